This design comes from an exercise in tuning for small area on the open sky130 flow, not from production work.
Only simulation tests tie the RTL to the original design; equivalence was not proved.
Order is by start time. A run may have started before the one above it ended, and the first run may already hold edits.
Not every run is shown, and edits may drop behaviour that the tests do not exercise.
Power figures rest on the tool's default switching activity, not on a simulated workload.

File: design.v
module ahb_decoder #(
        parameter  AHB_BASE_ADDR    =  32'h20300000,
        parameter  AHB_SPACE_WIDTH  =  16,
        parameter  AHB_ADDR_WIDTH   =  32,
        parameter  SLAVE_DEVICES    =  2
        )
(
    input   ahb_clk_in,
    input   ahb_rstn_in,
    input   [AHB_ADDR_WIDTH -1:0]  ahb_addr_in,
    input   multi_ready_in,
    output  reg  [$clog2(SLAVE_DEVICES) :0]  multi_sel_out,
    output  [SLAVE_DEVICES -1: 0]  slave_sel_out
);
localparam  SLAVE_DEVICE1_OFFSET = 16'h0;
localparam  SLAVE_DEVICE2_OFFSET = 16'h400;
localparam  SLAVE_DEVICE3_OFFSET = 16'h800;
localparam  SLAVE_DEVICE4_OFFSET = 16'hc00;
localparam  SLAVE_DEVICE1_ADDR =  AHB_BASE_ADDR + SLAVE_DEVICE1_OFFSET;
localparam  SLAVE_DEVICE2_ADDR =  AHB_BASE_ADDR + SLAVE_DEVICE2_OFFSET;
localparam  SLAVE_DEVICE3_ADDR =  AHB_BASE_ADDR + SLAVE_DEVICE3_OFFSET;
localparam  SLAVE_DEVICE4_ADDR =  AHB_BASE_ADDR + SLAVE_DEVICE4_OFFSET;
reg  [AHB_ADDR_WIDTH-1: 0]  addr_cur;
reg  [AHB_ADDR_WIDTH-1: 0]  addr_next;
reg  [SLAVE_DEVICES -1: 0]  cur_slave_selx;
reg  [SLAVE_DEVICES -1: 0]  next_slave_selx;
reg  trans_unready;
wire  addr_valid;
always @(*) begin
    next_slave_selx  =  0;
    case (addr_next[AHB_ADDR_WIDTH -1: 10])
            SLAVE_DEVICE1_ADDR[AHB_ADDR_WIDTH -1: 10]: next_slave_selx  =  2'd1;
            SLAVE_DEVICE2_ADDR[AHB_ADDR_WIDTH -1: 10]: next_slave_selx  =  2'd2;
            default: next_slave_selx        =  0;
    endcase
end
always @(*) begin
    multi_sel_out       =    0;
    cur_slave_selx      =    0;
    case (addr_cur[AHB_ADDR_WIDTH -1: 10])
            SLAVE_DEVICE1_ADDR[AHB_ADDR_WIDTH -1: 10]: begin
                multi_sel_out           =   2;
                cur_slave_selx          =   1;
            end
            SLAVE_DEVICE2_ADDR[AHB_ADDR_WIDTH -1: 10]: begin
                multi_sel_out           =   3;
                cur_slave_selx          =   2;
            end
            default: begin
                    multi_sel_out           =   addr_cur? 1: 0;
                    cur_slave_selx          =   0;
            end
    endcase
end
always @(posedge ahb_clk_in  or negedge ahb_rstn_in) begin
        if (!ahb_rstn_in) begin
            addr_cur            <=   0;
            addr_next           <=   0;
            trans_unready       <=   0;
        end
        else begin
            if (multi_ready_in) begin
                addr_cur         <=  addr_next;
                addr_next        <=  addr_valid? ahb_addr_in: 0;
                trans_unready    <=  addr_next?   1: 0;
            end
            else begin
                addr_cur         <=   trans_unready? addr_cur: addr_next;
                addr_next        <=   trans_unready? addr_next: (addr_valid ? ahb_addr_in:   0);
                trans_unready    <=   trans_unready? trans_unready: (addr_next? 1: 0);
            end
        end
end
assign  addr_valid  = (ahb_addr_in[AHB_ADDR_WIDTH -1: AHB_SPACE_WIDTH] ==  AHB_BASE_ADDR[AHB_ADDR_WIDTH -1: AHB_SPACE_WIDTH]);
assign  slave_sel_out  =  next_slave_selx | cur_slave_selx;
endmodule  
module ahb_master_if #(
                parameter  AHB_ADDR_WIDTH      =  32,
                parameter  AHB_DATA_WIDTH      =  32,
                parameter  AHB_WAIT_TIMEOUT    =  6
                )
(
    input  ahb_clk_in,
    input  ahb_rstn_in,
    output  reg  [AHB_ADDR_WIDTH-1: 0]  ahb_addr_out,
    output  reg  [2:0]  ahb_burst_out,
    input   [AHB_DATA_WIDTH-1: 0]  ahb_rdata_in,
    input   ahb_ready_in,
    input   ahb_resp_in,
    output  reg  [2:0]  ahb_size_out,
    output  reg  [1:0]  ahb_trans_out,
    output  reg  [AHB_DATA_WIDTH-1: 0] ahb_wdata_out,
    output  reg  ahb_write_out,
    input   [AHB_ADDR_WIDTH -1: 0]  other_addr_in,
    input   [2:0]  other_burst_in,
    output  other_busy_out,
    output  other_clk_out,
    input   other_delay_in,
    input   other_error_in,    
    output  reg  other_error_out,
    output  reg  [AHB_DATA_WIDTH-1: 0]  other_rdata_out,
    output  reg  other_ready_out,
    input   other_sel_in,
    input   [2:0]  other_size_in,
    input   other_valid_in,    
    input   [AHB_DATA_WIDTH-1: 0]  other_wdata_in,
    input   other_write_in
);
localparam  AHB_BURST_SINGLE   =  3'd0;
localparam  AHB_BURST_INCR     =  3'd1;
localparam  AHB_BURST_WRAP4    =  3'd2;
localparam  AHB_BURST_INCR4    =  3'd3;
localparam  AHB_BURST_WRAP8    =  3'd4;
localparam  AHB_BURST_INCR8    =  3'd5;
localparam  AHB_BURST_WRAP16   =  3'd6;
localparam  AHB_BURST_INCR16   =  3'd7;
localparam  AHB_TRANS_IDLE    = 2'd0;
localparam  AHB_TRANS_BUSY    = 2'd1;
localparam  AHB_TRANS_NONSEQ  = 2'd2;
localparam  AHB_TRANS_SEQ     = 2'd3;
localparam  STATE_RST               =  3'd0;
localparam  STATE_TRANS_IDLE        =  3'd1;
localparam  STATE_TRANS_BUSY        =  3'd2;
localparam  STATE_TRANS_NONSEQ      =  3'd3;
localparam  STATE_TRANS_SEQ         =  3'd4;
localparam  STATE_ERROR             =  3'd5;
reg  [2:0]  ahb_state;
reg  [2:0]  next_state;
reg  [AHB_DATA_WIDTH -1: 0]  ahb_wdata_next;
reg  [4:0]  burst_counter;
reg  busy_2_seq;
reg  [$clog2(AHB_WAIT_TIMEOUT) -1: 0]  wait_counter;
reg  [1:0]  trans_unready;
reg  [AHB_ADDR_WIDTH -1: 0]  burst_next_addr;
reg  [AHB_ADDR_WIDTH -1: 0]  trans_addr;
reg  [2:0]  trans_len;
wire  add_new_trans;
wire  addr_aligned;
wire  addr_changed;
wire  addr_cross_bound;
wire  [AHB_ADDR_WIDTH -1: 0]  addr_next;
wire  [AHB_ADDR_WIDTH -1: 0]  addr_other_end;
wire  [7:0]  ahb_size_byte;
wire  addr_valid;
wire  burst_changed;
wire  burst_len_fixed;
wire  prot_changed;
wire  size_changed;
wire  size_valid;
wire  [ 7:0 ]  size_byte;
wire  [ 6:0 ]  size_mask;
wire  strb_changed;
wire  trans_changed;
wire  ready_timeout;
wire  wrap4_bound;
wire  wrap8_bound;
wire  wrap16_bound;
wire  cur_burst_incr;
always @(*) begin
    trans_len  =  0;
    case(other_burst_in)
        AHB_BURST_SINGLE, AHB_BURST_INCR:  trans_len  =  0;
        AHB_BURST_INCR4,  AHB_BURST_WRAP4:   trans_len  =  2;
        AHB_BURST_INCR8,  AHB_BURST_WRAP8:   trans_len  =  3;
        AHB_BURST_INCR16, AHB_BURST_WRAP16:  trans_len  =  4;
    endcase
end
always @(*) begin
    burst_next_addr  =  0;
    if (!ahb_burst_out || !burst_counter)
        burst_next_addr  =  0;
    else if(ahb_burst_out[0])
        burst_next_addr  =  addr_next;
    else begin
        case(ahb_burst_out)
        AHB_BURST_WRAP4: burst_next_addr   =  !wrap4_bound?  addr_next: 
                                    ahb_addr_out - ( 3 << ahb_size_out );
        AHB_BURST_WRAP8: burst_next_addr   =  !wrap8_bound?  addr_next: 
                                    ahb_addr_out -  ( 7 << ahb_size_out );
        AHB_BURST_WRAP16: burst_next_addr  =  !wrap16_bound? addr_next:
                                    ahb_addr_out - ( 15 << ahb_size_out );
        default: burst_next_addr = 0;
        endcase
    end
end
always @(*) begin
    next_state =  0;
    if (!ahb_rstn_in)
        next_state      =  STATE_RST;
    else begin
        case (ahb_state)
            STATE_RST: begin
                if (!other_sel_in )
                    next_state          =    STATE_RST;
                else if (!other_valid_in)
                    next_state          =    STATE_TRANS_IDLE;
                else if ( other_error_in || !addr_valid  || !size_valid )
                    next_state          =    STATE_ERROR;
                else
                    next_state          =    STATE_TRANS_NONSEQ;
            end
            STATE_TRANS_IDLE: begin
                if (  trans_unready[1] || ( trans_unready && ( !other_sel_in || other_error_in || ready_timeout ) ) 
                       || ahb_resp_in  )
                    next_state         =     STATE_ERROR;
                else if(!other_sel_in)
                    next_state         =     STATE_RST;
                else if (  !other_valid_in )
                    next_state         =     STATE_TRANS_IDLE;
                else
                    next_state         =     STATE_TRANS_NONSEQ;
            end
            STATE_TRANS_BUSY: begin
                if ( !ahb_burst_out || (  burst_len_fixed && ( trans_changed || !other_sel_in || !other_valid_in
                        || !burst_counter ) )  || (trans_unready && ready_timeout) 
                        || other_error_in || ahb_resp_in )
                    next_state          =    STATE_ERROR;
                else  if(!other_sel_in)
                    next_state          =    STATE_RST;
                else  if (!other_valid_in)
                    next_state          =    STATE_TRANS_IDLE;
                else  if ( other_delay_in )
                    next_state          =    STATE_TRANS_BUSY;
                else  if ( burst_len_fixed || !trans_changed )
                    next_state          =    STATE_TRANS_SEQ;
                else
                    next_state          =    STATE_TRANS_NONSEQ;
            end
            STATE_TRANS_NONSEQ: begin
                if (!other_sel_in || ( !other_valid_in && burst_len_fixed) ||  other_error_in || 
                            (!ahb_burst_out && other_delay_in ) || (trans_unready && ready_timeout) )
                    next_state              =     STATE_ERROR;
                else  if (!other_valid_in)
                    next_state              =     STATE_TRANS_IDLE;
                else  if (other_delay_in)
                    next_state              =     STATE_TRANS_BUSY;
                else  if (ahb_burst_out)
                    next_state              =     STATE_TRANS_SEQ;
                else
                    next_state              =     STATE_TRANS_NONSEQ;
            end
            STATE_TRANS_SEQ: begin
                if ( !other_sel_in || !ahb_burst_out ||  other_error_in || ahb_resp_in || 
                    ( burst_counter && burst_len_fixed && ( trans_changed || !other_valid_in ) )
                    || (trans_unready && ready_timeout) || ( !burst_counter && burst_len_fixed 
                    && other_delay_in ) )
                    next_state         =     STATE_ERROR;
                else  if (!other_valid_in)
                    next_state         =     STATE_TRANS_IDLE;
                else if ( other_delay_in)
                    next_state         =     STATE_TRANS_BUSY;
                else if ( !burst_counter )
                    next_state         =     STATE_TRANS_NONSEQ;
                else
                    next_state         =    STATE_TRANS_SEQ;
            end
            STATE_ERROR: begin
                if (trans_unready[1])
                    next_state   =   STATE_ERROR;
                else
                    next_state   =   STATE_RST;
            end
            default: next_state           =   STATE_RST;
        endcase
    end
end
always @(negedge ahb_clk_in  or negedge ahb_rstn_in) begin
    if (!ahb_rstn_in)
        ahb_state       <=   STATE_RST;
    else
        ahb_state       <=   next_state;
end
always @(posedge ahb_clk_in or negedge ahb_rstn_in) begin
    if (!ahb_rstn_in) begin
        ahb_addr_out            <=   0;
        ahb_burst_out           <=   0;
        ahb_size_out            <=   0;
        ahb_trans_out           <=   0;
        ahb_write_out           <=   0;
        burst_counter           <=   0;
        busy_2_seq              <=   0;
        trans_unready           <=   0;
        wait_counter            <=   0;
        trans_addr              <=   0;
    end  else begin
        case (ahb_state)
            STATE_RST: begin
                ahb_addr_out            <=   0;
                ahb_burst_out           <=   0;
                ahb_size_out            <=   0;
                ahb_trans_out           <=   0;
                ahb_write_out           <=   0;
                burst_counter           <=   0;
                busy_2_seq              <=   0;
                trans_unready           <=   0;
                wait_counter            <=   0;
                trans_addr              <=   0;
            end
            STATE_TRANS_IDLE: begin
                ahb_trans_out       <=   AHB_TRANS_IDLE;
                busy_2_seq          <=  0;
                if ( trans_unready && ahb_ready_in )begin
                    trans_unready       <=   (trans_unready - 1);
                    wait_counter        <=   trans_unready[1] ? wait_counter: 0;
                end
                else if (trans_unready)begin
                    trans_unready       <=   trans_unready;
                    wait_counter        <=   (wait_counter + 1);
                end
                else begin
                    trans_unready       <=    0;
                    wait_counter        <=    0; 
                end
            end
            STATE_TRANS_BUSY:begin
                ahb_trans_out     <=   AHB_TRANS_BUSY;
                busy_2_seq        <=   1;
                ahb_addr_out      <=   burst_next_addr;
                burst_counter     <=   cur_burst_incr? 0 :(burst_counter - 1);
                if ( trans_unready && ahb_ready_in )begin
                    trans_unready       <=   (trans_unready - 1);
                    wait_counter        <=   trans_unready[1] ? wait_counter: 0;
                end
                else if (trans_unready)begin
                    trans_unready       <=   trans_unready;
                    wait_counter        <=   (wait_counter + 1);
                end
                else begin
                    trans_unready       <=    0;
                    wait_counter        <=    0; 
                end
            end
            STATE_TRANS_NONSEQ:begin
                ahb_addr_out        <=  add_new_trans?  other_addr_in  : ahb_addr_out;
                ahb_burst_out       <=  add_new_trans?  other_burst_in  : ahb_burst_out;
                ahb_size_out        <=  add_new_trans?  other_size_in  : ahb_size_out;
                ahb_trans_out       <=  add_new_trans? AHB_TRANS_NONSEQ : ahb_trans_out;
                ahb_write_out       <=  add_new_trans? other_write_in  : ahb_write_out ;
                burst_counter       <=   add_new_trans?  ( 1<<trans_len ):  burst_counter;
                busy_2_seq          <=   0;
                trans_addr          <=   add_new_trans?  other_addr_in  : ahb_addr_out;
                if ( add_new_trans )
                    trans_unready   <=  ahb_ready_in ? trans_unready: (trans_unready + 1);                    
                else
                    trans_unready   <=  ahb_ready_in? (trans_unready -1) : trans_unready;
                if (trans_unready[1])
                    wait_counter    <=  !ahb_ready_in ?  (wait_counter+1):  wait_counter;
                else
                    wait_counter    <=  !ahb_ready_in ? wait_counter  : 0;
            end
            STATE_TRANS_SEQ:begin
                ahb_trans_out       <=   AHB_TRANS_SEQ;
                if (busy_2_seq) begin
                    busy_2_seq <= 1'd0;                    
                    ahb_addr_out       <=  ahb_addr_out;
                    burst_counter      <=  burst_counter;
                end
                else if (burst_counter  || cur_burst_incr )begin
                    ahb_addr_out    <=  trans_unready[1] && !ahb_ready_in? ahb_addr_out : burst_next_addr;
                    burst_counter   <=  cur_burst_incr || (trans_unready[1] && !ahb_ready_in) ?
                                        burst_counter :  (burst_counter -1);
                end
                else  begin
                    ahb_addr_out    <=  ahb_addr_out;                    
                    burst_counter   <=  burst_counter;
                end
                trans_unready    <=  ahb_ready_in ? trans_unready:  (trans_unready + 1);
                if (ahb_ready_in)
                    wait_counter       <=  trans_unready[1]?  wait_counter: 0;
                else
                    wait_counter       <=  trans_unready? (wait_counter + 1) :  0;
            end
            STATE_ERROR: begin
                if (trans_unready && ahb_ready_in)
                    trans_unready   <=  (trans_unready - 1);
            end
            default: ;
        endcase
    end
end
always @(posedge ahb_clk_in or negedge ahb_rstn_in) begin
    if (!ahb_rstn_in) begin
        ahb_wdata_next    <=   0;
        ahb_wdata_out     <=   0;
        other_ready_out   <=   0;
        other_error_out   <=   0;
        other_rdata_out   <=   0;
    end
    else begin
        case  (ahb_state)
            STATE_RST: begin
                ahb_wdata_next    <=   0;
                ahb_wdata_out     <=   0;
                other_ready_out   <=   0;
                other_error_out   <=   0;
                other_rdata_out   <=   0;
            end
            STATE_TRANS_IDLE: begin
                ahb_wdata_next     <=   ahb_ready_in && ahb_write_out ? other_wdata_in: ahb_wdata_next;
                ahb_wdata_out      <=   ahb_ready_in && ahb_write_out ? ahb_wdata_next:  ahb_wdata_out;
                other_ready_out    <=   trans_unready?  ahb_ready_in:  0;
                other_error_out    <=   trans_unready?  ahb_resp_in:  0;
                other_rdata_out    <=   !trans_unready || ahb_resp_in || !ahb_ready_in ? 0: ahb_rdata_in;
            end
            STATE_TRANS_BUSY, STATE_TRANS_NONSEQ,
            STATE_TRANS_SEQ :begin
                ahb_wdata_next     <=   !trans_unready[1] || ahb_ready_in ? other_wdata_in: ahb_wdata_next;
                ahb_wdata_out      <=   !trans_unready[1] || ahb_ready_in ? ahb_wdata_next: ahb_wdata_out;
                other_ready_out    <=   ahb_ready_in;
                other_error_out    <=   ahb_resp_in;
                other_rdata_out    <=   !ahb_resp_in && ahb_ready_in? ahb_rdata_in: 0;
            end
            STATE_ERROR:begin
                ahb_wdata_next      <=   0;
                ahb_wdata_out       <=   0;
                other_ready_out     <=   1;
                other_error_out     <=   1;
                other_rdata_out     <=   0;
            end
            default:  ;
        endcase
    end
end
assign  add_new_trans  =  (other_ready_out || !trans_unready[1] ) && other_valid_in ;
assign  addr_aligned  =  ( other_addr_in & size_mask  )?  0: 1;
assign  addr_changed  = ( trans_addr != other_addr_in);
assign  addr_cross_bound  =  (addr_other_end[11:10]  != other_addr_in[11:10] );
assign  addr_other_end  =  ( other_addr_in + (size_byte << trans_len) );
assign  addr_next  =  ( ahb_addr_out + ahb_size_byte );
assign  ahb_size_byte  =  ( 1 <<  ahb_size_out);
assign  addr_valid  =  ( addr_aligned && !addr_cross_bound );
assign  burst_changed  =  ( other_burst_in  !=  ahb_burst_out);
assign  burst_len_fixed  =  (ahb_burst_out  >  AHB_BURST_INCR);
    assign  prot_changed  =  0;
    assign  strb_changed  =  0;
assign  ready_timeout  =  (wait_counter == AHB_WAIT_TIMEOUT);
assign  size_byte   =  ( 1 << other_size_in );
assign  size_changed  =  ( other_size_in  !=  ahb_size_out );
assign  size_mask   =  ( size_byte  - 1 );
assign  size_valid  =  ( size_byte  << 3 ) > AHB_DATA_WIDTH ? 0: 1;
assign  trans_changed  =  addr_changed || burst_changed || prot_changed 
                        || size_changed || strb_changed;
assign  cur_burst_incr = ( ahb_burst_out == AHB_BURST_INCR )? 1'd1: 1'd0 ;
assign  other_busy_out  =  trans_unready[1] && !ahb_ready_in ;
assign  other_clk_out =  ahb_clk_in;
assign   wrap4_bound   =  ( addr_next & ( ( ahb_size_byte << 2) - 1))?  0:  1;
assign   wrap8_bound   =  ( addr_next & ( ( ahb_size_byte << 3) - 1))?  0:  1;
assign   wrap16_bound  =  ( addr_next & ( ( ahb_size_byte << 4) - 1))?  0:  1;
endmodule
module ahb_multiplexor #(
        parameter AHB_DATA_WIDTH = 32,
        parameter SLAVE_DEICES = 2
    )
(
    input   ahb_clk_in,
    output  reg  [AHB_DATA_WIDTH-1: 0] ahb_rdata_out,
    output  reg  ahb_ready_out,
    output  reg  ahb_resp_out,    
    input   ahb_rstn_in,
    input   [ $clog2(SLAVE_DEICES): 0] decoder_sel_in,
    input  [AHB_DATA_WIDTH-1: 0]  slave1_rdata_in,    
    input  slave1_readyout_in,
    input  slave1_resp_in,
    input  [AHB_DATA_WIDTH-1: 0]  slave2_rdata_in,    
    input  slave2_readyout_in,
    input  slave2_resp_in
);
localparam  SLAVE_DEFAULT =  1;
localparam  SLAVE1_DEVICE =  2;
localparam  SLAVE2_DEVICE =  3;
always @(posedge ahb_clk_in or negedge ahb_rstn_in) begin
    if (!ahb_rstn_in) begin
        ahb_rdata_out       <=  0;
        ahb_ready_out       <=  1;
        ahb_resp_out        <=  0;
    end
    else  begin
        case (decoder_sel_in)
            SLAVE_DEFAULT:begin
                ahb_ready_out   <=  1;
                ahb_resp_out    <=  1;
            end
            SLAVE1_DEVICE:begin
                ahb_rdata_out        <=  slave1_rdata_in;
                ahb_ready_out        <=  slave1_readyout_in;
                ahb_resp_out         <=  slave1_resp_in;
            end
            SLAVE2_DEVICE:begin
                ahb_rdata_out        <=  slave2_rdata_in;
                ahb_ready_out        <=  slave2_readyout_in;
                ahb_resp_out         <=  slave2_resp_in;
            end
            default: begin
                ahb_rdata_out        <=  0;
                ahb_ready_out        <=  1;
                ahb_resp_out         <=  0;
            end
        endcase
    end
end
endmodule  
module ahb_slave_if #(  parameter   AHB_DATA_WIDTH    = 32,
                        parameter   AHB_ADDR_WIDTH    = 32,
                        parameter   AHB_WAIT_TIMEOUT  =  6
                        )
(
    input   ahb_clk_in,
    input   ahb_rstn_in,
    input   [AHB_ADDR_WIDTH -1:0]  ahb_addr_in,
    input   [2:0]  ahb_burst_in,
    output  reg  [AHB_DATA_WIDTH -1:0]  ahb_rdata_out,
    output  reg  ahb_ready_out,    
    output  reg  ahb_resp_out,
    input   ahb_sel_in,
    input   [2:0]  ahb_size_in,
    input   [1:0]  ahb_trans_in,
    input   [AHB_DATA_WIDTH -1: 0]  ahb_wdata_in,
    input   ahb_write_in,
    output  reg  [AHB_ADDR_WIDTH -1:0]  other_addr_out,
        output [2:0]  other_burst_out,
    output  other_clk_out,
    input   other_error_in,
    output  reg  other_error_out,
    input   [AHB_DATA_WIDTH -1: 0]  other_rdata_in,
    input   other_ready_in,
    output  reg  other_sel_out,
    output  reg  [2:0]  other_size_out,
    output  reg  [AHB_DATA_WIDTH -1:0]  other_wdata_out,
    output  reg  other_write_out
);
localparam  AHB_TRANS_IDLE = 2'd0;
localparam  AHB_TRANS_BUSY = 2'd1;
localparam  AHB_TRANS_NONSEQ = 2'd2;
localparam  AHB_TRANS_SEQ = 2'd3;
localparam  AHB_BURST_SINGLE   =  3'd0;
localparam  AHB_BURST_INCR     =  3'd1;
localparam  AHB_BURST_WRAP4    =  3'd2;
localparam  AHB_BURST_INCR4    =  3'd3;
localparam  AHB_BURST_WRAP8    =  3'd4;
localparam  AHB_BURST_INCR8    =  3'd5;
localparam  AHB_BURST_WRAP16   =  3'd6;
localparam  AHB_BURST_INCR16   =  3'd7;
localparam  STATE_RST               =   3'd0;
localparam  STATE_TRANS_IDLE        =   3'd1;
localparam  STATE_TRANS_BUSY        =   3'd2;
localparam  STATE_TRANS_NONSEQ      =   3'd3;
localparam  STATE_TRANS_SEQ         =   3'd4;
localparam  STATE_ERROR             =   3'd5;
reg  [2:0]  ahb_state;
reg  [2:0]  next_state;
reg  [3:0]  burst_counter;
reg  busy_2_seq;
reg  [AHB_ADDR_WIDTH -1: 0]  burst_next_addr;
reg  [2:0]  cur_burst;
reg  [2:0]  next_burst;
reg  [AHB_ADDR_WIDTH -1: 0]  trans_addr;
reg  [1:0]  trans_unready;
reg  [$clog2(AHB_WAIT_TIMEOUT) -1: 0]  wait_counter;
wire  add_new_trans;
wire  addr_aligned;
wire  addr_changed;
wire  addr_cross_bound;
wire  [AHB_ADDR_WIDTH -1: 0]  addr_next;
wire  [AHB_ADDR_WIDTH -1: 0]  addr_other_end;
wire  [7:0]  ahb_size_byte;
wire  addr_valid;
wire  burst_changed;
wire  cur_burst_incr;
wire  prot_changed;
wire  size_changed;
wire  size_valid;
wire  [ 7:0 ]  size_byte;
wire  [ 6:0 ]  size_mask;
wire  strb_changed;
wire  trans_changed;
wire  [2:0]  trans_len;
wire  wrap4_bound;
wire  wrap8_bound;
wire  wrap16_bound;
wire  ready_timeout;
wire  next_burst_incr;
wire  next_trans_idle;
wire  next_trans_busy;
wire  next_trans_nonseq;
wire  next_trans_seq;
wire  burst_addr_valid;
function  [2:0] get_len(input [2: 0] burst);
    case(burst)
        AHB_BURST_SINGLE, AHB_BURST_INCR:  get_len  =  0;
        AHB_BURST_INCR4,  AHB_BURST_WRAP4:   get_len  =  2;
        AHB_BURST_INCR8,  AHB_BURST_WRAP8:   get_len  =  3;
        AHB_BURST_INCR16, AHB_BURST_WRAP16:  get_len  =  4;
        default:   get_len = 0;
    endcase
endfunction
always @(*) begin
    burst_next_addr  =  0;
    if (!cur_burst || !burst_counter)
        burst_next_addr  =  0;
    else if(cur_burst[0])
        burst_next_addr  =  addr_next;
    else begin
        case(cur_burst)
            AHB_BURST_WRAP4: burst_next_addr   =  !wrap4_bound?  addr_next: 
                                        other_addr_out - ( 3 << other_size_out );
            AHB_BURST_WRAP8: burst_next_addr   =  !wrap8_bound?  addr_next: 
                                        other_addr_out -  ( 7 << other_size_out );
            AHB_BURST_WRAP16: burst_next_addr  =  !wrap16_bound? addr_next:
                                        other_addr_out - ( 15 << other_size_out );
            default: burst_next_addr = 0;
        endcase
    end
end
always @(*) begin
    if (!ahb_rstn_in)begin
        next_state       =    STATE_RST;
    end
    else begin
        case (ahb_state)
            STATE_RST:begin
                if (!ahb_sel_in)
                    next_state          =   STATE_RST;
                else  if (  !size_valid ||  !next_trans_nonseq || !addr_valid) 
                    next_state          =   STATE_ERROR;
                else
                    next_state          =   STATE_TRANS_NONSEQ;
            end
            STATE_TRANS_IDLE:begin
                if ( (!ahb_sel_in && trans_unready) || (ahb_sel_in && (next_trans_busy || next_trans_seq ))
                        ||  (  trans_unready  &&  ready_timeout ) )
                    next_state            =     STATE_ERROR;
                else if (!ahb_sel_in)
                    next_state            =     STATE_RST;
                else if (next_trans_nonseq)
                    next_state            =     STATE_TRANS_NONSEQ;
                else
                    next_state            =     STATE_TRANS_IDLE;
            end    
            STATE_TRANS_BUSY:begin
                if ( (!cur_burst_incr &&  ( !ahb_sel_in || burst_changed ||  trans_changed  || next_trans_idle 
                        || next_trans_nonseq || !burst_counter ) ) || (next_trans_busy && trans_changed) 
                        ||  (  trans_unready  &&  ready_timeout ) )
                        next_state                  =    STATE_ERROR;
                else  if (!ahb_sel_in)
                        next_state                  =    STATE_RST;
                else  if (next_trans_busy)
                        next_state                  =    STATE_TRANS_BUSY;
                else  if (next_trans_idle)
                        next_state                  =    STATE_TRANS_IDLE;
                else  if (next_trans_nonseq)
                        next_state                  =    STATE_TRANS_NONSEQ;
                else
                        next_state                  =    STATE_TRANS_SEQ;
            end
            STATE_TRANS_NONSEQ:begin
                if (!ahb_sel_in  || ( !cur_burst &&  (next_trans_busy || next_trans_seq) ) ||
                    ( !cur_burst_incr  && ( next_trans_idle ||next_trans_nonseq) ) ||  
                    (  trans_unready  &&  ready_timeout )  )
                    next_state              =   STATE_ERROR;
                else  if (next_trans_busy)
                        next_state                  =    STATE_TRANS_BUSY;
                else  if (next_trans_idle)
                        next_state                  =    STATE_TRANS_IDLE;
                else  if (next_trans_nonseq)
                        next_state                  =    STATE_TRANS_NONSEQ;
                else
                        next_state                  =    STATE_TRANS_SEQ;
            end
            STATE_TRANS_SEQ:begin
                if ( !ahb_sel_in  || !cur_burst || ( (next_trans_idle || next_trans_nonseq)  && burst_counter  ) || 
                ( !burst_counter && ( next_trans_seq || next_trans_busy ) && !cur_burst_incr ) 
                ||  (  trans_unready  &&  ready_timeout ) )
                    next_state              =   STATE_ERROR;
                else  if (next_trans_busy)
                        next_state                  =    STATE_TRANS_BUSY;
                else  if (next_trans_idle)
                        next_state                  =    STATE_TRANS_IDLE;
                else  if (next_trans_nonseq)
                        next_state                  =    STATE_TRANS_NONSEQ;
                else
                        next_state                  =    STATE_TRANS_SEQ;
            end
            STATE_ERROR: next_state  =  trans_unready[1] ?  STATE_ERROR:  STATE_RST;
            default:begin
                next_state         =    STATE_RST ;
            end
        endcase
    end
end
always @(negedge ahb_clk_in or negedge ahb_rstn_in) begin
    if (!ahb_rstn_in)
        ahb_state    <=    STATE_RST;
    else
        ahb_state    <=    next_state;
end
always @(posedge ahb_clk_in  or  negedge ahb_rstn_in) begin
    if (!ahb_rstn_in) begin
        burst_counter          <=   0;
        busy_2_seq             <=   0;
        cur_burst              <=   0;
        next_burst             <=   0;
        other_addr_out         <=   0;
        other_error_out        <=   0;
        other_sel_out          <=   0;
        other_size_out         <=   0;
        other_write_out        <=   0;
        trans_addr             <=   0;
        trans_unready          <=   0;
        wait_counter           <=   0;
    end
    else  begin
        case (ahb_state)
            STATE_RST: begin
                burst_counter          <=   0;
                busy_2_seq             <=   0;
                cur_burst              <=   0;
                next_burst             <=   0;
                other_addr_out         <=   0;
                other_error_out        <=   0;
                other_sel_out          <=   0;
                other_size_out         <=   0;
                other_write_out        <=   0;
                trans_addr             <=   0;
                trans_unready          <=   0;
                wait_counter           <=   0;
            end
            STATE_TRANS_IDLE: begin
                if (trans_unready  && other_ready_in )
                    trans_unready       <=  (trans_unready - 1);
                else
                    trans_unready       <=  trans_unready;
                if (trans_unready[1] && other_ready_in)
                    wait_counter        <=  wait_counter;
                else  if (other_ready_in)
                    wait_counter        <=  0;
                else
                    wait_counter        <=  (wait_counter + 1);
                busy_2_seq              <=  0;
                other_sel_out           <=  trans_unready? 1:  0;
            end
            STATE_TRANS_BUSY: begin
                if (trans_unready  && other_ready_in )
                    trans_unready       <=  (trans_unready - 1);
                else
                    trans_unready       <=  trans_unready;
                if (trans_unready[1] && other_ready_in)
                    wait_counter        <=  wait_counter;
                else  if (other_ready_in)
                    wait_counter        <=  0;
                else
                    wait_counter        <=  (wait_counter + 1);
                busy_2_seq              <=  1;
            end
            STATE_TRANS_NONSEQ: begin
                busy_2_seq         <=   0;
                cur_burst          <=   add_new_trans? ahb_burst_in : cur_burst;
                other_addr_out     <=   add_new_trans? ahb_addr_in: other_addr_out;
                other_sel_out      <=   1;
                other_size_out     <=   add_new_trans? ahb_size_in: other_size_out;
                other_write_out    <=   add_new_trans? ahb_write_in: other_write_out;
                burst_counter          <=    add_new_trans?  trans_len: burst_counter;
            end
            STATE_TRANS_SEQ:begin
                other_addr_out      <=   other_ready_in?  burst_next_addr: other_addr_out;
                burst_counter       <=   cur_burst_incr || !other_ready_in?  burst_counter: (burst_counter -  1);
            end
            STATE_ERROR: begin
                if (trans_unready && other_ready_in)
                    trans_unready   <=  (trans_unready - 1);
            end
            default: ;
        endcase
    end
end
always @(posedge ahb_clk_in  or  negedge ahb_rstn_in ) begin
    if (!ahb_rstn_in) begin
        other_wdata_out         <=    0;
        ahb_rdata_out           <=    0;
        ahb_ready_out           <=    0;
        ahb_resp_out            <=    0;
    end
    else begin
        case (ahb_state)
            STATE_RST: begin
                other_wdata_out         <=    0;
                ahb_rdata_out           <=    0;
                ahb_ready_out           <=    0;
                ahb_resp_out            <=    0;
            end
            STATE_TRANS_IDLE, STATE_TRANS_BUSY, STATE_TRANS_NONSEQ,
                STATE_TRANS_SEQ: begin
                other_wdata_out         <=    !other_write_out || other_error_in ? 0:  ahb_wdata_in;
                ahb_rdata_out           <=    other_write_out  || other_error_in ? 0:  other_rdata_in;
                ahb_ready_out           <=    other_ready_in;
                ahb_resp_out            <=    other_error_in;
            end
            STATE_ERROR: begin
                other_wdata_out         <=    0;
                ahb_rdata_out           <=    0;
                ahb_ready_out           <=    trans_unready[1]? 0:  1;
                ahb_resp_out            <=    1;
            end
            default: begin
                other_wdata_out         <=    0;
                ahb_rdata_out           <=    0;
                ahb_ready_out           <=    trans_unready[1]? 0:  1;
                ahb_resp_out            <=    1;
            end
        endcase
    end
end
assign  add_new_trans  =  (other_ready_in || !trans_unready[1] );
assign  addr_aligned  =  ( ( ahb_addr_in & size_mask ) & size_byte )?  0: 1;
assign  addr_changed  = ( burst_next_addr !=  ahb_addr_in );
assign  addr_cross_bound  =  (addr_other_end[11:10]  != ahb_addr_in[11:10] );
assign  addr_other_end  =  ( ahb_addr_in + (size_byte << trans_len) );
assign  addr_next  =  ( other_addr_out + ahb_size_byte );
assign  ahb_size_byte  =  ( 1 <<  other_size_out);
assign  addr_valid  =  ( addr_aligned || !addr_cross_bound );
assign  burst_changed  =  ( ahb_burst_in  !=  cur_burst );
assign  cur_burst_incr = ( cur_burst == AHB_BURST_INCR ) ;
    assign  other_burst_out  =  cur_burst;
assign next_trans_idle   =  (ahb_trans_in == AHB_TRANS_IDLE);
assign next_trans_busy   =  (ahb_trans_in == AHB_TRANS_BUSY);
assign next_trans_nonseq  = (ahb_trans_in == AHB_TRANS_NONSEQ);
assign next_trans_seq  =  (ahb_trans_in == AHB_TRANS_SEQ);
    assign  prot_changed  =  0;
    assign  strb_changed  =  0;
assign  ready_timeout  =  (wait_counter ==  AHB_WAIT_TIMEOUT);
assign  size_byte   =  ( 1 << ahb_size_in );
assign  size_changed  =  ( ahb_size_in  !=  other_size_out );
assign  size_mask   =  ( size_byte  - 1 );
assign  size_valid  =  ( size_byte  << 3 ) > AHB_DATA_WIDTH ? 0: 1;
assign  trans_changed  =  addr_changed || burst_changed || prot_changed 
                        || size_changed || strb_changed;
assign  trans_len  =  get_len(cur_burst);
assign  next_burst_incr = ( ahb_burst_in == AHB_BURST_INCR ) ;
assign  other_clk_out =  ahb_clk_in;
assign   wrap4_bound   =  ( addr_next & ( ( ahb_size_byte << 2) - 1))?  0:  1;
assign   wrap8_bound   =  ( addr_next & ( ( ahb_size_byte << 3) - 1))?  0:  1;
assign   wrap16_bound  =  ( addr_next & ( ( ahb_size_byte << 4) - 1))?  0:  1;
endmodule  
module ahb_system (
    input          clk,
    input          rstn,
    input  [31:0]  m_addr_in,
    input  [2:0]   m_burst_in,
    input  [2:0]   m_size_in,
    input          m_sel_in,
    input          m_valid_in,
    input          m_write_in,
    input          m_delay_in,
    input          m_error_in,
    input  [31:0]  m_wdata_in,
    output         m_busy_out,
    output         m_error_out,
    output [31:0]  m_rdata_out,
    output         m_ready_out,
    output [31:0]  s0_addr_out,
    output [2:0]   s0_burst_out,
    output [2:0]   s0_size_out,
    output         s0_sel_out,
    output         s0_write_out,
    output [31:0]  s0_wdata_out,
    output         s0_error_out,
    input          s0_error_in,
    input  [31:0]  s0_rdata_in,
    input          s0_ready_in,
    output [31:0]  s1_addr_out,
    output [2:0]   s1_burst_out,
    output [2:0]   s1_size_out,
    output         s1_sel_out,
    output         s1_write_out,
    output [31:0]  s1_wdata_out,
    output         s1_error_out,
    input          s1_error_in,
    input  [31:0]  s1_rdata_in,
    input          s1_ready_in
);
wire  [31:0]  bus_addr;
wire  [2:0]   bus_burst;
wire  [2:0]   bus_size;
wire  [1:0]   bus_trans;
wire  [31:0]  bus_wdata;
wire          bus_write;
wire  [31:0]  m_rdata;
wire          m_ready;
wire          m_resp;
wire  [31:0]  s_rdata0, s_rdata1;
wire          s_ready0, s_ready1;
wire          s_resp0,  s_resp1;
wire  [1:0]   multip_sel;
wire  [1:0]   selx;
ahb_multiplexor #(32, 2) multiplexor (
    .ahb_clk_in         (clk),
    .ahb_rstn_in        (rstn),
    .ahb_rdata_out      (m_rdata),
    .ahb_ready_out      (m_ready),
    .ahb_resp_out       (m_resp),
    .decoder_sel_in     (multip_sel),
    .slave1_rdata_in    (s_rdata0),
    .slave1_readyout_in (s_ready0),
    .slave1_resp_in     (s_resp0),
    .slave2_rdata_in    (s_rdata1),
    .slave2_readyout_in (s_ready1),
    .slave2_resp_in     (s_resp1)
);
ahb_decoder #(32'h20300000, 16, 32, 2) decoders (
    .ahb_clk_in     (clk),
    .ahb_rstn_in    (rstn),
    .ahb_addr_in    (bus_addr),
    .multi_ready_in (m_ready),
    .multi_sel_out  (multip_sel),
    .slave_sel_out  (selx)
);
ahb_master_if #(32, 32, 6) ahb_bus_master (
    .ahb_clk_in      (clk),
    .ahb_rstn_in     (rstn),
    .ahb_addr_out    (bus_addr),
    .ahb_burst_out   (bus_burst),
    .ahb_rdata_in    (m_rdata),
    .ahb_ready_in    (m_ready),
    .ahb_resp_in     (m_resp),
    .ahb_size_out    (bus_size),
    .ahb_trans_out   (bus_trans),
    .ahb_wdata_out   (bus_wdata),
    .ahb_write_out   (bus_write),
    .other_addr_in   (m_addr_in),
    .other_burst_in  (m_burst_in),
    .other_busy_out  (m_busy_out),
    .other_clk_out   (),
    .other_delay_in  (m_delay_in),
    .other_error_in  (m_error_in),
    .other_error_out (m_error_out),
    .other_rdata_out (m_rdata_out),
    .other_ready_out (m_ready_out),
    .other_sel_in    (m_sel_in),
    .other_size_in   (m_size_in),
    .other_valid_in  (m_valid_in),
    .other_wdata_in  (m_wdata_in),
    .other_write_in  (m_write_in)
);
ahb_slave_if #(32, 32, 6) slave0 (
    .ahb_clk_in      (clk),
    .ahb_rstn_in     (rstn),
    .ahb_addr_in     (bus_addr),
    .ahb_burst_in    (bus_burst),
    .ahb_rdata_out   (s_rdata0),
    .ahb_ready_out   (s_ready0),
    .ahb_resp_out    (s_resp0),
    .ahb_sel_in      (selx[0]),
    .ahb_size_in     (bus_size),
    .ahb_trans_in    (bus_trans),
    .ahb_wdata_in    (bus_wdata),
    .ahb_write_in    (bus_write),
    .other_addr_out  (s0_addr_out),
    .other_burst_out (s0_burst_out),
    .other_clk_out   (),
    .other_error_in  (s0_error_in),
    .other_error_out (s0_error_out),
    .other_rdata_in  (s0_rdata_in),
    .other_ready_in  (s0_ready_in),
    .other_sel_out   (s0_sel_out),
    .other_size_out  (s0_size_out),
    .other_wdata_out (s0_wdata_out),
    .other_write_out (s0_write_out)
);
ahb_slave_if #(32, 32, 6) slave1 (
    .ahb_clk_in      (clk),
    .ahb_rstn_in     (rstn),
    .ahb_addr_in     (bus_addr),
    .ahb_burst_in    (bus_burst),
    .ahb_rdata_out   (s_rdata1),
    .ahb_ready_out   (s_ready1),
    .ahb_resp_out    (s_resp1),
    .ahb_sel_in      (selx[1]),
    .ahb_size_in     (bus_size),
    .ahb_trans_in    (bus_trans),
    .ahb_wdata_in    (bus_wdata),
    .ahb_write_in    (bus_write),
    .other_addr_out  (s1_addr_out),
    .other_burst_out (s1_burst_out),
    .other_clk_out   (),
    .other_error_in  (s1_error_in),
    .other_error_out (s1_error_out),
    .other_rdata_in  (s1_rdata_in),
    .other_ready_in  (s1_ready_in),
    .other_sel_out   (s1_sel_out),
    .other_size_out  (s1_size_out),
    .other_wdata_out (s1_wdata_out),
    .other_write_out (s1_write_out)
);
endmodule
File: run.sh
#!/bin/bash
# synth_recipe.tcl (not shown) runs the flow's synth.tcl, then flattens the netlist and writes it again
# the make line also repeats each setting of config.mk as NAME=value (left out here)
make -C /OpenROAD-flow-scripts/flow DESIGN_CONFIG=/design/flow/config.mk WORK_HOME=/design/flow/orfs CLKGATE_MAP_FILE= SYNTH_SCRIPT=/design/flow/synth_recipe.tcl finish
File: config.mk
export PLATFORM = sky130hd
export DESIGN_NAME = ahb_system
export DESIGN_NICKNAME = ahb_system
export VERILOG_FILES = /design/flow/design.v
export SDC_FILE = /design/flow/constraint.sdc
export NUM_CORES = 4
export LEC_CHECK = 0
export CAP_MARGIN = 20
export CORE_MARGIN = 2
export CORE_UTILIZATION = 40
export SLEW_MARGIN = 20
File: constraint.sdc
create_clock -name core_clock -period 20.0 [get_ports {clk}]
set_input_delay 4.0000 -clock core_clock [delete_from_list [all_inputs] [get_ports {clk}]]
set_output_delay 4.0000 -clock core_clock [all_outputs]
set_load 0.01 [all_outputs]
==> results of run 1 <==
-- path summary, 6_finish.rpt --
path,endpoint,cells past startpoint,startpoint
max,slave1.ahb_state[0],21,slave1.other_size_out[1]
min,multiplexor.ahb_ready_out,2,slave0.ahb_ready_out
max reg2reg,slave1.ahb_state[0],21,slave1.other_size_out[1]
min reg2reg,multiplexor.ahb_ready_out,2,slave0.ahb_ready_out
max in group asynchronous,slave0.ahb_state[2],2,rstn
min in group asynchronous,slave1.other_addr_out[21],1,rstn
-- synth_stat cells, drive strengths merged, types with 146 or more instances --
master / instances
nand2: 627
dfrtp: 510
ha: 195
a21oi: 337
inv: 200
and2: 192
clkbuf: 353
xnor2: 187
nor3: 182
nor2: 485
xor2: 146
nand3: 168
o21ai: 443
-- cells in the final DEF, fill, tap and decap left out, types with 44 or more instances in the layout --
master           netlist  final
buf_4                  3    175
nand2_1              627    626
o21ai_0              429    426
o211ai_1              69     69
and3_1                44     44
xnor2_1              187    187
nand4_1               62     62
a22o_1                61     61
a21oi_1              334    332
ha_1                 195    195
clkdlybuf4s50_1        0    322
nor2_1               484    480
nor2b_1               51     49
nor3_1               181    176
nor4_1                93     92
o22ai_1               49     49
a21o_1                74     74
nand3_1              168    168
mux2_2                44     44
inv_1                200    200
a221oi_1              55     55
dfrtp_1              510    509
a211oi_1              63     62
a31oi_1               54     54
nand2b_1              54     54
mux2i_1               75     75
xor2_1               145    145
and2_1               189    188
clkbuf_16              0     66
-- routing by layer --
| layer | vias up | wire length [um] |
|---|---|---|
| met3 | 697 | 22300 |
| li1 | 21234 | - |
| met4 | 6 | 14100 |
| met1 | 23283 | 85500 |
| met2 | 2934 | 90100 |
| met5 | - | 35 |
-- layout make-up --
cell class | instances | share of cell area, %
flip-flops and latches | 520 | 25.1
inverters | 204 | 1.48
clock inverters | 20 | 0.710
diodes | 5 | 0.0242
multi-input cells | 4555 | 56.5
clock buffers | 93 | 3.65
repair buffers | 501 | 8.92
well taps | 1488 | 3.59
-- state kept, by name, summed over array words and instances (netlist names), 5 cells and up --
signal	count
slave1.other_addr_out	32
ahb_bus_master.ahb_wdata_out	32
ahb_bus_master.other_rdata_out	32
decoders.addr_next	32
ahb_bus_master.trans_addr	32
slave0.other_addr_out	32
decoders.addr_cur	32
ahb_bus_master.ahb_wdata_next	32
ahb_bus_master.burst_counter	5
slave1.ahb_rdata_out	32
slave0.ahb_rdata_out	32
slave1.other_wdata_out	32
multiplexor.ahb_rdata_out	32
slave0.other_wdata_out	32
ahb_bus_master.ahb_addr_out	32
-- critical path, stage by stage (launching register included) --
cell	delay, ns
dfrtp_1	0.57
inv_1	0.24
ha_1	0.37
nor2b_1	0.25
ha_1	0.32
ha_1	0.25
a221oi_1	0.29
o31ai_1	0.17
a21oi_1	0.18
buf_4	0.26
nor3_1	0.10
xnor2_1	0.87
nand4_1	0.45
or4_1	1.05
a21oi_4	0.61
mux2i_1	0.31
mux2i_1	0.14
o31ai_1	0.63
a41oi_1	0.22
or4b_2	0.67
o31ai_2	0.31
o221ai_1	0.17
-- through the flow --
| stage | hold WS, ns | cells | worst slack (ns) | instance area [sq um] | utilization (%) |
|---|---|---|---|---|---|
| finish | 0.465 | 7386 | 1.31 | 51800 | 46.9 |
| CTS | 0.466 | 7378 | 1.39 | 51700 | 46.8 |
| global route | 0.484 | 7385 | 1.03 | 51800 | 46.9 |
| global placement | 0.456 | 7265 | 1.09 | 49500 | 44.7 |
| detailed placement | 0.456 | 7265 | 1.19 | 49500 | 44.8 |
| floorplan | 0.444 | 5693 | 2.28 | 44600 | - |
-- power breakdown --
group	total [W]	switching, W	internal, W	leakage (nW)
Sequential	0.00115	0.0000432	0.00110	7.23
Combinational	0.000417	0.000287	0.000130	14.5
Clock	0.00125	0.000527	0.000724	1.09
-- logic make-up (layout without fill, tap and decap cells) --
kind of cell,after synthesis,after routing,synth area share [%]
other cells,1,7,0.00842
compound gates,1738,1738,26.6
flops,520,520,29.2
simple gates,2159,2159,23.7
mux,119,119,2.80
buf+inv,618,818,5.34
fa+ha+maj,204,204,5.77
xor+xnor,333,333,6.56
==> summary.txt, run 1 <==
Floorplan
In this run the horizontal extent of the chip is 338 um. The total area inside the core boundary comes to 111000 sq um. The die covers approximately 110000 sq um. The vertical extent of the die is around 340 um.

The floorplan has 122 rows. During I/O placement, the number of pins put on the boundary was between 300 and 400. The starting density of the core is between 40% and 50%.

Drt
The number of vias per cell after detailed routing is 6.52. Across all layers, the routed design uses just under 50000 vias. For this block, the initial DRC count from the detailed router was between 6000 and 7000. The first detailed-routing pass ran for 9 iterations. The average routed wire per standard cell is roughly 29 um. For this run, design rule violations remaining after detail routing come to 0.

Summed over all layers, the routed wires come to 212000 um. In this run the remaining antenna-violating nets after routing total 0.

Synthesis
The number of cells produced by synthesis is 5692. The area share of the largest cell type after synthesis is approximately 29%. After synthesis, the share of flip-flops with an asynchronous set or reset is 100%. Yosys attributes the largest share of cell area to dfrtp_1 (29%), ha_1 (5.5%), nand2_1 (5.3%). The count of flip-flops with a built-in enable after synthesis is 0.

For this run, the number of Yosys warnings is 4. The mean post-synth cell area is 7.83 sq um. Among all flip-flop cells after synthesis, the most frequent one is dfrtp_1. Synthesis instantiated between 100 and 150 different standard cells from the library. The sequential cell area fraction in the yosys report is 29.2%. The mapped netlist covers 44600 sq um. The synthesized design contains between 500 and 600 register bits. The synthesized design spends more area on one cell type than any other, namely dfrtp_1.

Global route
Global routing consumed, on the met3 layer, 8.76% of the routing resources. For this run, global-route usage on met2 was measured as between 50 and 60%. The via count of the first global-routing pass is 45704.

The number of antenna violations at the first check in global routing is 8. For met1 alone, demand over resource in global routing was 47.6%. The most heavily used metal layer in global routing is met2. In the global route stage, overall resource usage came out at 36.1%. The first global-routing pass estimated approximately 310000 um of wire. Entering global routing, the biggest net connects 123 pins. The global route total overflow is 0.

Finish
From synthesis to final layout, the design area changed by 16.3%. The net total in the final layout is 6192. The multi-input combinational cell area is 29300 sq um. The share of cells above drive strength 1 is 7.35%. The count of filler cells inserted in the layout is 11043. In the final layout, flip-flops and latches occupy roughly 13000 sq um.

Min path
The min-delay analysis places its worst path in the category reg2reg.

Clocking
The source-to-sink clock delay at the later pin of the worst-skew pair is 0.67 ns. TritonCTS built the clock tree. The number of setup buffers added after CTS is 0. Post-CTS repair changed the size of 0 cells. Buffers inserted to repair hold after CTS numbered 0.

The cell at the root of the clock tree is clkbuf_16. After clock tree synthesis, the clock-pin slew on the worst setup and hold paths is 0.06 ns. Counting every sink on the clock net gives 520.

The H-tree generated during clock tree synthesis spans 3 levels. The maximum clock path buffer count is 3. The number of buffers added by the clock tree synthesis step is 66.

Worst setup path
The critical path arrival is around 9.1 ns. Across all register-to-register paths, the minimum setup slack is 1.31 ns. The kind of end point of the critical path is a flop. The critical path is of the reg2reg type. The required arrival time at the worst endpoint is between 10 and 15 ns. The biggest fanout along the worst timing path is 13.

The worst setup path is launched from a flop.

Power
The power consumption is ~0.0028 W. The power density of the placed cells is 54.3 nW/um^2. IR analysis of the VDD net gives a maximum drop of 71.2 uV. The leakage power figure is between 20 and 25 nW.

Timing
Setup violations remaining at the end of the flow were counted as 0. The final hold violation count was 0. For the final routed database, the setup TNS stands at 0 ns. The worst pin sits at a relative slew slack of roughly 15%.

The final clock skew is between 0.06 and 0.07 ns. The final-report max-slew violation count is 0. Setup repair after global routing left no endpoint under its margin.

For the pin with the worst max-slew slack, the measured transition is 1.25 ns.

Placement
The HPWL after detailed placement is 157000 um. The congestion estimate from routability-driven global placement came to 1.05. The port buffer count is 323.

Outcome
The run finished with no timing, DRC or antenna violations.

Job
Max-cap violations in this run came to 0.
==> run 2, diff against run 1 <==
==> design.v (replaced) <==
module ahb_system (
    input          clk,
    input          rstn,
    input  [31:0]  m_addr_in,
    input  [2:0]   m_burst_in,
    input  [2:0]   m_size_in,
    input          m_sel_in,
    input          m_valid_in,
    input          m_write_in,
    input          m_delay_in,
    input          m_error_in,
    input  [31:0]  m_wdata_in,
    output         m_busy_out,
    output         m_error_out,
    output [31:0]  m_rdata_out,
    output         m_ready_out,
    output [31:0]  s0_addr_out,
    output [2:0]   s0_burst_out,
    output [2:0]   s0_size_out,
    output         s0_sel_out,
    output         s0_write_out,
    output [31:0]  s0_wdata_out,
    output         s0_error_out,
    input          s0_error_in,
    input  [31:0]  s0_rdata_in,
    input          s0_ready_in,
    output [31:0]  s1_addr_out,
    output [2:0]   s1_burst_out,
    output [2:0]   s1_size_out,
    output         s1_sel_out,
    output         s1_write_out,
    output [31:0]  s1_wdata_out,
    output         s1_error_out,
    input          s1_error_in,
    input  [31:0]  s1_rdata_in,
    input          s1_ready_in
);
localparam  ST_RST     =  3'd0;
localparam  ST_IDLE    =  3'd1;
localparam  ST_BUSY    =  3'd2;
localparam  ST_NONSEQ  =  3'd3;
localparam  ST_SEQ     =  3'd4;
localparam  ST_ERROR   =  3'd5;
localparam  TR_IDLE    =  2'd0;
localparam  TR_BUSY    =  2'd1;
localparam  TR_NONSEQ  =  2'd2;
localparam  TR_SEQ     =  2'd3;
function [31:0] burst_addr(input [31:0] a, input [2:0] sz, input [2:0] burst);
    integer     i;
    reg         c;
    reg         t;
    reg         kill;
    reg  [3:0]  top;
    begin
        kill = !burst[0] && !(a[6:0] & ~(7'h7f << sz));
        top  = {1'b0, sz} + {2'b00, burst[2:1]};
        c    = 1'b0;
        for (i = 0; i < 32; i = i + 1) begin
            t             = c || (i < 8 && sz == i);
            burst_addr[i] = a[i] ^ t;
            c             = a[i] && t && !(kill && top == i);
        end
    end
endfunction
reg  [31:0]  haddr;
reg  [2:0]   hburst;
reg  [2:0]   hsize;
reg  [1:0]   htrans;
reg          hwrite;
reg  [2:0]   m_state;
reg  [2:0]   m_next;
reg  [4:0]   m_bc;
reg          m_b2s;
reg  [1:0]   m_tu;
reg  [2:0]   m_wc;
reg  [31:0]  m_taddr;
reg  [31:0]  m_wnext;
reg  [31:0]  m_wout;
reg          m_ready_r;
reg          m_error_r;
reg  [31:0]  m_rdata_r;
reg  [31:0]  x_rdata;
reg          x_ready;
reg          x_resp;
reg  [1:0]   d_cur;
reg  [1:0]   d_nxt;
reg  [31:0]  c_rdata;
reg          c_ready;
reg          c_resp;
reg  [31:0]  w_data;
wire  [1:0]  h_class  =  (haddr[31:16] != 16'h2030)  ? 2'd0 :
                         (haddr[15:10] == 6'd0)      ? 2'd2 :
                         (haddr[15:10] == 6'd1)      ? 2'd3 : 2'd1;
wire         d_upd    =  x_ready || !d_cur;
wire  [1:0]  d_cur_nx =  d_upd ? d_nxt : d_cur;
wire  [1:0]  sel_x    =  { (d_nxt == 2'd3) || (d_cur == 2'd3),
                           (d_nxt == 2'd2) || (d_cur == 2'd2) };
always @(posedge clk or negedge rstn) begin
    if (!rstn) begin
        d_cur  <=  0;
        d_nxt  <=  0;
    end else if (d_upd) begin
        d_cur  <=  d_nxt;
        d_nxt  <=  h_class;
    end
end
wire  [31:0]  s_rdata_nx0, s_rdata_nx1;
wire          s_ready_nx0, s_ready_nx1;
wire          s_resp_nx0,  s_resp_nx1;
wire          s_wgate0,    s_wgate1;
ahb_sys_slave slave0 (
    .clk          (clk),
    .rstn         (rstn),
    .haddr        (haddr),
    .hburst       (hburst),
    .hsize        (hsize),
    .htrans       (htrans),
    .hwrite       (hwrite),
    .hsel         (sel_x[0]),
    .addr_out     (s0_addr_out),
    .burst_out    (s0_burst_out),
    .size_out     (s0_size_out),
    .sel_out      (s0_sel_out),
    .write_out    (s0_write_out),
    .error_in     (s0_error_in),
    .rdata_in     (s0_rdata_in),
    .ready_in     (s0_ready_in),
    .rdata_nx     (s_rdata_nx0),
    .ready_nx     (s_ready_nx0),
    .resp_nx      (s_resp_nx0),
    .wgate        (s_wgate0)
);
ahb_sys_slave slave1 (
    .clk          (clk),
    .rstn         (rstn),
    .haddr        (haddr),
    .hburst       (hburst),
    .hsize        (hsize),
    .htrans       (htrans),
    .hwrite       (hwrite),
    .hsel         (sel_x[1]),
    .addr_out     (s1_addr_out),
    .burst_out    (s1_burst_out),
    .size_out     (s1_size_out),
    .sel_out      (s1_sel_out),
    .write_out    (s1_write_out),
    .error_in     (s1_error_in),
    .rdata_in     (s1_rdata_in),
    .ready_in     (s1_ready_in),
    .rdata_nx     (s_rdata_nx1),
    .ready_nx     (s_ready_nx1),
    .resp_nx      (s_resp_nx1),
    .wgate        (s_wgate1)
);
assign  s0_wdata_out  =  s_wgate0 ? w_data : 32'd0;
assign  s1_wdata_out  =  s_wgate1 ? w_data : 32'd0;
assign  s0_error_out  =  1'b0;
assign  s1_error_out  =  1'b0;
always @(posedge clk) begin
    w_data   <=  m_wout;
    c_rdata  <=  d_cur_nx[0] ? s_rdata_nx1 : s_rdata_nx0;
    c_ready  <=  d_cur_nx[0] ? s_ready_nx1 : s_ready_nx0;
    c_resp   <=  d_cur_nx[0] ? s_resp_nx1  : s_resp_nx0;
end
always @(posedge clk or negedge rstn) begin
    if (!rstn) begin
        x_rdata  <=  0;
        x_ready  <=  1;
        x_resp   <=  0;
    end else begin
        case (d_cur)
            2'd1: begin
                x_ready  <=  1;
                x_resp   <=  1;
            end
            2'd2, 2'd3: begin
                x_rdata  <=  c_rdata;
                x_ready  <=  c_ready;
                x_resp   <=  c_resp;
            end
            default: begin
                x_rdata  <=  0;
                x_ready  <=  1;
                x_resp   <=  0;
            end
        endcase
    end
end
reg  [2:0]  m_len;
always @(*) begin
    case (m_burst_in)
        3'd2, 3'd3:  m_len  =  2;
        3'd4, 3'd5:  m_len  =  3;
        3'd6, 3'd7:  m_len  =  4;
        default:     m_len  =  0;
    endcase
end
wire  [6:0]   m_size_mask     =  ~(7'h7f << m_size_in);
wire  [3:0]   m_end_q         =  {1'b0, m_size_in} + {1'b0, m_len};
reg           m_cross;
integer       mi;
always @(*) begin
    m_cross  =  1'b1;
    for (mi = 0; mi < 10; mi = mi + 1)
        if (mi >= m_end_q && !m_addr_in[mi])
            m_cross  =  1'b0;
end
wire          m_addr_valid    =  !(m_addr_in[6:0] & m_size_mask) && !m_cross;
wire          m_size_valid    =  !m_size_in[2] && !(m_size_in[1] && m_size_in[0]);
wire          m_add_new       =  (m_ready_r || !m_tu[1]) && m_valid_in;
wire          m_trans_changed =  (m_taddr != m_addr_in) || (m_burst_in != hburst) || (m_size_in != hsize);
wire          m_len_fixed     =  hburst[2] || hburst[1];
wire          m_incr          =  (hburst == 3'd1);
wire          m_timeout       =  (m_wc == 3'd6);
wire  [31:0]  m_bnext         =  (!hburst || !m_bc) ? 32'd0 : burst_addr(haddr, hsize, hburst);
always @(*) begin
    m_next  =  ST_RST;
    case (m_state)
        ST_RST: begin
            if (!m_sel_in)
                m_next  =  ST_RST;
            else if (!m_valid_in)
                m_next  =  ST_IDLE;
            else if (m_error_in || !m_addr_valid || !m_size_valid)
                m_next  =  ST_ERROR;
            else
                m_next  =  ST_NONSEQ;
        end
        ST_IDLE: begin
            if (m_tu[1] || (m_tu && (!m_sel_in || m_error_in || m_timeout)) || x_resp)
                m_next  =  ST_ERROR;
            else if (!m_sel_in)
                m_next  =  ST_RST;
            else if (!m_valid_in)
                m_next  =  ST_IDLE;
            else
                m_next  =  ST_NONSEQ;
        end
        ST_BUSY: begin
            if (!hburst || (m_len_fixed && (m_trans_changed || !m_sel_in || !m_valid_in || !m_bc))
                    || (m_tu && m_timeout) || m_error_in || x_resp)
                m_next  =  ST_ERROR;
            else if (!m_sel_in)
                m_next  =  ST_RST;
            else if (!m_valid_in)
                m_next  =  ST_IDLE;
            else if (m_delay_in)
                m_next  =  ST_BUSY;
            else if (m_len_fixed || !m_trans_changed)
                m_next  =  ST_SEQ;
            else
                m_next  =  ST_NONSEQ;
        end
        ST_NONSEQ: begin
            if (!m_sel_in || (!m_valid_in && m_len_fixed) || m_error_in
                    || (!hburst && m_delay_in) || (m_tu && m_timeout))
                m_next  =  ST_ERROR;
            else if (!m_valid_in)
                m_next  =  ST_IDLE;
            else if (m_delay_in)
                m_next  =  ST_BUSY;
            else if (hburst)
                m_next  =  ST_SEQ;
            else
                m_next  =  ST_NONSEQ;
        end
        ST_SEQ: begin
            if (!m_sel_in || !hburst || m_error_in || x_resp
                    || (m_bc && m_len_fixed && (m_trans_changed || !m_valid_in))
                    || (m_tu && m_timeout) || (!m_bc && m_len_fixed && m_delay_in))
                m_next  =  ST_ERROR;
            else if (!m_valid_in)
                m_next  =  ST_IDLE;
            else if (m_delay_in)
                m_next  =  ST_BUSY;
            else if (!m_bc)
                m_next  =  ST_NONSEQ;
            else
                m_next  =  ST_SEQ;
        end
        ST_ERROR: begin
            m_next  =  m_tu[1] ? ST_ERROR : ST_RST;
        end
        default: m_next  =  ST_RST;
    endcase
end
always @(negedge clk or negedge rstn) begin
    if (!rstn)
        m_state  <=  ST_RST;
    else
        m_state  <=  m_next;
end
always @(posedge clk or negedge rstn) begin
    if (!rstn) begin
        haddr   <=  0;
        hburst  <=  0;
        hsize   <=  0;
        htrans  <=  0;
        hwrite  <=  0;
        m_bc    <=  0;
        m_b2s   <=  0;
        m_tu    <=  0;
        m_wc    <=  0;
    end else begin
        case (m_state)
            ST_RST: begin
                haddr   <=  0;
                hburst  <=  0;
                hsize   <=  0;
                htrans  <=  0;
                hwrite  <=  0;
                m_bc    <=  0;
                m_b2s   <=  0;
                m_tu    <=  0;
                m_wc    <=  0;
            end
            ST_IDLE: begin
                htrans  <=  TR_IDLE;
                m_b2s   <=  0;
                if (m_tu && x_ready) begin
                    m_tu  <=  m_tu - 2'd1;
                    m_wc  <=  m_tu[1] ? m_wc : 3'd0;
                end else if (m_tu) begin
                    m_wc  <=  m_wc + 3'd1;
                end else begin
                    m_wc  <=  0;
                end
            end
            ST_BUSY: begin
                htrans  <=  TR_BUSY;
                m_b2s   <=  1;
                haddr   <=  m_bnext;
                m_bc    <=  m_incr ? 5'd0 : (m_bc - 5'd1);
                if (m_tu && x_ready) begin
                    m_tu  <=  m_tu - 2'd1;
                    m_wc  <=  m_tu[1] ? m_wc : 3'd0;
                end else if (m_tu) begin
                    m_wc  <=  m_wc + 3'd1;
                end else begin
                    m_wc  <=  0;
                end
            end
            ST_NONSEQ: begin
                if (m_add_new) begin
                    haddr   <=  m_addr_in;
                    hburst  <=  m_burst_in;
                    hsize   <=  m_size_in;
                    htrans  <=  TR_NONSEQ;
                    hwrite  <=  m_write_in;
                    m_bc    <=  5'd1 << m_len;
                    m_tu    <=  x_ready ? m_tu : (m_tu + 2'd1);
                end else begin
                    m_tu    <=  x_ready ? (m_tu - 2'd1) : m_tu;
                end
                m_b2s  <=  0;
                if (m_tu[1])
                    m_wc  <=  !x_ready ? (m_wc + 3'd1) : m_wc;
                else
                    m_wc  <=  !x_ready ? m_wc : 3'd0;
            end
            ST_SEQ: begin
                htrans  <=  TR_SEQ;
                if (m_b2s) begin
                    m_b2s  <=  0;
                end else if (m_bc || m_incr) begin
                    haddr  <=  (m_tu[1] && !x_ready) ? haddr : m_bnext;
                    m_bc   <=  (m_incr || (m_tu[1] && !x_ready)) ? m_bc : (m_bc - 5'd1);
                end
                m_tu  <=  x_ready ? m_tu : (m_tu + 2'd1);
                if (x_ready)
                    m_wc  <=  m_tu[1] ? m_wc : 3'd0;
                else
                    m_wc  <=  m_tu ? (m_wc + 3'd1) : 3'd0;
            end
            ST_ERROR: begin
                if (m_tu && x_ready)
                    m_tu  <=  m_tu - 2'd1;
            end
            default: ;
        endcase
    end
end
always @(posedge clk) begin
    if (m_state == ST_NONSEQ && m_add_new)
        m_taddr  <=  m_addr_in;
    else if (m_state == ST_NONSEQ)
        m_taddr  <=  haddr;
end
always @(posedge clk) begin
    case (m_state)
        ST_IDLE: begin
            if (x_ready && hwrite) begin
                m_wnext  <=  m_wdata_in;
                m_wout   <=  m_wnext;
            end
        end
        ST_BUSY, ST_NONSEQ, ST_SEQ: begin
            if (!m_tu[1] || x_ready) begin
                m_wnext  <=  m_wdata_in;
                m_wout   <=  m_wnext;
            end
        end
        ST_RST, ST_ERROR: begin
            m_wnext  <=  0;
            m_wout   <=  0;
        end
        default: ;
    endcase
end
always @(posedge clk or negedge rstn) begin
    if (!rstn) begin
        m_ready_r  <=  0;
        m_error_r  <=  0;
        m_rdata_r  <=  0;
    end else begin
        case (m_state)
            ST_RST: begin
                m_ready_r  <=  0;
                m_error_r  <=  0;
                m_rdata_r  <=  0;
            end
            ST_IDLE: begin
                m_ready_r  <=  m_tu ? x_ready : 1'b0;
                m_error_r  <=  m_tu ? x_resp : 1'b0;
                m_rdata_r  <=  (!m_tu || x_resp || !x_ready) ? 32'd0 : x_rdata;
            end
            ST_BUSY, ST_NONSEQ, ST_SEQ: begin
                m_ready_r  <=  x_ready;
                m_error_r  <=  x_resp;
                m_rdata_r  <=  (!x_resp && x_ready) ? x_rdata : 32'd0;
            end
            ST_ERROR: begin
                m_ready_r  <=  1;
                m_error_r  <=  1;
                m_rdata_r  <=  0;
            end
            default: ;
        endcase
    end
end
assign  m_busy_out   =  m_tu[1] && !x_ready;
assign  m_ready_out  =  m_ready_r;
assign  m_error_out  =  m_error_r;
assign  m_rdata_out  =  m_rdata_r;
endmodule
module ahb_sys_slave (
    input              clk,
    input              rstn,
    input      [31:0]  haddr,
    input      [2:0]   hburst,
    input      [2:0]   hsize,
    input      [1:0]   htrans,
    input              hwrite,
    input              hsel,
    output reg [31:0]  addr_out,
    output reg [2:0]   burst_out,
    output reg [2:0]   size_out,
    output reg         sel_out,
    output reg         write_out,
    input              error_in,
    input      [31:0]  rdata_in,
    input              ready_in,
    output     [31:0]  rdata_nx,
    output             ready_nx,
    output             resp_nx,
    output reg         wgate
);
localparam  ST_RST     =  3'd0;
localparam  ST_IDLE    =  3'd1;
localparam  ST_BUSY    =  3'd2;
localparam  ST_NONSEQ  =  3'd3;
localparam  ST_SEQ     =  3'd4;
localparam  ST_ERROR   =  3'd5;
reg  [2:0]  state;
reg  [2:0]  next;
reg  [3:0]  bc;
reg  [2:0]  len;
function [31:0] burst_addr(input [31:0] a, input [2:0] sz, input [2:0] burst);
    integer     i;
    reg         c;
    reg         t;
    reg         kill;
    reg  [3:0]  top;
    begin
        kill = !burst[0] && !(a[6:0] & ~(7'h7f << sz));
        top  = {1'b0, sz} + {2'b00, burst[2:1]};
        c    = 1'b0;
        for (i = 0; i < 32; i = i + 1) begin
            t             = c || (i < 8 && sz == i);
            burst_addr[i] = a[i] ^ t;
            c             = a[i] && t && !(kill && top == i);
        end
    end
endfunction
always @(*) begin
    case (burst_out)
        3'd2, 3'd3:  len  =  2;
        3'd4, 3'd5:  len  =  3;
        3'd6, 3'd7:  len  =  4;
        default:     len  =  0;
    endcase
end
wire          t_idle    =  (htrans == 2'd0);
wire          t_busy    =  (htrans == 2'd1);
wire          t_nonseq  =  (htrans == 2'd2);
wire          t_seq     =  (htrans == 2'd3);
wire          incr      =  (burst_out == 3'd1);
wire  [31:0]  bnext     =  (!burst_out || !bc) ? 32'd0 : burst_addr(addr_out, size_out, burst_out);
wire          burst_chg =  (hburst != burst_out);
wire          trans_chg =  (bnext != haddr) || burst_chg || (hsize != size_out);
wire          active    =  (state == ST_IDLE) || (state == ST_BUSY) || (state == ST_NONSEQ) || (state == ST_SEQ);
always @(*) begin
    next  =  ST_RST;
    case (state)
        ST_RST: begin
            if (!hsel)
                next  =  ST_RST;
            else if (hsize[2] || (hsize[1] && hsize[0]) || !t_nonseq)
                next  =  ST_ERROR;
            else
                next  =  ST_NONSEQ;
        end
        ST_IDLE: begin
            if (hsel && (t_busy || t_seq))
                next  =  ST_ERROR;
            else if (!hsel)
                next  =  ST_RST;
            else if (t_nonseq)
                next  =  ST_NONSEQ;
            else
                next  =  ST_IDLE;
        end
        ST_BUSY: begin
            if ((!incr && (!hsel || burst_chg || trans_chg || t_idle || t_nonseq || !bc))
                    || (t_busy && trans_chg))
                next  =  ST_ERROR;
            else if (!hsel)
                next  =  ST_RST;
            else if (t_busy)
                next  =  ST_BUSY;
            else if (t_idle)
                next  =  ST_IDLE;
            else if (t_nonseq)
                next  =  ST_NONSEQ;
            else
                next  =  ST_SEQ;
        end
        ST_NONSEQ: begin
            if (!hsel || (!burst_out && (t_busy || t_seq)) || (!incr && (t_idle || t_nonseq)))
                next  =  ST_ERROR;
            else if (t_busy)
                next  =  ST_BUSY;
            else if (t_idle)
                next  =  ST_IDLE;
            else if (t_nonseq)
                next  =  ST_NONSEQ;
            else
                next  =  ST_SEQ;
        end
        ST_SEQ: begin
            if (!hsel || !burst_out || ((t_idle || t_nonseq) && bc)
                    || (!bc && (t_seq || t_busy) && !incr))
                next  =  ST_ERROR;
            else if (t_busy)
                next  =  ST_BUSY;
            else if (t_idle)
                next  =  ST_IDLE;
            else if (t_nonseq)
                next  =  ST_NONSEQ;
            else
                next  =  ST_SEQ;
        end
        default: next  =  ST_RST;
    endcase
end
always @(negedge clk or negedge rstn) begin
    if (!rstn)
        state  <=  ST_RST;
    else
        state  <=  next;
end
always @(posedge clk or negedge rstn) begin
    if (!rstn) begin
        bc         <=  0;
        burst_out  <=  0;
        addr_out   <=  0;
        sel_out    <=  0;
        size_out   <=  0;
        write_out  <=  0;
        wgate      <=  0;
    end else begin
        case (state)
            ST_RST: begin
                bc         <=  0;
                burst_out  <=  0;
                addr_out   <=  0;
                sel_out    <=  0;
                size_out   <=  0;
                write_out  <=  0;
            end
            ST_IDLE: begin
                sel_out    <=  0;
            end
            ST_NONSEQ: begin
                burst_out  <=  hburst;
                addr_out   <=  haddr;
                sel_out    <=  1;
                size_out   <=  hsize;
                write_out  <=  hwrite;
                bc         <=  {1'b0, len};
            end
            ST_SEQ: begin
                if (ready_in) begin
                    addr_out  <=  bnext;
                    if (!incr)
                        bc  <=  bc - 4'd1;
                end
            end
            default: ;
        endcase
        wgate  <=  active && write_out && !error_in;
    end
end
assign  rdata_nx  =  (active && !write_out && !error_in) ? rdata_in : 32'd0;
assign  ready_nx  =  active ? ready_in : (state != ST_RST);
assign  resp_nx   =  active ? error_in : (state != ST_RST);
endmodule
--- a/config.mk
+++ b/config.mk
@@ -5,6 +5,7 @@
 export SDC_FILE = /design/flow/constraint.sdc
 export NUM_CORES = 4
 export LEC_CHECK = 0
+export ABC_AREA = 1
 export CAP_MARGIN = 20
 export CORE_MARGIN = 2
 export CORE_UTILIZATION = 40
==> summary.txt, run 2 <==
Synthesis
The sequential cell area fraction in the yosys report is 43.6%. The area share of the largest cell type after synthesis is 23.7%. The netlist uses between 60 and 70 different library cells.

Counting every instance in the synthesized netlist gives 2907. By instance count, the leading cell after synthesis is nand2_1. The register bit count reported by yosys is 385. The synthesized design spends more area on one cell type than any other, namely dfrtp_1. Yosys printed 2 warnings.

The proportion of synthesized flip-flops having asynchronous set or reset is about 58%. Counting instances in the post-synthesis netlist gives the leading cell types as nand2_1 (714), inv_1 (410), o21ai_0 (267). The main flop type after synthesis is dfrtp_1. Yosys attributes the largest share of cell area to dfrtp_1 (24%), edfxtp_1 (13%), nand2_1 (12%). The combined area of all synthesized cells is 22400 sq um. The synthesized design contains 96 enable-type register cells. Averaged over all synthesized cells, the footprint is 7.72 sq um.

Worst setup path
The startpoint of the worst setup timing path is slave0.size_out[0]. STA classifies the critical path endpoint as a flop. STA classifies the critical path startpoint as a flop. The critical path is of the reg2reg type. The critical path arrival is between 9 and 10 ns. The biggest fanout along the worst timing path is 4. The largest individual stage delay along the critical path comes from the cell dfrtp_2.

STA puts the critical path data required time at ~10 ns. The largest single stage delay on the critical path is between 0.4 and 0.5 ns. In this run the critical register-to-register path is launched from slave0.size_out[0]. The most numerous cell type found on the critical path is o21ai_1.

Global route
The via count of the first global-routing pass came to 20570. The first-pass GRT wire length is between 100000 and 150000 um. The number of antenna violations at the first check in global routing was 1.

Entering global routing, the biggest net connects 145 pins. The global route total overflow is 0. Global routing used 27.4% of the available tracks across all layers.

Placement
Before CTS, the worst setup slack after placement is -0.473 ns. The wire-length estimate of the detail-placed layout is 61200 um. Once placement finished, the instance area stood at 26600 sq um. Routability-driven placement finished with a final weighted congestion of roughly 0.94. The port buffer count is roughly 320.

Finish
Leaving out fill and tap cells, the most frequent cells in the layout are nand2_1 (710), inv_1 (406), clkdlybuf4s50_1 (322). The area added between synthesis and finish is 28.7%. The area of all placed cells without fillers is 28900 sq um.

The net total in the final layout is 3527. Leaving out fill and tap cells, the most frequent cell in the layout is nand2_1. The share of cells above drive strength 1 is 10.7%.

Counting the fill cells in the layout gives 5354. Cells fill approximately 52% of the core in the end. The multi-input combinational cells in the finished layout cover a total of between 10000 and 15000 sq um.

The area used by sequential logic in the layout is 9790 sq um.

Timing
Setup repair after global routing could not meet its margin everywhere. The number of setup violations in the final report is 0. The slack of the critical path is 0.452 ns. The worst-case headroom to the max-slew limit is a little under a third.

The final clock skew is approximately 0.024 ns. The final hold violation count was 0. At the pin with the least slew margin, the transition time is 1.05 ns. Hold timing on the final database bottoms out at a slack of 0.333 ns. The final-report max-slew violation count came to 0.

Floorplan
Pin placement for this block handled 326 I/O pins. The initialized floorplan defines 86 standard-cell rows. The floorplan step defined a die boundary enclosing 58000 sq um. The starting density of the core is 40.6%. The floorplan step set the die height to 241 um. From left edge to right edge, the die measures 241 um. The core footprint is between 50000 and 60000 sq um.

Min path
The critical hold path startpoint is m_wout[7]. In this run the worst hold path is classified as reg2reg.

Drt
Dividing the detail-routed via count by the number of cells gives 5.27. The count of nets left with antenna violations once routing finished came out at 0. The total wire length after detailed routing is 81400 um. In the final routed layout, each cell accounts on average for 20.2 um.

The DRC violation count after routing is 0. The count of routing violations after the opening detailed-route iteration is between 1500 and 2000. The detailed-routing iteration count for the pre-antenna-repair pass is 5. The routed layout has 21287 vias.

Clocking
The cell at the root of the clock tree is clkbuf_16. The maximum clock path buffer count is 3. The clock input transition at the sequential cells of the worst setup and hold paths is approximately 0.060 ns. The number of clock buffers added by TritonCTS is 45. For the worst-skew pair, the clock arrives at the later sink with an insertion delay of 0.59 ns. The TritonCTS clock tree is yes. The level count of the clock H-tree is 2.

The tree built by TritonCTS fans out to roughly 390 sinks.

Power
The leakage power figure is 13.4 nW. The power consumption is 0.00232 W. The power density of the placed cells is between 80 and 90 nW/um^2. Across the VDD grid, the largest voltage drop is roughly 70 uV.

Job
The count of max-cap constraint violations is 0.

Outcome
The run finished with no timing, DRC or antenna violations.
==> run 2: cell types whose count changed in the layout (fill, tap and decap cells not counted), moves of 82 or more <==
cell      before  now
nor4_1        92    2
o21ai_0      426  219
edfxtp_1       0   96
xnor2_1      187   19
and2_1       188    2
nand2_1      626  710
inv_1        200  406
nor3_1       176   25
buf_4        175   93
nor2_1       480  236
ha_1         195   62
a21oi_1      332   59
xor2_1       145   16
dfrtp_1      509  211
==> run 2: worst max-delay path, delay by kind of cell, from the launching register on <==
kind	cells	cell delay [ns]
AOI/OAI and AO/OA	25	1.88
DFF	1	0.45
buffers and inverters	13	0.85
and+or+nand+nor	16	1.34
adders and majority gates	30	4.83
==> run 2: per-stage QoR <==
step,setup TNS [ns],cells
detailed placement,-2.51,3935
global route,-0.512,4035
finish,0,4036
global placement,-0.880,3935
floorplan,0,2908
CTS,0,4028
==> run 2: path summary, 6_finish.rpt <==
check	endpoint	slack, ns	cells past startpoint
worst max-delay path	slave0.state[2]	0.45	84
worst min-delay path	w_data[7]	0.33	0
worst max register to register	slave0.state[2]	0.45	84
worst min register to register	w_data[7]	0.33	0
max in group asynchronous	m_state[0]	6.16	1
min in group asynchronous	slave1.addr_out[11]	3.39	1
==> run 2: timing repair <==
action / CTS / global route
hold buffers: 0 / 0
buffers inserted: 13 / 5
pin swaps: 27 / 41
gates resized for setup: 73 / 126
gates cloned: 0 / 0
endpoints found under the setup margin: 6 / 6
==> run 2: final cells by class <==
| type | instances | area share (%) |
|---|---|---|
| multi-input cells | 1965 | 38.2 |
| diodes | 2 | 0.0173 |
| clock buffers | 57 | 4.16 |
| well taps | 748 | 3.24 |
| flip-flops and latches | 385 | 33.9 |
| clock inverters | 24 | 0.914 |
| repair buffers | 422 | 13.9 |
| inverters | 433 | 5.63 |
==> run 2: power breakdown <==
part / switching [W] / total (W) / internal [W]
logic: 0.000333 / 0.000470 / 0.000137
clock network: 0.000345 / 0.000824 / 0.000479
registers: 0.0000671 / 0.00103 / 0.000962
total: 0.000746 / 0.00232 / 0.00158
==> run 2: layer usage <==
layer  up-vias  GRT usage [%]  routed length, um
met3       112           4.46               5130
met5         -              0                  0
met1     10216           39.8              37700
met2       772           42.6              36700
met4         0           6.83               1800
li1      10187              -                  -
==> run 2: cell families (layout without fill, tap and decap cells) <==
kind of cell / count (synthesis) / count (layout) / synth area share [%]
AND/OR/NAND/NOR: 1289 / 1289 / 24.2
buffers and inverters: 558 / 936 / 10.4
AO/OA/AOI/OAI: 507 / 507 / 13.0
flip-flops: 385 / 385 / 43.6
adder cells (fa/ha/maj): 130 / 130 / 7.38
XOR/XNOR: 37 / 37 / 1.44
other: 1 / 4 / 0.0167
==> run 3, diff against run 2 <==
--- a/design.v
+++ b/design.v
@@ -158,9 +158,9 @@
 assign  s1_error_out  =  1'b0;
 always @(posedge clk) begin
     w_data   <=  m_wout;
-    c_rdata  <=  d_cur_nx[0] ? s_rdata_nx1 : s_rdata_nx0;
-    c_ready  <=  d_cur_nx[0] ? s_ready_nx1 : s_ready_nx0;
-    c_resp   <=  d_cur_nx[0] ? s_resp_nx1  : s_resp_nx0;
+    c_rdata  <=  (d_cur_nx == 2'd3) ? s_rdata_nx1 : (d_cur_nx == 2'd2) ? s_rdata_nx0 : 32'd0;
+    c_ready  <=  (d_cur_nx == 2'd3) ? s_ready_nx1 : (d_cur_nx == 2'd2) ? s_ready_nx0 : 1'b1;
+    c_resp   <=  (d_cur_nx == 2'd3) ? s_resp_nx1  : (d_cur_nx == 2'd2) ? s_resp_nx0  : d_cur_nx[0];
 end
 always @(posedge clk or negedge rstn) begin
     if (!rstn) begin
@@ -168,22 +168,9 @@
         x_ready  <=  1;
         x_resp   <=  0;
     end else begin
-        case (d_cur)
-            2'd1: begin
-                x_ready  <=  1;
-                x_resp   <=  1;
-            end
-            2'd2, 2'd3: begin
-                x_rdata  <=  c_rdata;
-                x_ready  <=  c_ready;
-                x_resp   <=  c_resp;
-            end
-            default: begin
-                x_rdata  <=  0;
-                x_ready  <=  1;
-                x_resp   <=  0;
-            end
-        endcase
+        x_rdata  <=  c_rdata;
+        x_ready  <=  c_ready;
+        x_resp   <=  c_resp;
     end
 end
 reg  [2:0]  m_len;
@@ -215,7 +202,9 @@
 wire  [31:0]  m_bnext         =  (!hburst || !m_bc) ? 32'd0 : burst_addr(haddr, hsize, hburst);
 always @(*) begin
     m_next  =  ST_RST;
-    case (m_state)
+    if (!rstn)
+        m_next  =  ST_RST;
+    else case (m_state)
         ST_RST: begin
             if (!m_sel_in)
                 m_next  =  ST_RST;
@@ -284,7 +273,7 @@
         default: m_next  =  ST_RST;
     endcase
 end
-always @(negedge clk or negedge rstn) begin
+always @(posedge clk or negedge rstn) begin
     if (!rstn)
         m_state  <=  ST_RST;
     else
@@ -292,17 +281,32 @@
 end
 always @(posedge clk or negedge rstn) begin
     if (!rstn) begin
-        haddr   <=  0;
-        hburst  <=  0;
-        hsize   <=  0;
-        htrans  <=  0;
-        hwrite  <=  0;
-        m_bc    <=  0;
-        m_b2s   <=  0;
         m_tu    <=  0;
-        m_wc    <=  0;
     end else begin
-        case (m_state)
+        case (m_next)
+            ST_RST:    m_tu  <=  0;
+            ST_IDLE, ST_BUSY: begin
+                if (m_tu && x_ready)
+                    m_tu  <=  m_tu - 2'd1;
+            end
+            ST_NONSEQ: begin
+                if (m_add_new)
+                    m_tu  <=  x_ready ? m_tu : (m_tu + 2'd1);
+                else
+                    m_tu  <=  x_ready ? (m_tu - 2'd1) : m_tu;
+            end
+            ST_SEQ:    m_tu  <=  x_ready ? m_tu : (m_tu + 2'd1);
+            ST_ERROR: begin
+                if (m_tu && x_ready)
+                    m_tu  <=  m_tu - 2'd1;
+            end
+            default: ;
+        endcase
+    end
+end
+always @(posedge clk) begin
+    begin
+        case (m_next)
             ST_RST: begin
                 haddr   <=  0;
                 hburst  <=  0;
@@ -311,14 +315,12 @@
                 hwrite  <=  0;
                 m_bc    <=  0;
                 m_b2s   <=  0;
-                m_tu    <=  0;
                 m_wc    <=  0;
             end
             ST_IDLE: begin
                 htrans  <=  TR_IDLE;
                 m_b2s   <=  0;
                 if (m_tu && x_ready) begin
-                    m_tu  <=  m_tu - 2'd1;
                     m_wc  <=  m_tu[1] ? m_wc : 3'd0;
                 end else if (m_tu) begin
                     m_wc  <=  m_wc + 3'd1;
@@ -332,7 +334,6 @@
                 haddr   <=  m_bnext;
                 m_bc    <=  m_incr ? 5'd0 : (m_bc - 5'd1);
                 if (m_tu && x_ready) begin
-                    m_tu  <=  m_tu - 2'd1;
                     m_wc  <=  m_tu[1] ? m_wc : 3'd0;
                 end else if (m_tu) begin
                     m_wc  <=  m_wc + 3'd1;
@@ -348,9 +349,6 @@
                     htrans  <=  TR_NONSEQ;
                     hwrite  <=  m_write_in;
                     m_bc    <=  5'd1 << m_len;
-                    m_tu    <=  x_ready ? m_tu : (m_tu + 2'd1);
-                end else begin
-                    m_tu    <=  x_ready ? (m_tu - 2'd1) : m_tu;
                 end
                 m_b2s  <=  0;
                 if (m_tu[1])
@@ -366,28 +364,23 @@
                     haddr  <=  (m_tu[1] && !x_ready) ? haddr : m_bnext;
                     m_bc   <=  (m_incr || (m_tu[1] && !x_ready)) ? m_bc : (m_bc - 5'd1);
                 end
-                m_tu  <=  x_ready ? m_tu : (m_tu + 2'd1);
                 if (x_ready)
                     m_wc  <=  m_tu[1] ? m_wc : 3'd0;
                 else
                     m_wc  <=  m_tu ? (m_wc + 3'd1) : 3'd0;
             end
-            ST_ERROR: begin
-                if (m_tu && x_ready)
-                    m_tu  <=  m_tu - 2'd1;
-            end
             default: ;
         endcase
     end
 end
 always @(posedge clk) begin
-    if (m_state == ST_NONSEQ && m_add_new)
+    if (m_next == ST_NONSEQ && m_add_new)
         m_taddr  <=  m_addr_in;
-    else if (m_state == ST_NONSEQ)
+    else if (m_next == ST_NONSEQ)
         m_taddr  <=  haddr;
 end
 always @(posedge clk) begin
-    case (m_state)
+    case (m_next)
         ST_IDLE: begin
             if (x_ready && hwrite) begin
                 m_wnext  <=  m_wdata_in;
@@ -413,7 +406,7 @@
         m_error_r  <=  0;
         m_rdata_r  <=  0;
     end else begin
-        case (m_state)
+        case (m_next)
             ST_RST: begin
                 m_ready_r  <=  0;
                 m_error_r  <=  0;
@@ -508,10 +501,12 @@
 wire  [31:0]  bnext     =  (!burst_out || !bc) ? 32'd0 : burst_addr(addr_out, size_out, burst_out);
 wire          burst_chg =  (hburst != burst_out);
 wire          trans_chg =  (bnext != haddr) || burst_chg || (hsize != size_out);
-wire          active    =  (state == ST_IDLE) || (state == ST_BUSY) || (state == ST_NONSEQ) || (state == ST_SEQ);
+wire          active;
 always @(*) begin
     next  =  ST_RST;
-    case (state)
+    if (!rstn)
+        next  =  ST_RST;
+    else case (state)
         ST_RST: begin
             if (!hsel)
                 next  =  ST_RST;
@@ -573,7 +568,7 @@
         default: next  =  ST_RST;
     endcase
 end
-always @(negedge clk or negedge rstn) begin
+always @(posedge clk or negedge rstn) begin
     if (!rstn)
         state  <=  ST_RST;
     else
@@ -589,7 +584,7 @@
         write_out  <=  0;
         wgate      <=  0;
     end else begin
-        case (state)
+        case (next)
             ST_RST: begin
                 bc         <=  0;
                 burst_out  <=  0;
@@ -621,7 +616,8 @@
         wgate  <=  active && write_out && !error_in;
     end
 end
+assign  active    =  (next == ST_IDLE) || (next == ST_BUSY) || (next == ST_NONSEQ) || (next == ST_SEQ);
 assign  rdata_nx  =  (active && !write_out && !error_in) ? rdata_in : 32'd0;
-assign  ready_nx  =  active ? ready_in : (state != ST_RST);
-assign  resp_nx   =  active ? error_in : (state != ST_RST);
+assign  ready_nx  =  active ? ready_in : (next != ST_RST);
+assign  resp_nx   =  active ? error_in : (next != ST_RST);
 endmodule
==> summary.txt, run 3 <==
Outcome
The run finished with no timing, DRC or antenna violations.

Power
The internal power contribution is 0.00168 W. The net switching fraction of the power is 36.2%. Per report_power, the clock group accounts for 32.0% of the total.

The analysis attributes to cell leakage a power of 13.4 nW. The relative contribution of combinational cells to total power is 24.9%. Sequential cells account for about 43% of the total power.

The power density of the placed cells is 97.6 nW/um^2. For this design the total switching power over the nets is 0.000955 W. The maximum vdd ir drop is 68.7 uV. The power consumption is 0.00264 W.

Worst setup path
In this design, the critical path's most frequently occurring cell is ha_1. The cell at the slowest stage of the critical path is nor4_1. The reg-to-reg startpoint is slave1.size_out[2]. The worst setup path category is reg2reg. The capture point of the critical path is slave1.addr_out[6]. In this run the worst setup path begins at slave1.size_out[2].

On the worst path, the slowest cell contributes a delay of 0.61 ns. The critical path arrival is around 14 ns. The required arrival time at the worst endpoint is 20.50 ns. The biggest fanout along the worst timing path is 43. The worst register-to-register path ends at slave1.addr_out[6]. The element type at the critical path start is a flop. Counting cells, the worst reg-to-reg path comes to 87. The kind of end point of the critical path is a flop. For flop-to-flop paths, the worst setup slack is 6.43 ns.

Timing
Based on the critical path, the design can be clocked at up to 73.7 MHz. The actual transition at the worst max-transition pin is between 1 and 1.5 ns. Setup repair after global routing left no endpoint under its margin. The final critical path time including I/O delays and setup is 13.57 ns. The worst-case headroom to the max-slew limit is 28.5%. The share of the cycle needed by the critical path after routing is 67.9%.

Setup violations remaining at the end of the flow were counted as 0. The final-report max-slew violation count was 0. The final hold violation count is 0.

The final total negative setup slack is 0 ns. Final hold analysis gives a worst-case slack of 0.299 ns. The clock arrives with 0.0398 ns of skew.

Job
Across the run, the number of max-cap violations was 0.

Synthesis
The synthesized netlist contains 54 unique library cells. The number of cells produced by synthesis is 2817. In this run the biggest area consumer among cell types represents roughly a fifth of the synthesized area. Counting flops with an async set or reset pin after synthesis yields a share of between 40 and 50%. By count the netlist is led by nand2_1 (834), inv_1 (435), nor2_1 (247). The count of flip-flops with a built-in enable after synthesis is around 150. The Yosys step of the flow raised 2 warnings.

nand2_1 is the most common cell in the netlist. For this run, the leading register cell type out of synthesis is dfrtp_1. The combined area of all synthesized cells is about 22000 sq um. The mean post-synth cell area is 7.72 sq um. edfxtp_1 takes more of the synthesized area than any other cell. After synthesis the netlist holds a flip-flop and latch count of slightly below 400. Ranked by total cell area, the synthesized netlist is headed by edfxtp_1 (20%), dfrtp_1 (20%), nand2_1 (14%). Of the synthesized area, sequential elements account for 46.1%.

Finish
The number of cells in the finished layout apart from fillers is 3834. The share of cells above drive strength 1 is approximately 4.4%. The multi-input combinational cell area is between 9000 and 10000 sq um.

The area added between synthesis and finish is 24.2%. The count of filler cells inserted in the layout is around 5200. The number of antenna repair diodes is 0. Leaving out fill and tap cells, the most frequent cell in the layout is nand2_1. The final design utilization is 50.2%. Registers take 10000 sq um. In the layout the commonest cells are nand2_1 (831), inv_1 (435), clkdlybuf4s50_1 (322).

The final layout contains 3380 nets.

Global route
The global route total overflow is 0. The first-pass GRT wire length is 111000 um. The combined global-route utilization of all metal layers is 25.4%.

The via count of the first global-routing pass is 19092. The number of antenna violations at the first check in global routing is 1. Entering global routing, the biggest net connects 67 pins.

Drt
The total wire length after detailed routing is 72700 um. After the first detailed-routing iteration, the DRC count stood at 1549. For this run, design rule violations remaining after detail routing come to 0. The number of routed nets with antenna violations is 0.

The total via count in the routed design is 19746. After detailed routing, the average wire length per cell comes to 19.0 um. The number of vias per cell after detailed routing is 5.15. For this run, the detailed router's first-pass iteration total came to 5.

Floorplan
The floorplan step set the die width to 237 um. For this configuration, the core starts out at a cell density of 40.4%. The vertical extent of the die is 237 um. The die covers around 56000 sq um. In this run the standard cell core region covers 53800 sq um. After floorplanning, the core was divided into 85 placement rows.

The I/O pin count is 326.

Placement
The port buffer count is 323. The final estimated routing congestion in global placement is between 1 and 1.5. Detailed placement ended at an HPWL of 54900 um. The post-placement cell count is 3754.

Clocking
CTS placed an instance of clkbuf_16 at the clock tree root. The number of gates resized after CTS was 0. The TritonCTS clock tree is yes. The maximum clock path buffer count is 3. The clock input transition at the sequential cells of the worst setup and hold paths is ~0.060 ns.

The level count of the clock H-tree is 2. The clock net in this run drives a total of 385 sinks. Hold repair after CTS inserted 0 buffers. Buffers added to address setup during post-CTS repair amount to 0. The number of buffers added by the clock tree synthesis step is 44.

The later pin in the worst-skew pair is clocked with a latency of about 0.59 ns.

Min path
The type of the worst min-delay path is reg2reg.
run 3: changes by cell type after synthesis, moves of 25 or more:
cell / before / now
inv_1: 410 / 435
nand4_1: 54 / 29
a21oi_1: 61 / 32
nand2_1: 714 / 834
edfxtp_1: 96 / 146
dfrtp_1: 213 / 172
o21ai_0: 267 / 212
run 3: worst min path at each step:
stage / start / endpoint / slack [ns] / cells after the start
3_5_place_dp: c_ready / x_ready / 0.29 / 0
3_3_place_gp: c_ready / x_ready / 0.29 / 0
5_1_grt: c_ready / x_ready / 0.31 / 0
2_1_floorplan: c_ready / x_ready / 0.28 / 0
4_1_cts: c_ready / x_ready / 0.30 / 0
6_report: c_ready / x_ready / 0.30 / 0
run 3: stage by stage:
stage | setup slack [ns] | cell area (sq um)
2_1_floorplan | 9.29 | 21800
3_3_place_gp | 6.74 | 25500
3_5_place_dp | 6.58 | 25500
4_1_cts | 6.53 | 27000
5_1_grt | 5.20 | 27000
6_report | 6.43 | 27000
run 3: layout make-up:
cell class	count	share of cell area, %
sequential	385	37.2
multi-input combinational	1890	35.6
timing repair buffer	335	12.3
inverter	448	6.22
clock buffer	60	4.33
tap	696	3.22
clock inverter	20	1.12
run 3: power groups by stage:
stage | clock network (W) | registers [W] | logic (W)
after floorplan | 0 | 0.00107 | 0.000425
after global placement | 0 | 0.00114 | 0.000643
after detailed placement | 0 | 0.00115 | 0.000650
final | 0.000844 | 0.00114 | 0.000658
after CTS | 0.000864 | 0.00113 | 0.000653
after global routing | 0.000890 | 0.00115 | 0.000737
run 3: routing by layer:
| metal | global-route usage (%) | wire [um] | vias up | share of wire [%] |
|---|---|---|---|---|
| li1 | - | - | 9546 | - |
| met1 | 34.3 | 31200 | 9395 | 43 |
| met2 | 41.0 | 34000 | 673 | 47 |
| met3 | 4.54 | 4990 | 130 | 6.9 |
| met4 | 9.28 | 2460 | 2 | 3.4 |
| met5 | 0 | 16 | - | 0.022 |
run 3: logic make-up (layout without fill, tap and decap cells):
| kind of cell | after synthesis | count (layout) | share of synthesized area, % |
|---|---|---|---|
| simple gates | 1380 | 1380 | 26.2 |
| buf+inv | 543 | 863 | 9.88 |
| flops | 385 | 385 | 46.1 |
| compound gates | 338 | 338 | 8.48 |
| fa+ha+maj | 131 | 131 | 7.67 |
| xor+xnor | 39 | 39 | 1.57 |
| other cells | 1 | 2 | 0.0172 |
run 3: critical path: cells and delay by family (launching register included):
kind            cells  cell delay, ns
simple gates       18            3.61
fa+ha+maj          30            5.53
flops               1            0.55
compound gates     27            2.78
buf+inv            12            0.97
==> run 4, diff against run 3 <==
--- a/config.mk
+++ b/config.mk
@@ -8,5 +8,6 @@
 export ABC_AREA = 1
 export CAP_MARGIN = 20
 export CORE_MARGIN = 2
-export CORE_UTILIZATION = 40
+export CORE_UTILIZATION = 70
+export CTS_BUF_LIST = sky130_fd_sc_hd__clkbuf_4
 export SLEW_MARGIN = 20
==> summary.txt, run 4 <==
Outcome
The run finished with no timing, DRC or antenna violations.

Finish
After filler insertion, the fill cell instance count of the layout stands at 1577. Leaving out fill and tap cells, the most frequent cells in the layout are nand2_1 (831), inv_1 (435), clkdlybuf4s50_1 (322). The most common library cell in the layout ignoring fill and taps is nand2_1. The net total in the final layout is 3428.

Registers take 10000 sq um. In the final layout, the multi-input gates occupy 9620 sq um. The area growth from synthesis to layout is 21.5%. The number of cells in the finished layout apart from fillers is 3630. The share of cells above drive strength 1 is 7.28%.

Drt
The first detailed-routing pass took 9 iterations. After detailed routing, the average wire length per cell comes to ~21 um. The total wire length after detailed routing is 76700 um. The number of vias per cell after detailed routing is 6.25. The total via count in the routed design is ~23000. After the first detailed-routing iteration, the DRC count stood at 3590.

The number of routed nets with antenna violations is 0. The DRC violation count after routing is 0.

Synthesis
The synthesis warning total is 2. edfxtp_1 takes more of the synthesized area than any other cell. The mapped netlist covers around 22000 sq um. The most repeated cell in the gate-level netlist after synthesis is nand2_1. For this run, asynchronously set or reset flops after synthesis account for 44.9%. The synthesized design contains 146 enable-type register cells.

The area share of the largest cell type after synthesis is 20.2%. The number of cells produced by synthesis is 2817. After synthesis, the cell types taking the most area are edfxtp_1 (20%), dfrtp_1 (20%), nand2_1 (14%). In this run the mean area of a mapped cell was ~7.7 sq um. In this run, synthesis produced a sequential element count of 385. After synthesis, flip-flops and latches occupy 46.1% of the total area.

Ranked by instance count, the synthesized netlist is headed by nand2_1 (834), inv_1 (435), nor2_1 (247). Counting distinct cell types in the post-synthesis netlist gives 54. The main flop type after synthesis is dfrtp_1.

Global route
Global routing used 46.1% of the available tracks across all layers. The number of antenna violations at the first check in global routing came to 3. Summed over all layers, the global routing overflow is 0. Entering global routing, the biggest net connects a little under 90 pins. The via count of the first global-routing pass came to 22229. The first global-routing pass estimated 119000 um of wire.

Worst setup path
The worst setup path category is reg2reg. The worst reg-to-reg path cell count is between 80 and 90. The destination of the worst register-to-register timing path is slave1.addr_out[19]. The kind of end point of the critical path is a flop. The reg-to-reg startpoint is slave1.size_out[1]. The worst setup path is launched from a flop. The cell at the slowest stage of the critical path is o21ai_4.

In this run the worst setup path terminates at slave1.addr_out[19]. In this run the worst setup path begins at slave1.size_out[1]. For the worst setup path, the data required time is just over 20 ns. The cell that appears most often on the critical path is ha_1. The maximum single-stage delay on the critical path is roughly 0.96 ns.

In this run the worst path has a maximum fanout of 32. Across all register-to-register paths, the minimum setup slack is 6.30 ns. The critical path arrival is about 14 ns.

Floorplan
The width of the chip is 180 um. The I/O pin count is 326. The starting density of the core is between 70% and 80%. The die covers about 33000 sq um. After floorplanning, the core was sized to cover 30600 sq um. The vertical extent of the die is ~180 um.

The floorplan row count is 64.

Power
The power consumption is 0.00255 W. The part of the total power dissipated in sequential elements is 44.7%. The leakage power figure is 13.4 nW.

The internal power contribution is 0.00155 W. Per report_power, the combinational group accounts for 27.0% of the total. Summed over all nets, the switching power comes to 0.00101 W.

IR analysis of the VDD net gives a maximum drop of about 76 uV. The share of power burned in the clock network is 28.2%. Net switching is 39.5% of the power. In this run the power density over the cells is 96.6 nW/um^2.

Timing
Between clock sinks in the finished design, the worst skew comes to 0.0697 ns. After layout, the worst path uses between 60% and 70% of the clock period. For this run, the top clock speed supported by timing is between 70 and 80 MHz. The final-report max-slew violation count is 0. The actual transition at the worst max-transition pin is roughly 1.1 ns. The final critical path time including I/O delays and setup is roughly 14 ns. The number of setup violations in the final report is 0. Setup repair after global routing left no endpoint under its margin. The worst-case headroom to the max-slew limit is 26.2%. For the final routed database, the setup TNS stands at 0 ns. The final hold violation count came to 0.

Clocking
The cell at the root of the clock tree is clkbuf_4. The count of hold-fix buffers inserted at cts is 0. The number of setup buffers added after CTS is 0.

Gates resized during post-CTS repair numbered 0. Clock-pin slew was measured on the worst setup and hold paths at 0.07 ns. The level count of the clock H-tree is 3.

TritonCTS built the clock tree. The maximum clock path buffer count is 3. The number of clock sinks is 385. Counting the buffers created by CTS gives just under 100.

The source-to-sink clock delay at the later pin of the worst-skew pair is roughly 0.86 ns.

Placement
Input and output buffers added on the ports amount to 323. The final estimated routing congestion in global placement is around 0.99. The post-placement cell count is 3449.

Summed over all nets, the half-perimeter wirelength after detailed placement is approximately 50000 um.

Job
Max-cap violations in this run came to 0.

Min path
The path class of the tightest hold or removal check is reg2reg. The critical hold path startpoint is c_ready.
## run 4: power by group through the flow
stage                     logic [W]  clock network [W]  registers, W
after detailed placement   0.000617                  0       0.00113
final                      0.000691           0.000720       0.00114
after global routing       0.000737           0.000753       0.00114
after global placement     0.000588                  0       0.00112
after floorplan            0.000425                  0       0.00107
after CTS                  0.000651           0.000712       0.00113
## run 4: final cells by class
cell class / instances / share of cell area, %
Antenna cell: 4 / 0.0379
Clock buffer: 157 / 4.46
Clock inverter: 20 / 0.445
Inverter: 448 / 6.36
Multi-Input combinational cell: 1890 / 36.4
Sequential cell: 385 / 38.0
Tap cell: 396 / 1.87
Timing Repair Buffer: 330 / 12.5
## run 4: kinds of logic (layout without fill, tap and decap cells)
family          Yosys count  in the layout  share of synthesized area [%]
buf+inv                 543            955                           9.88
compound gates          338            338                           8.48
flops                   385            385                           46.1
xor+xnor                 39             39                           1.57
other cells               1              6                         0.0172
simple gates           1380           1380                           26.2
fa+ha+maj               131            131                           7.67
## run 4: per-stage QoR
stage / hold WS (ns) / worst slack [ns] / area [sq um] / util [%]
6_report: 0.309 / 6.30 / 26400 / 86.4
5_1_grt: 0.314 / 4.96 / 26400 / 86.4
4_1_cts: 0.311 / 6.22 / 26400 / 86.3
3_5_place_dp: 0.287 / 6.45 / 25100 / 82.1
3_3_place_gp: 0.286 / 6.96 / 25100 / 82.0
2_1_floorplan: 0.284 / 9.29 / 21800 / -
## run 4: worst max-delay path: cells and delay by family (launching register included)
| kind | cells | cell delay [ns] |
|---|---|---|
| and+or+nand+nor | 20 | 3.40 |
| DFF | 1 | 0.48 |
| AOI/OAI and AO/OA | 24 | 3.19 |
| buffers and inverters | 13 | 0.90 |
| adders and majority gates | 31 | 5.73 |
## run 4: per-layer routing
| metal | track usage, % | share of wire [%] |
|---|---|---|
| met4 | 27.0 | 6.8 |
| met3 | 11.2 | 13 |
| met1 | 57.3 | 34 |
| met5 | 0 | 0.053 |
| met2 | 73.8 | 46 |
## run 4: worst min-delay path by stage
stage | to | cells past startpoint
6_report | x_ready | 0
5_1_grt | x_ready | 0
4_1_cts | x_ready | 0
3_5_place_dp | x_ready | 0
3_3_place_gp | x_ready | 0
2_1_floorplan | x_ready | 0
==> run 5, diff against run 4 <==
==> flow/run.sh (new file) <==
#!/bin/bash
# The standard layout (standard.sh, ORFS from synthesis to finish) with two
# changes to how the layout is made: every port still gets a buffer, but the
# smallest one (buf_1), and clock tree synthesis adds no dummy loads.
set -euo pipefail
export BUFFER_PORTS_ARGS="-buffer_cell sky130_fd_sc_hd__buf_1"
export CTS_ARGS="-sink_clustering_enable -repair_clock_nets -dont_use_dummy_load -buf_list sky130_fd_sc_hd__clkbuf_4"
bash standard.sh > standard.log 2>&1
==> standard.sh (new file) <==
#!/bin/bash
# synth_recipe.tcl (not shown) runs the flow's synth.tcl, then flattens the netlist and writes it again
# the make line also repeats each setting of config.mk as NAME=value (left out here)
make -C /OpenROAD-flow-scripts/flow DESIGN_CONFIG=/design/flow/config.mk WORK_HOME=/design/flow/orfs CLKGATE_MAP_FILE= SYNTH_SCRIPT=/design/flow/synth_recipe.tcl "${@:-finish}"
removed: run.sh
==> summary.txt, run 5 <==
Outcome
The flow ran to the end and the layout has no timing, DRC or antenna violations.

Power
For this design the ratio of total power to cell area is 94.2 nW/um^2. The maximum vdd ir drop is between 80 and 90 uV. For this design the static power due to leakage is 12.3 nW.

Synthesis
The commonest cells after synthesis are nand2_1 (834), inv_1 (435), nor2_1 (247). Yosys printed 2 warnings. Among all flip-flop cells after synthesis, the most frequent one is dfrtp_1. In the synthesized netlist the async set-or-reset flop fraction comes to about 45%. A synthesized cell averages 7.72 sq um.

The share of synthesized area in the top cell type comes to 20.2%. nand2_1 is the most common cell in the netlist. In the synthesized netlist, the number of instances is about 2800. The biggest area contributor in the post-synthesis netlist is edfxtp_1. The cell area that synthesis handed to floorplanning was roughly 22000 sq um. The register bit count reported by yosys is 385. In this run, distinct cell masters in the synthesized netlist total 54. For this run, the register share of the synthesized area comes to 46.1%. After synthesis, the cell types taking the most area are edfxtp_1 (20%), dfrtp_1 (20%), nand2_1 (14%). The synthesized design contains 146 enable-type register cells.

Finish
The count of filler cells inserted in the layout is between 2000 and 2500. The final design utilization is 77.9%. Leaving out fill and tap cells, the most frequent cells in the layout are nand2_1 (832), inv_1 (435), buf_1 (322).

Relative to the synthesized area, the layout overhead comes to 9.47%. Leaving out fill and tap cells, the most frequent cell in the layout is nand2_1. The net count of the finished layout is 3424. The share of cells above drive strength 1 is 5.15%. Once layout is complete, the cells apart from fillers number 3544.

Worst setup path
The worst setup path category is reg2reg. STA puts the critical path data arrival time at around 14 ns. In this design, the stage delay of the slowest critical-path cell is 0.96 ns. The critical path's most frequent cell is ha_1.

The element type at the critical path start is a flop. Counting both buffers and inverters, the worst setup path holds a total of 13. The reg-to-reg startpoint is slave1.size_out[0]. The biggest fanout along the worst timing path is 32. The cell at the slowest stage of the critical path is o21ai_4. The required arrival time at the worst endpoint is 20.70 ns. The worst setup path is captured at a flop.

Tracing the worst setup path back leads to its startpoint at slave1.size_out[0]. The kind of cell with the highest combined delay on the critical path is adder cells.

Global route
The most heavily used metal layer in global routing is met2. The largest net degree at the start of global routing is 154. For this run, global-route usage on met3 was measured as 8.53%. For this run, the total global-route usage over all layers was measured as 38.5%.

The global route total overflow is 0. The global routing usage on met1 is between 50% and 60%. The first-pass GRT wire length is 99500 um.

The number of antenna violations at the first check in global routing came to 2. The via count of the first global-routing pass came to about 20000. The fraction of met2 tracks used by global routing is 60.8%.

Clocking
The number of clock sinks is 385. TritonCTS built the clock tree. The cell at the root of the clock tree is clkbuf_4. The number of buffers added by the clock tree synthesis step is 95.

The clock passes through at most 3 buffers. After clock tree synthesis, the clock-pin slew on the worst setup and hold paths is ~0.07 ns. CTS built an H-tree with a depth of 3. Buffers added to address setup during post-CTS repair amount to 0. The source-to-sink clock delay at the later pin of the worst-skew pair is 0.80 ns. The count of cells resized by post-cts repair is 0. Buffers inserted to repair hold after CTS numbered 0.

Timing
For the pin with the worst max-slew slack, the measured transition is 1.09 ns. The final clock skew is around 0.085 ns. The final hold violation count was 0. The number of setup violations in the final report is 0.

The slack of the critical path is 6.59 ns. The final-report max-slew violation count is 0. The smallest clock period supported by the final layout is computed as 13.41 ns. The worst-case headroom to the max-slew limit is a little over a quarter. Derived from the worst setup path, the maximum achievable clock frequency is around 75 MHz. In the finished design, the share of the clock period the worst path needs comes to 67.1%. Setup repair after global routing left no endpoint under its margin. In the final timing run, aggregate negative setup slack is 0 ns.

Floorplan
326 I/O pins were placed. The core region is 30600 sq um. The vertical extent of the die is roughly 180 um.

The overall die area is around 33000 sq um. The floorplan has 64 rows. The width of the chip is about 180 um. The initial utilization of the core area, before any placement, comes to approximately 71%.

Drt
The DRC violation count after routing is 0. The number of routed nets with antenna violations is 0. The detailed-routing iteration count for the pre-antenna-repair pass is 8. The average routed wire per standard cell is ~18 um.

The total via count in the routed design is 20523. The count of routing violations after the opening detailed-route iteration is 2232. The total wire length after detailed routing is 63300 um. After detailed routing, the number of vias per cell comes to slightly below 6.

Placement
The final estimated routing congestion in global placement is between 0.9 and 1. The worst slack at placement is 6.58 ns. The total half-perimeter wirelength after legalization and detailed placement is 46600 um. The port buffer count is 323. The post-placement cell count is 3447.

Min path
The critical hold path startpoint is c_ready. In this run the worst hold path is classified as reg2reg.

Job
The count of max-cap constraint violations is 0.
## run 5: final timing paths
| check | to | slack, ns | depth (start not counted) |
|---|---|---|---|
| max | slave1.addr_out[10] | 6.59 | 88 |
| min | x_ready | 0.30 | 0 |
| max reg2reg | slave1.addr_out[10] | 6.59 | 88 |
| min reg2reg | x_ready | 0.30 | 0 |
| max in group asynchronous | slave0.addr_out[5] | 15.54 | 2 |
| min in group asynchronous | slave0.bc[1] | 3.23 | 1 |
## run 5: per-stage QoR
step	power, W	hold WS (ns)	area, sq um
5_1_grt	0.00236	0.313	23800
6_report	0.00224	0.301	23800
3_5_place_dp	0.00172	0.289	23100
3_3_place_gp	0.00170	0.285	23100
2_1_floorplan	0.00149	0.284	21800
4_1_cts	0.00222	0.300	23800
## run 5: kinds of logic after synthesis
| group | count (synthesis) | synth area share, % |
|---|---|---|
| flip-flops | 385 | 46.1 |
| AO/OA/AOI/OAI | 338 | 8.48 |
| adder cells (fa/ha/maj) | 131 | 7.67 |
| buffers and inverters | 543 | 9.88 |
| other | 1 | 0.0172 |
| AND/OR/NAND/NOR | 1380 | 26.2 |
| XOR/XNOR | 39 | 1.57 |
## run 5: worst register-to-register path, delay by kind of cell (launching register included)
kind | cells | cell delay (ns)
adder cells (fa/ha/maj) | 31 | 5.70
flip-flops | 1 | 0.46
AND/OR/NAND/NOR | 20 | 3.19
buffers and inverters | 13 | 0.86
AO/OA/AOI/OAI | 24 | 3.13
## run 5: area by class of cell
type | count | area (sq um) | share of cell area, %
Sequential cell | 385 | 10000 | 42.1
Inverter | 448 | 1680 | 7.06
Clock buffer | 95 | 713 | 2.99
Tap cell | 396 | 495 | 2.08
Antenna cell | 2 | 5.00 | 0.0210
Multi-Input combinational cell | 1890 | 9620 | 40.4
Timing Repair Buffer | 328 | 1270 | 5.32
## run 5: power by group
group | switching [W] | total [W] | internal [W]
Combinational | 0.000454 | 0.000618 | 0.000164
Sequential | 0.000135 | 0.00113 | 0.000992
Clock | 0.000284 | 0.000499 | 0.000215
## run 5: routing by layer
metal | wire [um] | up-vias
li1 | - | 9615
met4 | 2450 | 0
met2 | 28800 | 1271
met1 | 24900 | 9447
met5 | 0 | -
met3 | 7110 | 190
==> run 6, diff against run 5 <==
--- a/design.v
+++ b/design.v
@@ -199,7 +199,20 @@
 wire          m_len_fixed     =  hburst[2] || hburst[1];
 wire          m_incr          =  (hburst == 3'd1);
 wire          m_timeout       =  (m_wc == 3'd6);
-wire  [31:0]  m_bnext         =  (!hburst || !m_bc) ? 32'd0 : burst_addr(haddr, hsize, hburst);
+wire  [31:0]  m_binc          =  burst_addr(haddr, hsize, hburst);
+wire          m_bzero         =  !hburst || !m_bc;
+reg  [31:0]  haddr_d;
+always @(*) begin
+    haddr_d  =  haddr;
+    case (m_next)
+        ST_RST:     haddr_d  =  32'd0;
+        ST_BUSY:    haddr_d  =  m_bzero ? 32'd0 : m_binc;
+        ST_NONSEQ:  if (m_add_new) haddr_d  =  m_addr_in;
+        ST_SEQ:     if (!m_b2s && (m_bc || m_incr) && !(m_tu[1] && !x_ready))
+                        haddr_d  =  m_bzero ? 32'd0 : m_binc;
+        default: ;
+    endcase
+end
 always @(*) begin
     m_next  =  ST_RST;
     if (!rstn)
@@ -308,7 +321,6 @@
     begin
         case (m_next)
             ST_RST: begin
-                haddr   <=  0;
                 hburst  <=  0;
                 hsize   <=  0;
                 htrans  <=  0;
@@ -331,7 +343,6 @@
             ST_BUSY: begin
                 htrans  <=  TR_BUSY;
                 m_b2s   <=  1;
-                haddr   <=  m_bnext;
                 m_bc    <=  m_incr ? 5'd0 : (m_bc - 5'd1);
                 if (m_tu && x_ready) begin
                     m_wc  <=  m_tu[1] ? m_wc : 3'd0;
@@ -343,7 +354,6 @@
             end
             ST_NONSEQ: begin
                 if (m_add_new) begin
-                    haddr   <=  m_addr_in;
                     hburst  <=  m_burst_in;
                     hsize   <=  m_size_in;
                     htrans  <=  TR_NONSEQ;
@@ -361,7 +371,6 @@
                 if (m_b2s) begin
                     m_b2s  <=  0;
                 end else if (m_bc || m_incr) begin
-                    haddr  <=  (m_tu[1] && !x_ready) ? haddr : m_bnext;
                     m_bc   <=  (m_incr || (m_tu[1] && !x_ready)) ? m_bc : (m_bc - 5'd1);
                 end
                 if (x_ready)
@@ -374,10 +383,9 @@
     end
 end
 always @(posedge clk) begin
-    if (m_next == ST_NONSEQ && m_add_new)
-        m_taddr  <=  m_addr_in;
-    else if (m_next == ST_NONSEQ)
-        m_taddr  <=  haddr;
+    haddr  <=  haddr_d;
+    if (m_next == ST_NONSEQ)
+        m_taddr  <=  haddr_d;
 end
 always @(posedge clk) begin
     case (m_next)
@@ -498,9 +506,10 @@
 wire          t_nonseq  =  (htrans == 2'd2);
 wire          t_seq     =  (htrans == 2'd3);
 wire          incr      =  (burst_out == 3'd1);
-wire  [31:0]  bnext     =  (!burst_out || !bc) ? 32'd0 : burst_addr(addr_out, size_out, burst_out);
+wire  [31:0]  binc      =  burst_addr(addr_out, size_out, burst_out);
+wire          bzero     =  !burst_out || !bc;
 wire          burst_chg =  (hburst != burst_out);
-wire          trans_chg =  (bnext != haddr) || burst_chg || (hsize != size_out);
+wire          trans_chg =  (bzero ? (haddr != 32'd0) : (binc != haddr)) || burst_chg || (hsize != size_out);
 wire          active;
 always @(*) begin
     next  =  ST_RST;
@@ -606,7 +615,7 @@
             end
             ST_SEQ: begin
                 if (ready_in) begin
-                    addr_out  <=  bnext;
+                    addr_out  <=  bzero ? 32'd0 : binc;
                     if (!incr)
                         bc  <=  bc - 4'd1;
                 end
==> flow/run.sh (replaced) <==
#!/bin/bash
# The standard layout (standard.sh: ORFS from synthesis to finish) with
# three changes to how the layout is made:
#  - synthesis maps the logic with an area-only ABC script (synth_area.tcl);
#  - every port still gets a buffer, but the smallest one (buf_1);
#  - clock tree synthesis uses clkbuf_4 and adds no dummy loads.
# make's full output goes to standard.log here; each ORFS step's log is under
# orfs/logs/.
set -euo pipefail
here=$(pwd)
export FLOW_SYNTH_TCL="$here/synth_recipe.tcl"
export AREA_ABC_SCRIPT="$here/flow/abc_area.script"
export BUFFER_PORTS_ARGS="-buffer_cell sky130_fd_sc_hd__buf_1"
export CTS_ARGS="-sink_clustering_enable -repair_clock_nets -dont_use_dummy_load -buf_list sky130_fd_sc_hd__clkbuf_4"
sed "s#SYNTH_SCRIPT=[^ ]*#SYNTH_SCRIPT=$here/flow/synth_area.tcl#" standard.sh > standard_area.sh
grep -q "SYNTH_SCRIPT=$here/flow/synth_area.tcl" standard_area.sh
bash standard_area.sh > standard.log 2>&1
==> flow/abc_area.script (new file) <==
strash
dc2
dch -f
map -a
strash
dc2
dch -f
map -a
topo
==> flow/synth_area.tcl (new file) <==
# The standard flow's synthesis script (synth_recipe.tcl) with one change: ABC maps the
# logic with an area-only script (abc_area.script beside this file) in place
# of the ORFS script. Registers are mapped before ABC runs, so they are the
# same as in the standard synthesis.
proc abc {args} {
  set i [lsearch $args -script]
  set args [lreplace $args $i [expr {$i + 1}] -script $::env(AREA_ABC_SCRIPT)]
  yosys abc {*}$args
}
source $::env(FLOW_SYNTH_TCL)
==> summary.txt, run 6 <==
Outcome
The run finished with no timing, DRC or antenna violations.

Synthesis
The combined area of all synthesized cells is 19500 sq um. The synthesized design devotes to its leading area cell type 22.0% of total area. In the synthesized netlist the dominant register cell turns out to be dfrtp_1. For this run, the number of Yosys warnings is 2. Counting flops with an async set or reset pin after synthesis yields a share of 44.9%. The largest total area in the synthesized netlist belongs to dfrtp_1. The count of flip-flops with a built-in enable after synthesis is 114. The register bit count reported by yosys is 385. In the post-synthesis netlist, the biggest area contributors are dfrtp_1 (22%), edfxtp_1 (18%), dfxtp_1 (10%). After technology mapping, the gate count stands at 2150. The number of unique standard cell types used by synthesis is 41.

The sequential cell area fraction in the yosys report is 49.7%. By count the netlist is led by clkinv_1 (357), nor2_1 (290), nand2_1 (234). The mean post-synth cell area is 9.09 sq um. The most repeated cell in the gate-level netlist after synthesis is clkinv_1.

Finish
Leaving out fill and tap cells, the most frequent cell in the layout is clkinv_1. The top cell types in the final layout, fill and taps aside, are clkinv_1 (357), buf_1 (322), nor2_1 (284). In the final design database the tool counted roughly 2900 nets. Of the cells placed in the final design, the portion with a size suffix greater than 1 is 5.33%. Compared with the post-synthesis result, the final layout area differs by 13.5%. After filler insertion, the fill cell instance count of the layout stands at 1771.

Clocking
In this run the deepest clock path goes through 3 buffers. Buffers added to address setup during post-CTS repair amount to 0. The source-to-sink clock delay at the later pin of the worst-skew pair is between 0.7 and 0.8 ns. The cell at the root of the clock tree is clkbuf_4. After clock tree synthesis, the clock-pin slew on the worst setup and hold paths is ~0.070 ns. The H-tree generated during clock tree synthesis spans 3 levels.

Counting every sink on the clock net gives 385. The number of buffers added by the clock tree synthesis step is 96. TritonCTS built the clock tree. After clock tree synthesis, the repair step resized 0 gates.

After clock tree synthesis, the flow added hold-fix buffers numbering 0.

Timing
Dividing the final minimum period by the clock period gives about three quarters. In this run the tightest slew margin relative to its limit is 33.1%. The final critical path time including I/O delays and setup is 15.04 ns.

The final-report max-slew violation count is 0. For this run, the top clock speed supported by timing is 66.5 MHz. Setup repair after global routing left no endpoint under its margin. The final total negative setup slack is 0 ns.

On the final layout, the worst clock skew is 0.0895 ns. The actual transition at the worst max-transition pin is between 0.9 and 1 ns. The final hold violation count was 0. The slack of the critical path is 4.96 ns.

The number of setup violations in the final report is 0.

Drt
The top layer used by detailed routing is met4. In the routed layout, each cell is associated on average with a via count of about 6.4. The average routed wire per standard cell is 20.1 um. Detailed routing placed a total of 27300 um of wire on met2. The detailed router placed 18864 vias in this run. The detailed router finished its first iteration with 2630 violations.

After detailed routing, the number of remaining DRC violations is 0. The total wire length after detailed routing is roughly 60000 um. The first detailed-routing pass took 7 iterations. The wire length the detailed router placed on met1 is 22400 um.

In this run the remaining antenna-violating nets after routing total 0. Summed over all nets, wire length on met3 after detailed routing comes to 7300 um.

Global route
The number of antenna violations at the first check in global routing was 1. The via count of the first global-routing pass is 17941. Entering global routing, the biggest net connects 71 pins. The first-pass GRT wire length is 91300 um.

Summed over all layers, the global routing overflow is 0. In the global route stage, overall resource usage came out at 40.0%.

Worst setup path
The maximum single-stage delay on the critical path is 0.88 ns. Along the worst path, the maximum fanout reaches 65. The critical path's most frequent cell is ha_1. The number of buffer and inverter stages on the critical path is 5. The critical path in this run is classified as reg2reg. The slowest stage of the critical path is the clkinv_1 cell.

The kind of end point of the critical path is a flop. STA classifies the critical path startpoint as a flop. The critical path arrival is 15.63 ns. The kind of cell with the highest combined delay on the critical path is adder cells. The required arrival time at the worst endpoint is 20.59 ns.

Floorplan
The die covers slightly below 30000 sq um. The die is 171 um tall. The core footprint is between 20000 and 30000 sq um. From left edge to right edge, the die measures 171 um. For this configuration, the core starts out at a cell density of ~71%. The I/O pin count is 326.

In this run the core area contains between 60 and 70 standard-cell rows.

Job
The count of max-cap constraint violations is 0.

Power
The power density of the placed cells is 105 nW/um^2. Summed over all cells, the static leakage comes to 9.02 nW. The maximum vdd ir drop is 106 uV.

Placement
During placement, the flow inserted port buffers numbering 323. The worst slack at placement is approximately 5.2 ns. After legalization and detailed placement, the total HPWL measured around 43000 um. The congestion estimate from routability-driven global placement came to 1.03.

Min path
The path class of the tightest hold or removal check is reg2reg.
run 6: cell types whose count changed after synthesis, sizes merged, moves of 28 or more:
cell,delta
dfxtp,+32
clkbuf,-40
inv,-446
a32oi,+70
buf,-53
clkinv,+355
nand3,-129
nand2,-615
edfxtp,-32
a22oi,+28
a21oi,+53
nor2,+28
o21ai,-57
run 6: area by class of cell:
type | instances | area [sq um] | area share, %
diodes | 1 | 2.50 | 0.0113
well taps | 378 | 473 | 2.13
inverters | 357 | 1340 | 6.04
clock buffers | 96 | 721 | 3.25
repair buffers | 343 | 1390 | 6.27
multi-input cells | 1407 | 8540 | 38.5
flip-flops and latches | 385 | 9720 | 43.8
run 6: worst paths after layout:
check / start / endpoint / slack (ns) / depth (start not counted)
min in group asynchronous: rstn / slave1.bc[0] / 3.36 / 1
hold reg to reg: c_rdata[28] / x_rdata[28] / 0.29 / 0
max in group asynchronous: rstn / x_rdata[4] / 14.49 / 3
setup / recovery: slave1.size_out[0] / slave1.bc[3] / 4.96 / 81
setup reg to reg: slave1.size_out[0] / slave1.bc[3] / 4.96 / 81
hold / removal: c_rdata[28] / x_rdata[28] / 0.29 / 0
run 6: cell families (layout without fill, tap and decap cells):
kind of cell               after synthesis  count (layout)  synth area share (%)
buffers and inverters                  359             796                  6.94
AOI/OAI and AO/OA                      545             545                  18.1
DFF                                    385             385                  49.7
adders and majority gates              130             130                  8.48
and+or+nand+nor                        672             672                  14.2
other                                    1               3                0.0192
xor gates and xnor gates                58              58                  2.60
run 6: layer usage:
| layer | track usage (%) | up-vias |
|---|---|---|
| met5 | 0 | - |
| met2 | 62.6 | 1347 |
| met1 | 53.1 | 8842 |
| met4 | 17.9 | 0 |
| li1 | - | 8416 |
| met3 | 9.88 | 259 |
run 6: worst register-to-register path: cells and delay by family (launching register included):
kind	cells	cell delay (ns)
xor gates and xnor gates	2	0.38
AOI/OAI and AO/OA	23	3.60
buffers and inverters	5	1.68
and+or+nand+nor	20	2.75
DFF	1	0.47
adders and majority gates	31	6.02
run 6: power breakdown:
part           total, W  switching [W]  internal (W)
Sequential      0.00110       0.000136      0.000968
Combinational  0.000739       0.000530      0.000209
Clock          0.000494       0.000277      0.000217
run 6: stage by stage:
stage          hold slack [ns]  instance area (sq um)  total power (W)  utilization [%]  instances
3_3_place_gp             0.288                  21400          0.00178             77.5       2868
4_1_cts                  0.286                  22200          0.00230             80.2       2965
5_1_grt                  0.281                  22200          0.00245             80.3       2967
2_1_floorplan            0.284                  19500          0.00154                -       2151
6_report                 0.286                  22200          0.00234             80.3       2967
3_5_place_dp             0.287                  21400          0.00182             77.6       2869
==> run 7, diff against run 6 <==
==> flow/run.sh (replaced) <==
#!/bin/bash
# The standard layout (standard.sh: ORFS from synthesis to finish) with
# three changes to how the layout is made:
#  - synthesis maps the logic with an area-only ABC script (synth_area.tcl);
#  - every port still gets a buffer, but the smallest one (buf_1);
#  - clock tree synthesis uses clkbuf_4 in clusters of at most 8 sinks and
#    adds no dummy loads.
# make's full output goes to standard.log here; each ORFS step's log is under
# orfs/logs/.
set -euo pipefail
here=$(pwd)
export FLOW_SYNTH_TCL="$here/synth_recipe.tcl"
export AREA_ABC_SCRIPT="$here/flow/abc_area.script"
export BUFFER_PORTS_ARGS="-buffer_cell sky130_fd_sc_hd__buf_1"
export CTS_ARGS="-sink_clustering_enable -repair_clock_nets -dont_use_dummy_load -buf_list sky130_fd_sc_hd__clkbuf_4 -sink_clustering_size 8 -sink_clustering_max_diameter 50"
sed "s#SYNTH_SCRIPT=[^ ]*#SYNTH_SCRIPT=$here/flow/synth_area.tcl#" standard.sh > standard_area.sh
grep -q "SYNTH_SCRIPT=$here/flow/synth_area.tcl" standard_area.sh
bash standard_area.sh > standard.log 2>&1
==> flow/abc_area.script (replaced) <==
strash
&get -n
&st
&deepsyn -T 30
&put
dch -f
map -a
topo
==> summary.txt, run 7 <==
Placement
The count of buffers added on input and output ports is 323. The total half-perimeter wirelength after legalization and detailed placement is 43000 um. The final estimated routing congestion in global placement is around 1.1. The worst slack at placement is 5.53 ns. In this run, placement finished with an instance count of 2736.

Drt
Using the TritonRoute via totals, the vias-per-cell ratio works out to approximately 6.3. The total via count in the routed design is 17615. The routed design has 59100 um of wire. The count of routing violations after the opening detailed-route iteration is ~2200. Before antenna repair, the detailed router went through 6 iterations. After detailed routing, the average wire length per cell comes to roughly 21 um. The detail route stage leaves a number of antenna-violating nets equal to 0.

In the routed design, unresolved DRC markers number 0.

Synthesis
The mean post-synth cell area is 9.15 sq um. The combined area of all synthesized cells is 18800 sq um. The proportion of synthesized flip-flops having asynchronous set or reset is between 40% and 50%. Sorting the synthesized cells by how often they occur yields clkinv_1 (476), nor2_1 (283), nand2_1 (178).

The number of unique standard cell types used by synthesis is 43. After synthesis, the share of cell area in mux cells is 0%. The synthesis warning total is 2. The number of cells produced by synthesis is 2059. The complex-gate fraction of the synthesized area is 15.6%.

By area, the combinational part of the netlist is dominated by compound AO/OA/AOI/OAI gates. Summed over all instances, the cell type with the most area after synthesis is dfrtp_1. The area share of the largest cell type after synthesis is between 20% and 30%.

The sequential cell area fraction in the yosys report is 51.6%. The main flop type after synthesis is dfrtp_1. Yosys attributes the largest share of cell area to dfrtp_1 (23%), edfxtp_1 (18%), dfxtp_1 (10%). In this run, synthesis inferred 114 flip-flops with an integrated enable. Of the total synthesized cell area, the portion taken by XOR and XNOR cells is 1.21%. After Yosys synthesis, full adders, half adders and majority gates account for between 8 and 9% of the synthesized area.

The register bit count reported by yosys is 385. After Yosys synthesis, and, or, nand and nor cells account for about an eighth of the synthesized area. The most repeated cell in the gate-level netlist after synthesis is clkinv_1.

Timing
Setup repair after global routing left no endpoint under its margin. Across all setup checks in the final design, the least slack found is 5.49 ns. The final-report max-slew violation count is 0. The final critical path takes up 72.6% of the cycle. Across the routed clock network, the largest skew measured is 0.102 ns. Timing would allow up to 68.9 MHz. The final total negative setup slack is 0 ns. The final hold violation count is 0. At the pin with the least slew margin, the transition time is about 0.96 ns.

The number of setup violations in the final report is 0. Headroom to the max-slew limit came out at 35.4%. The worst path needs ~15 ns of the cycle, external delays included.

Job
The count of max-cap constraint violations is 0.

Global route
The first global-routing pass estimated slightly above 90000 um of wire. The largest net degree at the start of global routing is slightly above 70. Summed over all layers, the global routing overflow is 0. The via count of the first global-routing pass came to 17197. The combined global-route utilization of all metal layers is 41.3%.

The number of antenna violations at the first check in global routing came to 1.

Finish
The area added between synthesis and finish is 11.8%. Leaving out fill and tap cells, the most frequent cell in the layout is clkinv_1. After the flow finishes, the layout carries non-filler instances totaling 2795. Leaving out fill and tap cells, the most frequent cells in the layout are clkinv_1 (474), buf_1 (322), nor2_1 (281).

Fill cells in the final layout number around 1700. At the end of the flow, the number of nets in the layout was between 2000 and 3000. The post-route netlist has 3.79% of its cells at a drive strength greater than 1.

Power
For this design the ratio of total power to cell area is 91.8 nW/um^2. The leakage power figure is 8.67 nW. The maximum vdd ir drop is ~74 uV.

Floorplan
In this run the count of I/O pins placed on the die edge is about 330. In this run the vertical extent of the chip is 168 um. The starting density of the core is 70.7%. The die is between 150 and 200 um wide.

The floorplan row count is 60. The core footprint is 26700 sq um. The overall die area is 28200 sq um.

Clocking
Clock latency on the worst-skew pair, taken at its later pin, is 0.74 ns. In this run, post-CTS repair resized a total of 0 instances. The clock input transition at the sequential cells of the worst setup and hold paths is 0.11 ns. The number of buffers added by the clock tree synthesis step is 57. The count of hold-fix buffers inserted at cts is 0. TritonCTS built the clock tree.

Counting every sink on the clock net gives 385. The clock tree synthesis step divided the H-tree into 2 levels. In this run the clock root is driven by a clkbuf_4. The longest clock path from root to sink contains 3 buffers.

The number of setup buffers added after CTS is 0.

Worst setup path
STA classifies the critical path startpoint as a flop. Among the stages of the critical path, the cell type that occurs most often is ha_1. The critical path is of the reg2reg type.

On the worst path, the slowest cell contributes a delay of approximately 0.57 ns. The critical path arrival is 15.13 ns. The cell at the slowest stage of the critical path is nor2_1.

The worst setup path is captured at a flop. The required arrival time at the worst endpoint is about 20 ns. Of all nets on the critical path, the largest fanout is 31.

Min path
The type of the worst min-delay path is reg2reg.

Outcome
The run finished with no timing, DRC or antenna violations.
[run 7: path summary, 6_finish.rpt]
kind,cells past startpoint,to,start,slack [ns]
worst max-delay path,88,slave0.bc[3],slave0.size_out[1],5.49
max in group asynchronous,3,x_rdata[16],rstn,15.07
worst min-delay path,0,x_rdata[5],c_rdata[5],0.28
worst max register to register,88,slave0.bc[3],slave0.size_out[1],5.49
min in group asynchronous,1,slave1.addr_out[19],rstn,3.20
worst min register to register,0,x_rdata[5],c_rdata[5],0.28
[run 7: area by class of cell]
cell class	instances	area (sq um)	share of cell area [%]
antenna	2	5.00	0.0238
inverter	476	1790	8.49
timing repair buffer	337	1320	6.28
clock buffer	57	428	2.03
tap	341	427	2.03
sequential	385	9720	46.1
multi-input combinational	1197	7370	35.0
[run 7: per-stage QoR]
stage | utilization [%] | total power, W | hold WS, ns | area, sq um
after floorplan | - | 0.00134 | 0.284 | 18800
after global placement | 77.3 | 0.00150 | 0.286 | 20600
after detailed placement | 77.3 | 0.00153 | 0.291 | 20600
after CTS | 78.9 | 0.00191 | 0.290 | 21000
after global routing | 79.0 | 0.00201 | 0.286 | 21100
final | 79.0 | 0.00193 | 0.285 | 21100
[run 7: power breakdown]
group	switching, W	leakage (nW)	internal, W
sequential	0.0000871	4.46	0.000959
clock	0.000256	0.262	0.000130
combinational	0.000366	3.94	0.000134
total	0.000709	8.67	0.00122
[run 7: metal layers]
metal | up-vias | part of all wire (%) | GRT usage, %
met1 | 8244 | 37 | 52.9
li1 | 7804 | - | -
met5 | - | 0 | 0
met4 | 0 | 5.0 | 18.9
met2 | 1296 | 47 | 67.9
met3 | 271 | 11 | 8.72
[run 7: cells by family (layout without fill, tap and decap cells)]
group	after synthesis	after routing
AO/OA/AOI/OAI	436	436
buffers and inverters	478	870
adder cells (fa/ha/maj)	130	130
flip-flops	385	385
other	1	4
AND/OR/NAND/NOR	603	603
XOR/XNOR	26	26
[run 7: critical path, delay by kind of cell, from the launching register on]
| family | cells | cell delay, ns |
|---|---|---|
| adder cells (fa/ha/maj) | 31 | 6.04 |
| AO/OA/AOI/OAI | 33 | 4.17 |
| AND/OR/NAND/NOR | 17 | 2.88 |
| buffers and inverters | 7 | 0.82 |
| flip-flops | 1 | 0.51 |
==> run 8, diff against run 7 <==
--- a/design.v
+++ b/design.v
@@ -286,12 +286,8 @@
         default: m_next  =  ST_RST;
     endcase
 end
-always @(posedge clk or negedge rstn) begin
-    if (!rstn)
-        m_state  <=  ST_RST;
-    else
-        m_state  <=  m_next;
-end
+always @(posedge clk)
+    m_state  <=  m_next;
 always @(posedge clk or negedge rstn) begin
     if (!rstn) begin
         m_tu    <=  0;
@@ -577,15 +573,17 @@
         default: next  =  ST_RST;
     endcase
 end
-always @(posedge clk or negedge rstn) begin
-    if (!rstn)
-        state  <=  ST_RST;
-    else
-        state  <=  next;
+always @(posedge clk) begin
+    state  <=  next;
+    case (next)
+        ST_RST:     bc  <=  0;
+        ST_NONSEQ:  bc  <=  {1'b0, len};
+        ST_SEQ:     if (ready_in && !incr) bc  <=  bc - 4'd1;
+        default: ;
+    endcase
 end
 always @(posedge clk or negedge rstn) begin
     if (!rstn) begin
-        bc         <=  0;
         burst_out  <=  0;
         addr_out   <=  0;
         sel_out    <=  0;
@@ -595,7 +593,6 @@
     end else begin
         case (next)
             ST_RST: begin
-                bc         <=  0;
                 burst_out  <=  0;
                 addr_out   <=  0;
                 sel_out    <=  0;
@@ -611,14 +608,10 @@
                 sel_out    <=  1;
                 size_out   <=  hsize;
                 write_out  <=  hwrite;
-                bc         <=  {1'b0, len};
             end
             ST_SEQ: begin
-                if (ready_in) begin
+                if (ready_in)
                     addr_out  <=  bzero ? 32'd0 : binc;
-                    if (!incr)
-                        bc  <=  bc - 4'd1;
-                end
             end
             default: ;
         endcase
--- a/flow/run.sh
+++ b/flow/run.sh
@@ -1,7 +1,8 @@
 #!/bin/bash
 # The standard layout (standard.sh: ORFS from synthesis to finish) with
 # three changes to how the layout is made:
-#  - synthesis maps the logic with an area-only ABC script (synth_area.tcl);
+#  - synthesis maps the logic for area (synth_area.tcl: no adder cells, an
+#    area-only ABC script);
 #  - every port still gets a buffer, but the smallest one (buf_1);
 #  - clock tree synthesis uses clkbuf_4 in clusters of at most 8 sinks and
 #    adds no dummy loads.
==> flow/synth_area.tcl (replaced) <==
# The standard flow's synthesis script (synth_recipe.tcl) with two changes to how the
# logic is mapped: Yosys does not pull out half and full adders for the
# adder cells (extract_fa), and ABC maps all the logic with an area-only
# script (abc_area.script beside this file) in place of the ORFS script.
# Registers are mapped before either step, so they are the same as in the
# standard synthesis.
proc extract_fa {args} {
  puts "synth_area.tcl: extract_fa skipped"
}
proc abc {args} {
  set i [lsearch $args -script]
  set args [lreplace $args $i [expr {$i + 1}] -script $::env(AREA_ABC_SCRIPT)]
  yosys abc {*}$args
}
source $::env(FLOW_SYNTH_TCL)
==> summary.txt, run 8 <==
Placement
The congestion estimate from routability-driven global placement came to around 1.1. Input and output buffers added on the ports amount to 323. Before CTS, the worst setup slack after placement is slightly above 6 ns. The number of placed instances, taps included, is ~2800. Detailed placement finished with a half-perimeter wire length of 43300 um.

Power
Summed over all nets, the switching power comes to 0.000644 W. The share of total power dissipated in the clock network is 21.2%. The leakage power figure is 7.47 nW. The maximum vdd ir drop is 79.9 uV.

Combinational logic burns about 22% of the power. Registers are responsible for 56.5% of the overall power. In this run switching power makes up 35.4% of total power. The power density of the placed cells is 90.1 nW/um^2. The internal portion of the total power is about 0.0012 W.

Outcome
The run finished with no timing, DRC or antenna violations.

Drt
The DRC violation count after routing is 0. Once detail routing completed, the nets flagged for antenna violations numbered 0. The total wire length after detailed routing is 60000 um. The count of routing violations after the opening detailed-route iteration is 2620. Dividing the detail-routed wire length by the instance count gives 21.0 um. The routed layout has 17737 vias. The first detailed-routing pass ran for 8 iterations. The number of vias per cell after detailed routing is 6.22.

Synthesis
Counting flops with a built-in enable in the synthesized netlist gives between 100 and 150. The most used flip-flop cell after synthesis is dfrtp_1. By instance count, the leading cell after synthesis is clkinv_1. The combined area of all synthesized cells is 18000 sq um. In the synthesized netlist the async set-or-reset flop fraction comes to 40.5%.

Sorting the synthesized cells by area gives the leading types as dfrtp_1 (22%), edfxtp_1 (20%), dfxtp_1 (12%). The area share of the largest cell type after synthesis is between 20 and 25%. Sorting the synthesized cells by how often they occur yields clkinv_1 (483), nor2_1 (391), nand2_1 (207). The synthesized design spends more area on one cell type than any other, namely dfrtp_1.

The share of the Yosys chip area taken by registers is 53.9%. Averaged over all synthesized cells, the footprint is 8.46 sq um. The number of unique standard cell types used by synthesis is 40. The Yosys step of the flow raised 2 warnings. After technology mapping, the gate count stands at roughly 2100.

After synthesis the netlist holds a flip-flop and latch count of approximately 390.

Min path
The cell depth of the worst hold path is 0. The worst hold path terminates at w_data[13]. The path class of the tightest hold or removal check is reg2reg. The startpoint identified for the worst hold timing path is m_wout[13].

Worst setup path
The largest individual stage delay along the critical path comes from the cell nand2_1. Of all nets on the critical path, the largest fanout is 20. The required arrival time at the worst endpoint is 20.56 ns. By instance count, the cell type seen most on the critical path is nor2_1. The critical path contains buffers and inverters numbering 18 combined.

The worst register-to-register path ends at slave0.addr_out[23]. Counting cells, the worst reg-to-reg path comes to 79. The worst setup path category is reg2reg. The kind of cell with the highest combined delay on the critical path is simple AND/OR/NAND/NOR gates. The reg-to-reg startpoint is slave0.size_out[2].

The kind of end point of the critical path is a flop. The maximum single-stage delay on the critical path is 0.78 ns. STA puts the critical path data arrival time at ~15 ns. The element type at the critical path start is a flop.

The worst reg-to-reg setup slack is 5.72 ns.

Timing
The final-report max-slew violation count was 0. Between clock sinks in the finished design, the worst skew comes to between 0.1 and 0.15 ns. The number of setup violations in the final report is 0. The final total negative setup slack is 0 ns. In the finished design, the share of the clock period the worst path needs comes to 71.4%. Timing would allow up to 70.0 MHz. The final hold violation count was 0. The actual transition at the worst max-transition pin is 1.06 ns. Setup repair after global routing left no endpoint under its margin.

Across all setup checks in the final design, the least slack found is 5.72 ns. The worst pin sits at a relative slew slack of 29.2%. The final critical path time including I/O delays and setup is roughly 14 ns.

Clocking
The H-tree was split into 2 levels. The count of cells resized by post-cts repair is 0. The tree is rooted in a clkbuf_4.

The number of buffers added by the clock tree synthesis step is 55. The clock input transition at the sequential cells of the worst setup and hold paths is 0.10 ns. TritonCTS built the clock tree. The count of hold-fix buffers inserted at cts is 0. The number of setup buffers added after CTS is 0.

The maximum clock path buffer count is 3. At the later pin of the worst-skew pair, clock insertion delay measures between 0.7 and 0.8 ns. The number of clock sinks is between 300 and 400.

Global route
The global route total overflow is 0. The first-pass GRT wire length is 90200 um. The number of antenna violations at the first check in global routing is 2. The largest net degree at the start of global routing is 135. The via count of the first global-routing pass is 16916. The combined global-route utilization of all metal layers is ~44%.

Floorplan
The overall die area is 27000 sq um. The width of the chip is 164 um. The floorplan step set the die height to 164 um. The I/O pin count is 326. The floorplan row count is 58.

The core footprint is ~25000 sq um. Once the floorplan was initialized, standard cells occupied a little under three quarters of the core.

Finish
Leaving out fill and tap cells, the most frequent cell in the layout is clkinv_1. The number of cells in the finished layout apart from fillers is 2850. The area added between synthesis and finish is 12.0%.

The share of cells above drive strength 1 is under 10%. The net total in the final layout is 2665. Leaving out fill and tap cells, the most frequent cells in the layout are clkinv_1 (483), nor2_1 (390), buf_1 (322).

Job
Across the run, the number of max-cap violations was 0.
[run 8: changes by cell type after synthesis, sizes merged, moves of 25 or more]
cell,delta
a21boi,-26
a21oi,+42
ha,-126
nand2,+29
nor2,+108
o221ai,-25
xor2,+26
[run 8: logic make-up after synthesis]
| family | after synthesis | synth area share (%) |
|---|---|---|
| buffers and inverters | 485 | 10.1 |
| other | 1 | 0.0208 |
| flip-flops | 385 | 53.9 |
| AO/OA/AOI/OAI | 453 | 16.1 |
| XOR/XNOR | 59 | 2.87 |
| AND/OR/NAND/NOR | 746 | 17.0 |
[run 8: power by group through the flow]
stage / logic, W / clock network, W / registers, W
final: 0.000406 / 0.000386 / 0.00103
after global placement: 0.000374 / 0 / 0.00103
after global routing: 0.000443 / 0.000410 / 0.00103
after CTS: 0.000393 / 0.000382 / 0.00102
after floorplan: 0.000257 / 0 / 0.00101
after detailed placement: 0.000388 / 0 / 0.00104
[run 8: metal layers]
layer / vias up / GRT usage [%] / wire, um
met5: - / 0 / 0
met4: 0 / 26.7 / 4180
met3: 271 / 10.3 / 7530
met2: 1407 / 69.1 / 26800
met1: 8160 / 55.5 / 21400
li1: 7899 / - / -
[run 8: worst max path at each step]
stage / startpoint / to / slack, ns / cells past startpoint
finish: slave0.size_out[2] / slave0.addr_out[23] / 5.72 / 79
global route: slave0.size_out[0] / slave0.addr_out[27] / 3.98 / 79
CTS: slave0.size_out[2] / slave0.addr_out[27] / 6.07 / 79
detailed placement: slave0.size_out[0] / slave0.addr_out[21] / 6.11 / 79
global placement: slave0.size_out[0] / slave0.addr_out[28] / 6.67 / 79
floorplan: slave0.size_out[0] / slave0.addr_out[17] / 8.51 / 78
[run 8: cell type report]
type,instances,area (sq um)
Timing Repair Buffer,335,1320
Multi-Input combinational cell,1260,6510
Tap cell,330,413
Fill cell,1609,5070
Antenna cell,2,5.00
Clock buffer,55,413
Inverter,483,1810
Sequential cell,385,9710
[run 8: metrics by stage]
| step | cell area, sq um | util [%] | total power, W | hold WS (ns) |
|---|---|---|---|---|
| finish | 20200 | 79.9 | 0.00182 | 0.302 |
| global route | 20200 | 79.9 | 0.00189 | 0.306 |
| CTS | 20200 | 79.9 | 0.00180 | 0.299 |
| detailed placement | 19800 | 78.3 | 0.00142 | 0.301 |
| global placement | 19800 | 78.3 | 0.00140 | 0.285 |
| floorplan | 18000 | - | 0.00126 | 0.284 |
==> run 9, diff against run 8 <==
==> flow/abc_area.script (replaced) <==
strash
&get -n
&st
&deepsyn -T 30
&put
dch -f
amap -m
topo
==> summary.txt, run 9 <==
Power
The power density of the placed cells is 88.9 nW/um^2. The internal power contribution is around 0.0012 W. The power consumption is 0.00175 W. The net switching power of the design is around 0.0006 W. In this run, flip-flops and latches consume a little under three fifths of the power. The worst-case IR drop observed on VDD is roughly 81 uV.

The clock network is responsible for a little over a fifth of the overall power. In this run the static leakage power is 7.24 nW. Of the total power, combinational logic draws 21.1%. Net switching is between 30% and 40% of the power.

Worst setup path
The maximum single-stage delay on the critical path is 0.83 ns. At the worst endpoint, the required time is 20.50 ns. The worst setup path category is reg2reg. STA classifies the critical path endpoint as a flop. The most numerous cell type found on the critical path is nor2_1. For the worst setup path, the data arrival time is approximately 13 ns. The cell at the slowest stage of the critical path is clkinv_1. In this run the worst path has a maximum fanout of 25. The worst setup path is launched from a flop.

Timing
On the final layout, the worst clock skew is 0.142 ns. The final critical path time including I/O delays and setup is roughly 13 ns. The final hold violation count is 0.

The maximum operating frequency is ~77 MHz. In this run the tightest slew margin relative to its limit is 24.2%. At the pin with the least slew margin, the transition time is ~1.1 ns. Setup repair after global routing left no endpoint under its margin. Adding up every negative setup slack in the final design gives 0 ns.

The final-report max-slew violation count came to 0. The share of the cycle needed by the critical path after routing is 64.6%. Setup violations remaining at the end of the flow were counted as 0. Once routing completed, OpenROAD measured the worst setup slack at around 7.1 ns.

Clocking
The number of clock sinks is 385. The number of setup buffers added after CTS is 0. The clock input transition at the sequential cells of the worst setup and hold paths is 0.09 ns. The count of hold-fix buffers inserted at cts is 0. In this run, post-CTS repair resized a total of 0 instances.

TritonCTS built the clock tree. In this run the clock root is driven by a clkbuf_4. The maximum clock path buffer count is 3. The clock tree synthesis step divided the H-tree into 2 levels.

The source-to-sink clock delay at the later pin of the worst-skew pair is just under 0.8 ns. Clock tree synthesis inserted a total of 55 buffers.

Floorplan
The starting density of the core is 71.6%. The I/O pin count is 326. The die is roughly 160 um wide. The region available for standard cell placement spans between 20000 and 25000 sq um. The vertical extent of the die is 162 um. The overall die area is 26300 sq um. The floorplan row count is 57.

Synthesis
The combined area of all synthesized cells is 17500 sq um. The synthesized netlist devotes 0% of its cell area to XOR and XNOR gates. The register bit count reported by yosys is 385. The count of flip-flops with a built-in enable after synthesis is 122. The dominant combinational cell family by area after synthesis is compound AO/OA/AOI/OAI gates. The main flop type after synthesis is dfrtp_1. Of the total synthesized cell area, the portion taken by AND, OR, NAND and NOR gates is 16.9%. Ranked by total cell area, the synthesized netlist is headed by dfrtp_1 (22%), edfxtp_1 (21%), dfxtp_1 (12%). The largest total area in the synthesized netlist belongs to dfrtp_1. The number of cells produced by synthesis is roughly 1900. The share of the Yosys chip area taken by registers is between 50% and 60%. The portion of synthesized area spent on multiplexers is 0%. The post-synthesis adder-cell area fraction is 0%. For this run, the number of Yosys warnings is 2. The area share of the largest cell type after synthesis is between 20% and 30%. The complex-gate fraction of the synthesized area is 20.5%. Among all cell types in the netlist, the one instantiated most often is clkinv_1. The number of unique standard cell types used by synthesis is 55. The proportion of synthesized flip-flops having asynchronous set or reset is 40.5%. Averaged over all synthesized cells, the footprint is 9.14 sq um. Ranked by instance count, the synthesized netlist is headed by clkinv_1 (329), nor2_1 (301), dfrtp_1 (155), nand2_1 (155), edfxtp_1 (122).

Placement
OpenSTA, run right after detailed placement, puts the worst setup slack at 7.55 ns. The total half-perimeter wirelength after legalization and detailed placement is between 40000 and 50000 um. The final estimated routing congestion in global placement is 1.03. During placement, the flow inserted port buffers numbering 323. Once placement completed, the tool counted placed cells totaling 2579.

Global route
The first global-routing pass estimated 87700 um of wire. The via count of the first global-routing pass is about 16000. The number of antenna violations at the first check in global routing came to 7. For this run the aggregate overflow at the end of global routing stands at 0. The largest net degree at the start of global routing is 71. The combined global-route utilization of all metal layers is 43.0%.

Drt
After detailed routing, the average wire length per cell comes to between 20 and 25 um. The detail route stage leaves a number of antenna-violating nets equal to 0. The first detailed-routing pass ran for 9 iterations. Summed over all layers, the routed wires come to roughly 57000 um. The final route contains about 17000 vias. The number of vias per cell after detailed routing is 6.51. For this run, design rule violations remaining after detail routing come to 0. The first routing iteration left 2620 violations.

Finish
The final design utilization is 80.7%. The layout has 1499 filler cells. The area added between synthesis and finish is 12.6%. The number of cells in the finished layout apart from fillers is 2641.

The most common library cell in the layout ignoring fill and taps is clkinv_1. Cells with a size suffix above 1 make up 3.46% of the layout. For this run, the post-layout net count is 2457. The top cell types in the final layout, fill and taps aside, are clkinv_1 (329), buf_1 (322), nor2_1 (300).

Job
The tool flagged a number of max-cap violations equal to 0.

Outcome
The flow ran to the end and the layout has no timing, DRC or antenna violations.

Min path
The type of the worst min-delay path is reg2reg.
[run 9: area by class of cell]
class / instances / area [sq um] / area share, %
Clock buffer: 55 / 413 / 2.09
Inverter: 329 / 1230 / 6.26
Tap cell: 324 / 405 / 2.05
Sequential cell: 385 / 9710 / 49.2
Antenna cell: 7 / 17.5 / 0.0888
Multi-Input combinational cell: 1202 / 6610 / 33.5
Timing Repair Buffer: 339 / 1340 / 6.81
[run 9: cells by family after synthesis]
| family | after synthesis |
|---|---|
| simple gates | 666 |
| buf+inv | 331 |
| other cells | 1 |
| flops | 385 |
| compound gates | 534 |
[run 9: path summary, 6_finish.rpt]
path	slack (ns)	depth (start not counted)	end	from
max in group asynchronous	14.60	3	slave1.size_out[2]	rstn
worst max register to register	7.08	74	slave0.size_out[2]	slave0.size_out[0]
worst max-delay path	7.08	74	slave0.size_out[2]	slave0.size_out[0]
worst min register to register	0.31	0	x_rdata[2]	c_rdata[2]
worst min-delay path	0.31	0	x_rdata[2]	c_rdata[2]
min in group asynchronous	3.24	1	slave0.write_out	rstn
[run 9: stage by stage]
stage	cell area [sq um]	hold slack [ns]
6_report	19700	0.312
5_1_grt	19700	0.316
4_1_cts	19700	0.317
3_5_place_dp	19300	0.293
3_3_place_gp	19300	0.287
2_1_floorplan	17500	0.284
[run 9: critical path, delay by kind of cell (launching register included)]
kind | cells | cell delay (ns)
DFF | 1 | 0.56
and+or+nand+nor | 46 | 7.07
AOI/OAI and AO/OA | 17 | 2.99
buffers and inverters | 11 | 2.12
[run 9: power groups by stage]
stage,Clock (W),Sequential (W),Combinational (W)
final,0.000382,0.00100,0.000371
after global routing,0.000408,0.00101,0.000395
after CTS,0.000377,0.000997,0.000355
after detailed placement,0,0.00101,0.000348
after global placement,0,0.00100,0.000336
after floorplan,0,0.000987,0.000226
[run 9: layer usage]
layer	GRT usage (%)	share of wire (%)	vias to the layer above
li1	-	-	7578
met4	22.2	5.6	4
met2	69.2	47	1429
met3	10.2	13	270
met1	54.7	35	7912
met5	0	0.053	-
==> run 10, diff against run 9 <==
==> flow/abc_area.script (replaced) <==
strash
&get -n
&st
&deepsyn -T 30
&put
dch -f
amap -m
strash
dch -f
amap -m
topo
--- a/config.mk
+++ b/config.mk
@@ -8,6 +8,6 @@
 export ABC_AREA = 1
 export CAP_MARGIN = 20
 export CORE_MARGIN = 2
-export CORE_UTILIZATION = 70
+export CORE_UTILIZATION = 55
 export CTS_BUF_LIST = sky130_fd_sc_hd__clkbuf_4
 export SLEW_MARGIN = 20
==> summary.txt, run 10 <==
Synthesis
Counting distinct cell types in the post-synthesis netlist gives 52. The share of the Yosys chip area taken by registers is 55.4%. After synthesis, the largest area contributor takes up between 20 and 25% of total cell area. The count of flip-flops with a built-in enable after synthesis is 122. Yosys printed 2 warnings. The post-synthesis simple-gate area fraction is approximately 17%. The most repeated cell in the gate-level netlist after synthesis is clkinv_1. The proportion of synthesized flip-flops having asynchronous set or reset is 40.5%.

The post-synthesis adder-cell area fraction is 0%. In the post-synthesis netlist, the biggest area contributors are dfrtp_1 (22%), edfxtp_1 (21%), dfxtp_1 (12%). The complex-gate fraction of the synthesized area is 20.5%. The main flop type after synthesis is dfrtp_1.

Measured against the total synthesized area, the mux share comes to 0%. Of the total synthesized cell area, the portion taken by XOR and XNOR cells is 0%. After technology mapping, the gate count stands at ~1900. The combined area of all synthesized cells is 17500 sq um. The largest total area in the synthesized netlist belongs to dfrtp_1. The register bit count reported by yosys is 385. The mean post-synth cell area is 9.16 sq um.

By count the netlist is led by clkinv_1 (317), nor2_1 (311), dfrtp_1 (155). The dominant combinational cell family by area after synthesis is compound AO/OA/AOI/OAI gates.

Worst setup path
Along the worst path, the maximum fanout reaches 17. At the worst endpoint, the required time is 20.63 ns. STA classifies the critical path startpoint as a flop. STA classifies the critical path endpoint as a flop. The worst reg-to-reg setup slack is 7.17 ns. The cell that appears most often on the critical path is nand2_1.

By startpoint and endpoint, the worst setup path is classified as reg2reg. The largest individual stage delay along the critical path comes from the cell clkinv_1. The largest single stage delay on the critical path is 0.67 ns. The critical path arrival is 13.46 ns. The worst reg-to-reg path cell count is 68.

Drt
The number of vias per cell after detailed routing is 5.93. The first detailed-routing pass ran for 9 iterations. Once detail routing completed, the nets flagged for antenna violations numbered 0.

In this run, the number of DRC markers left after iteration 0 of detailed routing was 1323. The total wire length after detailed routing is ~53000 um. For this run, design rule violations remaining after detail routing come to 0. The detailed router placed approximately 16000 vias in this run.

Dividing the detail-routed wire length by the instance count gives 19.7 um.

Finish
The library cells used most frequently in the layout, excluding fill and tap cells, are buf_1 (322), clkinv_1 (317), nor2_1 (310). For this run, the post-layout net count is 2456. In the final layout, the share of cells above drive strength 1 is 3.68%. The area added between synthesis and finish is 13.3%. Counting the fill cells in the layout gives approximately 2700. Measured on the finished design, the core utilization comes to 63.1%. Leaving out fill and tap cells, the most frequent cell in the layout is buf_1.

Timing
The worst path needs 12.83 ns of the cycle, external delays included. The maximum operating frequency is 77.9 MHz. The final hold violation count was 0.

Between clock sinks in the finished design, the worst skew comes to 0.0565 ns. Setup repair after global routing left no endpoint under its margin. The final-report max-slew violation count is 0. Setup violations remaining at the end of the flow were counted as 0. The final critical path takes up 64.2% of the cycle.

The worst hold margin is 0.303 ns. Summed over all failing endpoints, the final setup total negative slack is 0 ns. At the pin with the least slew margin, the transition time is 0.880 ns. The worst pin sits at a relative slew slack of 39.8%.

Clocking
The root buffer cell chosen for the clock tree is clkbuf_4. The number of hold buffers added after CTS was 0. After clock tree synthesis, the clock-pin slew on the worst setup and hold paths is 0.10 ns. The count of cells resized by post-cts repair is 0. The maximum clock path buffer count is 3. The number of clock sinks is 385. Counting the buffers created by CTS gives 56. Once the clock tree was built, the setup fixing pass inserted 0 buffers. TritonCTS built the clock tree. The H-tree generated during clock tree synthesis spans 2 levels.

The source-to-sink clock delay at the later pin of the worst-skew pair is 0.73 ns.

Floorplan
The floorplan row count is 65. The width of the chip is between 150 and 200 um. For this design the top-level I/O count stands at approximately 330. The vertical extent of the die is 182 um. The die covers 33300 sq um. For this configuration, the core starts out at a cell density of 55.7%.

The core footprint is 31500 sq um.

Global route
The largest net degree at the start of global routing is slightly above 80. The number of antenna violations at the first check in global routing was 1. For this run the aggregate overflow at the end of global routing stands at 0. The combined global-route utilization of all metal layers is 31.5%.

The via count of the first global-routing pass was about 15000. The first-pass GRT wire length is 81500 um.

Placement
The port buffer count is 323. Detailed placement finished with a half-perimeter wire length of around 40000 um. The final estimated routing congestion in global placement is 0.965.

Power
The worst-case IR drop observed on VDD is about 73 uV. Dividing total power by cell area gives a power density of 87.3 nW/um^2. For this design the static power due to leakage is 7.30 nW.

Min path
The cell depth of the worst hold path is 0. The worst hold path belongs to the class reg2reg.

Outcome
The run finished with no timing, DRC or antenna violations.

Job
The tool flagged a number of max-cap violations equal to 0.
run 10: cell types whose count changed in the layout (fill, tap and decap cells not counted), sizes merged, moves of 7 or more:
cell	change
o211ai	+7
a222oi	-10
or2	+7
o21a	+9
nor3	+8
nor2	+10
clkinv	-12
o21ai	-9
nand2	-10
run 10: kinds of logic (layout without fill, tap and decap cells):
group,Yosys count,after routing
other,1,3
AND/OR/NAND/NOR,673,673
buffers and inverters,319,715
flip-flops,385,385
AO/OA/AOI/OAI,534,534
run 10: critical path, delay by kind of cell, from the launching register on:
family | cells | cell delay (ns)
AND/OR/NAND/NOR | 43 | 6.92
buffers and inverters | 6 | 1.66
flip-flops | 1 | 0.64
AO/OA/AOI/OAI | 19 | 3.49
run 10: report_power, final:
group | switching (W) | leakage (nW) | total (W) | internal [W]
registers | 0.0000601 | 4.41 | 0.000990 | 0.000930
clock network | 0.000251 | 0.258 | 0.000379 | 0.000128
logic | 0.000261 | 2.63 | 0.000364 | 0.000103
total | 0.000572 | 7.30 | 0.00173 | 0.00116
run 10: routing by layer:
| metal | track usage [%] | up-vias | part of all wire, % |
|---|---|---|---|
| met4 | 14.2 | 0 | 4.6 |
| li1 | - | 7575 | - |
| met3 | 6.71 | 150 | 9.2 |
| met2 | 50.7 | 835 | 46 |
| met1 | 41.2 | 7523 | 40 |
| met5 | 0 | - | 0 |
run 10: final timing paths:
check                                         from                   to
worst max-delay path            slave1.size_out[0]  slave1.addr_out[21]
worst min-delay path                       c_ready              x_ready
worst max register to register  slave1.size_out[0]  slave1.addr_out[21]
worst min register to register             c_ready              x_ready
max in group asynchronous                     rstn  slave0.addr_out[29]
min in group asynchronous                     rstn             d_cur[1]
run 10: through the flow:
step           cell area [sq um]  cells  total power, W  setup WS (ns)
6_report                   19900   2712         0.00173           7.17
2_1_floorplan              17500   1913         0.00122           7.31
3_3_place_gp               19400   2654         0.00136           8.05
5_1_grt                    19900   2712         0.00182           5.76
4_1_cts                    19800   2710         0.00174           7.58
3_5_place_dp               19400   2654         0.00136           7.66
run 10: final cells by class:
type                    count  area, sq um  area share (%)
inverters                 317         1190            5.99
flip-flops and latches    385         9710            48.9
repair buffers            342         1380            6.95
clock buffers              56          420            2.12
well taps                 402          503            2.53
multi-input cells        1209         6650            33.5
diodes                      1         2.50          0.0126
==> run 11, diff against run 10 <==
--- a/design.v
+++ b/design.v
@@ -70,7 +70,6 @@
 reg  [2:0]   m_state;
 reg  [2:0]   m_next;
 reg  [4:0]   m_bc;
-reg          m_b2s;
 reg  [1:0]   m_tu;
 reg  [2:0]   m_wc;
 reg  [31:0]  m_taddr;
@@ -199,6 +198,7 @@
 wire          m_len_fixed     =  hburst[2] || hburst[1];
 wire          m_incr          =  (hburst == 3'd1);
 wire          m_timeout       =  (m_wc == 3'd6);
+wire          m_b2s           =  (m_state == ST_BUSY);
 wire  [31:0]  m_binc          =  burst_addr(haddr, hsize, hburst);
 wire          m_bzero         =  !hburst || !m_bc;
 reg  [31:0]  haddr_d;
@@ -322,12 +322,10 @@
                 htrans  <=  0;
                 hwrite  <=  0;
                 m_bc    <=  0;
-                m_b2s   <=  0;
                 m_wc    <=  0;
             end
             ST_IDLE: begin
                 htrans  <=  TR_IDLE;
-                m_b2s   <=  0;
                 if (m_tu && x_ready) begin
                     m_wc  <=  m_tu[1] ? m_wc : 3'd0;
                 end else if (m_tu) begin
@@ -338,7 +336,6 @@
             end
             ST_BUSY: begin
                 htrans  <=  TR_BUSY;
-                m_b2s   <=  1;
                 m_bc    <=  m_incr ? 5'd0 : (m_bc - 5'd1);
                 if (m_tu && x_ready) begin
                     m_wc  <=  m_tu[1] ? m_wc : 3'd0;
@@ -356,7 +353,6 @@
                     hwrite  <=  m_write_in;
                     m_bc    <=  5'd1 << m_len;
                 end
-                m_b2s  <=  0;
                 if (m_tu[1])
                     m_wc  <=  !x_ready ? (m_wc + 3'd1) : m_wc;
                 else
@@ -365,7 +361,6 @@
             ST_SEQ: begin
                 htrans  <=  TR_SEQ;
                 if (m_b2s) begin
-                    m_b2s  <=  0;
                 end else if (m_bc || m_incr) begin
                     m_bc   <=  (m_incr || (m_tu[1] && !x_ready)) ? m_bc : (m_bc - 5'd1);
                 end
--- a/config.mk
+++ b/config.mk
@@ -8,6 +8,6 @@
 export ABC_AREA = 1
 export CAP_MARGIN = 20
 export CORE_MARGIN = 2
-export CORE_UTILIZATION = 55
+export CORE_UTILIZATION = 70
 export CTS_BUF_LIST = sky130_fd_sc_hd__clkbuf_4
 export SLEW_MARGIN = 20
==> summary.txt, run 11 <==
Outcome
The flow ran to the end and the layout has no timing, DRC or antenna violations.

Global route
Across every metal layer, demand over resource in global routing totals 44.6%. The first-pass GRT wire length is 89700 um. The global route total overflow is 0. Entering global routing, the biggest net connects 73 pins. The via count of the first global-routing pass is 16486. The number of antenna violations at the first check in global routing is 2.

Floorplan
Pin placement for this block handled 326 I/O pins. The die is 162 um tall. The core footprint is 24300 sq um. The die covers approximately 26000 sq um.

The initial utilization of the core area, before any placement, comes to 71.4%. The width of the chip is 162 um. In this run the core area contains between 50 and 60 standard-cell rows.

Worst setup path
The worst register-to-register path begins at slave1.size_out[0]. The critical path arrival is ~15 ns. The endpoint identified for the worst register-to-register timing path is slave1.addr_out[21]. The critical path's most frequent cell is nor2_1.

The worst setup path category is reg2reg. The element type at the critical path start is a flop. STA classifies the critical path endpoint as a flop. Along the worst path, the maximum fanout reaches 23. The number of buffer and inverter stages on the critical path is 10. Among all stages on the critical path, the largest delay is contributed by clkinv_1. For the worst flop-to-flop path, the logic depth is 74. Across all register-to-register paths, the minimum setup slack is 5.13 ns.

The maximum single-stage delay on the critical path is 0.87 ns. In this design, the largest share of critical-path delay is due to simple AND/OR/NAND/NOR gates. The required arrival time at the worst endpoint is slightly above 20 ns.

Synthesis
In this run the mean area of a mapped cell was 9.15 sq um. The most repeated cell in the gate-level netlist after synthesis is clkinv_1. The post-synthesis adder-cell area fraction is 0%. The dominant combinational cell family by area after synthesis is compound AO/OA/AOI/OAI gates. The synthesis warning total is 2. In the synthesized netlist, mux cells make up 0% of the area. The number of cells produced by synthesis is 1898. The cell area that synthesis handed to floorplanning was 17400 sq um.

By area the synthesized netlist is led by dfrtp_1 (22%), edfxtp_1 (21%), dfxtp_1 (12%). Summing the areas of all xor and xnor instances in the mapped netlist gives 0% of the synthesized area. The share of the Yosys chip area taken by registers is 55.7%. Of all flip-flops after synthesis, the portion carrying an async set or reset was 40.6%. The count of flip-flops with a built-in enable after synthesis is 121. The register bit count reported by yosys is roughly 380.

In the synthesized netlist the dominant register cell turns out to be dfrtp_1. By count the netlist is led by clkinv_1 (321), nor2_1 (293), nand2_1 (165). The post-synthesis simple-gate area fraction is 16.9%. The complex-gate fraction of the synthesized area is 20.3%.

After synthesis, the largest area contributor takes up 22.3% of total cell area. The number of unique standard cell types used by synthesis is 51. The cell taking the most area after synthesis is dfrtp_1.

Timing
Summed over all failing endpoints, the final setup total negative slack is 0 ns. Setup violations remaining at the end of the flow were counted as 0. The final critical path time including I/O delays and setup is 14.87 ns. The maximum operating frequency is about 67 MHz.

The final-report max-slew violation count is 0. The actual transition at the worst max-transition pin is 1.05 ns. Clock skew on the completed layout was measured at 0.0996 ns.

After layout, the worst path uses 74.4% of the clock period. In this run the tightest slew margin relative to its limit is 29.2%. Setup repair after global routing left no endpoint under its margin.

The final hold violation count is 0.

Clocking
The number of hold buffers added after CTS was 0. The TritonCTS clock tree is yes. Counting every sink on the clock net gives 384. Clock-pin slew was measured on the worst setup and hold paths at 0.10 ns. Once the clock tree was built, the setup fixing pass inserted 0 buffers. The level count of the clock H-tree is 2. The source-to-sink clock delay at the later pin of the worst-skew pair is 0.75 ns. The number of gates resized after CTS was 0.

The cell at the root of the clock tree is clkbuf_4. TritonCTS created 54 clock buffers. No sink is reached through more buffers than the 3 on the longest clock path.

Drt
After detailed routing, the number of vias per cell comes to between 6 and 7. The count of routing violations after the opening detailed-route iteration is around 2400. The first detailed-routing pass took 8 iterations. Summed over all layers, the routed wires come to 59000 um. The detailed router placed 17254 vias in this run. The number of routed nets with antenna violations is 0. Dividing the detail-routed wire length by the instance count gives 22.5 um.

For this run, design rule violations remaining after detail routing come to 0.

Finish
The filler cells instantiated in the layout total 1460. The finished layout holds 2615 standard cells, fillers aside. The net total in the final layout is ~2400. For this run, the share of the core covered by cells in the final layout is 80.5%. In the layout the commonest cells are buf_1 (322), clkinv_1 (321), nor2_1 (291). The area added between synthesis and finish is 12.7%. The share of cells above drive strength 1 is 3.45%. Leaving out fill and tap cells, the most frequent cell in the layout is buf_1. The finished cells cover 19600 sq um.

Placement
After detailed placement, the total cell area comes to 19100 sq um. The post-placement cell count is 2557. The final estimated routing congestion in global placement is 0.991. Detailed placement finished with a half-perimeter wire length of 41000 um. The port buffer count is between 300 and 400.

Min path
The critical hold path startpoint is c_ready. The cell depth of the worst hold path is 0. The worst hold path belongs to the class reg2reg. The end point of the most critical hold path is x_ready.

Power
The power consumption is 0.00174 W. The power density of the placed cells is slightly below 90 nW/um^2. The maximum vdd ir drop is 80.9 uV. The leakage power figure is 7.34 nW.

Job
The count of max-cap constraint violations is 0.
[run 11: power breakdown]
group          switching [W]  leakage, nW  internal [W]
Sequential         0.0000708         4.38      0.000936
Combinational       0.000256         2.72     0.0000974
Clock               0.000257        0.248      0.000123
Total               0.000583         7.34       0.00116
[run 11: layout make-up]
class	count	area, sq um	area share [%]
multi-input cells	1192	6530	33.4
diodes	3	7.51	0.0384
flip-flops and latches	384	9680	49.5
well taps	324	405	2.07
repair buffers	337	1340	6.85
inverters	321	1200	6.16
clock buffers	54	405	2.07
[run 11: routing by layer]
metal  up-vias  global-route usage, %  share of wire, %
li1       7481                      -                 -
met5         -                      0                 0
met4         0                   28.8               7.3
met2      1475                   72.1                47
met1      7964                   53.8                34
met3       334                   10.9                12
[run 11: how the worst max path moves through the flow]
stage,slack [ns],cells past startpoint,startpoint,end
after floorplan,7.21,14,m_addr_in[18],m_wnext[0]
after global placement,6.08,72,slave1.size_out[0],slave1.addr_out[19]
after detailed placement,5.39,73,slave1.size_out[0],slave1.addr_out[21]
after CTS,5.29,73,slave1.size_out[0],slave1.addr_out[21]
after global routing,3.82,78,slave1.size_out[0],slave1.addr_out[21]
final,5.13,74,slave1.size_out[0],slave1.addr_out[21]
[run 11: per-stage QoR]
step / hold slack, ns / setup slack (ns)
finish: 0.321 / 5.13
global route: 0.329 / 3.82
CTS: 0.316 / 5.29
detailed placement: 0.286 / 5.39
global placement: 0.289 / 6.08
floorplan: 0.284 / 7.21
[run 11: worst register-to-register path, delay by kind of cell, from the launching register on]
kind | cells | cell delay, ns
simple gates | 35 | 5.67
compound gates | 29 | 5.46
flops | 1 | 0.53
buf+inv | 10 | 3.15
[run 11: kinds of logic after synthesis]
group           count (synthesis)
buf+inv                       323
other cells                     1
simple gates                  661
flops                         384
compound gates                529
==> run 12, diff against run 11 <==
--- a/design.v
+++ b/design.v
@@ -73,20 +73,20 @@
 reg  [1:0]   m_tu;
 reg  [2:0]   m_wc;
 reg  [31:0]  m_taddr;
-reg  [31:0]  m_wnext;
-reg  [31:0]  m_wout;
+reg  [31:0]  m_wnext_n;     
+reg  [31:0]  m_wout_n;
 reg          m_ready_r;
 reg          m_error_r;
 reg  [31:0]  m_rdata_r;
-reg  [31:0]  x_rdata;
+reg  [31:0]  x_rdata_n;     
 reg          x_ready;
 reg          x_resp;
 reg  [1:0]   d_cur;
 reg  [1:0]   d_nxt;
-reg  [31:0]  c_rdata;
+reg  [31:0]  c_rdata_n;
 reg          c_ready;
 reg          c_resp;
-reg  [31:0]  w_data;
+reg  [31:0]  w_data_n;
 wire  [1:0]  h_class  =  (haddr[31:16] != 16'h2030)  ? 2'd0 :
                          (haddr[15:10] == 6'd0)      ? 2'd2 :
                          (haddr[15:10] == 6'd1)      ? 2'd3 : 2'd1;
@@ -151,23 +151,23 @@
     .resp_nx      (s_resp_nx1),
     .wgate        (s_wgate1)
 );
-assign  s0_wdata_out  =  s_wgate0 ? w_data : 32'd0;
-assign  s1_wdata_out  =  s_wgate1 ? w_data : 32'd0;
+assign  s0_wdata_out  =  s_wgate0 ? ~w_data_n : 32'd0;
+assign  s1_wdata_out  =  s_wgate1 ? ~w_data_n : 32'd0;
 assign  s0_error_out  =  1'b0;
 assign  s1_error_out  =  1'b0;
 always @(posedge clk) begin
-    w_data   <=  m_wout;
-    c_rdata  <=  (d_cur_nx == 2'd3) ? s_rdata_nx1 : (d_cur_nx == 2'd2) ? s_rdata_nx0 : 32'd0;
+    w_data_n <=  m_wout_n;
+    c_rdata_n <= ~((d_cur_nx == 2'd3) ? s_rdata_nx1 : (d_cur_nx == 2'd2) ? s_rdata_nx0 : 32'd0);
     c_ready  <=  (d_cur_nx == 2'd3) ? s_ready_nx1 : (d_cur_nx == 2'd2) ? s_ready_nx0 : 1'b1;
     c_resp   <=  (d_cur_nx == 2'd3) ? s_resp_nx1  : (d_cur_nx == 2'd2) ? s_resp_nx0  : d_cur_nx[0];
 end
 always @(posedge clk or negedge rstn) begin
     if (!rstn) begin
-        x_rdata  <=  0;
+        x_rdata_n  <=  32'hffffffff;
         x_ready  <=  1;
         x_resp   <=  0;
     end else begin
-        x_rdata  <=  c_rdata;
+        x_rdata_n  <=  c_rdata_n;
         x_ready  <=  c_ready;
         x_resp   <=  c_resp;
     end
@@ -382,19 +382,19 @@
     case (m_next)
         ST_IDLE: begin
             if (x_ready && hwrite) begin
-                m_wnext  <=  m_wdata_in;
-                m_wout   <=  m_wnext;
+                m_wnext_n  <=  ~m_wdata_in;
+                m_wout_n   <=  m_wnext_n;
             end
         end
         ST_BUSY, ST_NONSEQ, ST_SEQ: begin
             if (!m_tu[1] || x_ready) begin
-                m_wnext  <=  m_wdata_in;
-                m_wout   <=  m_wnext;
+                m_wnext_n  <=  ~m_wdata_in;
+                m_wout_n   <=  m_wnext_n;
             end
         end
         ST_RST, ST_ERROR: begin
-            m_wnext  <=  0;
-            m_wout   <=  0;
+            m_wnext_n  <=  32'hffffffff;
+            m_wout_n   <=  32'hffffffff;
         end
         default: ;
     endcase
@@ -414,12 +414,12 @@
             ST_IDLE: begin
                 m_ready_r  <=  m_tu ? x_ready : 1'b0;
                 m_error_r  <=  m_tu ? x_resp : 1'b0;
-                m_rdata_r  <=  (!m_tu || x_resp || !x_ready) ? 32'd0 : x_rdata;
+                m_rdata_r  <=  (!m_tu || x_resp || !x_ready) ? 32'd0 : ~x_rdata_n;
             end
             ST_BUSY, ST_NONSEQ, ST_SEQ: begin
                 m_ready_r  <=  x_ready;
                 m_error_r  <=  x_resp;
-                m_rdata_r  <=  (!x_resp && x_ready) ? x_rdata : 32'd0;
+                m_rdata_r  <=  (!x_resp && x_ready) ? ~x_rdata_n : 32'd0;
             end
             ST_ERROR: begin
                 m_ready_r  <=  1;
==> summary.txt, run 12 <==
Worst setup path
In this run the register-to-register setup slack is 7.17 ns. The worst setup path category is reg2reg. The maximum single-stage delay on the critical path is 0.84 ns. Along the worst path, the maximum fanout reaches 18. For this design, the slowest cell found on the critical path is o21ai_0. The kind of end point of the critical path is a flop.

The element type at the critical path start is a flop. The critical path arrival is 13.43 ns. At the worst endpoint, the required time is just over 20 ns. Counting stages on the worst path, the most repeated cell is nand2_1. The reg-to-reg startpoint is slave1.size_out[0]. The number of cells on the worst reg-to-reg path is 70. The destination of the worst register-to-register timing path is slave1.addr_out[6].

Timing
Dividing the final minimum period by the clock period gives 64.2%. The final critical path time including I/O delays and setup is 12.83 ns. The slack of the critical path is 7.17 ns.

The worst-case headroom to the max-slew limit is 27.7%. The maximum operating frequency is 77.9 MHz. Adding up every negative setup slack in the final design gives 0 ns. At the pin with the least slew margin, the transition time is 1.08 ns. Setup repair after global routing left no endpoint under its margin. The clock arrives with 0.0660 ns of skew. The final-report max-slew violation count came to 0. The final hold violation count came to 0. The number of setup violations in the final report is 0.

Drt
In the final routed layout, each cell accounts on average for between 20 and 25 um. Once detail routing completed, the nets flagged for antenna violations numbered 0. Summing over every cut layer, the via total after detailed routing is 16453. The number of vias per cell after detailed routing is 6.55.

In this run, the number of DRC markers left after iteration 0 of detailed routing was approximately 2500. The total wire length after detailed routing is 53900 um. For this run, design rule violations remaining after detail routing come to 0. Before antenna repair, the detailed router went through 7 iterations.

Finish
The filler cells instantiated in the layout total 1523. The top cell types in the final layout, fill and taps aside, are nor2_1 (352), buf_1 (322), clkinv_1 (221). The most common library cell in the layout ignoring fill and taps is nor2_1.

The area added between synthesis and finish is 13.2%. In the final layout, the share of cells above drive strength 1 is 5.43%. The net total in the final layout is 2338. The count of cells in the finished layout, fillers not included, comes to approximately 2500.

Synthesis
Each instance of the synthesized netlist takes up on average ~9.4 sq um. Multiplexer cells account for 0% of the synthesized area. The register bit count reported by yosys is around 380.

In the synthesized netlist, the cells that appear most often are nor2_1 (352), clkinv_1 (222), nand2_1 (151). The post-synthesis simple-gate area fraction is 17.1%. The synthesized netlist devotes 0% of its cell area to adder and majority cells. The main flop type after synthesis is dfrtp_1. The area share of the largest cell type after synthesis is between 20% and 30%.

The complex-gate fraction of the synthesized area is 20.4%. The sequential cell area fraction in the yosys report is 57.4%. Yosys instantiated no cell more often than nor2_1. For this run, the number of Yosys warnings is 2.

Yosys mapped a number of flops with a built-in enable equal to 121. In the synthesized netlist the async set-or-reset flop fraction comes to around 40%. The combined area of all synthesized cells is 16900 sq um. Ranked by total cell area, the synthesized netlist is headed by edfxtp_1 (21%), dfrtp_1 (18%), dfxtp_1 (13%). The number of cells produced by synthesis is ~1800. The number of unique standard cell types used by synthesis is 52. The cell taking the most area after synthesis is edfxtp_1.

The synthesized netlist devotes 0% of its cell area to XOR and XNOR gates. After synthesis, the largest family of logic cells by area is compound AO/OA/AOI/OAI gates.

Global route
For this run the aggregate overflow at the end of global routing stands at 0. The first global-routing pass estimated 84000 um of wire. The number of antenna violations at the first check in global routing is 2. Global routing consumed, over all layers together, 41.8% of the routing resources. The via count of the first global-routing pass was 16138. Entering global routing, the biggest net connects 65 pins.

Power
For this design the static power due to leakage is 6.73 nW. The worst-case IR drop observed on VDD is 70.6 uV. Overall power consumption after layout is estimated at 0.00182 W. The power density of the placed cells is roughly 95 nW/um^2.

Job
The count of max-cap constraint violations is 0.

Floorplan
The overall die area is 25400 sq um. The vertical extent of the die is 160 um. The width of the chip is 160 um. The starting density of the core is 71.7%. The floorplan row count is 56. The core region is 23600 sq um.

about 330 I/O pins were placed.

Placement
In this run the tool buffered the top-level ports with 323 buffer cells. Before CTS, the worst setup slack after placement is between 7 and 8 ns. The final estimated routing congestion in global placement is between 1 and 1.5.

The HPWL after detailed placement is 40000 um. The number of placed instances, taps included, is 2454.

Clocking
The source-to-sink clock delay at the later pin of the worst-skew pair is 0.72 ns. In this run, post-CTS hold repair placed 0 buffers. The cell at the root of the clock tree is clkbuf_4. The count of cells resized by post-cts repair is 0. Once the clock tree was built, the setup fixing pass inserted 0 buffers. Buffers inserted during clock tree synthesis total 55.

The number of clock sinks is 384. The maximum clock path buffer count is 3. The TritonCTS clock tree is yes.

The level count of the clock H-tree is 2. Clock-pin slew was measured on the worst setup and hold paths at 0.10 ns.

Min path
The startpoint identified for the worst hold timing path is c_rdata_n[16]. The cell depth of the worst hold path is 0. The path class of the tightest hold or removal check is reg2reg. The end point of the most critical hold path is x_rdata_n[16].

Outcome
The flow ran to the end and the layout has no timing, DRC or antenna violations.
[run 12: cell types whose count changed after synthesis, sizes merged, moves of 33 or more]
cell,change
clkinv,-99
nor2,+59
o22ai,-33
nor2b,-95
a22oi,+34
nand2b,+33
[run 12: how the worst max path moves through the flow]
stage	startpoint	endpoint	slack, ns	cells after the start
after floorplan	slave1.size_out[0]	slave1.addr_out[2]	7.31	74
after global placement	m_addr_in[9]	m_taddr[31]	7.80	43
after detailed placement	m_addr_in[9]	m_taddr[31]	7.32	43
after CTS	slave1.size_out[0]	slave1.addr_out[6]	7.66	70
after global routing	slave1.size_out[0]	slave1.addr_out[0]	5.88	70
final	slave1.size_out[0]	slave1.addr_out[6]	7.17	70
[run 12: cells by family (layout without fill, tap and decap cells)]
logic type | Yosys count | after routing
and+or+nand+nor | 673 | 673
DFF | 384 | 384
other | 1 | 3
buffers and inverters | 224 | 618
AOI/OAI and AO/OA | 514 | 514
[run 12: final cells by class]
cell class | instances | area (sq um) | area share (%)
multi-input combinational | 1189 | 6420 | 33.5
inverter | 222 | 833 | 4.35
timing repair buffer | 341 | 1370 | 7.16
sequential | 384 | 9720 | 50.7
antenna | 1 | 2.50 | 0.0131
tap | 319 | 399 | 2.08
clock buffer | 55 | 413 | 2.15
[run 12: worst max-delay path, delay by kind of cell (launching register included)]
kind            cells  cell delay [ns]
compound gates     18             4.44
buf+inv             8             1.46
flops               1             0.53
simple gates       44             6.30
[run 12: report_power, final]
part / switching [W] / internal (W) / total [W]
Sequential: 0.0000828 / 0.000937 / 0.00102
Clock: 0.000251 / 0.000126 / 0.000377
Combinational: 0.000299 / 0.000125 / 0.000424
[run 12: metrics by stage]
step	cell area, sq um	util, %	hold WS (ns)
after floorplan	16900	-	0.284
after global placement	18700	79.2	0.284
after detailed placement	18700	79.3	0.287
after CTS	19100	81.0	0.264
after global routing	19200	81.2	0.271
final	19200	81.2	0.292
[run 12: per-layer routing]
metal  vias up  global-route usage, %  share of wire, %
li1       7253                      -                 -
met1      7572                   51.7                34
met2      1347                   68.3                48
met3       279                   9.53                13
met4         2                   23.1               5.6
met5         -                      0             0.024

port drivers added, routing unchanged:
The results above use ideal ports. As a check the final layouts listed here were re-extracted and re-timed, cells and wires unchanged.
Step 1 (the two cells are an assumption about what drives the block):
set clk [get_ports {clk}]
set_driving_cell -lib_cell sky130_fd_sc_hd__clkbuf_16 $clk
set_driving_cell -lib_cell sky130_fd_sc_hd__buf_2 [delete_from_list [all_inputs] $clk]
Step 2 adds t to the input delays and takes it off the output delays; t is the mean of the earliest and latest rising clock arrival at the registers after step 1. Input paths then give back, and output paths get back, about the clock's delay inside the block.
Three values: no drivers, after step 1, after step 2; two values: the first two.
| run | t (ns) | setup WS [ns] | slew at the worst register clock pin (ns) | worst slew at a driven data input, ns | pins driven straight from the clock port |
|---|---|---|---|---|---|
| run 3 | 0.629 | 6.426 / 6.426 / 6.426 | 0.06 / 0.06 | 0.08 | 1 |
| run 4 | 0.880 | 6.298 / 6.298 / 6.298 | 0.09 / 0.09 | 0.06 | 1 |
| run 5 | 0.814 | 6.589 / 6.589 / 6.589 | 0.07 / 0.07 | 0.07 | 1 |
| run 6 | 0.748 | 4.962 / 4.962 / 4.962 | 0.08 / 0.08 | 0.07 | 1 |
| run 7 | 0.740 | 5.485 / 5.485 / 5.485 | 0.11 / 0.11 | 0.09 | 1 |
| run 8 | 0.759 | 5.724 / 5.724 / 5.724 | 0.10 / 0.10 | 0.07 | 1 |
| run 9 | 0.758 | 7.080 / 7.080 / 7.080 | 0.10 / 0.10 | 0.09 | 1 |
| run 10 | 0.752 | 7.166 / 7.166 / 7.166 | 0.10 / 0.10 | 0.06 | 1 |
| run 11 | 0.750 | 5.128 / 5.128 / 5.128 | 0.11 / 0.11 | 0.14 | 1 |
| run 12 | 0.734 | 7.168 / 7.168 / 7.020 | 0.10 / 0.10 | 0.06 | 1 |
After both steps every run listed still meets setup and hold. The setup slack of run 12, which loses most, moves by 0.000 ns with the drivers and by -0.148 ns with both steps.
